Background: an optimization exercise with open tools, aiming at small area. Do not read the settings as production practice. Where RTL was checked, it was by simulation tests only, not by an equivalence proof against the original. Order is by start time. A run may have started before the one above it ended, and the first run may already hold edits. The series may have gaps, and a smaller design here may also do less where the tests do not look. Only the layout flow was run in runs 6 and 7; the RTL was not checked for function there. Power is estimated from default activity; no workload was simulated.

**design/flow/config.mk**
```make
export PLATFORM = sky130hd
export DESIGN_NAME = main
export DESIGN_NICKNAME = main
export VERILOG_FILES = /design/flow/design.v
export SDC_FILE = /design/flow/constraint.sdc
export NUM_CORES = 4
export LEC_CHECK = 0
export CAP_MARGIN = 20
export CORE_MARGIN = 2
export CORE_UTILIZATION = 40
export PLACE_DENSITY = 0.6
export SLEW_MARGIN = 20
```
**design/flow/design.v**
```verilog
`timescale 1ns/1ps
`default_nettype none
module half_adder_1(a, b, sum, c_out);
input wire a, b;
output logic sum, c_out;
always_comb begin
  sum = a ^ b; 
  c_out = a & b;
end
endmodule
`timescale 1ns/1ps
`default_nettype none
module full_adder_1(a, b, c_in, sum, c_out);
input wire a, b, c_in;
output logic sum, c_out;
logic a_bar;
logic b_bar;
logic c_in_bar;
always_comb begin
  a_bar = ~a;
  b_bar = ~b;
  c_in_bar = ~c_in;
  sum = (a_bar & b_bar & c_in) | (a_bar & b & c_in_bar) | (a & b_bar & c_in_bar) | (a & b & c_in);
  c_out = (b & c_in) | (a & b) | (a & c_in);
end
endmodule
`timescale 1ns/1ps
`default_nettype none
module full_adder_2(a, b, sum, c_out);
input wire [1:0] a, b;
output logic [1:0] sum;
output logic c_out;
logic half_adder_1_0_c_out;
half_adder_1 HALF_ADDER_1_0 (.a(a[0]), .b(b[0]), .sum(sum[0]), .c_out(half_adder_1_0_c_out));
full_adder_1 FULL_ADDER_1_0 (.a(a[1]), .b(b[1]), .c_in(half_adder_1_0_c_out), .sum(sum[1]), .c_out(c_out));
endmodule
`timescale 1ns/1ps
`default_nettype none
module full_adder_3(a, b, c_in, sum, c_out);
input wire [2:0] a;
input wire b, c_in;
output logic [2:0] sum;
output logic c_out;
logic full_adder_1_0_c_out;
logic full_adder_1_1_c_out;
full_adder_1 FULL_ADDER_1_0 (.a(a[0]), .b(b), .c_in(c_in), .sum(sum[0]), .c_out(full_adder_1_0_c_out));
full_adder_1 FULL_ADDER_1_1 (.a(a[1]), .b(1'b0), .c_in(full_adder_1_0_c_out), .sum(sum[1]), .c_out(full_adder_1_1_c_out));
full_adder_1 FULL_ADDER_1_2 (.a(a[2]), .b(1'b0), .c_in(full_adder_1_1_c_out), .sum(sum[2]), .c_out(c_out));
endmodule
`timescale 1ns/1ps
`default_nettype none
module adder_8_1_bits(a, sum, c_out);
input wire [7:0] a;
output logic [2:0] sum;
output logic c_out;
logic full_adder_1_0_sum, full_adder_1_0_c_out, full_adder_1_1_sum, full_adder_1_1_c_out, full_adder_2_0_c_out;
logic [1:0] full_adder_2_0_sum;
full_adder_1 FULL_ADDER_1_0(.a(a[0]), .b(a[1]), .c_in(a[2]), .sum(full_adder_1_0_sum), .c_out(full_adder_1_0_c_out));
full_adder_1 FULL_ADDER_1_1(.a(a[3]), .b(a[4]), .c_in(a[5]), .sum(full_adder_1_1_sum), .c_out(full_adder_1_1_c_out));
full_adder_2 FULL_ADDER_2_0(.a({full_adder_1_0_c_out, full_adder_1_0_sum}), .b({full_adder_1_1_c_out, full_adder_1_1_sum}), .sum(full_adder_2_0_sum), .c_out(full_adder_2_0_c_out));
full_adder_3 FULL_ADDER_3_0(.a({full_adder_2_0_c_out, full_adder_2_0_sum}), .b(a[6]), .c_in(a[7]), .sum(sum), .c_out(c_out));
endmodule
`timescale 1ns/1ps
`default_nettype none
module comparator(live, neighbors, out);
input wire live;
input wire [2:0] neighbors;
output logic out;
always_comb begin
  out = (live & ~neighbors[2] & neighbors[1] & ~neighbors[0]) | (~neighbors[2] & neighbors[1] & neighbors[0]);
end
endmodule
`default_nettype none
`timescale 1ns/1ps
module conway_cell(clk, rst, ena, state_0, state_d, state_q, neighbors);
input wire clk;
input wire rst;
input wire ena;
input wire state_0;
output logic state_d;  
output logic state_q;
input wire [7:0] neighbors;
logic [2:0] sum;
logic c_out;
adder_8_1_bits ADDER_8_1(
    .a(neighbors),
    .sum(sum),
    .c_out(c_out)
    );
comparator COMPARATOR(
    .live(state_q),
    .neighbors(sum),
    .out(state_d)
    );
always_ff @(posedge clk ) begin
    if (rst == 1) begin
        state_q <= state_0;
    end
    else if (ena == 1) begin
        state_q <= state_d;
    end
end
endmodule
`timescale 1ns/1ps
module decoder_1_to_2(ena, in, out);
input wire ena;
input wire in;
output logic [1:0] out;
logic in_bar;
always_comb begin
  out[1] = in & ena;
  in_bar = ~ in;
  out[0] = in_bar & ena;
end
endmodule
`timescale 1ns/1ps
module decoder_2_to_4(ena, in, out);
input wire ena;
input wire [1:0] in;
output logic [3:0] out;
logic b_bar;
logic [1:0] decoder_0_out;
logic [1:0] decoder_1_out;
decoder_1_to_2 DECODER_0 (.ena(b_bar), .in(in[0]), .out(decoder_0_out[1:0]));
decoder_1_to_2 DECODER_1 (.ena(in[1]), .in(in[0]), .out(decoder_1_out[1:0]));
always_comb begin
    b_bar = ~ in[1];
    out[3] = decoder_1_out[1] & ena;
    out[2] = decoder_1_out[0] & ena;
    out[1] = decoder_0_out[1] & ena;
    out[0] = decoder_0_out[0] & ena;
end
endmodule
`timescale 1ns/1ps
module decoder_3_to_8(ena, in, out);
input wire ena;
input wire [2:0] in;
output logic [7:0] out;
logic c_bar;
logic [3:0] decoder_0_out;
logic [3:0] decoder_1_out;
decoder_2_to_4 DECODER_0 (.ena(c_bar), .in(in[1:0]), .out(decoder_0_out));
decoder_2_to_4 DECODER_1 (.ena(in[2]), .in(in[1:0]), .out(decoder_1_out));
always_comb begin
  c_bar = ~in[2];
  out[7] = decoder_1_out[3] & ena;
  out[6] = decoder_1_out[2] & ena;
  out[5] = decoder_1_out[1] & ena;
  out[4] = decoder_1_out[0] & ena;
  out[3] = decoder_0_out[3] & ena;
  out[2] = decoder_0_out[2] & ena;
  out[1] = decoder_0_out[1] & ena;
  out[0] = decoder_0_out[0] & ena;
end
endmodule
`default_nettype none
`timescale 1ns/1ps
module led_array_driver(ena, x, cells, rows, cols);
parameter N=8;  
parameter ROWS=N;
parameter COLS=N;
input wire ena;
input wire [$clog2(N):0] x;
input wire [N*N-1:0] cells;
output logic [N-1:0] rows;
output logic [N-1:0] cols;
initial begin
  if ((N <= 0) || (N > 8)) begin
    $error("N must be within 0 and 8.");
  end
  if (ROWS != COLS) begin
    $error("Non square led arrays are not supported. (%dx%d)", ROWS, COLS);
  end
  if (ROWS < N) begin
    $error("ROWS/COLS must be >= than the size of the Conway Grid.");
  end
end
wire [N-1:0] x_decoded;
decoder_3_to_8 COL_DECODER(ena, x[$clog2(N)-1:0], x_decoded);
always_comb begin
  cols = x_decoded;
  rows[0] = ~cells[x*ROWS];
  rows[1] = ~cells[x*ROWS + 1];
  rows[2] = ~cells[x*ROWS + 2];
  rows[3] = ~cells[x*ROWS + 3];
  rows[4] = ~cells[x*ROWS + 4];
  rows[5] = ~cells[x*ROWS + 5];
  rows[6] = ~cells[x*ROWS + 6];
  rows[7] = ~cells[x*ROWS + 7];
end
endmodule
`default_nettype none  
module main(clk, buttons, init_cells, leds, rgb, cols, rows);
parameter game_divider = 8;  
parameter display_divider = 2;  
parameter N = 8;  
parameter M = N + 2;  
initial if (N < 3) $error("N has to be >= 3 to make for interesting patterns.");
initial if (M !== (N+2)) $error("M must N+2=%d, not %d", N+2,M);  
input wire clk;
input wire [1:0] buttons;
logic rst; always_comb rst = buttons[0];  
input wire [N*N-1:0] init_cells;  
output logic [1:0] leds;
output logic [2:0] rgb;
output wire [N-1:0] cols;
output wire [N-1:0] rows;
logic [game_divider:0] game_counter;
logic [display_divider:0] display_counter;
logic rst_game; always_comb rst_game = buttons[0] | buttons[1];
logic step_game;
logic [$clog2(N):0] x;
wire [M*M-1:0] bordered_cells_q;  
wire [M*M-1:0] bordered_cells_d; 
logic [M*M-1:0] bordered_cells_0;  
logic [N*N-1:0] cells_q;  
logic [N*N-1:0] cells_0;  
always_comb begin : io_logic 
    leds[0] = buttons[0] ^ buttons[1];
    leds[1] = buttons[0] & buttons[1];
    rgb[0] = ~( buttons[0] & ~buttons[1]);
    rgb[1] = ~(~buttons[0] &  buttons[1]);
    rgb[2] = ~( buttons[0] &  buttons[1]);
end
led_array_driver #(.ROWS(N), .COLS(N), .N(N)) LED_DRIVER (
  .ena(1'b1),
  .cells(cells_q),
  .x(x),
  .rows(rows[N-1:0]),
  .cols(cols[N-1:0])
);
generate
  genvar r;
  for (r = 0; r < M; r = r + 1) begin : init_rows
    if ((r == 0) || (r == M-1)) begin : border_row
      always_comb bordered_cells_0[M*(r+1)-1:M*r] = 0;
    end else begin : inner_row
      always_comb bordered_cells_0[M*(r+1)-1:M*r] = {1'b0, init_cells[N*r-1:N*(r-1)], 1'b0};
    end
  end
endgenerate
function int cell_index(int i, int j);
  cell_index = M*j + i;
endfunction
generate
  genvar i;
  genvar j;
  for (i = 0; i < M; i = i + 1) begin : cells_x
    for (j = 0; j < M; j = j + 1) begin : cells_y
      if ( (i > 0) && (i < (M-1)) && (j > 0) && (j < (M-1)) ) begin
        conway_cell CELL(
          .clk(clk), .rst(rst_game), .ena(step_game),
          .neighbors({
            bordered_cells_q[cell_index(i-1, j-1)],
            bordered_cells_q[cell_index(i-1, j  )],
            bordered_cells_q[cell_index(i-1, j+1)],
            bordered_cells_q[cell_index(i  , j+1)],
            bordered_cells_q[cell_index(i+1, j+1)],
            bordered_cells_q[cell_index(i+1, j  )],
            bordered_cells_q[cell_index(i+1, j-1)],
            bordered_cells_q[cell_index(i  , j-1)]
          }),
          .state_0(bordered_cells_0[cell_index(i, j)]),
          .state_d(bordered_cells_d[cell_index(i, j)]),
          .state_q(bordered_cells_q[cell_index(i, j)])
        );
      end else begin  
        assign bordered_cells_q[cell_index(i,j)] = bordered_cells_0[cell_index(i,j)];
        assign bordered_cells_d[cell_index(i,j)] = 0;
      end
    end
  end
  for (i = 0; i < N; i = i + 1) begin
    always_comb begin
        cells_q[N*(i+1)-1:N*i] = bordered_cells_q[M*(i+2)-2:M*(i+1)+1];
        cells_0[N*(i+1)-1:N*i] = bordered_cells_0[M*(i+2)-2:M*(i+1)+1];
    end
  end
endgenerate
parameter faster_divider = 15;
always_ff @(posedge clk) begin : clocks_and_dividers  
  if (rst) begin
      game_counter <= 0;
      display_counter <= 0;
      x <= 0;
  end
  else begin
      if (game_counter[game_divider]) begin
        game_counter <= 0;
      end
      else begin 
        game_counter <= game_counter + 1;
      end
      if(display_counter[display_divider]) begin
        display_counter <= 0;
        if(x >= (N-1)) begin
          x <= 0;
        end
        else begin
          x <= x + 1;
        end
      end
      else begin
        display_counter <= display_counter + 1;
      end
  end
end  
always_comb step_game = game_counter[game_divider];  
endmodule
`default_nettype wire  
```
**design/flow/run.sh**
```bash
#!/bin/bash
# synth_recipe.tcl (not shown) runs the flow's synth.tcl, then flattens the netlist and writes it again
# the make line also repeats each setting of config.mk as NAME=value (left out here)
make -C /OpenROAD-flow-scripts/flow DESIGN_CONFIG=/design/flow/config.mk WORK_HOME=/design/flow/orfs CLKGATE_MAP_FILE= SYNTH_SCRIPT=/design/flow/synth_recipe.tcl finish
```
**design/flow/constraint.sdc**
```tcl
create_clock -name core_clock -period 7.0 [get_ports {clk}]
set_input_delay 1.4000 -clock core_clock [delete_from_list [all_inputs] [get_ports {clk}]]
set_output_delay 1.4000 -clock core_clock [all_outputs]
set_load 0.01 [all_outputs]
```
==> impl_metrics.toml, run 1 <==
[run_status]
status = "timing/DRC/antenna clean"

[global_route]
grt_max_degree = 66
grt_pass1_wl_um = 41520
first_global_vias = 8035
overflow = 0
track_usage_pct = 17.00
antenna_found_initial = 0

[sta]
fin_setup_tns_ns = 0
post-route-min-period_ns = 4.498
setup_violations = 0
fmax_mhz = 222.3
rsz0062_at_grt = "false"
maxSlewViolCount = 0
fin_skew_ns = 0.008703
period_share_pct = 64.25
hold_viol = 0
relSlewSlack_pct = 48.73
worst_pin_slew_ns = 0.7680

[worst_setup_path]
end_kind = "output port"
arrival_ns = 3.10
reg2reg_from = "cells_x[6].cells_y[7].genblk1.CELL.state_q"
r2r_cells = 11
start_kind = "primary input"
crit_type = "primary input to output port"
reg2reg_slack_ns = 3.95
critical_path_required_ns = 5.60
crit_fanout = 12
timing.rr.end = "cells_x[7].cells_y[6].genblk1.CELL.state_q"

[job]
cap_violations = 0

[place]
hpwlAfterDp_um = 19220
globalplace.congestion = 0.7785
port_buffers = 87

[routing]
routed_wl_um = 24540
via_count = 7591
met2WireLength_um = 12560
met1_length_um = 11060
top_layer = "met4"
wl_met3_um = 714
drc = 0
post_drt_via_cell_ratio = 4.730
drtAntennaViolNets = 0
first_iter_violations = 298
firstDrtPassIters = 4
wl_per_cell_um = 15.29

[clock_tree]
hold_buffers = 0
cts.sinks = 80
cts_inserted_buffers = 9
cts_tree = "yes"
cts_root_buf = "clkbuf_16"
postCtsSetupBuffers = 0
clockBufferDepth = 2
clk_latency_ns = 0.36
h-tree-depth = 3
cts_resized = 0
clk_pin_slew_ns = 0.08

[synthesis]
yosys_warnings = 9
ys_ff_latch = 80
yosysSeqAreaShare_pct = 18.77
syn_nets = 1546
syn_avg_cell_area_um2 = 10.55
synth_simple_gate_area_share_pct = 4.703
synth_top_family_by_area = "adder cells"
syn_inst = 1132
ys_async_sr_fraction_pct = 0
synthAdderAreaFrac_pct = 48.66
synth_compound_area_share_pct = 8.170
ys.flop_type = "edfxtp_1"
synth_edf_count = 64
syn_area_um2 = 11950
ys_types = 40
synth_mux_area_share_pct = 3.614
synth_xor_area_share_pct = 3.299

[min_path]
hp-start = "display_counter[0]"
worst_hold_path.endpoint = "display_counter[0]"
whs_path_depth = 1
hp-class = "flip-flop to flip-flop"

[cells_and_area]
nFillCells = 2808
drive_gt1_share_pct = 5.761
n_antenna_cell = 0
areaGrowthSynthToFinish_pct = 13.29
nNetsFinal = 1624

[floorplan]
design.die.area_um2 = 31260
start_util_pct = 40.41
boundaryPins = 88
rows = 63
die_x_um = 176.8
die_h_um = 176.8
core-area_um2 = 29560
critical path: stages:
cell,delay (ns)
clkdlybuf4s50_1,0.72
inv_1,0.16
ha_4,0.28
clkdlybuf4s50_1,0.53
cells by family after synthesis:
logic type,after synthesis
muxes,18
and+or+nand+nor,103
buffers and inverters,394
xor gates and xnor gates,45
adders and majority gates,347
AOI/OAI and AO/OA,145
DFF,80
routing by layer:
metal	vias up	GRT usage, %
li1	3650	-
met5	-	0
met3	12	1.890
met4	0	2.789
met1	3824	22.66
met2	105	30.31
worst max-delay path by stage:
stage / endpoint / slack [ns] / from / depth (start not counted)
floorplan: cells_x[1].cells_y[1].genblk1.CELL.state_q / 2.96 / buttons[0] / 6
global placement: rgb[1] / 2.53 / buttons[0] / 5
detailed placement: leds[0] / 2.49 / buttons[0] / 4
CTS: leds[0] / 2.49 / buttons[0] / 4
global route: cols[6] / 2.40 / x[0] / 4
finish: leds[0] / 2.50 / buttons[0] / 4
sequential cells by signal, summed over array words and instances (netlist names):
register                              count
x                                         4
display_counter                           3
cells_x.cells_y.genblk1.CELL.state_q     64
game_counter                              9
layout make-up:
cell class                      instances  area [µm²]  share of cell area [%]
Multi-Input combinational cell        658        8197                   60.57
Sequential cell                        80        2242                   16.57
Inverter                              370        1389                   10.26
Timing Repair Buffer                   91       920.9                   6.805
Tap cell                              390       488.0                   3.606
Clock buffer                            9       225.2                   1.664
Clock inverter                          7       71.32                  0.5270
stage by stage:
step	cells	utilization [%]	area (µm²)	worst slack, ns	hold slack, ns
after floorplan	1132	-	11950	2.956	0.3977
after global placement	1588	44.69	13210	2.525	0.4085
after detailed placement	1588	44.69	13210	2.489	0.4198
after CTS	1604	45.69	13510	2.490	0.4316
after global routing	1605	45.78	13530	2.401	0.4587
final	1605	45.78	13530	2.502	0.4228
cells in the mapped netlist, drive strengths merged, types with 2 or more instances:
cell type,count,area share [%]
a21o,8,0.50
a21oi,48,2.0
a31o,42,3.1
and2,5,0.26
buf,17,0.92
clkbuf,7,0.23
dfxtp,16,2.7
edfxtp,64,16
fa,196,33
ha,151,16
inv,369,12
mux2,2,0.19
mux4,16,3.4
nand2,28,0.88
nand2b,5,0.26
nand3,5,0.21
nor2,4,0.13
nor2b,45,2.4
nor3b,2,0.13
o2111ai,6,0.44
o211ai,12,0.75
o21ai,14,0.59
o22ai,14,0.73
or3,3,0.16
xnor2,8,0.59
xor2,37,2.7
layout by cell type, fill, tap and decap left out, types with 28 or more instances in the layout:
| cell type | instances |
|---|---|
| a31o_2 | 42 |
| nand2_1 | 28 |
| fa_1 | 196 |
| ha_1 | 150 |
| xor2_1 | 37 |
| clkdlybuf4s50_1 | 87 |
| a21oi_1 | 48 |
| edfxtp_1 | 64 |
| nor2b_1 | 45 |
| inv_1 | 369 |
Power of run 1 is not shown: default switching activity piles up to over one toggle a cycle in this logic, so the estimate is an artifact.
==> run 2: changes to the inputs <==
==> design/flow/design.v (replaced) <==
`default_nettype none
module main(clk, buttons, init_cells, leds, rgb, cols, rows);
input wire clk;
input wire [1:0] buttons;
input wire [63:0] init_cells;
output logic [1:0] leds;
output logic [2:0] rgb;
output logic [7:0] cols;
output logic [7:0] rows;
logic [63:0] cells;
logic [8:0] game_counter;
logic [2:0] display_counter;
logic [2:0] x;
logic pending;           
logic [2:0] first_row;   
logic [7:0] first_old;   
logic [7:0] prev_old;    
logic rst, load, step, adv;
always_comb begin
  rst = buttons[0];
  load = buttons[0] | buttons[1];
  step = game_counter[8];
  adv = display_counter[2];
end
always_comb begin
  leds[0] = buttons[0] ^ buttons[1];
  leds[1] = buttons[0] & buttons[1];
  rgb[0] = ~( buttons[0] & ~buttons[1]);
  rgb[1] = ~(~buttons[0] &  buttons[1]);
  rgb[2] = ~( buttons[0] &  buttons[1]);
end
logic [2:0] s, t, t1;
logic [7:0] w0, w1, w2;
always_comb begin
  s = x - 3'd1 + {2'd0, adv};
  t = s + 3'd1;
  t1 = s + 3'd2;
  w0 = cells[8*s +: 8];
  w1 = cells[8*t +: 8];
  w2 = cells[8*t1 +: 8];
  rows = ~(adv ? w0 : w1);
  cols = 8'd1 << x;
end
logic [7:0] above, below, center, next_row;
logic [1:0] v [0:9];
logic [3:0] tot;
integer k;
always_comb begin
  center = w1;
  if (t == 3'd0) above = 8'd0;
  else if (step) above = w0;
  else above = prev_old;
  if (t == 3'd7) below = 8'd0;
  else if (!step && (t1 == first_row)) below = first_old;
  else below = w2;
  v[0] = 2'd0;
  v[9] = 2'd0;
  for (k = 0; k < 8; k = k + 1)
    v[k+1] = {1'b0, above[k]} + {1'b0, center[k]} + {1'b0, below[k]};
  for (k = 0; k < 8; k = k + 1) begin
    tot = {2'd0, v[k]} + {2'd0, v[k+1]} + {2'd0, v[k+2]};
    next_row[k] = (tot == 4'd3) | (center[k] & (tot == 4'd4));
  end
end
logic upd;
always_comb upd = step | (pending & adv & (t != first_row));
integer y;
always_ff @(posedge clk) begin
  if (rst) begin
    game_counter <= 9'd0;
    display_counter <= 3'd0;
    x <= 3'd0;
  end else begin
    game_counter <= step ? 9'd0 : game_counter + 9'd1;
    display_counter <= adv ? 3'd0 : display_counter + 3'd1;
    if (adv) x <= x + 3'd1;
  end
  if (load) begin
    cells <= init_cells;
    pending <= 1'b0;
  end else begin
    if (upd) cells[8*t +: 8] <= next_row;
    if (step) pending <= 1'b1;
    else if (adv && (t == first_row)) pending <= 1'b0;
  end
  if (step) begin
    first_row <= t;
    first_old <= w1;
  end
  if (step | adv) prev_old <= w1;
end
endmodule
`default_nettype wire
==> impl_metrics.toml, run 2 <==
[sta]
relSlewSlack_pct = 23.94
worst_pin_slew_ns = 1.136
period_share_pct = 91.75
rsz0062_at_grt = "false"
hold_viol = 0
maxSlewViolCount = 0
post-route-min-period_ns = 6.423
setup_violations = 0
fin_skew_ns = 0.006830
fin_setup_tns_ns = 0
fmax_mhz = 155.7

[floorplan]
rows = 50
design.die.area_um2 = 19930
start_util_pct = 40.51
die_h_um = 141.2
boundaryPins = 88
core-area_um2 = 18580
die_x_um = 141.2

[clock_tree]
cts_resized = 0
clk_pin_slew_ns = 0.08
h-tree-depth = 3
hold_buffers = 0
clk_latency_ns = 0.36
cts_root_buf = "clkbuf_16"
postCtsSetupBuffers = 0
clockBufferDepth = 2
cts_inserted_buffers = 9
cts.sinks = 99
cts_tree = "yes"

[power_and_ir_drop]
p_int_uw = 1601
seqPwrFrac_pct = 25.0
switching_share_pct = 46.64
pwr_density_cell_nw_per_um2 = 339.0
switching_power_uw = 1399
irDropWorstVdd_uv = 178.5
p_leak_uw = 0.003278
p_comb_share_pct = 58.3
p_clk_share_pct = 16.7

[worst_setup_path]
crit_type = "flip-flop to flip-flop"
start_kind = "flip-flop"
r2r_cells = 20
critical_path_required_ns = 7.18
timing.rr.end = "cells[9]"
arrival_ns = 6.60
crit_end = "cells[9]"
reg2reg_from = "x[0]"
critPathLaunch = "x[0]"
crit_fanout = 15
end_kind = "flip-flop"
reg2reg_slack_ns = 0.58

[cells_and_area]
nNetsFinal = 870
nFillCells = 1667
largest_register_ffs = 64
n_antenna_cell = 0
reg_top3 = "cells (64), game_counter (9)"
drive_gt1_share_pct = 10.09
layout.cells.non_filler = 987
areaGrowthSynthToFinish_pct = 17.60
final_common_cell = "inv_1"
regMostFlops = "cells"
final_cell_mix = "inv_1 (102), clkdlybuf4s50_1 (87), edfxtp_1 (83), nand3_1 (55), o221ai_1 (55)"

[routing]
post_drt_via_cell_ratio = 6.060
wl_per_cell_um = 23.33
via_count = 5981
drc = 0
drtAntennaViolNets = 0
firstDrtPassIters = 7
routed_wl_um = 23030
first_iter_violations = 448

[synthesis]
syn_area_um2 = 7527
synthTopCellsByArea = "edfxtp_1 (33%), o221ai_1 (6.4%), mux4_2 (6.3%)"
ys_types = 57
ys.flop_type = "edfxtp_1"
synth_edf_count = 83
synth_commonest_cells = "inv_1 (102), edfxtp_1 (83), nand3_1 (55), o221ai_1 (55)"
syn_nets = 802
yosysTopAreaCell = "edfxtp_1"
synth_top_area_share_pct = 33.11
yosys_warnings = 2
syn_inst = 680
syn_avg_cell_area_um2 = 11.07
ys_async_sr_fraction_pct = 0
yosysMostFrequentCell = "inv_1"
ys_ff_latch = 99
yosysSeqAreaShare_pct = 37.37

[run_status]
status = "timing/DRC/antenna clean"

[job]
cap_violations = 0

[global_route]
antenna_found_initial = 0
first_global_vias = 5739
grt_pass1_wl_um = 34830
track_usage_pct = 23.43
overflow = 0
grt_max_degree = 96

[place]
numPlacedInstances = 971
hpwlAfterDp_um = 17410
globalplace.congestion = 1.012
port_buffers = 87

[min_path]
hp-class = "flip-flop to flip-flop"
[run 2: cell count changes after synthesis, sizes merged, moves of 21 or more]
cell	change
inv	-265
fa	-175
ha	-117
o221ai	+55
nand3	+50
a21oi	-42
a31o	-41
nor2b	-37
mux2i	+34
xor2	-32
nor2	+24
clkbuf	+21
[run 2: area by class of cell]
| class | count | area [µm²] | area share, % |
|---|---|---|---|
| inverter | 104 | 390.4 | 4.410 |
| sequential | 99 | 2813 | 31.77 |
| tap | 234 | 292.8 | 3.307 |
| clock inverter | 7 | 65.06 | 0.7350 |
| timing repair buffer | 97 | 945.9 | 10.69 |
| multi-input combinational | 437 | 4120 | 46.54 |
| clock buffer | 9 | 225.2 | 2.544 |
[run 2: power groups by stage]
stage                     sequential, µW  combinational (µW)  clock (µW)
after floorplan                      741                1180           0
final                                750                1750         500
after CTS                            749                1750         504
after global routing                 755                1920         525
after detailed placement             761                1740           0
after global placement               759                1670           0
[run 2: stage by stage]
stage | hold WS [ns] | setup WS, ns | power (µW) | area [µm²] | utilization (%)
2_1_floorplan | 0.4003 | 0.2078 | 1917 | 7527 | -
3_3_place_gp | 0.4138 | 0.7763 | 2428 | 8562 | 46.08
3_5_place_dp | 0.4233 | 0.6316 | 2502 | 8562 | 46.08
4_1_cts | 0.4347 | 0.6075 | 3000 | 8852 | 47.64
5_1_grt | 0.4630 | 0.2765 | 3195 | 8852 | 47.64
6_report | 0.4290 | 0.5772 | 3000 | 8852 | 47.64
[run 2: per-layer routing]
metal  part of all wire (%)  wire length [µm]  up-vias  global-route usage (%)
met5                      0                 0        -                       0
met2                     46             10670      225                   36.00
met4                    3.4               783        0                   9.737
met3                    6.1              1415       38                   3.193
met1                     44             10170     3016                   33.47
li1                       -                 -     2702                       -
[run 2: cells by family after synthesis]
logic type | synth area share (%)
XOR/XNOR | 1.795
flip-flops | 37.37
multiplexers | 15.89
AO/OA/AOI/OAI | 14.08
AND/OR/NAND/NOR | 11.42
adder cells (fa/ha/maj) | 11.24
buffers and inverters | 8.211
[run 2: worst min-delay path by stage]
stage | start | end | slack (ns) | cells after the start
6_report | display_counter[0] | display_counter[0] | 0.43 | 1
3_5_place_dp | display_counter[0] | display_counter[0] | 0.42 | 1
4_1_cts | display_counter[0] | display_counter[0] | 0.43 | 1
3_3_place_gp | display_counter[0] | display_counter[0] | 0.41 | 1
5_1_grt | display_counter[0] | display_counter[0] | 0.46 | 1
2_1_floorplan | display_counter[0] | display_counter[0] | 0.40 | 1
[run 2: worst max-delay path, stage by stage, from the launching register on]
cell       delay (ns)
dfxtp_1          0.40
inv_1            0.13
ha_4             0.17
ha_1             0.29
inv_2            0.21
ha_1             0.22
xor3_2           0.42
inv_2            0.30
mux2_2           0.46
inv_1            0.10
fa_1             0.45
fa_1             0.54
inv_1            0.04
ha_1             0.19
fa_1             0.53
inv_1            0.09
fa_1             0.54
inv_1            0.05
a2111oi_0        0.63
a32oi_4          0.21
o221ai_1         0.25
==> run 3: changes to the inputs <==
--- a/design/flow/config.mk
+++ b/design/flow/config.mk
@@ -5,6 +5,7 @@
 export SDC_FILE = /design/flow/constraint.sdc
 export NUM_CORES = 4
 export LEC_CHECK = 0
+export ABC_AREA = 1
 export CAP_MARGIN = 20
 export CORE_MARGIN = 2
 export CORE_UTILIZATION = 40
==> impl_metrics.toml, run 3 <==
[run_status]
status = "timing/DRC/antenna clean"

[sta]
relSlewSlack_pct = 40.26
fin_setup_tns_ns = 0
worst_pin_slew_ns = 0.8960
period_share_pct = 92.93
post-route-min-period_ns = 6.505
holdWs_ns = 0.4227
maxSlewViolCount = 0
fin_ws_ns = 0.4950
setup_violations = 0
rsz0062_at_grt = "false"
fin_skew_ns = 0.01340
fmax_mhz = 153.7
hold_viol = 0

[clock_tree]
postCtsSetupBuffers = 0
cts_tree = "yes"
cts_root_buf = "clkbuf_16"
clk_pin_slew_ns = 0.07
cts_resized = 0
clk_latency_ns = 0.36
cts_inserted_buffers = 9
cts.sinks = 99
clockBufferDepth = 2
h-tree-depth = 3
hold_buffers = 0

[place]
dp_slack_ns = 0.5542
port_buffers = 87
globalplace.congestion = 0.9644
placed_cell_area_um2 = 9045
hpwlAfterDp_um = 20080

[worst_setup_path]
arrival_ns = 6.72
worst_path_most_repeated_cell = "inv_1"
crit_fanout = 16
critical_path_required_ns = 7.22
end_kind = "flip-flop"
cpMaxStageDelayCell = "dfxtp_1"
crit_type = "flip-flop to flip-flop"
cp_slowest_stage_delay_ns = 0.61
start_kind = "flip-flop"

[global_route]
grt_max_degree = 79
antenna_found_initial = 0
overflow = 0
first_global_vias = 7094
grt_pass1_wl_um = 39820
track_usage_pct = 24.28

[routing]
drc = 0
post_drt_via_cell_ratio = 5.400
wl_per_cell_um = 18.67
drtAntennaViolNets = 0
via_count = 7452
routed_wl_um = 25760
first_iter_violations = 814
firstDrtPassIters = 6

[synthesis]
yosysSeqAreaShare_pct = 34.97
ys_async_sr_fraction_pct = 0
yosys_warnings = 2
yosysMostFrequentCell = "nand2_1"
ys_ff_latch = 99
ys_types = 45
syn_area_um2 = 8044
synth_top_area_share_pct = 30.98
yosysTopAreaCell = "edfxtp_1"
ys.flop_type = "edfxtp_1"
syn_avg_cell_area_um2 = 7.625
synthTopCellsByArea = "edfxtp_1 (31%), nand2_1 (11%), a21oi_1 (7.7%)"
synth_commonest_cells = "nand2_1 (238), a21oi_1 (123), nor2_1 (120)"
syn_nets = 1177
syn_inst = 1055
synth_edf_count = 83

[cells_and_area]
n_antenna_cell = 0
largest_register_ffs = 64
nNetsFinal = 1232
regMostFlops = "cells"
final_common_cell = "nand2_1"
final_cell_area_um2 = 9358
drive_gt1_share_pct = 9.327
areaGrowthSynthToFinish_pct = 16.33
final_cell_mix = "nand2_1 (238), a21oi_1 (123), nor2_1 (120), inv_1 (94), clkdlybuf4s50_1 (87)"
reg_top3 = "cells (64), game_counter (9)"

[power_and_ir_drop]
switching_share_pct = 47.23
irDropWorstVdd_uv = 190.0
pwr_density_cell_nw_per_um2 = 338.0
p_int_uw = 1669
switching_power_uw = 1494
seqPwrFrac_pct = 23.4
p_comb_share_pct = 59.7
p_clk_share_pct = 16.9
p_leak_uw = 0.003834

[floorplan]
start_util_pct = 41.06
rows = 51
design.die.area_um2 = 21260
die_x_um = 145.8
core-area_um2 = 19590
die_h_um = 145.8
boundaryPins = 88

[min_path]
hp-class = "flip-flop to flip-flop"

[job]
cap_violations = 0
run 3: cell count changes after synthesis, moves of 11 or more:
cell,change
mux4_2,-21
o21ai_0,+38
nand3_1,+21
nand3_2,+18
buf_2,+17
mux2i_1,-34
nor2_1,+92
a21oi_1,+119
nand2_2,+22
nand2_1,+205
mux4_1,-11
o221ai_1,-47
run 3: critical path, delay by kind of cell (launching register included):
kind                     cells  cell delay [ns]
AO/OA/AOI/OAI                3             0.42
adder cells (fa/ha/maj)      9             3.56
buffers and inverters        6             0.70
flip-flops                   1             0.61
AND/OR/NAND/NOR             10             1.06
run 3: final timing paths:
check | from | end | slack [ns] | cells past startpoint
max | display_counter[2] | cells[49] | 0.49 | 28
min | display_counter[0] | display_counter[0] | 0.42 | 1
max reg2reg | display_counter[2] | cells[49] | 0.49 | 28
min reg2reg | display_counter[0] | display_counter[0] | 0.42 | 1
run 3: through the flow:
step	power (µW)	utilization (%)	instances
after detailed placement	2620	46.17	1364
after global placement	2588	46.17	1364
after CTS	3159	47.77	1380
after floorplan	2086	-	1055
after global routing	3419	47.77	1380
final	3163	47.77	1380
run 3: power groups by stage:
stage	Sequential (µW)	Clock, µW	Combinational [µW]
after floorplan	737	0	1350
after global placement	753	0	1830
after detailed placement	753	0	1870
after CTS	740	540	1880
after global routing	747	559	2110
final	741	534	1890
run 3: cell families (layout without fill, tap and decap cells):
kind of cell	after synthesis	in the layout	share of synthesized area, %
AND/OR/NAND/NOR	524	524	30.32
AO/OA/AOI/OAI	214	214	14.68
buffers and inverters	158	218	8.882
flip-flops	99	99	34.97
adder cells (fa/ha/maj)	55	55	10.51
XOR/XNOR	5	5	0.6379
run 3: final cells by class:
cell class / count / area [µm²]
Clock buffer: 11 / 264.0
Multi-Input combinational cell: 798 / 4537
Inverter: 104 / 410.4
Tap cell: 265 / 331.6
Timing Repair Buffer: 98 / 953.4
Fill cell: 2042 / 10230
Sequential cell: 99 / 2813
Clock inverter: 5 / 48.80
run 3: per-layer routing:
layer,up-vias,global-route usage (%),part of all wire [%]
met2,306,40.52,48
met4,0,6.765,2.3
li1,3630,-,-
met3,39,3.229,7.2
met1,3477,33.11,43
met5,-,0,0
==> run 4: changes to the inputs <==
--- a/design/flow/design.v
+++ b/design/flow/design.v
@@ -29,42 +29,48 @@
   rgb[1] = ~(~buttons[0] &  buttons[1]);
   rgb[2] = ~( buttons[0] &  buttons[1]);
 end
-logic [2:0] s, t, t1;
+logic [2:0] t;
+logic [7:0] dt;
 logic [7:0] w0, w1, w2;
+integer j;
 always_comb begin
-  s = x - 3'd1 + {2'd0, adv};
-  t = s + 3'd1;
-  t1 = s + 3'd2;
-  w0 = cells[8*s +: 8];
-  w1 = cells[8*t +: 8];
-  w2 = cells[8*t1 +: 8];
+  t = x + {2'd0, adv};
+  dt = 8'd1 << t;
+  w0 = 8'd0; w1 = 8'd0; w2 = 8'd0;
+  for (j = 0; j < 8; j = j + 1) begin
+    w0 = w0 | ({8{dt[(j+1)%8]}} & cells[8*j +: 8]);
+    w1 = w1 | ({8{dt[j]}} & cells[8*j +: 8]);
+    w2 = w2 | ({8{dt[(j+7)%8]}} & cells[8*j +: 8]);
+  end
   rows = ~(adv ? w0 : w1);
   cols = 8'd1 << x;
 end
 logic [7:0] above, below, center, next_row;
-logic [1:0] v [0:9];
-logic [3:0] tot;
+logic [7:0] u0, u1;      
+logic [9:0] v0, v1;      
+logic l0, lc, hs, hc;
 integer k;
 always_comb begin
   center = w1;
-  if (t == 3'd0) above = 8'd0;
+  if (dt[0]) above = 8'd0;
   else if (step) above = w0;
   else above = prev_old;
-  if (t == 3'd7) below = 8'd0;
-  else if (!step && (t1 == first_row)) below = first_old;
+  if (dt[7]) below = 8'd0;
+  else if (!step && (t + 3'd1 == first_row)) below = first_old;
   else below = w2;
-  v[0] = 2'd0;
-  v[9] = 2'd0;
-  for (k = 0; k < 8; k = k + 1)
-    v[k+1] = {1'b0, above[k]} + {1'b0, center[k]} + {1'b0, below[k]};
+  v0[0] = 1'b0; v1[0] = 1'b0; v0[9] = 1'b0; v1[9] = 1'b0;
   for (k = 0; k < 8; k = k + 1) begin
-    tot = {2'd0, v[k]} + {2'd0, v[k+1]} + {2'd0, v[k+2]};
-    next_row[k] = (tot == 4'd3) | (center[k] & (tot == 4'd4));
+    {u1[k], u0[k]} = {1'b0, above[k]} + {1'b0, below[k]};
+    {v1[k+1], v0[k+1]} = {1'b0, above[k]} + {1'b0, center[k]} + {1'b0, below[k]};
+  end
+  for (k = 0; k < 8; k = k + 1) begin
+    {lc, l0} = {1'b0, v0[k]} + {1'b0, v0[k+2]} + {1'b0, u0[k]};
+    {hc, hs} = {1'b0, v1[k]} + {1'b0, v1[k+2]} + {1'b0, u1[k]};
+    next_row[k] = ~hc & (hs ^ lc) & (l0 | center[k]);
   end
 end
 logic upd;
 always_comb upd = step | (pending & adv & (t != first_row));
-integer y;
 always_ff @(posedge clk) begin
   if (rst) begin
     game_counter <= 9'd0;
@@ -73,13 +79,14 @@
   end else begin
     game_counter <= step ? 9'd0 : game_counter + 9'd1;
     display_counter <= adv ? 3'd0 : display_counter + 3'd1;
-    if (adv) x <= x + 3'd1;
+    x <= t;
   end
   if (load) begin
     cells <= init_cells;
     pending <= 1'b0;
   end else begin
-    if (upd) cells[8*t +: 8] <= next_row;
+    for (int y = 0; y < 8; y++)
+      if (upd & dt[y]) cells[8*y +: 8] <= next_row;
     if (step) pending <= 1'b1;
     else if (adv && (t == first_row)) pending <= 1'b0;
   end
--- a/design/flow/config.mk
+++ b/design/flow/config.mk
@@ -5,7 +5,6 @@
 export SDC_FILE = /design/flow/constraint.sdc
 export NUM_CORES = 4
 export LEC_CHECK = 0
-export ABC_AREA = 1
 export CAP_MARGIN = 20
 export CORE_MARGIN = 2
 export CORE_UTILIZATION = 40
==> impl_metrics.toml, run 4 <==
[global_route]
grt_max_degree = 52
track_usage_pct = 22.30
first_global_vias = 6061
antenna_found_initial = 1
overflow = 0
grt_pass1_wl_um = 33980

[synthesis]
synth_top_area_share_pct = 33.01
yosysMostFrequentCell = "edfxtp_1"
yosysTopAreaCell = "edfxtp_1"
yosysSeqAreaShare_pct = 37.26
ys_ff_latch = 99
yosys_warnings = 1
syn_area_um2 = 7550
ys_types = 68
synth_edf_count = 83
ys_async_sr_fraction_pct = 0
syn_nets = 911
synthTopCellsByArea = "edfxtp_1 (33%), fa_1 (5.3%), nor3_1 (4.5%)"
syn_avg_cell_area_um2 = 9.414
syn_inst = 802
ys.flop_type = "edfxtp_1"
synth_commonest_cells = "edfxtp_1 (83), nor3_1 (68), a21oi_1 (62), nor2_1 (62), nor2b_1 (47)"

[sta]
period_share_pct = 83.24
worst_pin_slew_ns = 1.055
fmax_mhz = 171.6
hold_viol = 0
fin_setup_tns_ns = 0
rsz0062_at_grt = "false"
setup_violations = 0
maxSlewViolCount = 0
relSlewSlack_pct = 29.13
post-route-min-period_ns = 5.827
fin_skew_ns = 0.007887

[clock_tree]
cts.sinks = 99
postCtsSetupBuffers = 0
cts_resized = 0
cts_tree = "yes"
cts_root_buf = "clkbuf_16"
clk_latency_ns = 0.35
cts_inserted_buffers = 9
h-tree-depth = 3
clockBufferDepth = 2
clk_pin_slew_ns = 0.07
hold_buffers = 0

[cells_and_area]
regMostFlops = "cells"
n_antenna_cell = 0
drive_gt1_share_pct = 9.101
nNetsFinal = 972
final_cell_area_um2 = 8950
final_common_cell = "clkdlybuf4s50_1"
final_cell_mix = "clkdlybuf4s50_1 (87), edfxtp_1 (83), nor3_1 (68), nor2_1 (62), a21oi_1 (62)"
layout.cells.non_filler = 1102
reg_top3 = "cells (64), game_counter (9)"
areaGrowthSynthToFinish_pct = 18.54
largest_register_ffs = 64

[floorplan]
core-area_um2 = 18640
start_util_pct = 40.50
boundaryPins = 88
design.die.area_um2 = 19990
die_h_um = 141.4
rows = 50
die_x_um = 141.4

[run_status]
status = "timing/DRC/antenna clean"

[min_path]
whs_path_depth = 1
hp-start = "display_counter[0]"
worst_hold_path.endpoint = "display_counter[0]"
hp-class = "flip-flop to flip-flop"

[worst_setup_path]
critical_path_required_ns = 5.60
start_kind = "flip-flop"
reg2reg_slack_ns = 1.31
crit_type = "flip-flop to output port"
reg2reg_from = "display_counter[2]"
r2r_cells = 15
crit_fanout = 21
end_kind = "output port"
arrival_ns = 4.43
timing.rr.end = "cells[14]"

[routing]
routed_wl_um = 21710
wl_per_cell_um = 19.70
drtAntennaViolNets = 0
post_drt_via_cell_ratio = 5.949
firstDrtPassIters = 5
first_iter_violations = 616
drc = 0
via_count = 6556

[power_and_ir_drop]
p_leak_uw = 0.003355
pwr_density_cell_nw_per_um2 = 353.9
irDropWorstVdd_uv = 160.9

[place]
placed_cell_area_um2 = 8670
port_buffers = 87
globalplace.congestion = 0.8972
hpwlAfterDp_um = 15830
numPlacedInstances = 1086

[job]
cap_violations = 0
[run 4: cell types whose count changed after synthesis, sizes merged, moves of 34 or more]
cell	before	now
nor3	19	68
nor2b	0	47
inv	102	32
nand3	95	13
o21ai	59	25
nand2	267	42
a21oi	123	62
nor2	131	63
[run 4: metrics by stage]
stage | util (%) | power [µW] | hold slack (ns) | worst slack (ns)
after CTS | 48.01 | 3168 | 0.4371 | 1.266
after global placement | 46.50 | 2664 | 0.4201 | 1.569
after global routing | 48.01 | 3409 | 0.4496 | 0.9465
final | 48.01 | 3168 | 0.4364 | 1.173
after detailed placement | 46.50 | 2681 | 0.4246 | 1.425
after floorplan | - | 2203 | 0.4003 | 2.040
[run 4: how the worst max path moves through the flow]
| stage | from | end | slack (ns) | cells past startpoint |
|---|---|---|---|---|
| 6_report | display_counter[2] | rows[4] | 1.17 | 11 |
| 5_1_grt | display_counter[2] | cells[38] | 0.95 | 16 |
| 4_1_cts | display_counter[2] | rows[4] | 1.27 | 11 |
| 3_5_place_dp | display_counter[2] | cells[49] | 1.42 | 15 |
| 3_3_place_gp | display_counter[2] | cells[33] | 1.57 | 15 |
| 2_1_floorplan | x[0] | cells[14] | 2.04 | 20 |
[run 4: layout make-up]
class | instances | area (µm²)
multi-input combinational | 606 | 4363
timing repair buffer | 115 | 1081
clock inverter | 4 | 23.77
inverter | 32 | 120.1
sequential | 99 | 2813
clock buffer | 12 | 256.5
fill | 1769 | 9693
tap | 234 | 292.8
[run 4: kinds of logic after synthesis]
logic type	share of synthesized area, %
buffers and inverters	5.336
and+or+nand+nor	20.95
muxes	6.795
xor gates and xnor gates	2.370
adders and majority gates	8.949
AOI/OAI and AO/OA	18.35
DFF	37.26
[run 4: layer usage]
layer | vias to the layer above | global-route usage (%) | wire length (µm)
met5 | - | 0 | 13
met4 | 2 | 9.105 | 717
met3 | 44 | 3.847 | 1564
met2 | 285 | 35.31 | 10030
met1 | 3118 | 30.46 | 9381
li1 | 3107 | - | -
[run 4: worst max-delay path: stages, from the launching register on]
cell and delay, ns:
dfxtp_1 0.30, buf_4 0.21, ha_1 0.21, ha_1 0.73, inv_1 0.12, nor2_1 0.21, ha_1 0.84, buf_4 0.27
a22o_1 0.38, nor2_1 0.07, a32o_1 0.23, clkdlybuf4s50_1 0.48
[run 4: where the power goes]
| group | switching (µW) | internal (µW) |
|---|---|---|
| Sequential | 149 | 921 |
| Combinational | 889 | 725 |
| Clock | 223 | 260 |
==> run 5: changes to the inputs <==
==> design/flow/flow/run.sh (new file) <==
#!/bin/bash
# Layout flow: the standard flow (standard.sh), with two changes:
#  - synthesis maps the logic with the area-oriented ABC script in
#    flow/abc_area.script instead of ORFS's speed script (the registers are
#    mapped before ABC runs, so they are the standard synthesis's);
#  - the port buffers are sky130_fd_sc_hd__buf_1 cells.
# Each step's full output goes to a log file in the work folder.
set -euo pipefail
W=$PWD
cat > "$W/area_synth.tcl" <<EOF
proc abc {args} {
  set i [lsearch -exact \$args -script]
  if {\$i >= 0} { set args [lreplace \$args \$i [expr {\$i + 1}] -script $W/flow/abc_area.script] }
  yosys abc {*}\$args
}
source $W/synth_recipe.tcl
EOF
sed "s#SYNTH_SCRIPT=[^ ]*#SYNTH_SCRIPT=$W/area_synth.tcl#" standard.sh > area_standard.sh
grep -q "SYNTH_SCRIPT=$W/area_synth.tcl" area_standard.sh
export BUFFER_PORTS_ARGS="-buffer_cell sky130_fd_sc_hd__buf_1"
bash area_standard.sh synth > "$W/synth.log" 2>&1
bash area_standard.sh > "$W/layout.log" 2>&1
test -f out/final.def
==> design/flow/flow/abc_area.script (new file) <==
strash
dch
map -a
strash
dch
map -a
topo
stime -c
==> design/flow/standard.sh (new file) <==
#!/bin/bash
# synth_recipe.tcl (not shown) runs the flow's synth.tcl, then flattens the netlist and writes it again
# the make line also repeats each setting of config.mk as NAME=value (left out here)
make -C /OpenROAD-flow-scripts/flow DESIGN_CONFIG=/design/flow/config.mk WORK_HOME=/design/flow/orfs CLKGATE_MAP_FILE= SYNTH_SCRIPT=/design/flow/synth_recipe.tcl "${@:-finish}"
removed: design/flow/run.sh
==> impl_metrics.toml, run 5 <==
[sta]
hold_viol = 0
worst_pin_slew_ns = 0.9141
fin_setup_tns_ns = 0
post-route-min-period_ns = 5.919
period_share_pct = 84.56
maxSlewViolCount = 0
setup_violations = 0
relSlewSlack_pct = 38.42
fmax_mhz = 168.9
rsz0062_at_grt = "false"
fin_skew_ns = 0.01015
fin_ws_ns = 1.081

[clock_tree]
cts_tree = "yes"
cts_inserted_buffers = 9
clk_latency_ns = 0.36
cts_resized = 0
postCtsSetupBuffers = 0
cts.sinks = 99
clk_pin_slew_ns = 0.07
cts_root_buf = "clkbuf_16"
hold_buffers = 0
clockBufferDepth = 2
h-tree-depth = 3

[synthesis]
synth_xor_area_share_pct = 1.029
syn_inst = 659
ys_ff_latch = 99
ys.flop_type = "edfxtp_1"
yosysTopAreaCell = "edfxtp_1"
syn_nets = 768
synth_compound_area_share_pct = 16.42
synth_edf_count = 83
yosysSeqAreaShare_pct = 47.20
ys_async_sr_fraction_pct = 0
synthAdderAreaFrac_pct = 11.34
ys_types = 32
synthTopCellsByArea = "edfxtp_1 (42%), nand2_1 (11%), fa_1 (6.7%)"
synth_mux_area_share_pct = 0
synth_simple_gate_area_share_pct = 17.66
yosys_warnings = 1
synth_top_family_by_area = "simple AND/OR/NAND/NOR gates"
yosysMostFrequentCell = "nand2_1"
synth_commonest_cells = "nand2_1 (182), clkinv_1 (100), edfxtp_1 (83)"
syn_area_um2 = 5959
synth_top_area_share_pct = 41.82
syn_avg_cell_area_um2 = 9.043

[place]
globalplace.congestion = 0.9650
dp_slack_ns = 1.232
port_buffers = 87
hpwlAfterDp_um = 13400
numPlacedInstances = 952

[routing]
drc = 0
drtAntennaViolNets = 0
post_drt_via_cell_ratio = 5.545
firstDrtPassIters = 7
via_count = 5368
wl_per_cell_um = 19.26
routed_wl_um = 18640
first_iter_violations = 578

[job]
cap_violations = 0

[floorplan]
design.die.area_um2 = 15890
rows = 44
core-area_um2 = 14530
start_util_pct = 41.00
die_x_um = 126.1
die_h_um = 126.1
boundaryPins = 88

[min_path]
hp-class = "flip-flop to flip-flop"
whs_path_depth = 1
hp-start = "display_counter[0]"

[cells_and_area]
reg_top3 = "cells (64), game_counter (9)"
nFillCells = 1421
largest_register_ffs = 64
final_common_cell = "nand2_1"
areaGrowthSynthToFinish_pct = 17.72
regMostFlops = "cells"
final_cell_mix = "nand2_1 (182), clkinv_1 (99), buf_1 (87), edfxtp_1 (83), nor2_1 (44)"
nNetsFinal = 888
n_antenna_cell = 0
layout.cells.non_filler = 968
drive_gt1_share_pct = 5.357

[worst_setup_path]
critPathLaunch = "display_counter[2]"
start_kind = "flip-flop"
arrival_ns = 4.52
critical_path_required_ns = 5.60
reg2reg_from = "display_counter[2]"
crit_type = "flip-flop to output port"
r2r_cells = 20
end_kind = "output port"
crit_fanout = 20

[global_route]
grt_max_degree = 71
overflow = 0
first_global_vias = 5224
track_usage_pct = 23.79
grt_pass1_wl_um = 28950
antenna_found_initial = 0

[power_and_ir_drop]
irDropWorstVdd_uv = 123.1
pwr_density_cell_nw_per_um2 = 269.4
p_leak_uw = 0.002787

[run_status]
status = "timing/DRC/antenna clean"
-- run 5: cells by family (layout without fill, tap and decap cells) --
family / Yosys count / after routing
xor gates and xnor gates: 7 / 7
and+or+nand+nor: 263 / 263
buffers and inverters: 101 / 226
AOI/OAI and AO/OA: 147 / 147
adders and majority gates: 42 / 42
DFF: 99 / 99
-- run 5: power by group --
group | switching [µW] | leakage (µW) | internal [µW]
Sequential | 57.5 | 0.000969 | 756
Clock | 225 | 0.000159 | 333
Combinational | 330 | 0.00166 | 189
Total | 613 | 0.00279 | 1280
-- run 5: critical path, stage by stage (launching register included) --
cell,delay (ns)
dfxtp_1,0.30
buf_4,0.20
ha_1,0.20
ha_1,0.19
or2_2,0.29
nand2_1,0.18
clkinv_1,0.25
nand2_1,0.12
buf_4,0.25
clkinv_1,0.24
buf_4,0.27
nand2_1,0.07
nand2_1,0.06
nor4_1,0.62
clkinv_1,0.33
o21ai_0,0.38
buf_1,0.19
-- run 5: worst paths after layout --
| path | to | slack (ns) |
|---|---|---|
| setup / recovery | rows[2] | 1.08 |
| hold / removal | display_counter[0] | 0.43 |
| setup reg to reg | cells[45] | 1.09 |
| hold reg to reg | display_counter[0] | 0.43 |
-- run 5: area by class of cell --
class / instances / area [µm²] / share of cell area (%)
multi-input combinational: 459 / 2768 / 39.45
timing repair buffer: 110 / 499.2 / 7.116
inverter: 100 / 376.6 / 5.368
clock buffer: 12 / 256.5 / 3.656
clock inverter: 4 / 72.57 / 1.034
tap: 184 / 230.2 / 3.282
sequential: 99 / 2813 / 40.09
-- run 5: through the flow --
step                util [%]  hold slack (ns)  total power, µW  cell area, µm²
floorplan                  -           0.4003             1157            5959
global placement       46.00           0.4131             1314            6685
detailed placement     46.00           0.4226             1339            6685
CTS                    48.26           0.4333             1890            7014
global route           48.27           0.4547             1991            7015
finish                 48.27           0.4291             1890            7015
-- run 5: per-layer routing --
layer | wire length (µm) | vias to the layer above | part of all wire (%) | global-route usage [%]
li1 | - | 2551 | - | -
met1 | 7926 | 2476 | 43 | 32.32
met2 | 8540 | 301 | 46 | 37.79
met3 | 1679 | 40 | 9.0 | 4.885
met4 | 493 | 0 | 2.6 | 8.791
met5 | 0 | - | 0 | 0
==> run 6: changes to the inputs <==
==> design/flow/design.v (replaced) <==
`default_nettype none
module main(clk, buttons, init_cells, leds, rgb, cols, rows);
input wire clk;
input wire [1:0] buttons;
input wire [63:0] init_cells;
output logic [1:0] leds;
output logic [2:0] rgb;
output logic [7:0] cols;
output logic [7:0] rows;
logic [63:0] dead;         
logic [7:0] game_lo;       
logic game_hi;             
logic [2:0] display_counter;
logic [2:0] x;
logic [2:0] todo;          
logic [7:0] first_old;     
logic [7:0] prev_old;      
logic rst, load, step, adv;
always_comb begin
  rst = buttons[0];
  load = buttons[0] | buttons[1];
  step = game_hi;
  adv = display_counter[2];
end
always_comb begin
  leds[0] = buttons[0] ^ buttons[1];
  leds[1] = buttons[0] & buttons[1];
  rgb[0] = ~( buttons[0] & ~buttons[1]);
  rgb[1] = ~(~buttons[0] &  buttons[1]);
  rgb[2] = ~( buttons[0] &  buttons[1]);
end
logic [2:0] t;
logic [7:0] dt;
logic [7:0] w0, w1, w2;
integer j;
always_comb begin
  t = x + {2'd0, adv};
  dt = 8'd1 << t;
  w0 = 8'd0; w1 = 8'd0; w2 = 8'd0;
  for (j = 0; j < 8; j = j + 1) begin
    w0 = w0 | ({8{dt[(j+1)%8]}} & ~dead[8*j +: 8]);
    w1 = w1 | ({8{dt[j]}} & ~dead[8*j +: 8]);
    w2 = w2 | ({8{dt[(j+7)%8]}} & ~dead[8*j +: 8]);
  end
  rows = ~(adv ? w0 : w1);
  cols = 8'd1 << x;
end
logic [7:0] above, below, center, next_row;
logic [7:0] u0, u1;      
logic [9:0] v0, v1;      
logic l0, lc, hs, hc;
integer k;
always_comb begin
  center = w1;
  if (dt[0]) above = 8'd0;
  else if (step) above = w0;
  else above = prev_old;
  if (dt[7]) below = 8'd0;
  else if (!step && (todo == 3'd1)) below = first_old;
  else below = w2;
  v0[0] = 1'b0; v1[0] = 1'b0; v0[9] = 1'b0; v1[9] = 1'b0;
  for (k = 0; k < 8; k = k + 1) begin
    {u1[k], u0[k]} = {1'b0, above[k]} + {1'b0, below[k]};
    {v1[k+1], v0[k+1]} = {1'b0, above[k]} + {1'b0, center[k]} + {1'b0, below[k]};
  end
  for (k = 0; k < 8; k = k + 1) begin
    {lc, l0} = {1'b0, v0[k]} + {1'b0, v0[k+2]} + {1'b0, u0[k]};
    {hc, hs} = {1'b0, v1[k]} + {1'b0, v1[k+2]} + {1'b0, u1[k]};
    next_row[k] = ~hc & (hs ^ lc) & (l0 | center[k]);
  end
end
logic [7:0] game_lo_next;
logic game_lo_last;
always_comb begin
  game_lo_next = {game_lo[6:0], game_lo[7] ^ game_lo[5] ^ game_lo[4] ^ game_lo[3] ^ (game_lo[6:0] == 7'd0)};
  game_lo_last = (game_lo == 8'h80);
end
logic upd;
logic [7:0] we;
always_comb begin
  upd = ~load & (step | (adv & (todo != 3'd0)));
  we = dt & {8{upd}};
end
always_ff @(posedge clk) begin
  if (rst) begin
    game_lo <= 8'd0;
    game_hi <= 1'b0;
    display_counter <= 3'd0;
    x <= 3'd0;
  end else begin
    game_lo <= step ? 8'd0 : game_lo_next;
    game_hi <= ~step & game_lo_last;
    display_counter <= adv ? 3'd0 : display_counter + 3'd1;
    x <= t;
  end
  for (int y = 0; y < 8; y++)
    if (load | we[y])
      dead[8*y +: 8] <= ~((init_cells[8*y +: 8] & {8{load}}) | (next_row & {8{we[y]}}));
  if (load) todo <= 3'd0;
  else if (step) todo <= 3'd7;
  else if (adv && (todo != 3'd0)) todo <= todo - 3'd1;
  if (step) first_old <= w1;
  if (step | adv) prev_old <= w1;
end
endmodule
`default_nettype wire
--- a/design/flow/config.mk
+++ b/design/flow/config.mk
@@ -8,5 +8,6 @@
 export CAP_MARGIN = 20
 export CORE_MARGIN = 2
 export CORE_UTILIZATION = 40
+export CTS_BUF_LIST = sky130_fd_sc_hd__clkbuf_8
 export PLACE_DENSITY = 0.6
 export SLEW_MARGIN = 20
==> impl_metrics.toml, run 6 <==
[run_status]
status = "timing/DRC/antenna clean"

[sta]
maxSlewViolCount = 0
fin_ws_ns = 1.197
post-route-min-period_ns = 5.803
hold_viol = 0
fin_setup_tns_ns = 0
rsz0062_at_grt = "false"
relSlewSlack_pct = 26.49
worst_pin_slew_ns = 1.095
fin_skew_ns = 0.01424
setup_violations = 0
period_share_pct = 82.90
fmax_mhz = 172.3

[cells_and_area]
drive_gt1_share_pct = 5.421
nFillCells = 1386
largest_register_ffs = 64
final_common_cell = "buf_1"
areaGrowthSynthToFinish_pct = 15.18
regMostFlops = "dead"
final_cell_mix = "buf_1 (87), edfxtp_1 (80), clkinv_1 (79), o22ai_1 (74), nor2_1 (71)"
nNetsFinal = 803
n_antenna_cell = 0
layout.cells.non_filler = 881

[synthesis]
synth_top_family_by_area = "compound AO/OA/AOI/OAI gates"
synth_mux_area_share_pct = 0
synthAdderAreaFrac_pct = 10.79
ys_async_sr_fraction_pct = 0
synth_simple_gate_area_share_pct = 11.83
ys_ff_latch = 98
ys_types = 27
syn_nets = 688
synth_top_area_share_pct = 41.77
synth_edf_count = 80
synth_compound_area_share_pct = 23.12
yosysTopAreaCell = "edfxtp_1"
yosysSeqAreaShare_pct = 48.03
synth_commonest_cells = "edfxtp_1 (80), clkinv_1 (79), o22ai_1 (74)"
yosysMostFrequentCell = "edfxtp_1"
syn_avg_cell_area_um2 = 9.900
syn_inst = 581
synth_xor_area_share_pct = 1.066
yosys_warnings = 1
synthTopCellsByArea = "edfxtp_1 (42%), a22oi_1 (8.4%), o22ai_1 (8.0%)"
syn_area_um2 = 5752
ys.flop_type = "edfxtp_1"

[worst_setup_path]
start_kind = "flip-flop"
cp_slowest_stage_delay_ns = 0.86
critical_path_required_ns = 5.60
cp_top_family = "simple AND/OR/NAND/NOR gates"
end_kind = "output port"
path_cells = "buf_4, ha_1, ha_1, or2_2, nand2_1, clkinv_1, nand2_1, buf_4, o22ai_1, nor4_1, clkinv_1, o21ai_0, buf_1"
crit_fanout = 21
cpMaxStageDelayCell = "nor4_1"
reg2reg_slack_ns = 1.38
reg2reg_from = "display_counter[2]"
crit_type = "flip-flop to output port"
crit_buf_inv = 5
arrival_ns = 4.40
timing.rr.end = "dead[1]"
r2r_cells = 22

[min_path]
hp-class = "flip-flop to flip-flop"
worst_hold_path.endpoint = "game_lo[7]"
hp-start = "game_lo[6]"
whs_path_depth = 2

[global_route]
grt_pass1_wl_um = 28050
first_global_vias = 5091
antenna_found_initial = 0
overflow = 0
track_usage_pct = 24.66
grt_max_degree = 66

[place]
port_buffers = 87
numPlacedInstances = 865
globalplace.congestion = 0.9308
hpwlAfterDp_um = 13320
dp_slack_ns = 1.576

[routing]
drtAntennaViolNets = 0
firstDrtPassIters = 7
drc = 0
via_count = 5394
wl_per_cell_um = 20.82
routed_wl_um = 18350
post_drt_via_cell_ratio = 6.123
first_iter_violations = 571

[power_and_ir_drop]
switching_share_pct = 33.02
p_comb_share_pct = 25.7
p_total_uw = 1452
p_clk_share_pct = 26.3
p_leak_uw = 0.002195
pwr_density_cell_nw_per_um2 = 219.1
irDropWorstVdd_uv = 140.9
p_int_uw = 972.3
seqPwrFrac_pct = 48.0
switching_power_uw = 479.3

[clock_tree]
clk_latency_ns = 0.39
clk_pin_slew_ns = 0.11
h-tree-depth = 3
postCtsSetupBuffers = 0
cts_root_buf = "clkbuf_8"
clockBufferDepth = 2
cts_inserted_buffers = 9
cts.sinks = 98
cts_tree = "yes"
hold_buffers = 0
cts_resized = 0

[floorplan]
start_util_pct = 41.12
core-area_um2 = 13990
rows = 43
boundaryPins = 88
die_h_um = 123.9
design.die.area_um2 = 15350
die_x_um = 123.9

[job]
cap_violations = 0
==> run 6: cells by family after synthesis <==
kind of cell    after synthesis
compound gates              204
simple gates                153
flops                        98
buf+inv                      79
fa+ha+maj                    40
xor+xnor                      7
==> run 6: stage by stage <==
stage                     hold slack (ns)  area (µm²)  util (%)
after global placement             0.4066        6431     45.98
after detailed placement           0.4158        6431     45.98
after floorplan                    0.3964        5752         -
after global routing               0.4423        6625     47.36
final                              0.4259        6625     47.36
after CTS                          0.4238        6625     47.36
==> run 6: worst max path at each step <==
stage	startpoint	endpoint	cells past startpoint
2_1_floorplan	display_counter[2]	dead[17]	23
3_3_place_gp	display_counter[2]	dead[17]	23
3_5_place_dp	display_counter[2]	dead[25]	22
4_1_cts	display_counter[2]	rows[5]	13
5_1_grt	display_counter[2]	rows[5]	13
6_report	display_counter[2]	rows[5]	13
==> run 6: worst reg2reg max path, delay by kind of cell (launching register included) <==
| family | cells | cell delay, ns |
|---|---|---|
| flops | 1 | 0.32 |
| buf+inv | 5 | 0.86 |
| simple gates | 11 | 2.88 |
| compound gates | 2 | 0.26 |
| fa+ha+maj | 4 | 1.02 |
==> run 6: final cells by class <==
cell class              instances  area, µm²  area share (%)
repair buffers                104      454.2           6.856
flip-flops and latches         98       2763           41.70
clock inverters                 7      70.07           1.058
clock buffers                   9      123.9           1.870
inverters                      79      296.5           4.476
well taps                     180      225.2           3.399
multi-input cells             404       2693           40.64
==> run 6: power groups by stage <==
stage / combinational, µW / sequential (µW) / clock [µW]
2_1_floorplan: 227 / 698 / 0
3_3_place_gp: 357 / 707 / 0
3_5_place_dp: 367 / 708 / 0
4_1_cts: 370 / 695 / 386
5_1_grt: 410 / 700 / 414
6_report: 373 / 697 / 382
==> run 6: metal layers <==
layer / global-route usage, % / part of all wire, %
met3: 4.396 / 7.4
met2: 37.67 / 45
met1: 35.61 / 44
met4: 8.146 / 3.1
met5: 0 / 0
==> run 7: changes to the inputs <==
--- a/design/flow/config.mk
+++ b/design/flow/config.mk
@@ -7,7 +7,9 @@
 export LEC_CHECK = 0
 export CAP_MARGIN = 20
 export CORE_MARGIN = 2
-export CORE_UTILIZATION = 40
-export CTS_BUF_LIST = sky130_fd_sc_hd__clkbuf_8
-export PLACE_DENSITY = 0.6
+export CORE_UTILIZATION = 60
+export CTS_BUF_LIST = sky130_fd_sc_hd__clkbuf_4 sky130_fd_sc_hd__clkbuf_8
+export CTS_CLUSTER_DIAMETER = 40
+export CTS_CLUSTER_SIZE = 10
+export PLACE_DENSITY = 0.7
 export SLEW_MARGIN = 20
==> impl_metrics.toml, run 7 <==
[cells_and_area]
finish.utilization_pct = 70.24
drive_gt1_share_pct = 5.165
final_cell_mix = "buf_1 (87), edfxtp_1 (80), clkinv_1 (79), o22ai_1 (74), nor2_1 (71)"
nNetsFinal = 799
largest_register_ffs = 64
areaGrowthSynthToFinish_pct = 13.38
regMostFlops = "dead"
final_common_cell = "buf_1"
n_antenna_cell = 0

[clock_tree]
clk_pin_slew_ns = 0.11
hold_buffers = 0
clk_latency_ns = 0.40
postCtsSetupBuffers = 0
cts.sinks = 98
cts_inserted_buffers = 9
clockBufferDepth = 2
cts_root_buf = "clkbuf_8"
cts_tree = "yes"
cts_resized = 0
h-tree-depth = 3

[global_route]
grt_pass1_wl_um = 27410
overflow = 0
track_usage_pct = 35.65
grt_max_degree = 65
antenna_found_initial = 0
first_global_vias = 5083

[synthesis]
yosysTopAreaCell = "edfxtp_1"
synth_top_area_share_pct = 41.77
syn_avg_cell_area_um2 = 9.900
ys_ff_latch = 98
yosysMostFrequentCell = "edfxtp_1"
ys_async_sr_fraction_pct = 0
syn_area_um2 = 5752
ys_types = 27
synthTopCellsByArea = "edfxtp_1 (42%), a22oi_1 (8.4%), o22ai_1 (8.0%)"
ys.flop_type = "edfxtp_1"
syn_inst = 581
syn_nets = 688
yosys_warnings = 1
synth_commonest_cells = "edfxtp_1 (80), clkinv_1 (79), o22ai_1 (74)"
yosysSeqAreaShare_pct = 48.03
synth_edf_count = 80

[run_status]
status = "timing/DRC/antenna clean"

[sta]
fin_skew_ns = 0.02008
fin_ws_ns = 0.9577
rsz0062_at_grt = "false"
relSlewSlack_pct = 21.61
fin_setup_tns_ns = 0
period_share_pct = 86.32
post-route-min-period_ns = 6.042
setup_violations = 0
fmax_mhz = 165.5
hold_viol = 0
worst_pin_slew_ns = 1.168
maxSlewViolCount = 0

[routing]
wl_met3_um = 2469
first_iter_violations = 647
firstDrtPassIters = 6
top_layer = "met4"
drc = 0
met1_length_um = 6812
drtAntennaViolNets = 0
via_count = 5449
routed_wl_um = 17900
post_drt_via_cell_ratio = 6.597
met2WireLength_um = 8167
wl_per_cell_um = 21.67

[place]
globalplace.congestion = 0.9310
hpwlAfterDp_um = 12570
port_buffers = 87
dp_slack_ns = 1.144

[power_and_ir_drop]
switching_power_uw = 490.1
irDropWorstVdd_uv = 112.4
p_comb_share_pct = 25.5
pwr_density_cell_nw_per_um2 = 218.7
p_total_uw = 1426
switching_share_pct = 34.36
p_leak_uw = 0.002168
p_int_uw = 936.1
p_clk_share_pct = 25.7
seqPwrFrac_pct = 48.7

[floorplan]
rows = 35
design.die.area_um2 = 10390
start_util_pct = 61.95
die_x_um = 101.9
boundaryPins = 88
core-area_um2 = 9284
die_h_um = 101.9

[worst_setup_path]
crit_fanout = 26
critical_path_required_ns = 5.60
r2r_cells = 24
end_kind = "output port"
reg2reg_from = "display_counter[2]"
crit_type = "flip-flop to output port"
reg2reg_slack_ns = 0.96
critPathLaunch = "display_counter[2]"
start_kind = "flip-flop"
arrival_ns = 4.64
timing.rr.end = "dead[17]"

[min_path]
hp-start = "game_lo[2]"
hp-class = "flip-flop to flip-flop"
whs_path_depth = 2
worst_hold_path.endpoint = "game_lo[3]"

[job]
cap_violations = 0
-- run 7: final cells by class --
class / count / area [µm²]
timing repair buffer: 100 / 424.2
clock inverter: 7 / 60.06
inverter: 79 / 296.5
multi-input combinational: 404 / 2693
tap: 129 / 161.4
sequential: 98 / 2763
clock buffer: 9 / 123.9
fill: 765 / 2763
-- run 7: layer usage --
metal | vias to the layer above | track usage (%)
met4 | 0 | 13.85
li1 | 2443 | -
met2 | 456 | 54.55
met3 | 47 | 9.029
met1 | 2503 | 49.26
met5 | - | 0
-- run 7: logic make-up after synthesis --
| kind of cell | after synthesis | share of synthesized area [%] |
|---|---|---|
| compound gates | 204 | 23.12 |
| flops | 98 | 48.03 |
| buf+inv | 79 | 5.155 |
| simple gates | 153 | 11.83 |
| fa+ha+maj | 40 | 10.79 |
| xor+xnor | 7 | 1.066 |
-- run 7: power groups by stage --
stage / clock network (µW) / logic [µW] / registers (µW)
3_5_place_dp: 0 / 351 / 707
4_1_cts: 362 / 353 / 693
6_report: 367 / 364 / 695
3_3_place_gp: 0 / 340 / 706
5_1_grt: 384 / 398 / 698
2_1_floorplan: 0 / 227 / 698
-- run 7: per-stage QoR --
stage                     cell area (µm²)  instances  hold WS [ns]
after floorplan                      5752        581        0.3964
after global placement               6330        809        0.4084
after detailed placement             6337        810        0.4170
after CTS                            6521        826        0.4328
after global routing                 6521        826        0.4518
final                                6521        826        0.4280
-- run 7: worst max-delay path by stage --
stage | to | depth (start not counted) | slack (ns)
after floorplan | dead[17] | 23 | 2.07
after global placement | dead[25] | 24 | 1.35
after detailed placement | dead[33] | 24 | 1.14
after CTS | rows[6] | 12 | 1.09
after global routing | dead[33] | 24 | 0.43
final | rows[6] | 12 | 0.96
-- run 7: critical path, cell delays in order, from the launching register on --
cell and delay [ns]:
dfxtp_1 0.55, ha_1 0.32, ha_1 0.19, or2_2 0.29
nand2_1 0.15, clkinv_1 0.17, nand2_1 0.77, buf_4 0.31
o22ai_1 0.09, nor4_1 0.79, clkinv_1 0.23, o21ai_0 0.21
buf_1 0.18
==> run 8: changes to the inputs <==
--- a/design/flow/design.v
+++ b/design/flow/design.v
@@ -7,7 +7,7 @@
 output logic [2:0] rgb;
 output logic [7:0] cols;
 output logic [7:0] rows;
-logic [63:0] dead;         
+logic [63:0] cells;
 logic [7:0] game_lo;       
 logic game_hi;             
 logic [2:0] display_counter;
@@ -38,9 +38,9 @@
   dt = 8'd1 << t;
   w0 = 8'd0; w1 = 8'd0; w2 = 8'd0;
   for (j = 0; j < 8; j = j + 1) begin
-    w0 = w0 | ({8{dt[(j+1)%8]}} & ~dead[8*j +: 8]);
-    w1 = w1 | ({8{dt[j]}} & ~dead[8*j +: 8]);
-    w2 = w2 | ({8{dt[(j+7)%8]}} & ~dead[8*j +: 8]);
+    w0 = w0 | ({8{dt[(j+1)%8]}} & cells[8*j +: 8]);
+    w1 = w1 | ({8{dt[j]}} & cells[8*j +: 8]);
+    w2 = w2 | ({8{dt[(j+7)%8]}} & cells[8*j +: 8]);
   end
   rows = ~(adv ? w0 : w1);
   cols = 8'd1 << x;
@@ -76,10 +76,11 @@
   game_lo_last = (game_lo == 8'h80);
 end
 logic upd;
-logic [7:0] we;
+logic [7:0] we, hold;
 always_comb begin
   upd = ~load & (step | (adv & (todo != 3'd0)));
   we = dt & {8{upd}};
+  hold = ~we & {8{~load}};
 end
 always_ff @(posedge clk) begin
   if (rst) begin
@@ -94,8 +95,8 @@
     x <= t;
   end
   for (int y = 0; y < 8; y++)
-    if (load | we[y])
-      dead[8*y +: 8] <= ~((init_cells[8*y +: 8] & {8{load}}) | (next_row & {8{we[y]}}));
+    cells[8*y +: 8] <= (init_cells[8*y +: 8] & {8{load}}) | (next_row & {8{we[y]}})
+                     | (cells[8*y +: 8] & {8{hold[y]}});
   if (load) todo <= 3'd0;
   else if (step) todo <= 3'd7;
   else if (adv && (todo != 3'd0)) todo <= todo - 3'd1;
==> design/flow/config.mk (replaced) <==
export PLATFORM = sky130hd
export DESIGN_NAME = main
export DESIGN_NICKNAME = main
export VERILOG_FILES = /design/flow/design.v
export SDC_FILE = /design/flow/constraint.sdc
export NUM_CORES = 4
export LEC_CHECK = 0
export CAP_MARGIN = 20
export CORE_MARGIN = 2
export CORE_UTILIZATION = 40
export CTS_BUF_LIST = sky130_fd_sc_hd__clkbuf_8
export PLACE_DENSITY = 0.6
export SLEW_MARGIN = 20
==> impl_metrics.toml, run 8 <==
[run_status]
status = "timing/DRC/antenna clean"

[power_and_ir_drop]
irDropWorstVdd_uv = 142.0
switching_power_uw = 542.2
p_leak_uw = 0.002322
p_total_uw = 1533
switching_share_pct = 35.37
p_int_uw = 990.6
p_clk_share_pct = 27.8
p_comb_share_pct = 30.9
seqPwrFrac_pct = 41.4
pwr_density_cell_nw_per_um2 = 232.8

[synthesis]
ys_types = 26
yosys_warnings = 1
syn_avg_cell_area_um2 = 8.138
synth_commonest_cells = "clkinv_1 (136), o21ai_0 (85), dfxtp_1 (82)"
synth_mux_area_share_pct = 0
synthAdderAreaFrac_pct = 10.93
synth_xor_area_share_pct = 1.388
yosysSeqAreaShare_pct = 37.36
synthTopCellsByArea = "dfxtp_1 (29%), a22oi_1 (10%), clkinv_1 (9.0%)"
synth_top_area_share_pct = 28.90
ys_async_sr_fraction_pct = 0
synth_simple_gate_area_share_pct = 11.70
ys_ff_latch = 98
yosysTopAreaCell = "dfxtp_1"
synth_top_family_by_area = "compound AO/OA/AOI/OAI gates"
syn_area_um2 = 5680
syn_inst = 698
synth_edf_count = 16
syn_nets = 805
yosysMostFrequentCell = "clkinv_1"
synth_compound_area_share_pct = 29.65
ys.flop_type = "dfxtp_1"

[min_path]
hp-class = "flip-flop to flip-flop"

[cells_and_area]
drive_gt1_share_pct = 4.279
final_cell_mix = "clkinv_1 (136), buf_1 (87), o21ai_0 (85), dfxtp_1 (82), a22oi_1 (79)"
areaGrowthSynthToFinish_pct = 15.90
n_antenna_cell = 0
final_common_cell = "clkinv_1"
nNetsFinal = 920
largest_register_ffs = 64
regMostFlops = "cells"
nFillCells = 1414

[sta]
fin_skew_ns = 0.01567
hold_viol = 0
post-route-min-period_ns = 5.642
fin_setup_tns_ns = 0
worst_pin_slew_ns = 1.218
relSlewSlack_pct = 18.50
period_share_pct = 80.60
fin_ws_ns = 1.358
fmax_mhz = 177.2
rsz0062_at_grt = "false"
setup_violations = 0
maxSlewViolCount = 0

[clock_tree]
hold_buffers = 0
cts_tree = "yes"
cts_resized = 0
clk_latency_ns = 0.40
cts.sinks = 98
postCtsSetupBuffers = 0
cts_root_buf = "clkbuf_8"
cts_inserted_buffers = 9
clockBufferDepth = 2
clk_pin_slew_ns = 0.10
h-tree-depth = 3

[place]
globalplace.congestion = 0.9134
port_buffers = 87
hpwlAfterDp_um = 14980
dp_slack_ns = 1.166

[worst_setup_path]
critPathLaunch = "display_counter[2]"
r2r_cells = 21
path_cells = "ha_1, ha_1, or2_2, nand2_1, nand2_1, clkinv_1, a22oi_1, o221ai_1, nor2_1, clkinv_1, o21ai_0, buf_1"
cp_slowest_stage_delay_ns = 0.67
reg2reg_slack_ns = 1.38
reg2reg_from = "display_counter[2]"
crit_fanout = 15
start_kind = "flip-flop"
timing.rr.end = "cells[29]"
crit_type = "flip-flop to output port"
crit_end = "rows[0]"
end_kind = "output port"
arrival_ns = 4.24
cpMaxStageDelayCell = "dfxtp_1"
critical_path_required_ns = 5.60

[global_route]
grt_pass1_wl_um = 31990
track_usage_pct = 28.80
antenna_found_initial = 1
grt_max_degree = 43
overflow = 0
first_global_vias = 5671

[floorplan]
design.die.area_um2 = 15170
die_x_um = 123.2
boundaryPins = 88
core-area_um2 = 13880
rows = 43
start_util_pct = 40.92
die_h_um = 123.2

[routing]
wl_per_cell_um = 21.21
drc = 0
via_count = 5976
drtAntennaViolNets = 0
post_drt_via_cell_ratio = 5.988
firstDrtPassIters = 9
routed_wl_um = 21170
first_iter_violations = 744

[job]
cap_violations = 0
-- run 8: changes by cell type after synthesis, moves of 6 or more --
cell	before	now
nand2_1	29	46
nor4_1	19	12
clkinv_1	79	136
a22oi_1	64	79
o22ai_1	74	42
nor2_1	71	65
dfxtp_1	18	82
edfxtp_1	80	16
o21ai_0	36	85
o221ai_1	4	20
-- run 8: cell type report --
class	count	area, µm²	area share, %
clock buffers	10	137.6	2.090
clock inverters	6	81.33	1.235
inverters	136	510.5	7.754
multi-input cells	464	3053	46.37
flip-flops and latches	98	2122	32.23
well taps	180	225.2	3.421
repair buffers	104	454.2	6.899
-- run 8: cells by family (layout without fill, tap and decap cells) --
family	after synthesis	count (layout)
compound gates	260	260
buf+inv	136	256
flops	98	98
fa+ha+maj	40	40
xor+xnor	9	9
simple gates	155	155
-- run 8: per-stage QoR --
step | util [%] | std cells | instance area, µm² | hold WS [ns]
3_5_place_dp | 45.82 | 982 | 6360 | 0.4159
6_report | 47.43 | 998 | 6584 | 0.4251
2_1_floorplan | - | 698 | 5680 | 0.3964
5_1_grt | 47.43 | 998 | 6584 | 0.4436
4_1_cts | 47.39 | 998 | 6579 | 0.4296
3_3_place_gp | 45.82 | 982 | 6360 | 0.4097
-- run 8: critical path, delay by kind of cell, from the launching register on --
kind / cells / cell delay [ns]
and+or+nand+nor: 4 / 1.08
buffers and inverters: 3 / 0.95
AOI/OAI and AO/OA: 3 / 0.74
DFF: 1 / 0.67
adders and majority gates: 2 / 0.40
-- run 8: worst min-delay path by stage --
| stage | cells after the start | from | to | slack [ns] |
|---|---|---|---|---|
| after global placement | 1 | display_counter[0] | display_counter[0] | 0.41 |
| after global routing | 2 | game_lo[6] | game_lo[7] | 0.44 |
| final | 2 | game_lo[1] | game_lo[2] | 0.43 |
| after detailed placement | 2 | game_lo[6] | game_lo[7] | 0.42 |
| after floorplan | 1 | display_counter[0] | display_counter[0] | 0.40 |
| after CTS | 2 | game_lo[6] | game_lo[7] | 0.43 |
-- run 8: power by group through the flow --
| stage | clock network [µW] | registers (µW) | logic, µW |
|---|---|---|---|
| 2_1_floorplan | 0 | 640 | 284 |
| 3_3_place_gp | 0 | 647 | 447 |
| 3_5_place_dp | 0 | 646 | 460 |
| 4_1_cts | 431 | 633 | 461 |
| 5_1_grt | 450 | 638 | 529 |
| 6_report | 426 | 634 | 473 |
-- run 8: per-layer routing --
metal,global-route usage (%),vias to the layer above,part of all wire (%)
met1,38.45,2825,40
met3,7.011,61,11
li1,-,2762,-
met2,44.33,328,45
met5,0,-,0
met4,12.43,0,3.6
==> run 9: changes to the inputs <==
==> design/flow/config.mk (replaced) <==
export PLATFORM = sky130hd
export DESIGN_NAME = main
export DESIGN_NICKNAME = main
export VERILOG_FILES = /design/flow/design.v
export SDC_FILE = /design/flow/constraint.sdc
export NUM_CORES = 4
export LEC_CHECK = 0
export CAP_MARGIN = 5
export CORE_MARGIN = 2
export CORE_UTILIZATION = 40
export CTS_BUF_LIST = sky130_fd_sc_hd__clkbuf_8
export GPL_TIMING_DRIVEN = 0
export PLACE_DENSITY = 0.6
export SLEW_MARGIN = 5
==> impl_metrics.toml, run 9 <==
[worst_setup_path]
reg2reg_from = "display_counter[2]"
critical_path_required_ns = 7.32
r2r_cells = 22
crit_type = "flip-flop to flip-flop"
crit_fanout = 20
start_kind = "flip-flop"
reg2reg_slack_ns = 0.60
arrival_ns = 6.72
timing.rr.end = "cells[39]"
end_kind = "flip-flop"

[synthesis]
ys_async_sr_fraction_pct = 0
syn_area_um2 = 5680
syn_inst = 698
syn_avg_cell_area_um2 = 8.138
ys_types = 26
synth_edf_count = 16
synth_top_area_share_pct = 28.90
synth_commonest_cells = "clkinv_1 (136), o21ai_0 (85), dfxtp_1 (82)"
ys_ff_latch = 98
yosysSeqAreaShare_pct = 37.36
yosys_warnings = 1
syn_nets = 805
synthTopCellsByArea = "dfxtp_1 (29%), a22oi_1 (10%), clkinv_1 (9.0%)"
ys.flop_type = "dfxtp_1"
yosysMostFrequentCell = "clkinv_1"
yosysTopAreaCell = "dfxtp_1"

[global_route]
grt_max_degree = 67
grt_pass1_wl_um = 30970
overflow = 0
antenna_found_initial = 0
track_usage_pct = 27.87
first_global_vias = 5507

[cells_and_area]
areaGrowthSynthToFinish_pct = 13.37
regMostFlops = "cells"
nFillCells = 1401
final_cell_area_um2 = 6440
drive_gt1_share_pct = 3.109
largest_register_ffs = 64
final_cell_mix = "clkinv_1 (135), buf_1 (87), o21ai_0 (84), dfxtp_1 (82), a22oi_1 (79)"
final_common_cell = "clkinv_1"
n_antenna_cell = 0
nNetsFinal = 906

[sta]
hold_viol = 0
setup_violations = 0
holdWs_ns = 0.4265
worst_pin_slew_ns = 1.366
period_share_pct = 91.37
fin_skew_ns = 0.01300
rsz0062_at_grt = "false"
maxSlewViolCount = 0
relSlewSlack_pct = 8.373
fmax_mhz = 156.4
post-route-min-period_ns = 6.396

[job]
cap_violations = 0

[power_and_ir_drop]
pwr_density_cell_nw_per_um2 = 220.4
p_leak_uw = 0.002238
p_total_uw = 1420
irDropWorstVdd_uv = 127.9

[floorplan]
core-area_um2 = 13880
rows = 43
start_util_pct = 40.92
die_x_um = 123.2
die_h_um = 123.2
design.die.area_um2 = 15170
boundaryPins = 88

[min_path]
hp-start = "display_counter[0]"
worst_hold_path.endpoint = "display_counter[0]"
whs_path_depth = 1
hp-class = "flip-flop to flip-flop"

[clock_tree]
clk_pin_slew_ns = 0.10
cts_inserted_buffers = 9
postCtsSetupBuffers = 0
clk_latency_ns = 0.40
cts_root_buf = "clkbuf_8"
clockBufferDepth = 2
cts_tree = "yes"
h-tree-depth = 3
cts.sinks = 98

[routing]
via_count = 5876
firstDrtPassIters = 8
drtAntennaViolNets = 0
post_drt_via_cell_ratio = 5.972
drc = 0
first_iter_violations = 612
wl_per_cell_um = 20.96
routed_wl_um = 20620

[run_status]
status = "timing/DRC/antenna clean"

[place]
globalplace.congestion = 0.9672
hpwlAfterDp_um = 14280
port_buffers = 87
placed_cell_area_um2 = 6262
==> run 9: cell counts after synthesis <==
No cell type changed its count.
==> run 9: logic make-up (layout without fill, tap and decap cells) <==
logic type	count (synthesis)	count (layout)	share of synthesized area, %
compound gates	260	260	29.65
simple gates	155	155	11.70
buf+inv	136	242	8.987
flops	98	98	37.36
fa+ha+maj	40	40	10.93
xor+xnor	9	9	1.388
==> run 9: per-layer routing <==
metal  up-vias  part of all wire, %  wire (µm)  track usage, %
met5         -                    0          0               0
met4         0                  2.8        569           10.80
met3        49                   11       2180           8.303
met2       318                   45       9296           42.96
met1      2771                   42       8576           36.71
li1       2738                    -          -               -
==> run 9: how the worst max path moves through the flow <==
stage,startpoint,slack (ns),to,cells after the start
after floorplan,display_counter[2],2.09,cells[10],19
after global placement,display_counter[2],-0.22,cells[25],21
after detailed placement,display_counter[2],0.30,cells[25],19
after CTS,display_counter[2],0.30,cells[25],19
after global routing,display_counter[2],0.04,cells[5],21
final,display_counter[2],0.60,cells[39],22
==> run 9: layout make-up <==
type | count | area, µm² | area share (%)
Inverter | 136 | 511.7 | 7.946
Sequential cell | 98 | 2122 | 32.95
Tap cell | 180 | 225.2 | 3.497
Timing Repair Buffer | 90 | 354.1 | 5.498
Clock buffer | 9 | 123.9 | 1.923
Clock inverter | 7 | 37.54 | 0.5829
Multi-Input combinational cell | 464 | 3065 | 47.60
==> run 9: through the flow <==
step	utilization [%]	setup slack (ns)	instances	setup TNS [ns]
6_report	46.39	0.6042	984	0
3_5_place_dp	45.11	0.2987	967	0
5_1_grt	46.39	0.03684	984	0
2_1_floorplan	-	2.091	698	0
3_3_place_gp	44.90	-0.2156	965	-1.633
4_1_cts	46.28	0.2985	983	0
==> run 9: worst max-delay path, cell delays in order (launching register included) <==
cell and delay (ns):
dfxtp_1 0.67, ha_1 0.25, ha_1 0.16, clkinv_1 0.10, nor2_1 0.12, clkinv_1 0.10
nor2_1 0.47, clkinv_1 0.78, o22ai_1 0.37, a21oi_1 0.07, o221ai_1 0.11, a21oi_1 0.07
o221ai_1 0.20, nor2_1 0.07, nor3_1 0.23, clkinv_1 0.15, fa_1 0.63, clkinv_1 0.09
ha_1 0.27, o22ai_1 0.07, a211oi_1 1.00, a22oi_1 0.16, o21ai_0 0.16
==> run 9: timing repair <==
action / in CTS / in global routing
setup endpoints to repair: 0 / 8
hold buffers: 0 / 0
gates resized for setup: 0 / 2
==> run 9: where the power goes <==
part | leakage (µW) | internal [µW] | total (µW) | switching, µW
Combinational | 0.00131 | 146 | 446 | 300
Clock | 0.0000957 | 126 | 341 | 215
Sequential | 0.000831 | 613 | 633 | 20.2
==> run 10: changes to the inputs <==
--- a/design/flow/flow/run.sh
+++ b/design/flow/flow/run.sh
@@ -3,6 +3,7 @@
 #  - synthesis maps the logic with the area-oriented ABC script in
 #    flow/abc_area.script instead of ORFS's speed script (the registers are
 #    mapped before ABC runs, so they are the standard synthesis's);
+#  - synthesis leaves the adders to ABC (no full/half-adder cell extraction);
 #  - the port buffers are sky130_fd_sc_hd__buf_1 cells.
 # Each step's full output goes to a log file in the work folder.
 set -euo pipefail
@@ -17,6 +18,7 @@
 EOF
 sed "s#SYNTH_SCRIPT=[^ ]*#SYNTH_SCRIPT=$W/area_synth.tcl#" standard.sh > area_standard.sh
 grep -q "SYNTH_SCRIPT=$W/area_synth.tcl" area_standard.sh
+export ADDER_MAP_FILE=
 export BUFFER_PORTS_ARGS="-buffer_cell sky130_fd_sc_hd__buf_1"
 bash area_standard.sh synth > "$W/synth.log" 2>&1
 bash area_standard.sh > "$W/layout.log" 2>&1
==> design/flow/flow/abc_area.script (replaced) <==
strash
dc2
dc2
dch -f
map -a
strash
dch -f
map -a
topo
==> impl_metrics.toml, run 10 <==
[synthesis]
syn_area_um2 = 5508
yosysTopAreaCell = "dfxtp_1"
ys_async_sr_fraction_pct = 0
yosys_warnings = 1
synthTopCellsByArea = "dfxtp_1 (30%), a22oi_1 (13%), edfxtp_1 (8.7%)"
synth_commonest_cells = "nor2_1 (117), clkinv_1 (111), nand2_1 (108)"
yosysSeqAreaShare_pct = 38.53
syn_nets = 829
ys.flop_type = "dfxtp_1"
synth_edf_count = 16
syn_avg_cell_area_um2 = 7.228
syn_inst = 762
synth_top_area_share_pct = 29.80
yosysMostFrequentCell = "nor2_1"
ys_types = 28
ys_ff_latch = 98

[place]
globalplace.congestion = 0.9159
placed_cell_area_um2 = 6156
port_buffers = 87
hpwlAfterDp_um = 14920

[floorplan]
design.die.area_um2 = 14720
rows = 42
start_util_pct = 41.26
core-area_um2 = 13350
die_x_um = 121.3
boundaryPins = 88
die_h_um = 121.3

[power_and_ir_drop]
seqPwrFrac_pct = 45.8
switching_share_pct = 34.54
p_leak_uw = 0.002325
irDropWorstVdd_uv = 136.2
p_comb_share_pct = 25.9
p_clk_share_pct = 28.3
p_int_uw = 927.2
pwr_density_cell_nw_per_um2 = 222.3
switching_power_uw = 489.3

[cells_and_area]
final_cell_mix = "nor2_1 (114), clkinv_1 (110), nand2_1 (108), a22oi_1 (94), buf_1 (87)"
largest_register_ffs = 64
final_cell_area_um2 = 6371
areaGrowthSynthToFinish_pct = 15.67
finish.utilization_pct = 47.73
regMostFlops = "cells"
final_common_cell = "nor2_1"
drive_gt1_share_pct = 4.243
nNetsFinal = 934
n_antenna_cell = 0

[global_route]
overflow = 0
grt_pass1_wl_um = 29790
grt_max_degree = 46
track_usage_pct = 26.32
antenna_found_initial = 0
first_global_vias = 5871

[min_path]
hp-start = "game_lo[1]"
worst_hold_path.endpoint = "game_lo[2]"
whs_path_depth = 2
hp-class = "flip-flop to flip-flop"

[clock_tree]
clk_latency_ns = 0.39
hold_buffers = 0
clockBufferDepth = 2
cts_inserted_buffers = 9
clk_pin_slew_ns = 0.09
postCtsSetupBuffers = 0
cts_resized = 0
cts_tree = "yes"
cts_root_buf = "clkbuf_8"
h-tree-depth = 3
cts.sinks = 98

[routing]
routed_wl_um = 19430
wl_per_cell_um = 18.54
firstDrtPassIters = 8
first_iter_violations = 741
drtAntennaViolNets = 0
met2WireLength_um = 9047
via_count = 6273
post_drt_via_cell_ratio = 5.986
drc = 0
top_layer = "met4"
met1_length_um = 7978
wl_met3_um = 1657

[sta]
post-route-min-period_ns = 6.249
fmax_mhz = 160.0
fin_skew_ns = 0.009014
hold_viol = 0
rsz0062_at_grt = "false"
maxSlewViolCount = 0
relSlewSlack_pct = 37.36
setup_violations = 0
worst_pin_slew_ns = 0.9362
period_share_pct = 89.26

[worst_setup_path]
critical_path_required_ns = 7.23
arrival_ns = 6.48
cp_slowest_stage_delay_ns = 0.74
timing.rr.end = "cells[28]"
r2r_cells = 21
crit_fanout = 19
path_cells = "clkinv_1, nor2_1, nor2_1, clkinv_1, nand2_1, nor2_2, clkinv_1, nor2_1, a2111oi_0, a211oi_1, clkinv_1, nor2_1, clkinv_1, nand2_1, xor2_1, nand2_1, nand2_1, nand2_1, xor2_1, o21ai_1, o21ai_0"
crit_type = "flip-flop to flip-flop"
reg2reg_slack_ns = 0.75
end_kind = "flip-flop"
cpMaxStageDelayCell = "dfxtp_1"
reg2reg_from = "display_counter[2]"
start_kind = "flip-flop"

[run_status]
status = "timing/DRC/antenna clean"

[job]
cap_violations = 0
run 10: stage by stage:
| stage | TNS [ns] | instances | power, µW | worst slack, ns | hold WS [ns] |
|---|---|---|---|---|---|
| after floorplan | 0 | 762 | 894.8 | 2.071 | 0.4026 |
| after global placement | -4.809 | 1025 | 1004 | -0.3475 | 0.4102 |
| after detailed placement | 0 | 1032 | 1022 | 0.1662 | 0.4154 |
| after CTS | 0 | 1048 | 1419 | 0.1318 | 0.4310 |
| after global routing | 0 | 1048 | 1488 | 0.3311 | 0.4478 |
| final | 0 | 1048 | 1417 | 0.7515 | 0.4254 |
run 10: worst max path at each step:
stage | from | endpoint | slack [ns] | depth (start not counted)
floorplan | display_counter[2] | cells[13] | 2.07 | 26
global placement | display_counter[2] | cells[53] | -0.35 | 24
detailed placement | display_counter[2] | cells[20] | 0.17 | 21
CTS | display_counter[2] | cells[28] | 0.13 | 21
global route | display_counter[2] | cells[36] | 0.33 | 21
finish | display_counter[2] | cells[28] | 0.75 | 21
run 10: layout make-up:
class                      count  area [µm²]
clock buffer                   9       123.9
sequential                    98        2122
clock inverter                 7       86.33
multi-input combinational    553        3002
tap                          176       220.2
timing repair buffer          94       399.1
fill                        1407        6977
inverter                     111       417.9
run 10: power by group through the flow:
| stage | clock network [µW] | logic (µW) | registers, µW |
|---|---|---|---|
| final | 400 | 367 | 649 |
| after global routing | 429 | 406 | 653 |
| after CTS | 408 | 364 | 647 |
| after detailed placement | 0 | 362 | 660 |
| after global placement | 0 | 345 | 659 |
| after floorplan | 0 | 247 | 648 |
run 10: cell families after synthesis:
group | Yosys count | synth area share [%]
buf+inv | 111 | 7.565
flops | 98 | 38.53
simple gates | 270 | 19.79
compound gates | 267 | 31.58
xor+xnor | 16 | 2.544
run 10: routing by layer:
metal / vias up / GRT usage, %
met5: - / 0
met4: 0 / 12.36
met3: 61 / 4.182
met2: 358 / 43.96
met1: 2906 / 33.19
li1: 2948 / -
run 10: worst max-delay path: cells and delay by family, from the launching register on:
| kind | cells | cell delay, ns |
|---|---|---|
| flip-flops | 1 | 0.74 |
| XOR/XNOR | 2 | 0.50 |
| AO/OA/AOI/OAI | 4 | 1.30 |
| AND/OR/NAND/NOR | 10 | 2.07 |
| buffers and inverters | 5 | 1.46 |
==> run 11: changes to the inputs <==
--- a/design/flow/config.mk
+++ b/design/flow/config.mk
@@ -9,6 +9,8 @@
 export CORE_MARGIN = 2
 export CORE_UTILIZATION = 40
 export CTS_BUF_LIST = sky130_fd_sc_hd__clkbuf_8
+export CTS_CLUSTER_DIAMETER = 300
+export CTS_CLUSTER_SIZE = 30
 export GPL_TIMING_DRIVEN = 0
 export PLACE_DENSITY = 0.6
 export SLEW_MARGIN = 5
==> impl_metrics.toml, run 11 <==
[routing]
routed_wl_um = 19430
drc = 0
drtAntennaViolNets = 0
post_drt_via_cell_ratio = 5.986
wl_per_cell_um = 18.54
first_iter_violations = 741
firstDrtPassIters = 8
via_count = 6273

[synthesis]
synth_edf_count = 16
synth_commonest_cells = "nor2_1 (117), clkinv_1 (111), nand2_1 (108)"
synth_top_area_share_pct = 29.80
syn_inst = 762
ys_ff_latch = 98
syn_avg_cell_area_um2 = 7.228
syn_nets = 829
yosysMostFrequentCell = "nor2_1"
syn_area_um2 = 5508
yosysTopAreaCell = "dfxtp_1"
ys_async_sr_fraction_pct = 0
ys_types = 28
yosysSeqAreaShare_pct = 38.53
yosys_warnings = 1
synthTopCellsByArea = "dfxtp_1 (30%), a22oi_1 (13%), edfxtp_1 (8.7%)"
ys.flop_type = "dfxtp_1"

[worst_setup_path]
crit_fanout = 19
crit_type = "flip-flop to flip-flop"
cp_slowest_stage_delay_ns = 0.74
cpMaxStageDelayCell = "dfxtp_1"
timing.rr.end = "cells[28]"
end_kind = "flip-flop"
crit_buf_inv = 5
r2r_cells = 21
path_cells = "clkinv_1, nor2_1, nor2_1, clkinv_1, nand2_1, nor2_2, clkinv_1, nor2_1, a2111oi_0, a211oi_1, clkinv_1, nor2_1, clkinv_1, nand2_1, xor2_1, nand2_1, nand2_1, nand2_1, xor2_1, o21ai_1, o21ai_0"
reg2reg_from = "display_counter[2]"
critical_path_required_ns = 7.23
arrival_ns = 6.48
reg2reg_slack_ns = 0.75
cp_top_family = "simple AND/OR/NAND/NOR gates"
start_kind = "flip-flop"

[run_status]
status = "timing/DRC/antenna clean"

[cells_and_area]
nFillCells = 1407
finish.utilization_pct = 47.73
drive_gt1_share_pct = 4.243
largest_register_ffs = 64
nNetsFinal = 934
final_cell_mix = "nor2_1 (114), clkinv_1 (110), nand2_1 (108), a22oi_1 (94), buf_1 (87)"
final_common_cell = "nor2_1"
n_antenna_cell = 0
regMostFlops = "cells"
areaGrowthSynthToFinish_pct = 15.67

[power_and_ir_drop]
p_clk_share_pct = 28.3
seqPwrFrac_pct = 45.8
switching_share_pct = 34.54
switching_power_uw = 489.3
pwr_density_cell_nw_per_um2 = 222.3
p_leak_uw = 0.002325
irDropWorstVdd_uv = 136.2
p_comb_share_pct = 25.9
p_int_uw = 927.2

[clock_tree]
cts_root_buf = "clkbuf_8"
cts.sinks = 98
clk_pin_slew_ns = 0.09
h-tree-depth = 3
cts_inserted_buffers = 9
cts_tree = "yes"
clockBufferDepth = 2
clk_latency_ns = 0.39

[sta]
fin_ws_ns = 0.7515
fmax_mhz = 160.0
fin_skew_ns = 0.009014
setup_violations = 0
hold_viol = 0
rsz0062_at_grt = "false"
worst_pin_slew_ns = 0.9362
maxSlewViolCount = 0
period_share_pct = 89.26
relSlewSlack_pct = 37.36
post-route-min-period_ns = 6.249

[place]
dp_slack_ns = 0.1662
hpwlAfterDp_um = 14920
globalplace.congestion = 0.9159
port_buffers = 87

[floorplan]
start_util_pct = 41.26
rows = 42
design.die.area_um2 = 14720
die_x_um = 121.3
boundaryPins = 88
die_h_um = 121.3
core-area_um2 = 13350

[min_path]
worst_hold_path.endpoint = "game_lo[2]"
whs_path_depth = 2
hp-start = "game_lo[1]"
hp-class = "flip-flop to flip-flop"

[global_route]
antenna_found_initial = 0
first_global_vias = 5871
grt_pass1_wl_um = 29790
overflow = 0
track_usage_pct = 26.32
grt_max_degree = 46

[job]
cap_violations = 0
[run 11: cell counts in the layout (fill, tap and decap cells not counted)]
No cell type changed its count.
[run 11: cells by family after synthesis]
kind of cell    Yosys count  share of synthesized area [%]
xor+xnor                 16                          2.544
compound gates          267                          31.58
buf+inv                 111                          7.565
simple gates            270                          19.79
flops                    98                          38.53
[run 11: through the flow]
| stage | TNS, ns | hold WS [ns] | area [µm²] | power (µW) | cells |
|---|---|---|---|---|---|
| finish | 0 | 0.4254 | 6371 | 1417 | 1048 |
| global route | 0 | 0.4478 | 6371 | 1488 | 1048 |
| CTS | 0 | 0.4310 | 6366 | 1419 | 1048 |
| detailed placement | 0 | 0.4154 | 6156 | 1022 | 1032 |
| global placement | -4.809 | 0.4102 | 6055 | 1004 | 1025 |
| floorplan | 0 | 0.4026 | 5508 | 894.8 | 762 |
[run 11: worst max path at each step]
stage                       start   endpoint  slack [ns]  cells past startpoint
2_1_floorplan  display_counter[2]  cells[13]        2.07                     26
3_3_place_gp   display_counter[2]  cells[53]       -0.35                     24
3_5_place_dp   display_counter[2]  cells[20]        0.17                     21
4_1_cts        display_counter[2]  cells[28]        0.13                     21
5_1_grt        display_counter[2]  cells[36]        0.33                     21
6_report       display_counter[2]  cells[28]        0.75                     21
[run 11: cell type report]
type / instances / area [µm²] / share of cell area [%]
clock buffers: 9 / 123.9 / 1.944
clock inverters: 7 / 86.33 / 1.355
inverters: 111 / 417.9 / 6.559
multi-input cells: 553 / 3002 / 47.11
flip-flops and latches: 98 / 2122 / 33.31
well taps: 176 / 220.2 / 3.456
repair buffers: 94 / 399.1 / 6.265
[run 11: power by group through the flow]
stage | logic (µW) | clock network (µW) | registers (µW)
after floorplan | 247 | 0 | 648
after global placement | 345 | 0 | 659
after detailed placement | 362 | 0 | 660
after CTS | 364 | 408 | 647
after global routing | 406 | 429 | 653
final | 367 | 400 | 649
[run 11: worst min-delay path, cell delays in order (launching register included)]
cell and delay (ns):
dfxtp_1 0.31, clkinv_1 0.05, nor2_1 0.04
[run 11: per-layer routing]
layer | GRT usage (%) | wire (µm) | vias up
met5 | 0 | 0 | -
li1 | - | - | 2948
met3 | 4.182 | 1657 | 61
met1 | 33.19 | 7978 | 2906
met4 | 12.36 | 743 | 0
met2 | 43.96 | 9047 | 358
[run 11: what timing repair did]
item                                    CTS  global route
endpoints found under the setup margin    0             4
hold buffers                              0             0
setup buffers                             0             0
gates resized for setup                   0             1
==> run 12: changes to the inputs <==
--- a/design/flow/design.v
+++ b/design/flow/design.v
@@ -49,6 +49,7 @@
 logic [7:0] u0, u1;      
 logic [9:0] v0, v1;      
 logic l0, lc, hs, hc;
+logic [3:0] tot, nb;
 integer k;
 always_comb begin
   center = w1;
@@ -60,12 +61,16 @@
   else below = w2;
   v0[0] = 1'b0; v1[0] = 1'b0; v0[9] = 1'b0; v1[9] = 1'b0;
   for (k = 0; k < 8; k = k + 1) begin
-    {u1[k], u0[k]} = {1'b0, above[k]} + {1'b0, below[k]};
-    {v1[k+1], v0[k+1]} = {1'b0, above[k]} + {1'b0, center[k]} + {1'b0, below[k]};
+    u0[k] = above[k] ^ below[k];
+    u1[k] = above[k] & below[k];
+    v0[k+1] = u0[k] ^ center[k];
+    v1[k+1] = u1[k] | (u0[k] & center[k]);
   end
   for (k = 0; k < 8; k = k + 1) begin
-    {lc, l0} = {1'b0, v0[k]} + {1'b0, v0[k+2]} + {1'b0, u0[k]};
-    {hc, hs} = {1'b0, v1[k]} + {1'b0, v1[k+2]} + {1'b0, u1[k]};
+    l0 = v0[k] ^ v0[k+2] ^ u0[k];
+    lc = (v0[k] & v0[k+2]) | (u0[k] & (v0[k] ^ v0[k+2]));
+    hs = v1[k] ^ v1[k+2] ^ u1[k];
+    hc = (v1[k] & v1[k+2]) | (u1[k] & (v1[k] ^ v1[k+2]));
     next_row[k] = ~hc & (hs ^ lc) & (l0 | center[k]);
   end
 end
--- a/design/flow/flow/run.sh
+++ b/design/flow/flow/run.sh
@@ -19,6 +19,7 @@
 sed "s#SYNTH_SCRIPT=[^ ]*#SYNTH_SCRIPT=$W/area_synth.tcl#" standard.sh > area_standard.sh
 grep -q "SYNTH_SCRIPT=$W/area_synth.tcl" area_standard.sh
 export ADDER_MAP_FILE=
+export CTS_ARGS="-sink_clustering_enable -repair_clock_nets -dont_use_dummy_load -buf_list sky130_fd_sc_hd__clkbuf_8"
 export BUFFER_PORTS_ARGS="-buffer_cell sky130_fd_sc_hd__buf_1"
 bash area_standard.sh synth > "$W/synth.log" 2>&1
 bash area_standard.sh > "$W/layout.log" 2>&1
--- a/design/flow/config.mk
+++ b/design/flow/config.mk
@@ -9,8 +9,6 @@
 export CORE_MARGIN = 2
 export CORE_UTILIZATION = 40
 export CTS_BUF_LIST = sky130_fd_sc_hd__clkbuf_8
-export CTS_CLUSTER_DIAMETER = 300
-export CTS_CLUSTER_SIZE = 30
 export GPL_TIMING_DRIVEN = 0
 export PLACE_DENSITY = 0.6
 export SLEW_MARGIN = 5
==> impl_metrics.toml, run 12 <==
[global_route]
grt_pass1_wl_um = 30090
antenna_found_initial = 0
track_usage_pct = 26.61
first_global_vias = 5670
grt_max_degree = 43
overflow = 0

[worst_setup_path]
start_kind = "flip-flop"
reg2reg_slack_ns = 0.66
cp_slowest_stage_delay_ns = 0.70
critPathLaunch = "display_counter[2]"
critical_path_required_ns = 7.22
crit_type = "flip-flop to flip-flop"
path_cells = "clkinv_1, nor2_1, nand2_1, nand2_1, nand2_1, nor2_2, clkinv_1, o22ai_1, a221oi_1, o2111a_1, a21oi_1, o21ai_0, nor2_1, clkinv_1, nand2_1, nor2_1, nor2_1, clkinv_1, nand2_1, nand2_1, o21ai_0, xor2_1, o221ai_1, o21ai_0"
end_kind = "flip-flop"
crit_end = "cells[49]"
cpMaxStageDelayCell = "nor2_2"
reg2reg_from = "display_counter[2]"
crit_fanout = 17
arrival_ns = 6.56
timing.rr.end = "cells[49]"
r2r_cells = 24
worst_path_most_repeated_cell = "nand2_1"

[synthesis]
yosysSeqAreaShare_pct = 38.83
syn_area_um2 = 5465
synth_top_area_share_pct = 30.04
synthTopCellsByArea = "dfxtp_1 (30%), a22oi_1 (12%), edfxtp_1 (8.8%)"
syn_inst = 746
syn_nets = 813
ys_async_sr_fraction_pct = 0
yosysTopAreaCell = "dfxtp_1"
ys_ff_latch = 98
syn_avg_cell_area_um2 = 7.326
ys.flop_type = "dfxtp_1"
yosysMostFrequentCell = "nor2_1"
ys_types = 28
synth_commonest_cells = "nor2_1 (115), clkinv_1 (105), nand2_1 (103)"
synth_edf_count = 16
yosys_warnings = 1

[cells_and_area]
final_common_cell = "nor2_1"
finish.utilization_pct = 46.96
final_cell_mix = "nor2_1 (112), clkinv_1 (103), nand2_1 (103), o21ai_0 (94), a22oi_1 (90)"
n_antenna_cell = 0
regMostFlops = "cells"
nNetsFinal = 917
largest_register_ffs = 64
final_cell_area_um2 = 6243
areaGrowthSynthToFinish_pct = 14.24
drive_gt1_share_pct = 3.302
nFillCells = 1347

[sta]
fmax_mhz = 157.8
relSlewSlack_pct = 27.55
period_share_pct = 90.55
rsz0062_at_grt = "false"
fin_skew_ns = 0.01968
post-route-min-period_ns = 6.338
setup_violations = 0
worst_pin_slew_ns = 1.085
holdWs_ns = 0.4237
fin_ws_ns = 0.6617
maxSlewViolCount = 0
hold_viol = 0

[clock_tree]
cts_root_buf = "clkbuf_8"
cts.sinks = 98
clockBufferDepth = 2
postCtsSetupBuffers = 0
cts_tree = "yes"
clk_pin_slew_ns = 0.09
h-tree-depth = 3
clk_latency_ns = 0.38
cts_inserted_buffers = 9

[place]
dp_slack_ns = 0.2705
globalplace.congestion = 0.9312
port_buffers = 87
placed_cell_area_um2 = 6106
hpwlAfterDp_um = 14660

[power_and_ir_drop]
p_leak_uw = 0.002190
p_clk_share_pct = 23.0
irDropWorstVdd_uv = 123.2
switching_power_uw = 459.0
pwr_density_cell_nw_per_um2 = 208.1
p_comb_share_pct = 27.3
p_int_uw = 840.0
seqPwrFrac_pct = 49.7
switching_share_pct = 35.33

[routing]
drtAntennaViolNets = 0
via_count = 6112
drc = 0
wl_per_cell_um = 18.86
routed_wl_um = 19310
first_iter_violations = 667
post_drt_via_cell_ratio = 5.969
firstDrtPassIters = 8

[floorplan]
rows = 42
start_util_pct = 41.11
die_x_um = 120.9
die_h_um = 120.9
design.die.area_um2 = 14610
core-area_um2 = 13300
boundaryPins = 88

[job]
cap_violations = 0

[run_status]
status = "timing/DRC/antenna clean"

[min_path]
hp-class = "flip-flop to flip-flop"
==> run 12: cell types whose count changed after synthesis, sizes merged, moves of 4 or more <==
cell and delta:
a21oi -13, a22oi -4, clkinv -6, nand2 -5, nand3 -4, o21ai +12, o221ai +7, o22ai -5
==> run 12: logic make-up (layout without fill, tap and decap cells) <==
kind of cell | after synthesis | after routing | share of synthesized area (%)
compound gates | 268 | 268 | 32.21
xor+xnor | 19 | 19 | 3.045
buf+inv | 105 | 207 | 7.212
flops | 98 | 98 | 38.83
simple gates | 256 | 256 | 18.70
==> run 12: repair_timing <==
action	CTS	global route
endpoints found under the setup margin	0	17
hold buffers	0	0
gates resized for setup	0	3
==> run 12: final cells by class <==
type,count,area [µm²],area share (%)
inverter,105,399.1,6.393
multi-input combinational,543,2987,47.84
clock buffer,9,123.9,1.984
timing repair buffer,93,391.6,6.273
sequential,98,2122,33.99
tap,176,220.2,3.527
==> run 12: critical path, delay by kind of cell (launching register included) <==
family,cells,cell delay (ns)
xor+xnor,1,0.11
buf+inv,4,1.40
compound gates,8,1.79
flops,1,0.63
simple gates,11,2.24
==> run 12: power by group through the flow <==
stage          clock [µW]  sequential (µW)  combinational (µW)
3_3_place_gp            0              656                 333
5_1_grt               329              649                 392
6_report              299              646                 355
3_5_place_dp            0              657                 348
4_1_cts               309              644                 350
2_1_floorplan           0              646                 237
==> run 12: per-stage QoR <==
step | std cells | power [µW] | TNS, ns
finish | 1024 | 1299 | 0
global route | 1024 | 1371 | 0
CTS | 1024 | 1303 | 0
detailed placement | 1015 | 1005 | 0
global placement | 1009 | 989.1 | -1.725
floorplan | 746 | 883.0 | 0
==> run 12: worst min-delay path by stage <==
| stage | start | to | slack [ns] | depth (start not counted) |
|---|---|---|---|---|
| 6_report | game_lo[6] | game_lo[7] | 0.42 | 2 |
| 3_3_place_gp | game_lo[6] | game_lo[7] | 0.41 | 2 |
| 4_1_cts | game_lo[6] | game_lo[7] | 0.43 | 2 |
| 3_5_place_dp | game_lo[6] | game_lo[7] | 0.41 | 2 |
| 2_1_floorplan | game_lo[6] | game_lo[7] | 0.40 | 2 |
| 5_1_grt | game_lo[6] | game_lo[7] | 0.45 | 2 |
==> run 12: layer usage <==
metal	track usage, %	wire [µm]	vias up
met5	0	0	-
met4	9.012	471	0
met3	4.793	1471	43
met2	42.70	8975	279
met1	36.06	8391	2904
li1	-	-	2886
==> run 13: changes to the inputs <==
--- a/design/flow/flow/run.sh
+++ b/design/flow/flow/run.sh
@@ -19,7 +19,7 @@
 sed "s#SYNTH_SCRIPT=[^ ]*#SYNTH_SCRIPT=$W/area_synth.tcl#" standard.sh > area_standard.sh
 grep -q "SYNTH_SCRIPT=$W/area_synth.tcl" area_standard.sh
 export ADDER_MAP_FILE=
-export CTS_ARGS="-sink_clustering_enable -repair_clock_nets -dont_use_dummy_load -buf_list sky130_fd_sc_hd__clkbuf_8"
+export CTS_ARGS="-sink_clustering_enable -repair_clock_nets -dont_use_dummy_load -buf_list \"sky130_fd_sc_hd__clkbuf_4 sky130_fd_sc_hd__clkbuf_8 sky130_fd_sc_hd__clkbuf_16\""
 export BUFFER_PORTS_ARGS="-buffer_cell sky130_fd_sc_hd__buf_1"
 bash area_standard.sh synth > "$W/synth.log" 2>&1
 bash area_standard.sh > "$W/layout.log" 2>&1
==> impl_metrics.toml, run 13 <==
[cells_and_area]
nFillCells = 1334
regArea_um2 = 2122
n_antenna_cell = 0
multiInputGateArea_um2 = 2987
final_cell_area_um2 = 6345
largest_register_ffs = 64
final_cell_mix = "nor2_1 (112), clkinv_1 (103), nand2_1 (103), o21ai_0 (94), a22oi_1 (90)"
regMostFlops = "cells"
areaGrowthSynthToFinish_pct = 16.09
nNetsFinal = 917
final_common_cell = "nor2_1"
drive_gt1_share_pct = 3.302

[worst_setup_path]
crit_fanout = 17
reg2reg_from = "display_counter[2]"
path_cells = "clkinv_1, nor2_1, nand2_1, nand2_1, nand2_1, nor2_2, clkinv_1, o22ai_1, a221oi_1, o2111a_1, a21oi_1, o21ai_0, nor2_1, clkinv_1, nand2_1, nor2_1, nor2_1, clkinv_1, nand2_1, nand2_1, o21ai_0, xor2_1, o221ai_1, o21ai_0"
worst_path_most_repeated_cell = "nand2_1"
crit_type = "flip-flop to flip-flop"
cpMaxStageDelayCell = "nor2_2"
arrival_ns = 6.56
r2r_cells = 24
start_kind = "flip-flop"
cp_top_family = "simple AND/OR/NAND/NOR gates"
reg2reg_slack_ns = 0.63
timing.rr.end = "cells[49]"
end_kind = "flip-flop"
cp_slowest_stage_delay_ns = 0.71
crit_buf_inv = 4
critical_path_required_ns = 7.19

[synthesis]
synth_top_area_share_pct = 30.04
ys.flop_type = "dfxtp_1"
syn_area_um2 = 5465
synthTopCellsByArea = "dfxtp_1 (30%), a22oi_1 (12%), edfxtp_1 (8.8%)"
synth_edf_count = 16
yosysSeqAreaShare_pct = 38.83
yosysTopAreaCell = "dfxtp_1"
yosysMostFrequentCell = "nor2_1"
ys_types = 28
syn_inst = 746
yosys_warnings = 1
syn_avg_cell_area_um2 = 7.326
syn_nets = 813
ys_async_sr_fraction_pct = 0
synth_commonest_cells = "nor2_1 (115), clkinv_1 (105), nand2_1 (103)"
ys_ff_latch = 98

[place]
globalplace.congestion = 0.9312
port_buffers = 87
placed_cell_area_um2 = 6106
hpwlAfterDp_um = 14660

[routing]
met1_length_um = 8491
routed_wl_um = 19310
first_iter_violations = 666
drtAntennaViolNets = 0
post_drt_via_cell_ratio = 5.979
firstDrtPassIters = 6
wl_met3_um = 1452
top_layer = "met4"
wl_per_cell_um = 18.86
met2WireLength_um = 8976
via_count = 6123
drc = 0

[global_route]
overflow = 0
first_global_vias = 5689
grt_max_degree = 43
grt_pass1_wl_um = 30100
track_usage_pct = 26.59
antenna_found_initial = 0

[sta]
rsz0062_at_grt = "false"
setup_violations = 0
relSlewSlack_pct = 26.56
worst_pin_slew_ns = 1.100
hold_viol = 0
period_share_pct = 91.05
post-route-min-period_ns = 6.374
fmax_mhz = 156.9
maxSlewViolCount = 0
fin_skew_ns = 0.01457
fin_setup_tns_ns = 0

[clock_tree]
cts_root_buf = "clkbuf_16"
cts_tree = "yes"
h-tree-depth = 3
cts_inserted_buffers = 9
cts.sinks = 98
clockBufferDepth = 2
clk_latency_ns = 0.35
clk_pin_slew_ns = 0.07
postCtsSetupBuffers = 0

[floorplan]
boundaryPins = 88
core-area_um2 = 13300
die_h_um = 120.9
start_util_pct = 41.11
rows = 42
die_x_um = 120.9
design.die.area_um2 = 14610

[min_path]
hp-start = "game_lo[6]"
hp-class = "flip-flop to flip-flop"
worst_hold_path.endpoint = "game_lo[7]"
whs_path_depth = 2

[job]
cap_violations = 0

[power_and_ir_drop]
pwr_density_cell_nw_per_um2 = 224.7
p_leak_uw = 0.002237
irDropWorstVdd_uv = 136.5

[run_status]
status = "timing/DRC/antenna clean"
[run 13: cell counts after synthesis]
Identical to the previous run, type by type.
[run 13: worst register-to-register path: cells and delay by family, from the launching register on]
family                 cells  cell delay, ns
AO/OA/AOI/OAI              8            1.80
XOR/XNOR                   1            0.11
flip-flops                 1            0.64
buffers and inverters      4            1.41
AND/OR/NAND/NOR           11            2.26
[run 13: layer usage]
layer  vias up  track usage, %
met2       290           42.91
li1       2894               -
met5         -               0
met3        28           4.605
met1      2911           36.09
met4         0           8.648
[run 13: logic make-up after synthesis]
family                    count (synthesis)  share of synthesized area [%]
and+or+nand+nor                         256                          18.70
AOI/OAI and AO/OA                       268                          32.21
DFF                                      98                          38.83
xor gates and xnor gates                 19                          3.045
buffers and inverters                   105                          7.212
[run 13: cell type report]
class                   count  share of cell area, %
flip-flops and latches     98                  33.45
well taps                 176                  3.471
repair buffers             93                  6.172
inverters                 105                  6.291
clock buffers               9                  3.550
multi-input cells         543                  47.07
[run 13: through the flow]
step / util [%] / setup WS (ns) / cells / power [µW] / hold slack [ns]
finish: 47.72 / 0.6264 / 1024 / 1426 / 0.4203
detailed placement: 45.93 / 0.2705 / 1015 / 1005 / 0.4141
CTS: 47.62 / 0.2238 / 1024 / 1429 / 0.4228
global placement: 45.22 / -0.1140 / 1009 / 989.1 / 0.4073
floorplan: - / 2.119 / 746 / 883.0 / 0.4021
global route: 47.72 / 0.2385 / 1024 / 1495 / 0.4448
[run 13: repair_timing]
action / in CTS / in global routing
hold buffers: 0 / 0
setup endpoints to repair: 0 / 20
gates resized for setup: 0 / 3
[run 13: where the power goes]
part           switching [µW]  total [µW]  internal (µW)
clock network             196         423            227
registers                34.7         646            612
logic                     242         356            113
[run 13: how the worst max path moves through the flow]
stage | startpoint | end | depth (start not counted)
6_report | display_counter[2] | cells[49] | 24
4_1_cts | display_counter[2] | cells[49] | 24
3_5_place_dp | display_counter[2] | cells[49] | 24
2_1_floorplan | display_counter[2] | cells[17] | 21
3_3_place_gp | display_counter[2] | cells[49] | 23
5_1_grt | display_counter[2] | cells[43] | 24
==> run 14: changes to the inputs <==
==> design/flow/flow/run.sh (replaced) <==
#!/bin/bash
# Layout flow: the standard flow (standard.sh), with these changes:
#  - synthesis maps the logic with the area-oriented ABC script in
#    flow/abc_area.script instead of ORFS's speed script (the registers are
#    mapped before ABC runs, so they are the standard synthesis's);
#  - synthesis leaves the adders to ABC (no full/half-adder cell extraction);
#  - the port buffers are sky130_fd_sc_hd__buf_1 cells;
#  - clock tree synthesis adds no dummy loads.
# Each step's full output goes to a log file in the work folder.
set -euo pipefail
W=$PWD
cat > "$W/area_synth.tcl" <<EOF
proc abc {args} {
  set i [lsearch -exact \$args -script]
  if {\$i >= 0} { set args [lreplace \$args \$i [expr {\$i + 1}] -script $W/flow/abc_area.script] }
  yosys abc {*}\$args
}
source $W/synth_recipe.tcl
EOF
sed "s#SYNTH_SCRIPT=[^ ]*#SYNTH_SCRIPT=$W/area_synth.tcl#" standard.sh > area_standard.sh
grep -q "SYNTH_SCRIPT=$W/area_synth.tcl" area_standard.sh
export ADDER_MAP_FILE=
export CTS_ARGS="-sink_clustering_enable -repair_clock_nets -dont_use_dummy_load -buf_list sky130_fd_sc_hd__clkbuf_8"
export BUFFER_PORTS_ARGS="-buffer_cell sky130_fd_sc_hd__buf_1"
bash area_standard.sh synth > "$W/synth.log" 2>&1
bash area_standard.sh > "$W/layout.log" 2>&1
test -f out/final.def
==> impl_metrics.toml, run 14 <==
[sta]
relSlewSlack_pct = 27.55
holdWs_ns = 0.4237
period_share_pct = 90.55
maxSlewViolCount = 0
fmax_mhz = 157.8
fin_skew_ns = 0.01968
worst_pin_slew_ns = 1.085
post-route-min-period_ns = 6.338
fin_ws_ns = 0.6617
rsz0062_at_grt = "false"
hold_viol = 0
setup_violations = 0
fin_setup_tns_ns = 0

[floorplan]
rows = 42
core-area_um2 = 13300
die_x_um = 120.9
design.die.area_um2 = 14610
start_util_pct = 41.11
boundaryPins = 88
die_h_um = 120.9

[routing]
wl_per_cell_um = 18.86
post_drt_via_cell_ratio = 5.969
drc = 0
via_count = 6112
drtAntennaViolNets = 0
firstDrtPassIters = 8
routed_wl_um = 19310
first_iter_violations = 667

[global_route]
overflow = 0
track_usage_pct = 26.61
first_global_vias = 5670
antenna_found_initial = 0
grt_max_degree = 43
grt_pass1_wl_um = 30090

[cells_and_area]
final_common_cell = "nor2_1"
areaGrowthSynthToFinish_pct = 14.24
largest_register_ffs = 64
finish.utilization_pct = 46.96
n_antenna_cell = 0
regArea_um2 = 2122
regMostFlops = "cells"
drive_gt1_share_pct = 3.302
final_cell_mix = "nor2_1 (112), clkinv_1 (103), nand2_1 (103), o21ai_0 (94), a22oi_1 (90)"
nFillCells = 1347
nNetsFinal = 917
multiInputGateArea_um2 = 2987

[synthesis]
syn_inst = 746
synth_mux_area_share_pct = 0
synth_top_area_share_pct = 30.04
synthTopCellsByArea = "dfxtp_1 (30%), a22oi_1 (12%), edfxtp_1 (8.8%)"
synthAdderAreaFrac_pct = 0
synth_commonest_cells = "nor2_1 (115), clkinv_1 (105), nand2_1 (103)"
yosysSeqAreaShare_pct = 38.83
synth_xor_area_share_pct = 3.045
ys.flop_type = "dfxtp_1"
synth_compound_area_share_pct = 32.21
ys_ff_latch = 98
synth_top_family_by_area = "compound AO/OA/AOI/OAI gates"
syn_nets = 813
syn_area_um2 = 5465
yosysMostFrequentCell = "nor2_1"
yosys_warnings = 1
ys_types = 28
ys_async_sr_fraction_pct = 0
synth_simple_gate_area_share_pct = 18.70
synth_edf_count = 16
syn_avg_cell_area_um2 = 7.326
yosysTopAreaCell = "dfxtp_1"

[place]
hpwlAfterDp_um = 14660
dp_slack_ns = 0.2705
globalplace.congestion = 0.9312
port_buffers = 87

[clock_tree]
h-tree-depth = 3
clk_pin_slew_ns = 0.09
cts_inserted_buffers = 9
clockBufferDepth = 2
cts.sinks = 98
clk_latency_ns = 0.38
cts_root_buf = "clkbuf_8"
cts_tree = "yes"
hold_buffers = 0
postCtsSetupBuffers = 0

[worst_setup_path]
crit_buf_inv = 4
end_kind = "flip-flop"
crit_type = "flip-flop to flip-flop"
cp_slowest_stage_delay_ns = 0.70
start_kind = "flip-flop"
critical_path_required_ns = 7.22
path_cells = "clkinv_1, nor2_1, nand2_1, nand2_1, nand2_1, nor2_2, clkinv_1, o22ai_1, a221oi_1, o2111a_1, a21oi_1, o21ai_0, nor2_1, clkinv_1, nand2_1, nor2_1, nor2_1, clkinv_1, nand2_1, nand2_1, o21ai_0, xor2_1, o221ai_1, o21ai_0"
worst_path_most_repeated_cell = "nand2_1"
arrival_ns = 6.56
crit_fanout = 17
cp_top_family = "simple AND/OR/NAND/NOR gates"
cpMaxStageDelayCell = "nor2_2"

[job]
cap_violations = 0

[power_and_ir_drop]
irDropWorstVdd_uv = 123.2
p_leak_uw = 0.002190
pwr_density_cell_nw_per_um2 = 208.1

[run_status]
status = "timing/DRC/antenna clean"

[min_path]
hp-class = "flip-flop to flip-flop"
-- run 14: cells by family after synthesis --
logic type,Yosys count
buf+inv,105
compound gates,268
xor+xnor,19
flops,98
simple gates,256
-- run 14: stage by stage --
step	std cells	power [µW]	area, µm²
2_1_floorplan	746	883.0	5465
3_3_place_gp	1009	989.1	6012
3_5_place_dp	1015	1005	6106
4_1_cts	1024	1303	6230
5_1_grt	1024	1371	6243
6_report	1024	1299	6243
-- run 14: layout make-up --
type | count | area share, %
clock buffers | 9 | 1.984
inverters | 105 | 6.393
multi-input cells | 543 | 47.84
flip-flops and latches | 98 | 33.99
well taps | 176 | 3.527
repair buffers | 93 | 6.273
-- run 14: worst paths after layout --
kind / slack, ns / to / depth (start not counted) / startpoint
hold / removal: 0.42 / game_lo[7] / 2 / game_lo[6]
hold reg to reg: 0.42 / game_lo[7] / 2 / game_lo[6]
setup / recovery: 0.66 / cells[49] / 24 / display_counter[2]
setup reg to reg: 0.66 / cells[49] / 24 / display_counter[2]
-- run 14: tightest hold or removal path: cells and delay by family (launching register included) --
family / cells / cell delay, ns
AND/OR/NAND/NOR: 1 / 0.03
flip-flops: 1 / 0.32
buffers and inverters: 1 / 0.04
-- run 14: metal layers --
metal	part of all wire [%]	track usage, %	vias up	wire length, µm
li1	-	-	2886	-
met1	43	36.06	2904	8391
met2	46	42.70	279	8975
met3	7.6	4.793	43	1471
met4	2.4	9.012	0	471
met5	0	0	-	0
-- run 14: timing repair --
action                                  CTS  global route
endpoints found under the setup margin    0            17
endpoints found under the hold margin     0             0
resized for setup                         0             3
-- run 14: power breakdown --
part / total (µW) / switching (µW) / internal [µW]
Sequential: 646 / 34.6 / 611
Clock: 299 / 183 / 116
Combinational: 355 / 242 / 113
Total: 1300 / 459 / 840
==> run 15: changes to the inputs <==
--- a/design/flow/config.mk
+++ b/design/flow/config.mk
@@ -7,8 +7,8 @@
 export LEC_CHECK = 0
 export CAP_MARGIN = 5
 export CORE_MARGIN = 2
-export CORE_UTILIZATION = 40
+export CORE_UTILIZATION = 55
 export CTS_BUF_LIST = sky130_fd_sc_hd__clkbuf_8
 export GPL_TIMING_DRIVEN = 0
-export PLACE_DENSITY = 0.6
+export PLACE_DENSITY = 0.7
 export SLEW_MARGIN = 5
==> impl_metrics.toml, run 15 <==
[run_status]
status = "timing/DRC/antenna clean"

[clock_tree]
h-tree-depth = 3
cts_tree = "yes"
clk_pin_slew_ns = 0.10
cts_inserted_buffers = 9
cts.sinks = 98
clk_latency_ns = 0.37
clockBufferDepth = 2
postCtsSetupBuffers = 0
cts_root_buf = "clkbuf_8"
hold_buffers = 0
cts_resized = 0

[synthesis]
synth_mux_area_share_pct = 0
synth_top_family_by_area = "compound AO/OA/AOI/OAI gates"
synth_top_area_share_pct = 30.04
yosysTopAreaCell = "dfxtp_1"
syn_nets = 813
synth_simple_gate_area_share_pct = 18.70
synth_commonest_cells = "nor2_1 (115), clkinv_1 (105), nand2_1 (103)"
ys.flop_type = "dfxtp_1"
synth_compound_area_share_pct = 32.21
synth_xor_area_share_pct = 3.045
synthTopCellsByArea = "dfxtp_1 (30%), a22oi_1 (12%), edfxtp_1 (8.8%)"
ys_async_sr_fraction_pct = 0
syn_avg_cell_area_um2 = 7.326
synth_edf_count = 16
yosysMostFrequentCell = "nor2_1"
ys_ff_latch = 98
yosys_warnings = 1
syn_area_um2 = 5465
syn_inst = 746
yosysSeqAreaShare_pct = 38.83
synthAdderAreaFrac_pct = 0
ys_types = 28

[global_route]
overflow = 0
antenna_found_initial = 0
track_usage_pct = 33.90
first_global_vias = 5651
grt_pass1_wl_um = 28920
grt_max_degree = 53

[place]
hpwlAfterDp_um = 13970
globalplace.congestion = 0.9829
dp_slack_ns = 0.3996
placed_cell_area_um2 = 6071
port_buffers = 87

[worst_setup_path]
critical_path_required_ns = 7.22
reg2reg_from = "display_counter[2]"
crit_type = "flip-flop to flip-flop"
end_kind = "flip-flop"
start_kind = "flip-flop"
timing.rr.end = "cells[41]"
crit_fanout = 17
reg2reg_slack_ns = 0.65
arrival_ns = 6.57
r2r_cells = 24

[floorplan]
core-area_um2 = 9729
die_h_um = 103.7
start_util_pct = 56.17
die_x_um = 103.7
boundaryPins = 88
rows = 36
design.die.area_um2 = 10750

[routing]
post_drt_via_cell_ratio = 6.324
drc = 0
drtAntennaViolNets = 0
first_iter_violations = 599
routed_wl_um = 18460
wl_per_cell_um = 18.80
firstDrtPassIters = 6
via_count = 6210

[power_and_ir_drop]
seqPwrFrac_pct = 49.7
p_clk_share_pct = 22.9
pwr_density_cell_nw_per_um2 = 209.4
p_comb_share_pct = 27.4
p_leak_uw = 0.002199
switching_share_pct = 35.21
switching_power_uw = 457.0
irDropWorstVdd_uv = 138.5
p_int_uw = 841.0

[cells_and_area]
nFillCells = 918
areaGrowthSynthToFinish_pct = 13.44
final_cell_mix = "nor2_1 (112), clkinv_1 (104), nand2_1 (103), o21ai_0 (94), a22oi_1 (90)"
final_common_cell = "nor2_1"
multiInputGateArea_um2 = 2982
nNetsFinal = 918
regMostFlops = "cells"
n_antenna_cell = 0
largest_register_ffs = 64
regArea_um2 = 2122
drive_gt1_share_pct = 3.298
final_cell_area_um2 = 6200

[min_path]
whs_path_depth = 2
worst_hold_path.endpoint = "game_lo[1]"
hp-start = "game_lo[0]"
hp-class = "flip-flop to flip-flop"

[sta]
fin_skew_ns = 0.02049
fin_ws_ns = 0.6526
post-route-min-period_ns = 6.347
hold_viol = 0
maxSlewViolCount = 0
fmax_mhz = 157.5
relSlewSlack_pct = 35.00
period_share_pct = 90.68
setup_violations = 0
rsz0062_at_grt = "false"
worst_pin_slew_ns = 0.9737

[job]
cap_violations = 0
[run 15: cell types whose count changed in the layout (fill, tap and decap cells not counted), sizes merged]
cell / delta
clkinvlp: -1
clkinv: +1
buf: +1
[run 15: cell families after synthesis]
| group | count (synthesis) |
|---|---|
| and+or+nand+nor | 256 |
| AOI/OAI and AO/OA | 268 |
| buffers and inverters | 105 |
| xor gates and xnor gates | 19 |
| DFF | 98 |
[run 15: worst max-delay path: stages, from the launching register on]
cell and delay (ns):
dfxtp_1 0.60, clkinv_1 0.46, nor2_1 0.26, nand2_1 0.10, nand2_1 0.17, nand2_1 0.12, nor2_2 0.69, clkinv_1 0.55
o22ai_1 0.31, a221oi_1 0.08, o2111a_1 0.19, a21oi_1 0.15, o21ai_0 0.14, nor2_1 0.26, clkinv_1 0.15, nand2_1 0.13
nor2_1 0.07, nor2_1 0.24, clkinv_1 0.17, nand2_1 0.10, nand2_1 0.07, o21ai_0 0.27, xor2_1 0.12, o221ai_1 0.59
o21ai_0 0.18
[run 15: per-layer routing]
metal | global-route usage (%) | vias to the layer above | share of wire [%]
li1 | - | 2901 | -
met1 | 43.82 | 2837 | 40
met2 | 54.87 | 409 | 45
met3 | 6.419 | 63 | 10
met4 | 16.02 | 0 | 4.5
met5 | 0 | - | 0
[run 15: worst max-delay path by stage]
stage / from / endpoint
3_3_place_gp: display_counter[2] / cells[9]
5_1_grt: display_counter[2] / cells[41]
4_1_cts: display_counter[2] / cells[57]
3_5_place_dp: display_counter[2] / cells[33]
2_1_floorplan: display_counter[2] / cells[17]
6_report: display_counter[2] / cells[41]
[run 15: power by group through the flow]
stage / combinational [µW] / sequential [µW] / clock, µW
after global routing: 389 / 649 / 324
after CTS: 348 / 644 / 297
after floorplan: 237 / 646 / 0
final: 355 / 646 / 297
after global placement: 331 / 656 / 0
after detailed placement: 346 / 657 / 0
[run 15: area by class of cell]
cell class,count,share of cell area (%)
Tap cell,133,2.684
Clock buffer,9,1.998
Multi-Input combinational cell,543,48.09
Timing Repair Buffer,94,6.620
Sequential cell,98,34.23
Inverter,105,6.377
[run 15: stage by stage]
step                      hold WS [ns]  TNS (ns)  power, µW  cells  utilization, %
after detailed placement        0.4182         0       1003    973           62.40
after global placement          0.4094   -0.7547      987.2    966           61.24
after CTS                       0.4326         0       1289    982           63.67
final                           0.4298         0       1298    982           63.72
after global routing            0.4601         0       1362    982           63.72
after floorplan                 0.4021         0      883.0    746               -
==> run 16: changes to the inputs <==
==> design/flow/config.mk (replaced) <==
export PLATFORM = sky130hd
export DESIGN_NAME = main
export DESIGN_NICKNAME = main
export VERILOG_FILES = /design/flow/design.v
export SDC_FILE = /design/flow/constraint.sdc
export NUM_CORES = 4
export LEC_CHECK = 0
export CAP_MARGIN = 0
export CORE_MARGIN = 2
export CORE_UTILIZATION = 40
export CTS_BUF_LIST = sky130_fd_sc_hd__clkbuf_8
export GPL_TIMING_DRIVEN = 0
export PLACE_DENSITY = 0.6
export SLEW_MARGIN = 0
==> impl_metrics.toml, run 16 <==
[run_status]
status = "timing/DRC/antenna clean"

[cells_and_area]
areaGrowthSynthToFinish_pct = 14.58
regMostFlops = "cells"
drive_gt1_share_pct = 3.302
final_common_cell = "nor2_1"
nNetsFinal = 917
n_antenna_cell = 0
final_cell_area_um2 = 6262
largest_register_ffs = 64
nFillCells = 1315
layout.cells.non_filler = 1024
final_cell_mix = "nor2_1 (112), clkinv_1 (103), nand2_1 (103), o21ai_0 (94), a22oi_1 (90)"

[clock_tree]
clk_latency_ns = 0.39
cts.sinks = 98
cts_resized = 0
h-tree-depth = 3
hold_buffers = 0
clk_pin_slew_ns = 0.09
cts_root_buf = "clkbuf_8"
cts_tree = "yes"
postCtsSetupBuffers = 0
clockBufferDepth = 2
cts_inserted_buffers = 9

[sta]
rsz0062_at_grt = "false"
worst_pin_slew_ns = 1.053
holdWs_ns = 0.4274
maxSlewViolCount = 0
setup_violations = 0
relSlewSlack_pct = 29.70
fin_setup_tns_ns = 0
fmax_mhz = 154.1
hold_viol = 0
post-route-min-period_ns = 6.491
period_share_pct = 92.73
fin_skew_ns = 0.02076

[floorplan]
core-area_um2 = 13300
design.die.area_um2 = 14610
die_h_um = 120.9
boundaryPins = 88
start_util_pct = 41.11
rows = 42
die_x_um = 120.9

[synthesis]
synth_edf_count = 16
syn_area_um2 = 5465
syn_inst = 746
yosys_warnings = 1
yosysSeqAreaShare_pct = 38.83
yosysMostFrequentCell = "nor2_1"
synth_commonest_cells = "nor2_1 (115), clkinv_1 (105), nand2_1 (103)"
syn_nets = 813
synthTopCellsByArea = "dfxtp_1 (30%), a22oi_1 (12%), edfxtp_1 (8.8%)"
yosysTopAreaCell = "dfxtp_1"
ys_types = 28
syn_avg_cell_area_um2 = 7.326
ys_async_sr_fraction_pct = 0
synth_top_area_share_pct = 30.04
ys.flop_type = "dfxtp_1"
ys_ff_latch = 98

[power_and_ir_drop]
irDropWorstVdd_uv = 91.29
p_total_uw = 1303
p_leak_uw = 0.002196
pwr_density_cell_nw_per_um2 = 208.1

[global_route]
first_global_vias = 5643
grt_pass1_wl_um = 30330
antenna_found_initial = 0
track_usage_pct = 26.97
overflow = 0
grt_max_degree = 70

[worst_setup_path]
crit_type = "flip-flop to flip-flop"
critical_path_required_ns = 7.22
start_kind = "flip-flop"
crit_fanout = 17
end_kind = "flip-flop"
arrival_ns = 6.71

[routing]
wl_per_cell_um = 19.02
routed_wl_um = 19480
post_drt_via_cell_ratio = 5.937
drc = 0
drtAntennaViolNets = 0
first_iter_violations = 609
firstDrtPassIters = 6
via_count = 6079

[place]
globalplace.congestion = 0.9312
placed_cell_area_um2 = 6125
port_buffers = 87
hpwlAfterDp_um = 14620
numPlacedInstances = 1015

[job]
cap_violations = 0

[min_path]
hp-class = "flip-flop to flip-flop"
run 16: power breakdown:
| part | total [µW] | switching (µW) | internal (µW) | leakage (µW) |
|---|---|---|---|---|
| logic | 356 | 242 | 114 | 0.00130 |
| registers | 645 | 34.4 | 611 | 0.000831 |
| clock network | 302 | 186 | 116 | 0.0000647 |
| total | 1300 | 463 | 841 | 0.00220 |
run 16: area by class of cell:
cell class	count	area [µm²]	share of cell area (%)
inverter	105	399.1	6.374
sequential	98	2122	33.89
clock buffer	9	123.9	1.978
multi-input combinational	543	2987	47.69
timing repair buffer	93	410.4	6.553
tap	176	220.2	3.516
run 16: critical path, stage by stage, from the launching register on:
cell and delay (ns):
dfxtp_1 0.64, clkinv_1 0.52, nor2_1 0.26, nand2_1 0.10, nand2_1 0.18, nand2_1 0.15, nor2_2 0.74, clkinv_1 0.57
o22ai_1 0.32, a221oi_1 0.07, o2111a_1 0.16, a21oi_1 0.14, o21ai_0 0.13, nor2_1 0.24, clkinv_1 0.14, nand2_1 0.13
nor2_1 0.07, nor2_1 0.26, clkinv_1 0.20, nand2_1 0.10, nand2_1 0.07, o21ai_0 0.27, xor2_1 0.11, o221ai_1 0.57
o21ai_0 0.18
run 16: kinds of logic (layout without fill, tap and decap cells):
group / Yosys count / after routing / share of synthesized area (%)
AOI/OAI and AO/OA: 268 / 268 / 32.21
and+or+nand+nor: 256 / 256 / 18.70
buffers and inverters: 105 / 207 / 7.212
DFF: 98 / 98 / 38.83
xor gates and xnor gates: 19 / 19 / 3.045
run 16: routing by layer:
metal  track usage [%]  vias to the layer above  share of wire, %
met3             4.887                       35               8.9
met5                 0                        -                 0
met1             36.40                     2813                43
met4             10.25                        0               2.2
li1                  -                     2903                 -
met2             42.87                      328                46
run 16: path summary, 6_finish.rpt:
check	from	endpoint	slack, ns	cells after the start
setup / recovery	display_counter[2]	cells[49]	0.51	24
hold / removal	game_lo[6]	game_lo[7]	0.43	2
setup reg to reg	display_counter[2]	cells[49]	0.51	24
hold reg to reg	game_lo[6]	game_lo[7]	0.43	2
run 16: per-stage QoR:
stage / setup slack, ns / utilization, %
6_report: 0.5091 / 47.10
5_1_grt: 0.08976 / 47.10
4_1_cts: 0.1734 / 47.00
3_5_place_dp: 0.2255 / 46.07
3_3_place_gp: -0.1140 / 45.22
2_1_floorplan: 2.119 / -
==> run 17: changes to the inputs <==
--- a/design/flow/design.v
+++ b/design/flow/design.v
@@ -40,7 +40,7 @@
   for (j = 0; j < 8; j = j + 1) begin
     w0 = w0 | ({8{dt[(j+1)%8]}} & cells[8*j +: 8]);
     w1 = w1 | ({8{dt[j]}} & cells[8*j +: 8]);
-    w2 = w2 | ({8{dt[(j+7)%8]}} & cells[8*j +: 8]);
+    if (j > 0) w2 = w2 | ({8{dt[j-1]}} & cells[8*j +: 8]);
   end
   rows = ~(adv ? w0 : w1);
   cols = 8'd1 << x;
@@ -56,8 +56,7 @@
   if (dt[0]) above = 8'd0;
   else if (step) above = w0;
   else above = prev_old;
-  if (dt[7]) below = 8'd0;
-  else if (!step && (todo == 3'd1)) below = first_old;
+  if (!step && (todo == 3'd1) && !dt[7]) below = first_old;
   else below = w2;
   v0[0] = 1'b0; v1[0] = 1'b0; v0[9] = 1'b0; v1[9] = 1'b0;
   for (k = 0; k < 8; k = k + 1) begin
==> design/flow/config.mk (replaced) <==
export PLATFORM = sky130hd
export DESIGN_NAME = main
export DESIGN_NICKNAME = main
export VERILOG_FILES = /design/flow/design.v
export SDC_FILE = /design/flow/constraint.sdc
export NUM_CORES = 4
export LEC_CHECK = 0
export CAP_MARGIN = 5
export CORE_MARGIN = 2
export CORE_UTILIZATION = 40
export CTS_BUF_LIST = sky130_fd_sc_hd__clkbuf_8
export GPL_TIMING_DRIVEN = 0
export PLACE_DENSITY = 0.6
export SLEW_MARGIN = 5
==> impl_metrics.toml, run 17 <==
[synthesis]
yosysTopAreaCell = "dfxtp_1"
ys_types = 30
syn_inst = 721
syn_nets = 788
syn_avg_cell_area_um2 = 7.502
synth_edf_count = 16
ys_ff_latch = 98
ys.flop_type = "dfxtp_1"
syn_area_um2 = 5409
yosysMostFrequentCell = "clkinv_1"
yosysSeqAreaShare_pct = 39.23
synth_commonest_cells = "clkinv_1 (105), a22oi_1 (95), o21ai_0 (94)"
yosys_warnings = 1
synth_top_area_share_pct = 30.35
ys_async_sr_fraction_pct = 0
synthTopCellsByArea = "dfxtp_1 (30%), a22oi_1 (13%), edfxtp_1 (8.9%)"

[global_route]
grt_pass1_wl_um = 29750
grt_max_degree = 47
track_usage_pct = 26.65
overflow = 0
first_global_vias = 5623
antenna_found_initial = 0

[power_and_ir_drop]
p_leak_uw = 0.002162
pwr_density_cell_nw_per_um2 = 212.3
irDropWorstVdd_uv = 177.9

[cells_and_area]
areaGrowthSynthToFinish_pct = 14.32
layout.cells.non_filler = 999
drive_gt1_share_pct = 3.281
n_antenna_cell = 0
nFillCells = 1355
regMostFlops = "cells"
final_cell_mix = "clkinv_1 (104), a22oi_1 (95), o21ai_0 (94), nand2_1 (92), buf_1 (87)"
nNetsFinal = 892
largest_register_ffs = 64
final_common_cell = "clkinv_1"

[clock_tree]
cts_resized = 0
clk_latency_ns = 0.38
h-tree-depth = 3
cts_tree = "yes"
cts_root_buf = "clkbuf_8"
clockBufferDepth = 2
cts.sinks = 98
postCtsSetupBuffers = 0
cts_inserted_buffers = 9
hold_buffers = 0
clk_pin_slew_ns = 0.08

[floorplan]
boundaryPins = 88
die_h_um = 120.3
rows = 42
design.die.area_um2 = 14470
core-area_um2 = 13240
start_util_pct = 40.84
die_x_um = 120.3

[place]
hpwlAfterDp_um = 14670
numPlacedInstances = 990
dp_slack_ns = 0.1911
globalplace.congestion = 0.9298
port_buffers = 87

[routing]
routed_wl_um = 19060
via_count = 5933
first_iter_violations = 608
drtAntennaViolNets = 0
drc = 0
wl_per_cell_um = 19.08
firstDrtPassIters = 5
post_drt_via_cell_ratio = 5.939

[sta]
relSlewSlack_pct = 28.86
maxSlewViolCount = 0
fin_skew_ns = 0.01886
worst_pin_slew_ns = 1.040
fmax_mhz = 158.3
post-route-min-period_ns = 6.316
period_share_pct = 90.23
fin_ws_ns = 0.6839
hold_viol = 0
rsz0062_at_grt = "false"
setup_violations = 0

[job]
cap_violations = 0

[worst_setup_path]
critPathLaunch = "display_counter[2]"
crit_fanout = 17
arrival_ns = 6.54
r2r_cells = 22
start_kind = "flip-flop"
reg2reg_from = "display_counter[2]"
crit_end = "cells[60]"
crit_type = "flip-flop to flip-flop"
reg2reg_slack_ns = 0.68
timing.rr.end = "cells[60]"
critical_path_required_ns = 7.22
end_kind = "flip-flop"

[run_status]
status = "timing/DRC/antenna clean"

[min_path]
hp-class = "flip-flop to flip-flop"
-- run 17: logic make-up (layout without fill, tap and decap cells) --
kind of cell,after synthesis,in the layout,share of synthesized area [%]
AOI/OAI and AO/OA,280,280,33.68
xor gates and xnor gates,22,22,3.562
DFF,98,98,39.23
buffers and inverters,105,207,7.287
and+or+nand+nor,214,214,15.87
adders and majority gates,2,2,0.3701
-- run 17: cell type report --
class                           instances  area [µm²]  share of cell area [%]
Tap cell                              176       220.2                   3.561
Sequential cell                        98        2122                   34.32
Inverter                              105       395.4                   6.394
Timing Repair Buffer                   93       399.1                   6.455
Multi-Input combinational cell        518        2923                   47.27
Clock buffer                            9       123.9                   2.003
-- run 17: worst min path at each step --
| stage | start | endpoint | depth (start not counted) |
|---|---|---|---|
| 3_5_place_dp | game_lo[2] | game_lo[3] | 2 |
| 6_report | game_lo[6] | game_lo[7] | 2 |
| 4_1_cts | game_lo[6] | game_lo[7] | 2 |
| 3_3_place_gp | game_lo[6] | game_lo[7] | 2 |
| 5_1_grt | game_lo[6] | game_lo[7] | 2 |
| 2_1_floorplan | game_lo[6] | game_lo[7] | 2 |
-- run 17: per-layer routing --
layer / track usage (%) / part of all wire (%) / vias to the layer above
met3: 5.189 / 6.9 / 45
met4: 12.28 / 3.6 / 0
met1: 33.86 / 43 / 2771
met2: 43.71 / 46 / 287
li1: - / - / 2830
met5: 0 / 0 / -
-- run 17: per-stage QoR --
step                      TNS, ns  cell area [µm²]  power (µW)  utilization (%)  hold WS [ns]
final                           0             6183        1313            46.69        0.4267
after global routing            0             6183        1379            46.69        0.4389
after CTS                       0             6181        1318            46.67        0.4329
after global placement     -6.236             5956        1015            44.97        0.4156
after floorplan                 0             5409       894.4                -        0.4021
after detailed placement        0             6057        1028            45.74        0.4158
-- run 17: where the power goes --
group | leakage, µW | internal [µW] | total [µW] | switching [µW]
Sequential | 0.000831 | 611 | 647 | 36.0
Combinational | 0.00127 | 121 | 373 | 253
Clock | 0.0000647 | 115 | 292 | 177
-- run 17: critical path: stages (launching register included) --
cell and delay [ns]:
dfxtp_1 0.73, clkinv_1 0.38, nor2_1 0.22, nand2_1 0.10, nand2_1 0.19, nand2_1 0.13
nor2_2 0.65, clkinv_1 0.56, o221ai_1 0.31, a2111oi_0 0.15, a21oi_1 0.17, o21ai_0 0.13
or2_2 0.37, nand2_1 0.15, nand2_1 0.07, nand2_1 0.17, clkinv_1 0.13, nand2_1 0.11
nand2_1 0.09, o31ai_1 0.32, nor2_1 0.07, o221ai_1 0.77, o21ai_0 0.19
==> run 18: changes to the inputs <==
--- a/design/flow/flow/run.sh
+++ b/design/flow/flow/run.sh
@@ -20,7 +20,7 @@
 sed "s#SYNTH_SCRIPT=[^ ]*#SYNTH_SCRIPT=$W/area_synth.tcl#" standard.sh > area_standard.sh
 grep -q "SYNTH_SCRIPT=$W/area_synth.tcl" area_standard.sh
 export ADDER_MAP_FILE=
-export CTS_ARGS="-sink_clustering_enable -repair_clock_nets -dont_use_dummy_load -buf_list sky130_fd_sc_hd__clkbuf_8"
+export CTS_ARGS="-sink_clustering_enable -repair_clock_nets -dont_use_dummy_load -buf_list sky130_fd_sc_hd__clkbuf_16 -sink_clustering_size 50 -sink_clustering_max_diameter 500"
 export BUFFER_PORTS_ARGS="-buffer_cell sky130_fd_sc_hd__buf_1"
 bash area_standard.sh synth > "$W/synth.log" 2>&1
 bash area_standard.sh > "$W/layout.log" 2>&1
==> impl_metrics.toml, run 18 <==
[routing]
drc = 0
post_drt_via_cell_ratio = 5.983
via_count = 5977
wl_per_cell_um = 19.10
first_iter_violations = 630
firstDrtPassIters = 5
routed_wl_um = 19080
drtAntennaViolNets = 0

[global_route]
track_usage_pct = 26.65
grt_max_degree = 47
grt_pass1_wl_um = 29760
first_global_vias = 5566
overflow = 0
antenna_found_initial = 0

[place]
hpwlAfterDp_um = 14670
placed_cell_area_um2 = 6057
dp_slack_ns = 0.1911
port_buffers = 87
globalplace.congestion = 0.9298
numPlacedInstances = 990

[floorplan]
core-area_um2 = 13240
rows = 42
design.die.area_um2 = 14470
start_util_pct = 40.84
die_x_um = 120.3
die_h_um = 120.3
boundaryPins = 88

[synthesis]
synth_xor_area_share_pct = 3.562
synth_edf_count = 16
ys_types = 30
syn_avg_cell_area_um2 = 7.502
synthAdderAreaFrac_pct = 0.3701
syn_nets = 788
syn_area_um2 = 5409
yosysTopAreaCell = "dfxtp_1"
synth_commonest_cells = "clkinv_1 (105), a22oi_1 (95), o21ai_0 (94)"
synthTopCellsByArea = "dfxtp_1 (30%), a22oi_1 (13%), edfxtp_1 (8.9%)"
yosysSeqAreaShare_pct = 39.23
synth_top_family_by_area = "compound AO/OA/AOI/OAI gates"
yosysMostFrequentCell = "clkinv_1"
synth_top_area_share_pct = 30.35
synth_mux_area_share_pct = 0
ys_async_sr_fraction_pct = 0
ys.flop_type = "dfxtp_1"
synth_compound_area_share_pct = 33.68
ys_ff_latch = 98
synth_simple_gate_area_share_pct = 15.87
yosys_warnings = 1
syn_inst = 721

[clock_tree]
clockBufferDepth = 2
hold_buffers = 0
cts_root_buf = "clkbuf_16"
postCtsSetupBuffers = 0
cts_tree = "yes"
cts_inserted_buffers = 9
clk_pin_slew_ns = 0.06
h-tree-depth = 3
clk_latency_ns = 0.35
cts_resized = 0
cts.sinks = 98

[worst_setup_path]
cpMaxStageDelayCell = "o221ai_1"
worst_path_most_repeated_cell = "nand2_1"
reg2reg_from = "display_counter[2]"
cp_slowest_stage_delay_ns = 0.74
r2r_cells = 22
reg2reg_slack_ns = 0.66
crit_type = "flip-flop to flip-flop"
start_kind = "flip-flop"
arrival_ns = 6.52
path_cells = "clkinv_1, nor2_1, nand2_1, nand2_1, nand2_1, nor2_2, clkinv_1, o221ai_1, a2111oi_0, a21oi_1, o21ai_0, or2_2, nand2_1, nand2_1, nand2_1, clkinv_1, nand2_1, nand2_1, o31ai_1, nor2_1, o221ai_1, o21ai_0"
critical_path_required_ns = 7.19
timing.rr.end = "cells[60]"
crit_end = "cells[60]"
critPathLaunch = "display_counter[2]"
end_kind = "flip-flop"
crit_fanout = 17

[sta]
setup_violations = 0
fin_ws_ns = 0.6643
relSlewSlack_pct = 28.12
fmax_mhz = 157.8
worst_pin_slew_ns = 1.051
maxSlewViolCount = 0
fin_skew_ns = 0.01316
post-route-min-period_ns = 6.336
fin_setup_tns_ns = 0
period_share_pct = 90.51
rsz0062_at_grt = "false"
hold_viol = 0

[power_and_ir_drop]
irDropWorstVdd_uv = 184.0
pwr_density_cell_nw_per_um2 = 229.0
p_leak_uw = 0.002208

[run_status]
status = "timing/DRC/antenna clean"

[min_path]
hp-class = "flip-flop to flip-flop"

[job]
cap_violations = 0

[cells_and_area]
finish.utilization_pct = 47.46
drive_gt1_share_pct = 3.281
final_common_cell = "clkinv_1"
final_cell_area_um2 = 6285
final_cell_mix = "clkinv_1 (104), a22oi_1 (95), o21ai_0 (94), nand2_1 (92), buf_1 (87)"
nNetsFinal = 892
regMostFlops = "cells"
layout.cells.non_filler = 999
nFillCells = 1343
areaGrowthSynthToFinish_pct = 16.19
n_antenna_cell = 0
largest_register_ffs = 64
-- run 18: report_power, final --
part	internal (µW)	leakage (µW)	switching (µW)
sequential	612	0.000831	36.3
clock	227	0.000111	191
combinational	121	0.00127	253
-- run 18: layout make-up --
class / instances / area [µm²] / area share [%]
Multi-Input combinational cell: 518 / 2923 / 46.51
Sequential cell: 98 / 2122 / 33.76
Timing Repair Buffer: 93 / 399.1 / 6.351
Inverter: 105 / 395.4 / 6.291
Clock buffer: 9 / 225.2 / 3.584
Tap cell: 176 / 220.2 / 3.504
-- run 18: through the flow --
stage	hold slack [ns]	total power, µW
2_1_floorplan	0.4021	894.4
3_3_place_gp	0.4156	1015
3_5_place_dp	0.4158	1028
4_1_cts	0.4294	1445
5_1_grt	0.4349	1508
6_report	0.4238	1439
-- run 18: worst min-delay path by stage --
| stage | startpoint | to | slack [ns] | depth (start not counted) |
|---|---|---|---|---|
| floorplan | game_lo[6] | game_lo[7] | 0.40 | 2 |
| global placement | game_lo[6] | game_lo[7] | 0.42 | 2 |
| detailed placement | game_lo[2] | game_lo[3] | 0.42 | 2 |
| CTS | game_lo[6] | game_lo[7] | 0.43 | 2 |
| global route | game_lo[6] | game_lo[7] | 0.43 | 2 |
| finish | game_lo[6] | game_lo[7] | 0.42 | 2 |
-- run 18: logic make-up after synthesis --
kind of cell	Yosys count
adders and majority gates	2
buffers and inverters	105
AOI/OAI and AO/OA	280
and+or+nand+nor	214
DFF	98
xor gates and xnor gates	22
-- run 18: routing by layer --
layer,part of all wire [%],global-route usage (%),up-vias
met1,43,34.18,2818
met4,2.9,10.03,0
met3,6.9,5.708,44
li1,-,-,2833
met5,0,0,-
met2,47,44.03,282
-- run 18: worst max-delay path: cells and delay by family, from the launching register on --
family	cells	cell delay, ns
flip-flops	1	0.73
AND/OR/NAND/NOR	12	2.33
AO/OA/AOI/OAI	7	2.02
buffers and inverters	3	1.08
==> run 19: changes to the inputs <==
--- a/design/flow/flow/run.sh
+++ b/design/flow/flow/run.sh
@@ -20,7 +20,7 @@
 sed "s#SYNTH_SCRIPT=[^ ]*#SYNTH_SCRIPT=$W/area_synth.tcl#" standard.sh > area_standard.sh
 grep -q "SYNTH_SCRIPT=$W/area_synth.tcl" area_standard.sh
 export ADDER_MAP_FILE=
-export CTS_ARGS="-sink_clustering_enable -repair_clock_nets -dont_use_dummy_load -buf_list sky130_fd_sc_hd__clkbuf_16 -sink_clustering_size 50 -sink_clustering_max_diameter 500"
+export CTS_ARGS="-sink_clustering_enable -repair_clock_nets -dont_use_dummy_load -buf_list sky130_fd_sc_hd__clkbuf_8 -sink_clustering_levels 1 -sink_clustering_size 25 -sink_clustering_max_diameter 500"
 export BUFFER_PORTS_ARGS="-buffer_cell sky130_fd_sc_hd__buf_1"
 bash area_standard.sh synth > "$W/synth.log" 2>&1
 bash area_standard.sh > "$W/layout.log" 2>&1
==> impl_metrics.toml, run 19 <==
[routing]
post_drt_via_cell_ratio = 5.939
wl_per_cell_um = 19.08
drtAntennaViolNets = 0
via_count = 5933
first_iter_violations = 608
firstDrtPassIters = 5
drc = 0
routed_wl_um = 19060

[global_route]
first_global_vias = 5623
antenna_found_initial = 0
overflow = 0
grt_max_degree = 47
track_usage_pct = 26.65
grt_pass1_wl_um = 29750

[cells_and_area]
nNetsFinal = 892
largest_register_ffs = 64
final_cell_mix = "clkinv_1 (104), a22oi_1 (95), o21ai_0 (94), nand2_1 (92), buf_1 (87)"
areaGrowthSynthToFinish_pct = 14.32
drive_gt1_share_pct = 3.281
regMostFlops = "cells"
n_antenna_cell = 0
final_cell_area_um2 = 6183
layout.cells.non_filler = 999
final_common_cell = "clkinv_1"

[worst_setup_path]
crit_end = "cells[60]"
critPathLaunch = "display_counter[2]"
start_kind = "flip-flop"
crit_type = "flip-flop to flip-flop"
arrival_ns = 6.54
critical_path_required_ns = 7.22
reg2reg_from = "display_counter[2]"
crit_fanout = 17
reg2reg_slack_ns = 0.68
r2r_cells = 22
timing.rr.end = "cells[60]"
end_kind = "flip-flop"

[floorplan]
die_x_um = 120.3
design.die.area_um2 = 14470
die_h_um = 120.3
boundaryPins = 88
core-area_um2 = 13240
rows = 42
start_util_pct = 40.84

[synthesis]
ys_async_sr_fraction_pct = 0
synth_commonest_cells = "clkinv_1 (105), a22oi_1 (95), o21ai_0 (94)"
synth_top_area_share_pct = 30.35
yosys_warnings = 1
yosysTopAreaCell = "dfxtp_1"
syn_inst = 721
ys.flop_type = "dfxtp_1"
yosysSeqAreaShare_pct = 39.23
yosysMostFrequentCell = "clkinv_1"
synth_edf_count = 16
ys_types = 30
ys_ff_latch = 98
synthTopCellsByArea = "dfxtp_1 (30%), a22oi_1 (13%), edfxtp_1 (8.9%)"
syn_nets = 788
syn_avg_cell_area_um2 = 7.502
syn_area_um2 = 5409

[clock_tree]
cts.sinks = 98
cts_resized = 0
clockBufferDepth = 2
clk_latency_ns = 0.38
postCtsSetupBuffers = 0
clk_pin_slew_ns = 0.08
h-tree-depth = 3
hold_buffers = 0
cts_inserted_buffers = 9
cts_tree = "yes"
cts_root_buf = "clkbuf_8"

[sta]
setup_violations = 0
relSlewSlack_pct = 28.86
hold_viol = 0
fin_skew_ns = 0.01886
post-route-min-period_ns = 6.316
fmax_mhz = 158.3
worst_pin_slew_ns = 1.040
period_share_pct = 90.23
maxSlewViolCount = 0
rsz0062_at_grt = "false"

[place]
port_buffers = 87
globalplace.congestion = 0.9298
hpwlAfterDp_um = 14670
numPlacedInstances = 990
placed_cell_area_um2 = 6057

[min_path]
hp-start = "game_lo[6]"
hp-class = "flip-flop to flip-flop"

[power_and_ir_drop]
pwr_density_cell_nw_per_um2 = 212.3
p_total_uw = 1313
irDropWorstVdd_uv = 177.9
p_leak_uw = 0.002162

[job]
cap_violations = 0

[run_status]
status = "timing/DRC/antenna clean"
[run 19: changes by cell type in the layout (fill, tap and decap cells not counted)]
cell,previous run,this run
clkbuf_8,0,9
clkbuf_16,9,0
[run 19: area by class of cell]
class                      instances  area [µm²]
inverter                         105       395.4
timing repair buffer              93       399.1
clock buffer                       9       123.9
tap                              176       220.2
multi-input combinational        518        2923
sequential                        98        2122
fill                            1355        7059
[run 19: layer usage]
| metal | GRT usage [%] | vias to the layer above | part of all wire [%] |
|---|---|---|---|
| met2 | 43.71 | 287 | 46 |
| met5 | 0 | - | 0 |
| met1 | 33.86 | 2771 | 43 |
| met3 | 5.189 | 45 | 6.9 |
| met4 | 12.28 | 0 | 3.6 |
| li1 | - | 2830 | - |
[run 19: critical path: stages, from the launching register on]
cell	delay, ns
dfxtp_1	0.73
clkinv_1	0.38
nor2_1	0.22
nand2_1	0.10
nand2_1	0.19
nand2_1	0.13
nor2_2	0.65
clkinv_1	0.56
o221ai_1	0.31
a2111oi_0	0.15
a21oi_1	0.17
o21ai_0	0.13
or2_2	0.37
nand2_1	0.15
nand2_1	0.07
nand2_1	0.17
clkinv_1	0.13
nand2_1	0.11
nand2_1	0.09
o31ai_1	0.32
nor2_1	0.07
o221ai_1	0.77
o21ai_0	0.19
[run 19: power breakdown]
part           switching [µW]  leakage [µW]  internal, µW
Clock                     177     0.0000647           115
Combinational             253       0.00127           121
Sequential               36.0      0.000831           611
Total                     466       0.00216           848
[run 19: how the worst min path moves through the flow]
stage            endpoint  slack (ns)  cells after the start
4_1_cts        game_lo[7]        0.43                      2
3_3_place_gp   game_lo[7]        0.42                      2
3_5_place_dp   game_lo[3]        0.42                      2
2_1_floorplan  game_lo[7]        0.40                      2
5_1_grt        game_lo[7]        0.44                      2
6_report       game_lo[7]        0.43                      2
[run 19: cells by family (layout without fill, tap and decap cells)]
kind of cell	after synthesis	in the layout	share of synthesized area [%]
flip-flops	98	98	39.23
XOR/XNOR	22	22	3.562
buffers and inverters	105	207	7.287
AND/OR/NAND/NOR	214	214	15.87
adder cells (fa/ha/maj)	2	2	0.3701
AO/OA/AOI/OAI	280	280	33.68
[run 19: metrics by stage]
stage / utilization [%] / setup TNS [ns] / hold WS [ns] / setup WS (ns)
2_1_floorplan: - / 0 / 0.4021 / 2.103
3_3_place_gp: 44.97 / -6.236 / 0.4156 / -0.5467
3_5_place_dp: 45.74 / 0 / 0.4158 / 0.1911
4_1_cts: 46.67 / 0 / 0.4329 / 0.1472
5_1_grt: 46.69 / 0 / 0.4389 / 0.1553
6_report: 46.69 / 0 / 0.4267 / 0.6839
==> run 20: changes to the inputs <==
--- a/design/flow/flow/run.sh
+++ b/design/flow/flow/run.sh
@@ -20,7 +20,7 @@
 sed "s#SYNTH_SCRIPT=[^ ]*#SYNTH_SCRIPT=$W/area_synth.tcl#" standard.sh > area_standard.sh
 grep -q "SYNTH_SCRIPT=$W/area_synth.tcl" area_standard.sh
 export ADDER_MAP_FILE=
-export CTS_ARGS="-sink_clustering_enable -repair_clock_nets -dont_use_dummy_load -buf_list sky130_fd_sc_hd__clkbuf_8 -sink_clustering_levels 1 -sink_clustering_size 25 -sink_clustering_max_diameter 500"
+export CTS_ARGS="-sink_clustering_enable -repair_clock_nets -dont_use_dummy_load -buf_list sky130_fd_sc_hd__clkbuf_8"
 export BUFFER_PORTS_ARGS="-buffer_cell sky130_fd_sc_hd__buf_1"
 bash area_standard.sh synth > "$W/synth.log" 2>&1
 bash area_standard.sh > "$W/layout.log" 2>&1
--- a/design/flow/config.mk
+++ b/design/flow/config.mk
@@ -10,5 +10,5 @@
 export CORE_UTILIZATION = 40
 export CTS_BUF_LIST = sky130_fd_sc_hd__clkbuf_8
 export GPL_TIMING_DRIVEN = 0
-export PLACE_DENSITY = 0.6
+export PLACE_DENSITY = 0.8
 export SLEW_MARGIN = 5
==> impl_metrics.toml, run 20 <==
[run_status]
status = "timing/DRC/antenna clean"

[worst_setup_path]
cp_slowest_stage_delay_ns = 0.80
arrival_ns = 6.50
critical_path_required_ns = 7.21
worst_path_most_repeated_cell = "nand2_1"
cpMaxStageDelayCell = "nor3_2"
reg2reg_slack_ns = 0.71
timing.rr.end = "cells[4]"
path_cells = "clkinv_1, nor2_1, nand2_1, xor2_1, nor3_2, clkinv_1, o22ai_1, a21oi_1, o211ai_1, a221oi_1, nand2_1, o211ai_1, nor2_1, clkinv_1, nand2_1, xor2_1, clkinv_1, nand2_1, nand2_1, o31ai_1, nor2_1, o221ai_1, o21ai_0"
r2r_cells = 23
crit_fanout = 17
crit_type = "flip-flop to flip-flop"
end_kind = "flip-flop"
reg2reg_from = "display_counter[2]"
start_kind = "flip-flop"

[synthesis]
ys_async_sr_fraction_pct = 0
syn_area_um2 = 5409
syn_nets = 788
synth_commonest_cells = "clkinv_1 (105), a22oi_1 (95), o21ai_0 (94)"
yosysSeqAreaShare_pct = 39.23
ys.flop_type = "dfxtp_1"
syn_avg_cell_area_um2 = 7.502
ys_types = 30
yosysTopAreaCell = "dfxtp_1"
ys_ff_latch = 98
synth_top_area_share_pct = 30.35
syn_inst = 721
yosys_warnings = 1
synthTopCellsByArea = "dfxtp_1 (30%), a22oi_1 (13%), edfxtp_1 (8.9%)"
yosysMostFrequentCell = "clkinv_1"
synth_edf_count = 16

[floorplan]
die_h_um = 120.3
die_x_um = 120.3
boundaryPins = 88
rows = 42
start_util_pct = 40.84
design.die.area_um2 = 14470
core-area_um2 = 13240

[cells_and_area]
n_antenna_cell = 0
nFillCells = 1365
final_common_cell = "clkinv_1"
drive_gt1_share_pct = 3.163
layout.cells.non_filler = 998
regMostFlops = "cells"
areaGrowthSynthToFinish_pct = 14.11
final_cell_mix = "clkinv_1 (104), a22oi_1 (95), o21ai_0 (94), nand2_1 (92), buf_1 (87)"
largest_register_ffs = 64
finish.utilization_pct = 46.61
nNetsFinal = 891

[job]
cap_violations = 0

[clock_tree]
cts_inserted_buffers = 9
clk_pin_slew_ns = 0.10
cts_tree = "yes"
clockBufferDepth = 2
h-tree-depth = 3
postCtsSetupBuffers = 0
clk_latency_ns = 0.38
cts.sinks = 98
cts_root_buf = "clkbuf_8"

[sta]
fin_setup_tns_ns = 0
maxSlewViolCount = 0
relSlewSlack_pct = 25.67
post-route-min-period_ns = 6.286
fin_skew_ns = 0.02807
fmax_mhz = 159.1
period_share_pct = 89.80
worst_pin_slew_ns = 1.113
rsz0062_at_grt = "false"
hold_viol = 0
setup_violations = 0

[power_and_ir_drop]
pwr_density_cell_nw_per_um2 = 211.5
irDropWorstVdd_uv = 111.6
p_leak_uw = 0.002156

[global_route]
overflow = 0
first_global_vias = 5571
grt_pass1_wl_um = 27950
track_usage_pct = 24.50
antenna_found_initial = 0
grt_max_degree = 51

[routing]
drc = 0
wl_per_cell_um = 17.85
routed_wl_um = 17810
first_iter_violations = 669
drtAntennaViolNets = 0
firstDrtPassIters = 6
post_drt_via_cell_ratio = 6.000
via_count = 5988

[min_path]
whs_path_depth = 2
hp-class = "flip-flop to flip-flop"
hp-start = "game_lo[6]"
worst_hold_path.endpoint = "game_lo[7]"

[place]
port_buffers = 87
globalplace.congestion = 0.9730
hpwlAfterDp_um = 13580
numPlacedInstances = 989
run 20: layout make-up:
cell class	instances	area, µm²	share of cell area, %
clock buffer	9	123.9	2.007
timing repair buffer	92	387.9	6.284
sequential	98	2122	34.38
inverter	105	395.4	6.406
multi-input combinational	518	2923	47.35
tap	176	220.2	3.568
run 20: how the worst max path moves through the flow:
stage	endpoint	from	cells past startpoint	slack, ns
after floorplan	cells[12]	display_counter[2]	23	2.10
after global placement	cells[52]	display_counter[2]	24	-0.13
after detailed placement	cells[4]	display_counter[2]	22	0.78
after CTS	cells[4]	display_counter[2]	22	0.72
after global routing	cells[52]	display_counter[2]	23	0.11
final	cells[4]	display_counter[2]	23	0.71
run 20: what timing repair did:
item / CTS / global route
resized for setup: 0 / 1
endpoints found under the setup margin: 0 / 8
hold buffers: 0 / 0
run 20: routing by layer:
metal  vias up  routed length, µm  GRT usage, %  part of all wire (%)
li1       2826                  -             -                     -
met1      2790               7500         32.54                    42
met2       328               8149         39.81                    46
met3        44               1586         3.821                   8.9
met4         0                576         10.10                   3.2
met5         -                  0             0                     0
run 20: cells by family (layout without fill, tap and decap cells):
family,Yosys count,after routing,synth area share [%]
AOI/OAI and AO/OA,280,280,33.68
and+or+nand+nor,214,214,15.87
buffers and inverters,105,206,7.287
DFF,98,98,39.23
xor gates and xnor gates,22,22,3.562
adders and majority gates,2,2,0.3701
run 20: metrics by stage:
step	hold WS [ns]	total power, µW	setup WS (ns)	cell area, µm²
2_1_floorplan	0.4021	894.4	2.103	5409
3_3_place_gp	0.4101	1006	-0.1319	5956
3_5_place_dp	0.4182	1013	0.7838	6046
4_1_cts	0.4324	1300	0.7189	6170
5_1_grt	0.4623	1367	0.1130	6172
6_report	0.4288	1305	0.7141	6172
run 20: where the power goes:
group	leakage (µW)	switching (µW)	internal, µW
Sequential	0.000831	34.9	612
Combinational	0.00126	243	120
Clock	0.0000647	180	116
Total	0.00216	458	848
run 20: critical path, delay by kind of cell (launching register included):
kind,cells,cell delay [ns]
flip-flops,1,0.73
XOR/XNOR,2,0.50
AO/OA/AOI/OAI,8,1.80
buffers and inverters,4,1.29
AND/OR/NAND/NOR,9,1.81
==> run 21: changes to the inputs <==
--- a/design/flow/config.mk
+++ b/design/flow/config.mk
@@ -9,6 +9,7 @@
 export CORE_MARGIN = 2
 export CORE_UTILIZATION = 40
 export CTS_BUF_LIST = sky130_fd_sc_hd__clkbuf_8
+export GPL_ROUTABILITY_DRIVEN = 0
 export GPL_TIMING_DRIVEN = 0
-export PLACE_DENSITY = 0.8
+export PLACE_DENSITY = 0.6
 export SLEW_MARGIN = 5
==> impl_metrics.toml, run 21 <==
[global_route]
track_usage_pct = 26.00
antenna_found_initial = 0
overflow = 0
first_global_vias = 5545
grt_pass1_wl_um = 29320
grt_max_degree = 45

[synthesis]
syn_avg_cell_area_um2 = 7.502
synth_mux_area_share_pct = 0
yosysSeqAreaShare_pct = 39.23
synth_compound_area_share_pct = 33.68
synth_edf_count = 16
syn_nets = 788
yosys_warnings = 1
syn_inst = 721
yosysTopAreaCell = "dfxtp_1"
ys_ff_latch = 98
synthAdderAreaFrac_pct = 0.3701
synth_xor_area_share_pct = 3.562
ys.flop_type = "dfxtp_1"
synth_top_family_by_area = "compound AO/OA/AOI/OAI gates"
synthTopCellsByArea = "dfxtp_1 (30%), a22oi_1 (13%), edfxtp_1 (8.9%)"
ys_async_sr_fraction_pct = 0
ys_types = 30
synth_commonest_cells = "clkinv_1 (105), a22oi_1 (95), o21ai_0 (94)"
synth_top_area_share_pct = 30.35
syn_area_um2 = 5409
yosysMostFrequentCell = "clkinv_1"
synth_simple_gate_area_share_pct = 15.87

[clock_tree]
clk_latency_ns = 0.39
h-tree-depth = 3
cts_root_buf = "clkbuf_8"
clk_pin_slew_ns = 0.09
clockBufferDepth = 2
cts_inserted_buffers = 9
cts_tree = "yes"
cts.sinks = 98

[worst_setup_path]
reg2reg_from = "display_counter[2]"
start_kind = "flip-flop"
crit_type = "flip-flop to flip-flop"
critPathLaunch = "display_counter[2]"
end_kind = "flip-flop"
crit_fanout = 17
r2r_cells = 25
critical_path_required_ns = 7.23
arrival_ns = 6.55

[routing]
firstDrtPassIters = 6
first_iter_violations = 657
routed_wl_um = 18890
drtAntennaViolNets = 0
post_drt_via_cell_ratio = 5.951
via_count = 5945
wl_per_cell_um = 18.90
drc = 0

[cells_and_area]
nFillCells = 1342
areaGrowthSynthToFinish_pct = 14.32
largest_register_ffs = 64
nNetsFinal = 892
finish.utilization_pct = 46.69
final_cell_area_um2 = 6183
final_cell_mix = "clkinv_1 (104), a22oi_1 (95), o21ai_0 (94), nand2_1 (92), buf_1 (87)"
multiInputGateArea_um2 = 2923
n_antenna_cell = 0
final_common_cell = "clkinv_1"
drive_gt1_share_pct = 3.281
regMostFlops = "cells"
layout.cells.non_filler = 999
regArea_um2 = 2122

[sta]
maxSlewViolCount = 0
post-route-min-period_ns = 6.322
setup_violations = 0
hold_viol = 0
period_share_pct = 90.31
fin_skew_ns = 0.03961
worst_pin_slew_ns = 1.126
relSlewSlack_pct = 23.01
fmax_mhz = 158.2
rsz0062_at_grt = "false"

[floorplan]
boundaryPins = 88
start_util_pct = 40.84
core-area_um2 = 13240
die_x_um = 120.3
rows = 42
design.die.area_um2 = 14470
die_h_um = 120.3

[power_and_ir_drop]
p_total_uw = 1318
p_leak_uw = 0.002162
pwr_density_cell_nw_per_um2 = 213.1
irDropWorstVdd_uv = 108.7

[place]
port_buffers = 87
hpwlAfterDp_um = 14250
placed_cell_area_um2 = 6057
numPlacedInstances = 990

[job]
cap_violations = 0

[min_path]
hp-class = "flip-flop to flip-flop"
hp-start = "game_lo[6]"
whs_path_depth = 2

[run_status]
status = "timing/DRC/antenna clean"
-- run 21: kinds of logic after synthesis --
family | count (synthesis)
flip-flops | 98
adder cells (fa/ha/maj) | 2
buffers and inverters | 105
AO/OA/AOI/OAI | 280
AND/OR/NAND/NOR | 214
XOR/XNOR | 22
-- run 21: critical path, stage by stage, from the launching register on --
cell,delay (ns)
dfxtp_1,0.77
clkinv_1,0.41
nor2_1,0.22
nand2_1,0.11
xor2_1,0.36
clkinv_1,0.14
nor2_2,0.24
buf_8,0.23
clkinv_1,0.49
o22ai_1,0.33
a21oi_1,0.07
o211ai_1,0.12
a221oi_1,0.11
nand2_1,0.10
o211ai_1,0.12
nor2_1,0.19
clkinv_1,0.12
nand2_1,0.14
xor2_1,0.29
clkinv_1,0.15
nand2_1,0.08
nand2_1,0.08
o31ai_1,0.33
nor2_1,0.07
o221ai_1,0.70
o21ai_0,0.18
-- run 21: final cells by class --
class / count / share of cell area [%]
multi-input combinational: 518 / 47.27
clock buffer: 9 / 2.003
inverter: 105 / 6.394
timing repair buffer: 93 / 6.455
sequential: 98 / 34.32
tap: 176 / 3.561
-- run 21: power breakdown --
part           total, µW  leakage [µW]  switching (µW)  internal [µW]
combinational        368       0.00127             248            121
clock                301     0.0000647             186            116
sequential           648      0.000831            36.3            612
total               1320       0.00216             470            848
-- run 21: routing by layer --
layer	wire length [µm]	up-vias	GRT usage [%]
li1	-	2826	-
met1	8397	2767	35.25
met2	8602	305	42.83
met3	1418	47	3.538
met4	467	0	8.648
met5	0	-	0
-- run 21: worst paths after layout --
path	endpoint	slack (ns)
setup / recovery	cells[52]	0.68
hold / removal	game_lo[7]	0.43
setup reg to reg	cells[52]	0.68
hold reg to reg	game_lo[7]	0.43
-- run 21: metrics by stage --
stage          setup slack, ns  hold slack (ns)  TNS (ns)
6_report                0.6785           0.4269         0
5_1_grt                0.09877           0.4474         0
4_1_cts                 0.3901           0.4290         0
3_5_place_dp            0.4029           0.4147         0
3_3_place_gp           -0.4608           0.4145    -3.772
2_1_floorplan            2.103           0.4021         0
-- run 21: repair_timing --
| action | CTS | global route |
|---|---|---|
| endpoints found under the setup margin | 0 | 9 |
| hold buffers | 0 | 0 |
| resized for setup | 0 | 1 |
| setup buffers | 0 | 0 |
==> run 22: changes to the inputs <==
==> design/flow/config.mk (replaced) <==
export PLATFORM = sky130hd
export DESIGN_NAME = main
export DESIGN_NICKNAME = main
export VERILOG_FILES = /design/flow/design.v
export SDC_FILE = /design/flow/constraint.sdc
export NUM_CORES = 4
export LEC_CHECK = 0
export CAP_MARGIN = 20
export CORE_MARGIN = 2
export CORE_UTILIZATION = 40
export CTS_BUF_LIST = sky130_fd_sc_hd__clkbuf_8
export GPL_TIMING_DRIVEN = 0
export PLACE_DENSITY = 0.6
export SLEW_MARGIN = 20
==> impl_metrics.toml, run 22 <==
[routing]
routed_wl_um = 19110
first_iter_violations = 506
firstDrtPassIters = 6
drtAntennaViolNets = 0
post_drt_via_cell_ratio = 5.934
via_count = 5934
drc = 0
wl_per_cell_um = 19.11

[clock_tree]
clk_pin_slew_ns = 0.09
cts_inserted_buffers = 9
postCtsSetupBuffers = 0
clk_latency_ns = 0.38
cts_tree = "yes"
cts_root_buf = "clkbuf_8"
hold_buffers = 0
cts_resized = 0
clockBufferDepth = 2
h-tree-depth = 3
cts.sinks = 98

[floorplan]
die_x_um = 120.3
boundaryPins = 88
design.die.area_um2 = 14470
die_h_um = 120.3
rows = 42
core-area_um2 = 13240
start_util_pct = 40.84

[synthesis]
synth_top_family_by_area = "compound AO/OA/AOI/OAI gates"
ys.flop_type = "dfxtp_1"
synth_edf_count = 16
yosysSeqAreaShare_pct = 39.23
synthTopCellsByArea = "dfxtp_1 (30%), a22oi_1 (13%), edfxtp_1 (8.9%)"
synth_top_area_share_pct = 30.35
yosysMostFrequentCell = "clkinv_1"
syn_inst = 721
ys_ff_latch = 98
yosys_warnings = 1
synthAdderAreaFrac_pct = 0.3701
synth_commonest_cells = "clkinv_1 (105), a22oi_1 (95), o21ai_0 (94)"
syn_area_um2 = 5409
syn_avg_cell_area_um2 = 7.502
synth_simple_gate_area_share_pct = 15.87
synth_xor_area_share_pct = 3.562
synth_mux_area_share_pct = 0
ys_async_sr_fraction_pct = 0
yosysTopAreaCell = "dfxtp_1"
ys_types = 30
syn_nets = 788
synth_compound_area_share_pct = 33.68

[worst_setup_path]
cp_slowest_stage_delay_ns = 0.72
critical_path_required_ns = 7.24
cpMaxStageDelayCell = "dfxtp_1"
crit_fanout = 17
crit_type = "flip-flop to flip-flop"
start_kind = "flip-flop"
arrival_ns = 6.35
end_kind = "flip-flop"

[cells_and_area]
largest_register_ffs = 64
areaGrowthSynthToFinish_pct = 14.36
nFillCells = 1368
n_antenna_cell = 0
finish.utilization_pct = 46.71
drive_gt1_share_pct = 3.519
final_cell_mix = "clkinv_1 (104), a22oi_1 (95), o21ai_0 (94), nand2_1 (92), buf_1 (87)"
regMostFlops = "cells"
final_common_cell = "clkinv_1"
nNetsFinal = 893

[sta]
maxSlewViolCount = 0
fin_setup_tns_ns = 0
hold_viol = 0
rsz0062_at_grt = "false"
period_share_pct = 87.29
post-route-min-period_ns = 6.110
relSlewSlack_pct = 26.65
fmax_mhz = 163.7
fin_skew_ns = 0.02021
worst_pin_slew_ns = 1.072
setup_violations = 0

[power_and_ir_drop]
switching_power_uw = 471.7
p_clk_share_pct = 22.5
p_int_uw = 848.5
pwr_density_cell_nw_per_um2 = 213.4
switching_share_pct = 35.73
p_comb_share_pct = 28.4
seqPwrFrac_pct = 49.0
p_leak_uw = 0.002165
irDropWorstVdd_uv = 105.1

[global_route]
grt_max_degree = 47
track_usage_pct = 26.43
overflow = 0
antenna_found_initial = 0
grt_pass1_wl_um = 29750
first_global_vias = 5609

[place]
hpwlAfterDp_um = 14740
globalplace.congestion = 0.9298
port_buffers = 87

[run_status]
status = "timing/DRC/antenna clean"

[min_path]
hp-class = "flip-flop to flip-flop"

[job]
cap_violations = 0
run 22: cell counts after synthesis:
No cell type changed its count.
run 22: per-stage QoR:
step           power, µW  instance area [µm²]  setup slack (ns)  hold slack [ns]  std cells
6_report            1320                 6186            0.8900           0.4304       1000
2_1_floorplan      894.4                 5409             2.103           0.4021        721
5_1_grt             1386                 6186            0.2661           0.4394       1000
4_1_cts             1317                 6180            0.6622           0.4328       1000
3_3_place_gp        1015                 5956           -0.5467           0.4156        984
3_5_place_dp        1027                 6056            0.7093           0.4170        991
run 22: cell type report:
cell class / count / area (µm²) / share of cell area [%]
clock buffers: 9 / 123.9 / 2.002
multi-input cells: 518 / 2929 / 47.35
well taps: 176 / 220.2 / 3.560
repair buffers: 94 / 395.4 / 6.392
inverters: 105 / 395.4 / 6.392
flip-flops and latches: 98 / 2122 / 34.30
run 22: layer usage:
| metal | share of wire, % | global-route usage [%] | wire length [µm] |
|---|---|---|---|
| met1 | 44 | 34.57 | 8361 |
| met4 | 3.3 | 11.92 | 635 |
| met5 | 0 | 0 | 0 |
| met3 | 6.7 | 3.491 | 1275 |
| met2 | 46 | 43.54 | 8840 |
run 22: cell families after synthesis:
logic type               after synthesis
flip-flops                            98
XOR/XNOR                              22
adder cells (fa/ha/maj)                2
AO/OA/AOI/OAI                        280
buffers and inverters                105
AND/OR/NAND/NOR                      214
run 22: worst max-delay path: cells and delay by family, from the launching register on:
kind | cells | cell delay [ns]
buf+inv | 6 | 1.55
compound gates | 8 | 1.70
xor+xnor | 2 | 0.65
flops | 1 | 0.72
simple gates | 9 | 1.35
run 22: path summary, 6_finish.rpt:
path,from,to,slack (ns),cells past startpoint
max,display_counter[2],cells[60],0.89,25
min,game_lo[6],game_lo[7],0.43,2
max reg2reg,display_counter[2],cells[60],0.89,25
min reg2reg,game_lo[6],game_lo[7],0.43,2
run 22: power by group through the flow:
stage	registers, µW	logic [µW]	clock network, µW
global route	651	414	321
global placement	658	357	0
CTS	646	371	300
finish	647	375	298
floorplan	646	248	0
detailed placement	659	369	0
==> run 23: changes to the inputs <==
==> design/flow/config.mk (replaced) <==
export PLATFORM = sky130hd
export DESIGN_NAME = main
export DESIGN_NICKNAME = main
export VERILOG_FILES = /design/flow/design.v
export SDC_FILE = /design/flow/constraint.sdc
export NUM_CORES = 4
export LEC_CHECK = 0
export CAP_MARGIN = 10
export CORE_MARGIN = 2
export CORE_UTILIZATION = 40
export CTS_BUF_LIST = sky130_fd_sc_hd__clkbuf_8
export GPL_TIMING_DRIVEN = 0
export PLACE_DENSITY = 0.6
export SLEW_MARGIN = 10
==> impl_metrics.toml, run 23 <==
[place]
placed_cell_area_um2 = 6061
port_buffers = 87
globalplace.congestion = 0.9298
hpwlAfterDp_um = 14700

[power_and_ir_drop]
irDropWorstVdd_uv = 142.2
p_total_uw = 1312
switching_power_uw = 464.6
switching_share_pct = 35.41
seqPwrFrac_pct = 49.4
pwr_density_cell_nw_per_um2 = 212.0
p_leak_uw = 0.002167
p_int_uw = 847.4
p_comb_share_pct = 28.4
p_clk_share_pct = 22.2

[floorplan]
design.die.area_um2 = 14470
start_util_pct = 40.84
core-area_um2 = 13240
boundaryPins = 88
die_x_um = 120.3
die_h_um = 120.3
rows = 42

[global_route]
first_global_vias = 5649
busiest_layer = "met2"
gr-usage-met1_pct = 34.35
overflow = 0
globalRouteMet2Util_pct = 43.75
track_usage_pct = 26.86
antenna_found_initial = 0
met3_usage_pct = 5.094
grt_max_degree = 47
grt_pass1_wl_um = 30080

[cells_and_area]
regMostFlops = "cells"
areaGrowthSynthToFinish_pct = 14.39
largest_register_ffs = 64
nNetsFinal = 893
final_cell_area_um2 = 6187
final_common_cell = "clkinv_1"
final_cell_mix = "clkinv_1 (104), a22oi_1 (95), o21ai_0 (94), nand2_1 (92), buf_1 (87)"
multiInputGateArea_um2 = 2923
nFillCells = 1366
n_antenna_cell = 0
drive_gt1_share_pct = 3.398
regArea_um2 = 2122

[synthesis]
ys_ff_latch = 98
syn_inst = 721
syn_nets = 788
synthTopCellsByArea = "dfxtp_1 (30%), a22oi_1 (13%), edfxtp_1 (8.9%)"
synth_edf_count = 16
ys_types = 30
syn_avg_cell_area_um2 = 7.502
yosys_warnings = 1
yosysMostFrequentCell = "clkinv_1"
synth_top_area_share_pct = 30.35
synth_commonest_cells = "clkinv_1 (105), a22oi_1 (95), o21ai_0 (94)"
yosysSeqAreaShare_pct = 39.23
syn_area_um2 = 5409
yosysTopAreaCell = "dfxtp_1"
ys_async_sr_fraction_pct = 0
ys.flop_type = "dfxtp_1"

[worst_setup_path]
critical_path_required_ns = 7.22
crit_type = "flip-flop to flip-flop"
arrival_ns = 6.53
crit_fanout = 17
start_kind = "flip-flop"
end_kind = "flip-flop"

[routing]
routed_wl_um = 19190
post_drt_via_cell_ratio = 5.926
wl_per_cell_um = 19.19
drc = 0
via_count = 5926
firstDrtPassIters = 5
drtAntennaViolNets = 0
first_iter_violations = 567

[sta]
setup_violations = 0
fin_skew_ns = 0.02058
post-route-min-period_ns = 6.311
worst_pin_slew_ns = 1.091
period_share_pct = 90.16
relSlewSlack_pct = 25.41
maxSlewViolCount = 0
rsz0062_at_grt = "false"
fmax_mhz = 158.4
hold_viol = 0

[clock_tree]
clockBufferDepth = 2
clk_pin_slew_ns = 0.09
hold_buffers = 0
cts.sinks = 98
clk_latency_ns = 0.38
cts_resized = 0
cts_inserted_buffers = 9
cts_root_buf = "clkbuf_8"
h-tree-depth = 3
postCtsSetupBuffers = 0
cts_tree = "yes"

[min_path]
hp-class = "flip-flop to flip-flop"

[job]
cap_violations = 0

[run_status]
status = "timing/DRC/antenna clean"
-- run 23: cell counts after synthesis --
Identical to the previous run, type by type.
-- run 23: final cells by class --
class	count	share of cell area, %
Clock buffer	9	2.002
Tap cell	176	3.559
Multi-Input combinational cell	518	47.24
Inverter	105	6.390
Timing Repair Buffer	94	6.512
Sequential cell	98	34.30
-- run 23: stage by stage --
step	std cells	hold slack [ns]	TNS [ns]	utilization, %	setup slack, ns
after floorplan	721	0.4021	0	-	2.103
final	1000	0.4269	0	46.72	0.6887
after global routing	1000	0.4459	0	46.72	0.02851
after detailed placement	991	0.4158	0	45.77	0.2339
after CTS	1000	0.4307	0	46.70	0.1898
after global placement	984	0.4156	-6.236	44.97	-0.5467
-- run 23: worst paths after layout --
check,start,end,slack [ns],depth (start not counted)
worst min register to register,game_lo[0],game_lo[1],0.43,2
worst max register to register,display_counter[2],cells[36],0.69,22
worst max-delay path,display_counter[2],cells[36],0.69,22
worst min-delay path,game_lo[0],game_lo[1],0.43,2
-- run 23: logic make-up after synthesis --
logic type / after synthesis / share of synthesized area, %
AO/OA/AOI/OAI: 280 / 33.68
buffers and inverters: 105 / 7.287
XOR/XNOR: 22 / 3.562
AND/OR/NAND/NOR: 214 / 15.87
adder cells (fa/ha/maj): 2 / 0.3701
flip-flops: 98 / 39.23
-- run 23: worst max-delay path, stage by stage (launching register included) --
cell       delay [ns]
dfxtp_1          0.74
clkinv_1         0.39
nor2_1           0.22
nand2_1          0.10
nand2_1          0.19
nand2_1          0.12
nor2_2           0.66
clkinv_1         0.55
o221ai_1         0.31
a2111oi_0        0.16
a21oi_1          0.20
o21ai_0          0.13
or2_2            0.37
nand2_1          0.15
nand2_1          0.07
nand2_1          0.16
clkinv_1         0.11
nand2_1          0.11
nand2_1          0.09
o31ai_1          0.32
nor2_1           0.08
o221ai_1         0.73
o21ai_0          0.19
-- run 23: power by group through the flow --
stage	Sequential, µW	Clock, µW	Combinational, µW
final	648	291	373
after global routing	651	323	411
after floorplan	646	0	248
after global placement	658	0	357
after detailed placement	658	0	369
after CTS	646	300	371
-- run 23: routing by layer --
layer	routed length (µm)	vias to the layer above
met5	0	-
met4	649	0
met3	1212	51
met2	8936	273
met1	8392	2770
li1	-	2832
==> run 24: changes to the inputs <==
--- a/design/flow/flow/run.sh
+++ b/design/flow/flow/run.sh
@@ -20,7 +20,7 @@
 sed "s#SYNTH_SCRIPT=[^ ]*#SYNTH_SCRIPT=$W/area_synth.tcl#" standard.sh > area_standard.sh
 grep -q "SYNTH_SCRIPT=$W/area_synth.tcl" area_standard.sh
 export ADDER_MAP_FILE=
-export CTS_ARGS="-sink_clustering_enable -repair_clock_nets -dont_use_dummy_load -buf_list sky130_fd_sc_hd__clkbuf_8"
+export CTS_ARGS="-sink_clustering_enable -repair_clock_nets -dont_use_dummy_load -buf_list \"sky130_fd_sc_hd__clkbuf_4 sky130_fd_sc_hd__clkbuf_8\""
 export BUFFER_PORTS_ARGS="-buffer_cell sky130_fd_sc_hd__buf_1"
 bash area_standard.sh synth > "$W/synth.log" 2>&1
 bash area_standard.sh > "$W/layout.log" 2>&1
==> design/flow/config.mk (replaced) <==
export PLATFORM = sky130hd
export DESIGN_NAME = main
export DESIGN_NICKNAME = main
export VERILOG_FILES = /design/flow/design.v
export SDC_FILE = /design/flow/constraint.sdc
export NUM_CORES = 4
export LEC_CHECK = 0
export CAP_MARGIN = 5
export CORE_MARGIN = 2
export CORE_UTILIZATION = 40
export CTS_BUF_LIST = sky130_fd_sc_hd__clkbuf_8
export GPL_TIMING_DRIVEN = 0
export PLACE_DENSITY = 0.6
export SLEW_MARGIN = 5
==> impl_metrics.toml, run 24 <==
[run_status]
status = "timing/DRC/antenna clean"

[worst_setup_path]
crit_end = "cells[60]"
critical_path_required_ns = 7.22
start_kind = "flip-flop"
r2r_cells = 22
crit_cells = 22
crit_buf_inv = 3
path_cells = "clkinv_1, nor2_1, nand2_1, nand2_1, nand2_1, nor2_2, clkinv_1, o221ai_1, a2111oi_0, a21oi_1, o21ai_0, or2_2, nand2_1, nand2_1, nand2_1, clkinv_1, nand2_1, nand2_1, o31ai_1, nor2_1, o221ai_1, o21ai_0"
crit_type = "flip-flop to flip-flop"
worst_path_most_repeated_cell = "nand2_1"
arrival_ns = 6.54
cp_top_family = "simple AND/OR/NAND/NOR gates"
critPathLaunch = "display_counter[2]"
crit_fanout = 17
reg2reg_slack_ns = 0.68
cpMaxStageDelayCell = "o221ai_1"
cp_slowest_stage_delay_ns = 0.77
timing.rr.end = "cells[60]"
reg2reg_from = "display_counter[2]"
end_kind = "flip-flop"

[synthesis]
synth_commonest_cells = "clkinv_1 (105), a22oi_1 (95), o21ai_0 (94)"
yosysMostFrequentCell = "clkinv_1"
syn_inst = 721
ys.flop_type = "dfxtp_1"
synth_edf_count = 16
yosysSeqAreaShare_pct = 39.23
synth_top_area_share_pct = 30.35
syn_nets = 788
ys_async_sr_fraction_pct = 0
ys_types = 30
syn_avg_cell_area_um2 = 7.502
ys_ff_latch = 98
syn_area_um2 = 5409
synthTopCellsByArea = "dfxtp_1 (30%), a22oi_1 (13%), edfxtp_1 (8.9%)"
yosysTopAreaCell = "dfxtp_1"
yosys_warnings = 1

[min_path]
hp-class = "flip-flop to flip-flop"
hp-start = "game_lo[6]"

[global_route]
track_usage_pct = 26.65
antenna_found_initial = 0
grt_max_degree = 47
first_global_vias = 5623
overflow = 0
grt_pass1_wl_um = 29750

[clock_tree]
postCtsSetupBuffers = 0
clk_latency_ns = 0.38
cts.sinks = 98
cts_inserted_buffers = 9
cts_resized = 0
clockBufferDepth = 2
hold_buffers = 0
cts_root_buf = "clkbuf_8"
cts_tree = "yes"
clk_pin_slew_ns = 0.08
h-tree-depth = 3

[cells_and_area]
areaGrowthSynthToFinish_pct = 14.32
nNetsFinal = 892
layout.cells.non_filler = 999
final_common_cell = "clkinv_1"
drive_gt1_share_pct = 3.281
n_antenna_cell = 0
largest_register_ffs = 64
regMostFlops = "cells"
final_cell_mix = "clkinv_1 (104), a22oi_1 (95), o21ai_0 (94), nand2_1 (92), buf_1 (87)"

[sta]
maxSlewViolCount = 0
setup_violations = 0
holdWs_ns = 0.4267
period_share_pct = 90.23
fmax_mhz = 158.3
post-route-min-period_ns = 6.316
hold_viol = 0
fin_ws_ns = 0.6839
fin_setup_tns_ns = 0
rsz0062_at_grt = "false"
fin_skew_ns = 0.01886
relSlewSlack_pct = 28.86
worst_pin_slew_ns = 1.040

[place]
numPlacedInstances = 990
dp_slack_ns = 0.1911
hpwlAfterDp_um = 14670
globalplace.congestion = 0.9298
port_buffers = 87

[routing]
via_count = 5933
routed_wl_um = 19060
drtAntennaViolNets = 0
firstDrtPassIters = 5
wl_per_cell_um = 19.08
first_iter_violations = 608
drc = 0
post_drt_via_cell_ratio = 5.939

[floorplan]
boundaryPins = 88
design.die.area_um2 = 14470
core-area_um2 = 13240
die_x_um = 120.3
start_util_pct = 40.84
die_h_um = 120.3
rows = 42

[job]
cap_violations = 0

[power_and_ir_drop]
p_leak_uw = 0.002162
irDropWorstVdd_uv = 177.9
pwr_density_cell_nw_per_um2 = 212.3
p_total_uw = 1313
==> run 24: cell counts after synthesis <==
Identical to the previous run, type by type.
==> run 24: per-layer routing <==
| layer | up-vias | global-route usage (%) | part of all wire, % |
|---|---|---|---|
| li1 | 2830 | - | - |
| met1 | 2771 | 33.86 | 43 |
| met2 | 287 | 43.71 | 46 |
| met3 | 45 | 5.189 | 6.9 |
| met4 | 0 | 12.28 | 3.6 |
| met5 | - | 0 | 0 |
==> run 24: power breakdown <==
| group | switching (µW) | internal [µW] |
|---|---|---|
| Combinational | 253 | 121 |
| Sequential | 36.0 | 611 |
| Clock | 177 | 115 |
| Total | 466 | 848 |
==> run 24: layout make-up <==
class | instances | area, µm²
multi-input cells | 518 | 2923
well taps | 176 | 220.2
flip-flops and latches | 98 | 2122
repair buffers | 93 | 399.1
inverters | 105 | 395.4
fillers | 1355 | 7059
clock buffers | 9 | 123.9
==> run 24: cell families after synthesis <==
logic type               count (synthesis)  synth area share (%)
flip-flops                              98                 39.23
adder cells (fa/ha/maj)                  2                0.3701
AND/OR/NAND/NOR                        214                 15.87
AO/OA/AOI/OAI                          280                 33.68
buffers and inverters                  105                 7.287
XOR/XNOR                                22                 3.562
==> run 24: how the worst min path moves through the flow <==
stage                  to  slack, ns  depth (start not counted)
3_5_place_dp   game_lo[3]       0.42                          2
6_report       game_lo[7]       0.43                          2
4_1_cts        game_lo[7]       0.43                          2
5_1_grt        game_lo[7]       0.44                          2
2_1_floorplan  game_lo[7]       0.40                          2
3_3_place_gp   game_lo[7]       0.42                          2
==> run 24: worst register-to-register path, stage by stage (launching register included) <==
cell,delay [ns]
dfxtp_1,0.73
clkinv_1,0.38
nor2_1,0.22
nand2_1,0.10
nand2_1,0.19
nand2_1,0.13
nor2_2,0.65
clkinv_1,0.56
o221ai_1,0.32
a2111oi_0,0.15
a21oi_1,0.17
o21ai_0,0.13
or2_2,0.37
nand2_1,0.15
nand2_1,0.07
nand2_1,0.17
clkinv_1,0.13
nand2_1,0.11
nand2_1,0.09
o31ai_1,0.32
nor2_1,0.07
o221ai_1,0.77
o21ai_0,0.20
==> run 24: per-stage QoR <==
stage | util [%] | instance area (µm²)
floorplan | - | 5409
global placement | 44.97 | 5956
detailed placement | 45.74 | 6057
CTS | 46.67 | 6181
global route | 46.69 | 6183
finish | 46.69 | 6183

## afterwards: timing with drivers on the ports
The flow's constraints put no driver on any port. The routed layouts listed below were extracted and timed again, unchanged, in two steps.
Step 1, drivers: a clkbuf_16 drives clk and a buf_2 each remaining input, both assumed.
Step 2 also shifts input and output timing later by t, the mid clock arrival at the registers, as if the neighbouring blocks saw the same clock.
a / b / c = no drivers / after step 1 / after step 2; a / b = the first two.
run | t, ns | setup slack, ns | worst setup path after step 2 | slew at the worst register clock pin (ns) | pins driven straight from the clock port
run 1 | 0.403 | 2.502 / 2.479 / 2.479 | input to output | 0.08 / 0.08 | 1
run 2 | 0.396 | 0.577 / 0.577 / 0.577 | register to register | 0.08 / 0.08 | 1
run 3 | 0.400 | 0.495 / 0.495 / 0.495 | register to register | 0.08 / 0.08 | 1
run 4 | 0.397 | 1.173 / 1.127 / 1.311 | register to register | 0.07 / 0.07 | 1
run 5 | 0.396 | 1.081 / 1.040 / 1.086 | register to register | 0.07 / 0.07 | 1
run 6 | 0.421 | 1.197 / 1.162 / 1.383 | register to register | 0.11 / 0.11 | 1
run 7 | 0.420 | 0.958 / 0.922 / 0.962 | register to register | 0.12 / 0.12 | 1
run 8 | 0.433 | 1.358 / 1.321 / 1.384 | register to register | 0.10 / 0.10 | 1
run 9 | 0.430 | 0.604 / 0.604 / 0.604 | register to register | 0.10 / 0.10 | 1
run 10 | 0.418 | 0.751 / 0.751 / 0.751 | register to register | 0.10 / 0.10 | 1
run 11 | 0.418 | 0.751 / 0.751 / 0.751 | register to register | 0.10 / 0.10 | 1
run 12 | 0.403 | 0.662 / 0.662 / 0.662 | register to register | 0.09 / 0.09 | 1
run 13 | 0.379 | 0.626 / 0.626 / 0.626 | register to register | 0.07 / 0.07 | 1
run 14 | 0.403 | 0.662 / 0.662 / 0.662 | register to register | 0.09 / 0.09 | 1
run 15 | 0.395 | 0.653 / 0.653 / 0.653 | register to register | 0.10 / 0.10 | 1
run 16 | 0.412 | 0.509 / 0.509 / 0.509 | register to register | 0.09 / 0.09 | 1
run 17 | 0.409 | 0.684 / 0.684 / 0.684 | register to register | 0.09 / 0.09 | 1
run 18 | 0.383 | 0.664 / 0.664 / 0.664 | register to register | 0.07 / 0.07 | 1
run 19 | 0.409 | 0.684 / 0.684 / 0.684 | register to register | 0.09 / 0.09 | 1
run 20 | 0.402 | 0.714 / 0.714 / 0.714 | register to register | 0.10 / 0.10 | 1
run 21 | 0.405 | 0.678 / 0.678 / 0.678 | register to register | 0.10 / 0.10 | 1
run 22 | 0.401 | 0.890 / 0.890 / 0.890 | register to register | 0.09 / 0.09 | 1
run 23 | 0.404 | 0.689 / 0.689 / 0.689 | register to register | 0.09 / 0.09 | 1
run 24 | 0.409 | 0.684 / 0.684 / 0.684 | register to register | 0.09 / 0.09 | 1
After both steps setup and hold are still met in every run listed. For run 1, which loses most, drivers alone change the setup slack by -0.023 ns; drivers and shift together by -0.023 ns.
